This design comes from an exercise in tuning for small area on the open sky130 flow, not from production work. RTL that was checked went through simulation tests only; none was proved equivalent to the original. Runs are listed by start time; runs that overlapped did not see each other's results, and the first one shown may already differ from the original design. Some runs may be left out. An edit can pass the tests and still lose a function that they never use. For runs 2, 4, 10 and 15, only the layout was checked, not whether the RTL still works. Power and IR drop assume default switching activity.

$ cat flow/config.mk
export PLATFORM = sky130hd
export DESIGN_NAME = kirin_cpu
export DESIGN_NICKNAME = kirin_cpu
export VERILOG_FILES = /design/flow/design.v
export SDC_FILE = /design/flow/constraint.sdc
export NUM_CORES = 4
export LEC_CHECK = 0
export CAP_MARGIN = 20
export CORE_MARGIN = 2
export CORE_UTILIZATION = 40
export SLEW_MARGIN = 20
$ cat flow/constraint.sdc
create_clock -name core_clock -period 6.0 [get_ports {clk}]
set_input_delay 1.2000 -clock core_clock [delete_from_list [all_inputs] [get_ports {clk}]]
set_output_delay 1.2000 -clock core_clock [all_outputs]
set_load 0.01 [all_outputs]
$ cat flow/design.v
module EQ_MI(
    input [15:0] data,
    output MI,
    output EQ
);
assign EQ = ~data[15] & ~data[14] & ~data[13] & ~data[12] & ~data[11] & ~data[10] & ~data[9] & ~data[8] & ~data[7] & ~data[6] & ~data[5] & ~data[4] & ~data[3] & ~data[2] & ~data[1] & ~data[0];
assign MI = data[15];
endmodule
module LDA_LDI(
    input [15:0] datain,
    input LDA_sig,
    output [15:0] dataout
);
assign dataout[15] = datain[15] & LDA_sig;
assign dataout[14] = datain[14] & LDA_sig;
assign dataout[13] = datain[13] & LDA_sig;
assign dataout[12] = datain[12] & LDA_sig;
assign dataout[11:0] = datain[11:0];
endmodule
module decoder(
    input [3:0] op,
    input fetch,
    input exec1,
    input exec2,
    input EQ,
    input MI,
	 input FIB_Ready,
	 input LCG_Ready,
    input LKL_Ready,
	 input count_en,
    output Extra,
    output Reset,
	 output Loop,
    output [11:0] control_port,
	 output LCG_sig,
	 output LKL_sig
);
wire LDA, STA, ADD, SUB, JMP, JMI, JEQ, STP, LDI, LSR, LSL, FIB, LCG, LKL;
assign LDA = ~op[3] & ~op[2] & ~op[1] & ~op[0];
assign STA = ~op[3] & ~op[2] & ~op[1] &  op[0];
assign ADD = ~op[3] & ~op[2] &  op[1] & ~op[0];
assign SUB = ~op[3] & ~op[2] &  op[1] &  op[0];
assign JMP = ~op[3] &  op[2] & ~op[1] & ~op[0];
assign JMI = ~op[3] &  op[2] & ~op[1] &  op[0];
assign JEQ = ~op[3] &  op[2] &  op[1] & ~op[0];
assign STP = ~op[3] &  op[2] &  op[1] &  op[0];
assign LDI =  op[3] & ~op[2] & ~op[1] & ~op[0];
assign LSL =  op[3] & ~op[2] & ~op[1] &  op[0];
assign LSR =  op[3] & ~op[2] &  op[1] & ~op[0];
assign FIB =  op[3] & ~op[2] &  op[1] &  op[0];
assign LCG =  op[3] &  op[2] & ~op[1] & ~op[0];
assign LKL =  op[3] &  op[2] & ~op[1] &  op[0];
assign Extra = LDA & exec1 | ADD & exec1 | SUB & exec1 | FIB & exec1 | LKL & exec1;
assign Reset = ~(FIB & exec1);
assign Loop = FIB & exec1 & ~FIB_Ready | LCG & exec1 & ~LCG_Ready | LKL & exec1 & ~LKL_Ready;
assign LCG_sig = LCG & exec1;
assign LKL_sig = LKL & exec1;
assign control_port[0] = STA & exec1 | FIB & exec2 & Reset;
assign control_port[1] = exec1 & ~count_en;
assign control_port[2] = LDA & exec2 | STA & exec1 | ADD & exec2 | SUB & exec2 | JMI & ~MI & exec1 | JEQ & ~EQ & exec1 | LDI & exec1 | LSR & exec1 | LSL & exec1 | FIB & exec2 | LCG & exec1 & LCG_Ready | LKL & exec2;
assign control_port[3] = JMP & exec1 | JMI & MI & exec1 | JEQ & EQ & exec1;
assign control_port[4] = ADD & exec2 | LSL & exec1;
assign control_port[5] = LDA & exec2 | ADD & exec2 | SUB & exec2 | LDI & exec1 | LSR & exec1 | LKL & exec2 | LSL & exec1;
assign control_port[6] = 0;  
assign control_port[7] = LDA & exec2 | ADD & exec2 | SUB & exec2 | LDI & exec1 | LKL & exec2 | LSL & exec1;
assign control_port[8] = LDA & exec1 | STA & exec1 | ADD & exec1 | SUB & exec1 | JMP & exec1 | JEQ & EQ & exec1 | JMI & MI & exec1 | LKL & exec1;
assign control_port[9] = LSL & exec1;
assign control_port[10] = LDA & exec2 | LDI & exec1;
assign control_port[11] = LDA & exec2;
endmodule
module state_machine(
    input [2:0] cs,
    input Extra,
    input Loop,
    output [2:0] ns,
    output fetch,
    output exec1,
    output exec2
);
assign ns[2] = 0;
assign ns[1] = ~cs[2]&~cs[1]&cs[0]&Extra&~Loop;
assign ns[0] = ~cs[2]&~cs[1]&~cs[0] | ~cs[2]&~cs[1]&cs[0]&Loop;
assign fetch = ~cs[2]&~cs[1]&~cs[0];
assign exec1 = ~cs[2]&~cs[1]&cs[0];
assign exec2 = ~cs[2]&cs[1]&~cs[0];
endmodule 
module LKL(
	input CLK,
	input rst,
	input [15:0] data,
	input LKL_sig,
	output [15:0] address,
	output reg LKL_Ready,
	output reg count_en
);
reg [15:0] previous_data;
reg [3:0] target;
reg [11:0] address_hold;
wire [11:0] address_now = (target == data[15:12]) ? previous_data[11:0] : (count_en == 0) ? {4'b0, data[7:0]} : data[11:0];
always@(posedge CLK)
begin
	if(rst)
	begin
		count_en <= 0;
		LKL_Ready <= 0;
		target <= 0;
		previous_data <= 0;
		address_hold <= 0;
	end
	else if(!LKL_sig)
	begin
		count_en <= 0;
		LKL_Ready <= 0;
		target <= 0;
		previous_data <= 0;
	end
	else
	begin
		count_en <= LKL_sig ? 1 : 0;
		LKL_Ready <= (target == data[15:12]) ? 1 : 0;
		target <= count_en ? target : data[11:8];
		previous_data <= (target != data[15:12]) ? data[15:0] : previous_data[15:0];
		address_hold <= address_now;
	end
end
assign address = {4'b0, LKL_sig ? address_now : address_hold};
endmodule
module LCG(
    input CLK,
    input rst,
    input LCG_sig,
	 input [11:0] number,
    output reg [15:0] sum,
	 output reg Ready
);
localparam [15:0] x0 = 2633;
localparam [15:0] a = 3;
localparam [15:0] b = 3;
reg [15:0] tmpN;
reg [15:0] tmpS;
reg [15:0] tmp;
reg [1:0] counter;
reg [8:0] i;
always@(posedge CLK)
begin
	if(rst)
	begin
		tmpN <= x0;
		tmpS <= 16'b0;
		tmp = 16'b0;
		counter = 0;
		i <= 0;
		Ready <= 0;
		sum <= 0;
	end
	else
	begin
	tmp = (counter == a) ? tmpN : tmp + tmpN;
	counter = (counter == a) ? 1 : counter + 1;
	if(counter == a)
	begin
		tmpN <=  LCG_sig ? tmp + b : 0;
	   tmpS <= LCG_sig ? tmpS + tmpN : 0;
		i <= (LCG_sig) ? (i==number-1) ? i : i + 1 : 0;
	   Ready <= (i == number-1) ? 1 : 0;
		sum <= tmpS;
	end
	end
end
endmodule
module Fibo(
	input CLK,
	input rst,
	input reset, 
	input [11:0] operand,
	input [15:0] number,
	output reg wren,
	output reg ready,
	output reg [11:0] address,
	output reg [15:0] result,
	output reg [11:0] bsf
);
reg[15:0] num1, num2;
reg[11:0] counter;
reg[1:0] stage;
always@(posedge CLK)
begin 
	if(rst)
	begin
		num1 <= 16'b0;
		num2 <= 16'b1;
		counter <= 12'b0;
		ready <= 0;
		result <= 16'b1;
		wren <= 1;
		bsf <= 12'b0;
		stage <= 0;
		address <= 0;
	end
	else if(reset)
	begin
		num1 <= 16'b0;
		num2 <= 16'b1;
		counter <= 12'b0;
		ready <= 0;
		wren <= 0;
		address <= 0;
		stage <= 0;
	end
	else
	begin
		if(operand <= bsf)
		begin 
			if((bsf == 0) & (operand == 0))
			begin 
				wren <= 1;
				address <= 0;
				stage <= 3;
				result <= 1;
				counter <= 0;
				ready <= 1;
			end
			else
			begin 
				wren <= 0;
				address <= operand;
				stage <= 3;
				counter <= operand;
				result <= number;
				ready <= (operand == address) ? 1 : 0;
			end
		end
		else
		begin
			if (bsf < 1)
			begin
				if (counter == operand)
				begin
					wren <= ready ? 0 : 1 ;
					stage <= 3;
					ready <= (operand == address) ? 1 : 0;
					bsf <= counter;
					address <= counter;
					result <= num2;
				end
				else
				begin 
					wren <= 1;
					address <= counter;
					counter <= counter + 1;
					num2 <= num1 + num2;
					num1 <= num2;
					result <= num1 + num2; 
					ready <=  0;
				end	
			end
			else 
			begin
					if (stage == 0)
					begin
						wren <= 0;
						address <= bsf - 1;
						stage <= 1;
					end 
					else if(stage == 1)
					begin 
						wren <= 0;
						address <= bsf;
						stage <= 2;
						counter <= bsf;
					end
					else if(stage == 2)
					begin 
						wren <= 0;
						num1 <= number;
						stage <= 3;
					end
					else
					begin
						if(counter == operand)
						begin
							wren <= ready ? 0 : 1 ;
							address <= operand;
							result <= num2;
							ready <= (operand == address) ? 1 : 0;
							stage <= 3;
							bsf <= counter ;
						end 
						else
						begin
						   wren <= 1;
							result <= (counter == bsf) ? number + num1 : num1 + num2;
							num1 <= (counter == bsf) ? number : num2;
							num2 <= num1 + num2;
							address <= counter + 1;
							counter <= counter + 1;
							ready <= 0;
						end
					end
			end	
		end
	end
end
endmodule 
module kirin_cpu(
	input clk,
	input rst,
	input [15:0] mem_rdata,
	output [11:0] mem_addr,
	output [15:0] mem_wdata,
	output mem_we,
	input [15:0] fib_rdata,
	output [11:0] fib_addr,
	output [15:0] fib_wdata,
	output fib_we,
	output [15:0] acc_out,
	output [15:0] lcg_sum
);
wire [2:0] cs, ns;
wire fetch, exec1, exec2;
wire Extra, Reset, Loop, LCG_sig, LKL_sig;
wire [11:0] Control;
wire EQ, MI;
wire FIB_Ready, LCG_Ready, LKL_Ready, count_en;
wire [15:0] lkl_address;
reg [2:0] state;
reg [15:0] IR;
reg [11:0] PC;
reg [15:0] ACC;
wire [15:0] Instruct = Control[1] ? mem_rdata : IR;
state_machine inst4(
	.cs(cs), .Extra(Extra), .Loop(Loop),
	.ns(ns), .fetch(fetch), .exec1(exec1), .exec2(exec2)
);
decoder inst(
	.op(Instruct[15:12]), .fetch(fetch), .exec1(exec1), .exec2(exec2),
	.EQ(EQ), .MI(MI),
	.FIB_Ready(FIB_Ready), .LCG_Ready(LCG_Ready), .LKL_Ready(LKL_Ready),
	.count_en(count_en),
	.Extra(Extra), .Reset(Reset), .Loop(Loop), .control_port(Control),
	.LCG_sig(LCG_sig), .LKL_sig(LKL_sig)
);
EQ_MI inst13(.data(ACC), .MI(MI), .EQ(EQ));
wire [15:0] mux4 = Control[9] ? ACC : mem_rdata;
wire [15:0] alu = Control[4] ? ACC + mux4 : ACC - mux4;
wire [15:0] lda_ldi;
LDA_LDI inst14(.datain(mux4), .LDA_sig(Control[11]), .dataout(lda_ldi));
wire [15:0] mux3 = Control[10] ? lda_ldi : alu;
wire [15:0] acc_d = LKL_Ready ? lkl_address : mux3;
wire [11:0] mux1 = Control[8] ? Instruct[11:0] : PC;
assign mem_addr = LKL_sig ? lkl_address[11:0] : mux1;
assign mem_wdata = ACC;
assign mem_we = Control[0];
LKL inst5(
	.CLK(clk), .rst(rst), .data(mem_rdata), .LKL_sig(LKL_sig),
	.address(lkl_address), .LKL_Ready(LKL_Ready), .count_en(count_en)
);
LCG inst9(
	.CLK(clk), .rst(rst), .LCG_sig(LCG_sig), .number(Instruct[11:0]),
	.sum(lcg_sum), .Ready(LCG_Ready)
);
wire [11:0] fib_bsf;
Fibo fibo(
	.CLK(clk), .rst(rst), .reset(Reset), .operand(Instruct[11:0]),
	.number(fib_rdata), .wren(fib_we), .ready(FIB_Ready),
	.address(fib_addr), .result(fib_wdata), .bsf(fib_bsf)
);
assign cs = state;
always @(posedge clk)
begin
	if (rst)
	begin
		state <= 3'b0;
		IR <= 16'b0;
		PC <= 12'b0;
		ACC <= 16'b0;
	end
	else
	begin
		state <= ns;
		if (Control[1])
			IR <= mem_rdata;
		if (Control[3])
			PC <= Instruct[11:0];
		else if (Control[2])
			PC <= PC + 12'd1;
		if (Control[5])
		begin
			if (Control[7])
				ACC <= acc_d;
			else
				ACC <= {Control[6], ACC[15:1]};
		end
	end
end
assign acc_out = ACC;
endmodule
$ cat flow/run.sh
#!/bin/bash
# synth_recipe.tcl (not shown) runs the flow's synth.tcl, then flattens the netlist and writes it again
# the make line also repeats each setting of config.mk as NAME=value (left out here)
make -C /OpenROAD-flow-scripts/flow DESIGN_CONFIG=/design/flow/config.mk WORK_HOME=/design/flow/orfs CLKGATE_MAP_FILE= SYNTH_SCRIPT=/design/flow/synth_recipe.tcl finish
==> results of run 1 <==
[through the flow]
stage | area, um^2 | cells | total power [mW] | utilization (%) | setup slack, ps
2_1_floorplan | 17200 | 2140 | 2.68 | - | 845
3_3_place_gp | 18900 | 2715 | 3.11 | 44.8 | 245
3_5_place_dp | 18900 | 2715 | 3.13 | 44.8 | 82.1
4_1_cts | 19900 | 2768 | 5.00 | 47.2 | 690
5_1_grt | 19900 | 2768 | 5.20 | 47.2 | 94.1
6_report | 19900 | 2768 | 4.97 | 47.2 | 646
[final cells by class]
type | instances | area (um^2) | area share, %
inverters | 57 | 219 | 1.10
clock inverters | 13 | 154 | 0.775
clock buffers | 40 | 847 | 4.26
multi-input cells | 1700 | 11500 | 57.9
well taps | 539 | 674 | 3.39
repair buffers | 179 | 1660 | 8.36
flip-flops and latches | 240 | 4800 | 24.2
[power by group through the flow]
stage                     Sequential [mW]  Clock [mW]  Combinational (mW)
after floorplan                      1.72           0               0.957
after global placement               1.73           0                1.38
after detailed placement             1.73           0                1.40
after CTS                            1.70        1.90                1.40
after global routing                 1.70        1.95                1.54
final                                1.70        1.85                1.42
[path summary, 6_finish.rpt]
kind / start / to / slack [ps] / cells after the start
worst min-delay path: fibo.result[0] / fibo.result[0] / 480 / 1
worst min register to register: fibo.result[0] / fibo.result[0] / 480 / 1
worst max register to register: inst5.count_en / ACC[14] / 830 / 17
worst max-delay path: mem_rdata[13] / ACC[14] / 650 / 18
[cells in the final DEF, fill, tap and decap left out, drive strengths merged, types with 23 or more instances in the layout]
| master | synthesis | final |
|---|---|---|
| clkdlybuf4s50 | 0 | 122 |
| xnor2 | 103 | 103 |
| nand3 | 51 | 51 |
| ha | 99 | 99 |
| o211ai | 24 | 24 |
| nand4 | 25 | 25 |
| nor4 | 23 | 23 |
| nand2 | 172 | 172 |
| mux2i | 116 | 116 |
| inv | 54 | 54 |
| dfxtp | 240 | 240 |
| a31oi | 25 | 25 |
| buf | 42 | 57 |
| a21o | 27 | 27 |
| nor3 | 64 | 64 |
| a211oi | 58 | 58 |
| a21oi | 167 | 167 |
| xor2 | 52 | 52 |
| clkbuf | 101 | 40 |
| o21ai | 83 | 83 |
| nor2 | 290 | 290 |
[logic make-up (layout without fill, tap and decap cells)]
| family | count (synthesis) | in the layout | synth area share [%] |
|---|---|---|---|
| muxes | 128 | 128 | 8.33 |
| xor gates and xnor gates | 155 | 155 | 7.96 |
| DFF | 240 | 240 | 28.0 |
| AOI/OAI and AO/OA | 572 | 572 | 22.4 |
| adders and majority gates | 104 | 104 | 7.81 |
| and+or+nand+nor | 741 | 741 | 20.3 |
| buffers and inverters | 200 | 289 | 5.17 |
[state kept, by name, indices dropped and copies added (netlist names), 16 cells and up]
register	flops
fibo.result	16
IR	16
inst9.tmp	16
fibo.num2	16
inst9.tmpN	16
ACC	16
fibo.num1	16
inst9.sum	16
inst9.tmpS	16
[routing by layer]
metal / share of wire (%) / GRT usage [%] / vias up
met3: 5.7 / 3.35 / 83
li1: - / - / 7931
met5: 0.069 / 0.779 / -
met2: 46 / 39.0 / 490
met1: 46 / 31.7 / 7748
met4: 2.5 / 6.39 / 2
==> results.sh, run 1 <==
export IMPL_outcome="timing/DRC/antenna clean"
export IMPL_yosysTopAreaCellShare_pct=28.0
export IMPL_yosys_register_bits=240
export IMPL_cp_required_ps=6480
export IMPL_crit_path_max_fanout=12
export IMPL_clkLatencyLatePin_ps=570
export IMPL_overflow=0
export IMPL_antenna_found_initial=0
export IMPL_grt_start_max_net_pins=48
export IMPL_cts_sinks=240
export IMPL_worst_pin_slew_ps=995
export IMPL_grt_usage_pct=23.5
export IMPL_end_kind="register"
export IMPL_cts_root_buf="clkbuf_16"
export IMPL_portBuffers=123
export IMPL_cts_tree="done"
export IMPL_p_per_area_nw_per_um2=250
export IMPL_final_setup_tns_ps=0
export IMPL_drt_vias_per_instance=5.87
export IMPL_clock_skew_ps=11.9
export IMPL_cts_setup_buffers=0
export IMPL_slew_viol_final=0
export IMPL_htree_levels=1
export IMPL_dp_hpwl_um=38700
export IMPL_initial_utilization_pct=40.7
export IMPL_clk_pin_slew_ps=70
export IMPL_vdd_ir_drop_worst_mv=0.246
export IMPL_worstPathArrival_ps=5830
export IMPL_drt_iter0_markers=1309
export IMPL_pwr_share_clk_pct=37.3
export IMPL_swShare_pct=33.8
export IMPL_drc_errors=0
export IMPL_grt_pass1_wl_um=84500
export IMPL_seq_area_frac_synth_pct=28.0
export IMPL_maxCapViolations=0
export IMPL_die_height_um=211
export IMPL_syn_nets=2278
export IMPL_cts_buffers=29
export IMPL_first_pass_iters=6
export IMPL_final_hold_violation_count=0
export IMPL_cts_resized=0
export IMPL_synth_area_leader_cell="dfxtp_1"
export IMPL_setup_violations=0
export IMPL_max_freq_mhz=187
export IMPL_synth_most_common_cell="nor2_1"
export IMPL_postCtsHoldBufs=0
export IMPL_gp_congestion=0.950
export IMPL_drive_gt1_share_pct=7.67
export IMPL_synth_edff_count=0
export IMPL_coreArea_um2=42100
export IMPL_combPwrFrac_pct=28.5
export IMPL_period_minus_slack_ps=5350
export IMPL_wirelength_um=53300
export IMPL_cp_start_kind="input pin"
export IMPL_fin_nets=2345
export IMPL_cpMaxStageDelayCell="nor2_1"
export IMPL_syn_avg_cell_area_um2=8.01
export IMPL_fin_crit_sh_pct=89.2
export IMPL_seqPwrFrac_pct=34.2
export IMPL_synthFlopType="dfxtp_1"
export IMPL_crit_family="compound AO/OA/AOI/OAI gates"
export IMPL_die_area_um2=44500
export IMPL_path_buf_inv=1
export IMPL_synth_area_um2=17200
export IMPL_hold_ws_ps=480
export IMPL_ios=124
export IMPL_grt_pass1_vias=15495
export IMPL_rsz0062_at_grt="no"
export IMPL_slew_headroom_pct=32.8
export IMPL_diodes=0
export IMPL_worstPathCellList="clkdlybuf4s50_1 > mux2i_1 > nand2_1 > nor3_1 > a31oi_1 > nor2_1 > nor2_1 > xnor2_1 > fa_1 > a21o_1 > a21oi_1 > o21ai_0 > a41oi_1 > o21ai_0 > o41ai_1 > xnor2_1 > a21oi_1 > a311oi_1"
export IMPL_syn_inst=2140
export IMPL_synth_cell_type_count=89
export IMPL_die_width_um=211
export IMPL_postSynth_asyncResetShare_pct=0
export IMPL_yosysWarnings=4
export IMPL_syn2layout_area_growth_pct=15.9
export IMPL_critPathKind="in -> reg"
export IMPL_synth_commonest_cells="nor2_1 (290), dfxtp_1 (240), nand2_1 (171), a21oi_1 (166), mux2i_1 (105)"
export IMPL_leakage_nw=7.52
export IMPL_ant_nets=0
export IMPL_rows=75
export IMPL_power_switching_mw=1.68
export IMPL_cp_slowest_stage_delay_ps=680
export IMPL_clockBufferDepth=3
export IMPL_internal_power_mw=3.29
export IMPL_fillers=4085
export IMPL_hp_class="reg -> reg"
export IMPL_synthTopCellsByArea="dfxtp_1 (28%), ha_1 (7.2%), nor2_1 (6.3%), mux2i_1 (6.1%), xnor2_1 (5.2%)"
export IMPL_routedWlPerCell_um=19.3
export IMPL_vias=16254
==> inputs of run 2 (changes only) <==
==> flow/design.v (replaced) <==
module add_seg #(parameter W = 16, parameter B = 4) (
	input [W-1:0] a,
	input [W-1:0] b,
	input ci,
	output [W-1:0] s
);
localparam NB = (W + B - 1) / B;
wire [W:0] c;
wire [NB:0] bc;               
assign bc[0] = ci;
genvar k, j;
generate
	for (k = 0; k < NB - 1; k = k + 1) begin : blk
		wire [B:0] gg;            
		wire [B:0] pp;            
		assign gg[0] = 1'b0;
		assign pp[0] = 1'b1;
		for (j = 0; j < B; j = j + 1) begin : bt
			assign gg[j+1] = a[k*B+j] & b[k*B+j] | (a[k*B+j] | b[k*B+j]) & gg[j];
			assign pp[j+1] = (a[k*B+j] | b[k*B+j]) & pp[j];
		end
		assign bc[k+1] = gg[B] | pp[B] & bc[k];
	end
	for (k = 0; k < W; k = k + 1) begin : bits
		wire cin = (k % B == 0) ? bc[k / B] : c[k];
		assign s[k] = a[k] ^ b[k] ^ cin;
		assign c[k+1] = a[k] & b[k] | a[k] & cin | b[k] & cin;
	end
endgenerate
endmodule
module inc #(parameter W = 12) (
	input [W-1:0] a,
	output [W-1:0] s,
	output co
);
wire [W:0] c;
assign c[0] = 1'b1;
genvar k;
generate
	for (k = 0; k < W; k = k + 1) begin : bits
		assign s[k] = a[k] ^ c[k];
		assign c[k+1] = a[k] & c[k];
	end
endgenerate
assign co = c[W];
endmodule
module dec #(parameter W = 12) (
	input [W-1:0] a,
	output [W-1:0] s
);
wire [W:0] b;
assign b[0] = 1'b1;
genvar k;
generate
	for (k = 0; k < W; k = k + 1) begin : bits
		assign s[k] = a[k] ^ b[k];
		assign b[k+1] = ~a[k] & b[k];
	end
endgenerate
endmodule
module LCG(
    input CLK,
    input rst,
    input LCG_sig,
    input [11:0] number,
    output reg [15:0] sum,
    output reg Ready
);
reg [15:0] N;
reg fN, fS;
reg [1:0] c;       
reg [8:0] i;
wire step = c[1];
wire [15:0] q = ({16{c[0]}} & {N[14:0], 1'b0}) | ({16{step}} & sum);
wire [15:0] s;
add_seg #(.W(16), .B(8)) add(.a(N), .b(q), .ci(~c[1] & ~c[0]), .s(s));
wire [8:0] i1;
wire i1c;
inc #(.W(9)) inci(.a(i), .s(i1), .co(i1c));
wire hit = {2'b0, i1c, i1} == number;      
always @(posedge CLK)
begin
	if (rst)
	begin
		c <= 2'd0;
		N <= 16'd7573;     
		fN <= 1'b1;
		fS <= 1'b0;
		sum <= 16'd0;
		i <= 9'd0;
		Ready <= 1'b0;
	end
	else
	begin
		c <= {c[0], ~c[1] & ~c[0]};
		N <= step ? (N | {16{~fN}}) : s;
		if (step)
		begin
			sum <= fS ? s : 16'd0;
			fN <= LCG_sig;
			fS <= LCG_sig;
			i <= LCG_sig ? (hit ? i : i1) : 9'd0;
			Ready <= hit;
		end
	end
end
endmodule
module kirin_cpu(
	input clk,
	input rst,
	input [15:0] mem_rdata,
	output [11:0] mem_addr,
	output [15:0] mem_wdata,
	output mem_we,
	input [15:0] fib_rdata,
	output [11:0] fib_addr,
	output [15:0] fib_wdata,
	output fib_we,
	output [15:0] acc_out,
	output [15:0] lcg_sum
);
reg e1, e2;                  
wire fetch = ~e1 & ~e2;
reg [11:0] IR;               
reg [1:0] irc;               
reg [11:0] PC;
reg [15:0] ACC;
reg count_en;                
reg lkl_rdy;
reg [15:0] num1;             
reg [15:0] num2;
reg [11:0] fa;               
reg [2:0] st;
reg D;                       
reg fready;
reg wren;
reg [11:0] bsf;
wire LCG_Ready;
wire [3:0] op = count_en ? 4'hD : mem_rdata[15:12];
wire oLDA = op == 4'h0, oSTA = op == 4'h1, oADD = op == 4'h2, oSUB = op == 4'h3;
wire oJMP = op == 4'h4, oJMI = op == 4'h5, oJEQ = op == 4'h6;
wire oLDI = op == 4'h8, oLSL = op == 4'h9, oLSR = op == 4'hA, oFIB = op == 4'hB;
wire oLCG = op == 4'hC, oLKL = op == 4'hD;
wire EQ = ACC == 16'd0;
wire MI = ACC[15];
wire LCG_sig = e1 & oLCG;
wire LKL_sig = e1 & oLKL;
wire fib_act = e1 & oFIB;
wire Loop = e1 & (oFIB & ~fready | oLCG & ~LCG_Ready | oLKL & ~lkl_rdy);
wire Extra = oLDA | oADD | oSUB | oFIB | oLKL;
wire sload = e1 & (oJMP | oJMI & MI | oJEQ & EQ);
wire cnt_en = e2 | e1 & (oSTA | oJMI & ~MI | oJEQ & ~EQ | oLDI | oLSR | oLSL | oLCG & LCG_Ready);
wire [11:0] operand = mem_rdata[11:0];
wire [11:0] prev = num1[11:0];
wire match = count_en & (IR[11:8] == mem_rdata[15:12]);
wire [11:0] lkl_addr = match ? prev : count_en ? mem_rdata[11:0] : {4'b0, mem_rdata[7:0]};
wire sel_op = e1 & (oLDA | oSTA | oADD | oSUB | oJMP | oJEQ & EQ | oJMI & MI);
assign mem_addr = LKL_sig ? lkl_addr : sel_op ? operand : PC;
assign mem_we = e1 & oSTA | e2 & (irc == 2'd3);
assign mem_wdata = ACC;
assign acc_out = ACC;
wire dsub = ~(e2 & (irc == 2'd1));
wire [15:0] addsub;
add_seg #(.W(16), .B(4)) acc_add(.a(ACC), .b(mem_rdata ^ {16{dsub}}), .ci(dsub), .s(addsub));
wire [11:0] pc1;
wire pc1c;
inc #(.W(12)) pc_inc(.a(PC), .s(pc1), .co(pc1c));
always @(posedge clk)
begin
	if (rst)
	begin
		e1 <= 1'b0;
		e2 <= 1'b0;
		IR <= 12'd0;
		irc <= 2'd0;
		PC <= 12'd0;
		ACC <= 16'd0;
		count_en <= 1'b0;
		lkl_rdy <= 1'b0;
	end
	else
	begin
		e1 <= fetch | Loop;
		e2 <= e1 & Extra & ~Loop;
		if (e1 & ~count_en)
		begin
			IR <= mem_rdata[11:0];
			irc <= {~(mem_rdata[15] ^ mem_rdata[13]), mem_rdata[13] & (mem_rdata[15] | ~mem_rdata[12])};
		end
		if (sload)
			PC <= operand;
		else if (cnt_en)
			PC <= pc1;
		if (e1)
		begin
			if (oLDI)
				ACC <= {4'b0, mem_rdata[11:0]};
			else if (oLSR)
				ACC <= {1'b0, ACC[15:1]};
			else if (oLSL)
				ACC <= {ACC[14:0], 1'b0};
		end
		else if (e2)
		begin
			case (irc)
			2'd2: ACC <= mem_rdata;
			2'd1: ACC <= addsub;
			2'd0: ACC <= lkl_rdy ? {4'b0, prev} : addsub;
			default: ;
			endcase
		end
		count_en <= LKL_sig;
		lkl_rdy <= LKL_sig & match;
	end
end
LCG lcg(
	.CLK(clk), .rst(rst), .LCG_sig(LCG_sig),
	.number((e1 & ~count_en) ? mem_rdata[11:0] : IR),
	.sum(lcg_sum), .Ready(LCG_Ready)
);
localparam [2:0] IDLE = 3'd0, S1 = 3'd1, S2 = 3'd2, S3 = 3'd3, SF = 3'd4, SG = 3'd5, DONE = 3'd6;
wire [15:0] number = fib_rdata;
wire bsf0 = bsf == 12'd0;
wire n0 = operand == 12'd0;
wire [11:0] fa1;
wire fa1c;
inc #(.W(12)) fa_inc(.a(fa), .s(fa1), .co(fa1c));
wire [11:0] bsfm1;
dec #(.W(12)) bsf_dec(.a(bsf), .s(bsfm1));
wire caseA = operand <= bsf;
wire hit1 = fa1 == operand;
wire loop0 = st == S1;                
wire st_num = st == S2 | st == S3 | st == SF;
wire [15:0] sum;
add_seg #(.W(16), .B(4)) fib_add(.a({num1[15:1], num1[0] | st == S2}), .b(st_num ? number : num2), .ci(1'b0), .s(sum));
assign fib_addr = fa;
assign fib_wdata = num2;
assign fib_we = wren;
always @(posedge clk)
begin
	if (rst)
	begin
		num1 <= 16'd0;
		num2 <= 16'd1;
		fa <= 12'd0;
		st <= IDLE;
		D <= 1'b0;
		fready <= 1'b0;
		wren <= 1'b1;
		bsf <= 12'd0;
	end
	else if (LKL_sig)
	begin
		if (~match)
			num1 <= {4'b0, mem_rdata[11:0]};
		num2 <= 16'd1;
		fa <= 12'd0;
		st <= IDLE;
		fready <= 1'b0;
		wren <= 1'b0;
	end
	else if (~fib_act)
	begin
		num1 <= 16'd0;
		num2 <= 16'd1;
		fa <= 12'd0;
		st <= IDLE;
		fready <= 1'b0;
		wren <= 1'b0;
	end
	else if (caseA)
	begin
		st <= DONE;
		if (bsf0)
		begin
			wren <= 1'b1;
			fa <= 12'd0;
			fready <= 1'b1;
		end
		else
		begin
			wren <= 1'b0;
			fa <= operand;
			fready <= (st != IDLE) | n0;
		end
	end
	else if (bsf0)
	begin
		wren <= 1'b1;
		fready <= 1'b0;
		if (loop0 & hit1)
		begin
			st <= DONE;
			bsf <= operand;
			fa <= operand;
		end
		else
		begin
			fa <= loop0 ? fa1 : fa;
			st <= S1;
			num2 <= sum;
			num1 <= num2;
		end
	end
	else
	begin
		case (st)
		IDLE: begin
			wren <= 1'b0;
			fa <= bsfm1;
			st <= S1;
		end
		S1: begin
			wren <= 1'b0;
			fa <= fa1;
			D <= hit1;
			st <= S2;
		end
		S2: begin
			wren <= 1'b0;
			num1 <= number;
			num2 <= sum;
			st <= S3;
		end
		S3: begin
			wren <= 1'b1;
			num1 <= num2;
			num2 <= sum;
			fa <= fa1;
			D <= hit1;
			st <= SF;
		end
		default: begin
			wren <= 1'b1;
			if (D)
			begin
				fa <= operand;
				fready <= 1'b1;
				bsf <= operand;
				st <= DONE;
				if (st == SF)
					num2 <= num1;
			end
			else
			begin
				if (st != SF)
					num1 <= num2;
				num2 <= sum;
				fa <= fa1;
				D <= hit1;
				st <= SG;
			end
		end
		endcase
	end
end
endmodule
==> results.sh, run 2 <==
export IMPL_outcome="timing/DRC/antenna clean"
export IMPL_first_pass_iters=6
export IMPL_grt_start_max_net_pins=71
export IMPL_top_layer="met5"
export IMPL_ant_nets=0
export IMPL_mostFrequentLayoutCell="dfxtp_1"
export IMPL_cts_buffers=17
export IMPL_max_freq_mhz=187
export IMPL_period_minus_slack_ps=5340
export IMPL_cp_required_ps=4800
export IMPL_seq_area_frac_synth_pct=25.6
export IMPL_dp_cells=1906
export IMPL_yosys_register_bits=154
export IMPL_r2r_end="lcg.sum[15]"
export IMPL_drc_errors=0
export IMPL_portBuffers=123
export IMPL_route_met3_wl_um=2220
export IMPL_antenna_found_initial=1
export IMPL_synth_area_leader_cell="dfxtp_1"
export IMPL_final_setup_tns_ps=0
export IMPL_rsz0062_at_grt="no"
export IMPL_synth_most_common_cell="dfxtp_1"
export IMPL_internal_power_mw=2.01
export IMPL_synthTopCellsByArea="dfxtp_1 (26%), ha_1 (11%), fa_1 (6.0%), a21oi_1 (4.5%), mux2i_1 (4.2%)"
export IMPL_synth_cell_type_count=76
export IMPL_slew_viol_final=0
export IMPL_fin_nets=1714
export IMPL_clk_pin_slew_ps=70
export IMPL_synth_area_um2=12100
export IMPL_seqPwrFrac_pct=38.8
export IMPL_vias=11071
export IMPL_initial_utilization_pct=40.7
export IMPL_wl_met1_um=17800
export IMPL_die_height_um=178
export IMPL_final_hold_violation_count=0
export IMPL_end_kind="output port"
export IMPL_hp_class="reg -> reg"
export IMPL_wirelength_um=38800
export IMPL_hold_ws_ps=460
export IMPL_power_switching_uw=997
export IMPL_slew_headroom_pct=25.3
export IMPL_maxCapViolations=0
export IMPL_clockBufferDepth=2
export IMPL_cts_resized=0
export IMPL_ff2ff_path_depth=19
export IMPL_cts_setup_buffers=0
export IMPL_swShare_pct=33.2
export IMPL_grt_pass1_vias=10746
export IMPL_overflow=0
export IMPL_met2_length_um=17600
export IMPL_clkLatencyLatePin_ps=440
export IMPL_drt_iter0_markers=970
export IMPL_die_width_um=178
export IMPL_htree_levels=4
export IMPL_drive_gt1_share_pct=7.69
export IMPL_holdPathStages=2
export IMPL_rows=63
export IMPL_syn_nets=1656
export IMPL_r2r_slack_ps=890
export IMPL_worstPathArrival_ps=4140
export IMPL_grt_pass1_wl_um=61300
export IMPL_postSynth_asyncResetShare_pct=0
export IMPL_r2r_start="lcg.c[0]"
export IMPL_hold_start="lcg.i[6]"
export IMPL_vdd_ir_drop_worst_mv=0.192
export IMPL_routedWlPerCell_um=20.0
export IMPL_leakage_nw=5.40
export IMPL_synth_edff_count=0
export IMPL_clock_skew_ps=9.82
export IMPL_worst_pin_slew_ps=1120
export IMPL_gp_congestion=0.923
export IMPL_cp_start_kind="input pin"
export IMPL_stdcell_count=1938
export IMPL_syn_inst=1477
export IMPL_synth_commonest_cells="dfxtp_1 (154), inv_1 (120), a21oi_1 (109), ha_1 (109), nor2_1 (109)"
export IMPL_grt_usage_pct=25.0
export IMPL_syn_avg_cell_area_um2=8.16
export IMPL_final_cell_mix="dfxtp_1 (154), clkdlybuf4s50_1 (122), inv_1 (120)"
export IMPL_critPathKind="in -> out"
export IMPL_fin_crit_sh_pct=89.1
export IMPL_combPwrFrac_pct=24.8
export IMPL_p_per_area_nw_per_um2=213
export IMPL_cts_sinks=154
export IMPL_ios=124
export IMPL_syn2layout_area_growth_pct=17.1
export IMPL_synthFlopType="dfxtp_1"
export IMPL_diodes=0
export IMPL_dp_hpwl_um=27900
export IMPL_cts_root_buf="clkbuf_16"
export IMPL_die_area_um2=31600
export IMPL_coreArea_um2=29600
export IMPL_whs_endpoint="lcg.i[6]"
export IMPL_setup_violations=0
export IMPL_crit_path_max_fanout=12
export IMPL_drt_vias_per_instance=5.71
export IMPL_cts_tree="done"
export IMPL_yosysTopAreaCellShare_pct=25.6
export IMPL_pwr_share_clk_pct=36.3
export IMPL_yosysWarnings=2
export IMPL_postCtsHoldBufs=0
-- run 2: changes by cell type after synthesis, sizes merged, moves of 66 or more --
cell	delta
xnor2	-82
nor2	-181
nand2	-67
inv	+66
dfxtp	-86
mux2i	-66
-- run 2: area by class of cell --
type	count	area (um^2)
timing repair buffer	164	1540
inverter	121	454
fill	2966	15500
clock inverter	12	129
multi-input combinational	1077	7980
sequential	154	3080
tap	390	488
clock buffer	20	447
-- run 2: kinds of logic (layout without fill, tap and decap cells) --
kind of cell | after synthesis | after routing | share of synthesized area (%)
AO/OA/AOI/OAI | 398 | 398 | 21.2
XOR/XNOR | 57 | 57 | 4.26
adder cells (fa/ha/maj) | 145 | 145 | 17.3
buffers and inverters | 246 | 317 | 8.65
flip-flops | 154 | 154 | 25.6
multiplexers | 78 | 78 | 7.08
AND/OR/NAND/NOR | 399 | 399 | 16.0
-- run 2: routing by layer --
layer	vias up	track usage, %
met5	-	0
met4	2	8.27
met3	74	3.79
met2	358	39.7
met1	5365	34.7
li1	5272	-
-- run 2: worst max path at each step --
stage / start / end / slack [ps]
6_report: mem_rdata[13] / mem_addr[11] / 660
5_1_grt: lcg.c[1] / lcg.sum[15] / 440
4_1_cts: mem_rdata[13] / mem_addr[11] / 720
3_5_place_dp: fib_rdata[0] / num2[15] / 390
3_3_place_gp: fib_rdata[0] / num2[15] / 410
2_1_floorplan: st[1] / num2[15] / 790
-- run 2: power by group through the flow --
stage / Combinational, mW / Sequential [mW] / Clock (mW)
after floorplan: 0.526 / 1.17 / 0
after global placement: 0.726 / 1.19 / 0
after detailed placement: 0.733 / 1.19 / 0
after CTS: 0.745 / 1.17 / 1.11
after global routing: 0.843 / 1.18 / 1.15
final: 0.747 / 1.17 / 1.09
-- run 2: worst max-delay path, cell delays in order --
cell and delay [ps]:
clkdlybuf4s50_1 460, buf_4 200, inv_1 120, a41o_1 250
a21bo_2 230, a31oi_1 590, mux2i_1 150, o21ai_0 330
clkdlybuf4s50_1 610
-- run 2: through the flow --
stage	util (%)	power (mW)	worst slack, ps	area [um^2]
after detailed placement	45.7	1.92	389	13500
after global placement	45.7	1.91	408	13500
final	47.6	3.01	657	14100
after CTS	47.6	3.02	723	14100
after floorplan	-	1.69	793	12100
after global routing	47.6	3.17	443	14100
==> inputs of run 3 (changes only) <==
--- a/flow/design.v
+++ b/flow/design.v
@@ -161,6 +161,7 @@
 assign acc_out = ACC;
 wire dsub = ~(e2 & (irc == 2'd1));
+wire [15:0] fib_a, fib_b;
 wire [15:0] addsub;
-add_seg #(.W(16), .B(4)) acc_add(.a(ACC), .b(mem_rdata ^ {16{dsub}}), .ci(dsub), .s(addsub));
+add_seg #(.W(16), .B(4)) add(.a(e1 ? fib_a : ACC), .b(e1 ? fib_b : mem_rdata ^ {16{dsub}}), .ci(~e1 & dsub), .s(addsub));
 wire [11:0] pc1;
 wire pc1c;
@@ -172,10 +173,6 @@
 		e1 <= 1'b0;
 		e2 <= 1'b0;
-		IR <= 12'd0;
-		irc <= 2'd0;
 		PC <= 12'd0;
 		ACC <= 16'd0;
-		count_en <= 1'b0;
-		lkl_rdy <= 1'b0;
 	end
 	else
@@ -183,9 +180,4 @@
 		e1 <= fetch | Loop;
 		e2 <= e1 & Extra & ~Loop;
-		if (e1 & ~count_en)
-		begin
-			IR <= mem_rdata[11:0];
-			irc <= {~(mem_rdata[15] ^ mem_rdata[13]), mem_rdata[13] & (mem_rdata[15] | ~mem_rdata[12])};
-		end
 		if (sload)
 			PC <= operand;
@@ -210,8 +202,16 @@
 			endcase
 		end
-		count_en <= LKL_sig;
-		lkl_rdy <= LKL_sig & match;
 	end
 end
+always @(posedge clk)
+begin
+	if (e1 & ~count_en)
+	begin
+		IR <= mem_rdata[11:0];
+		irc <= {~(mem_rdata[15] ^ mem_rdata[13]), mem_rdata[13] & (mem_rdata[15] | ~mem_rdata[12])};
+	end
+	count_en <= LKL_sig;
+	lkl_rdy <= LKL_sig & match;
+end
 LCG lcg(
 	.CLK(clk), .rst(rst), .LCG_sig(LCG_sig),
@@ -232,6 +232,7 @@
 wire loop0 = st == S1;                
 wire st_num = st == S2 | st == S3 | st == SF;
-wire [15:0] sum;
-add_seg #(.W(16), .B(4)) fib_add(.a({num1[15:1], num1[0] | st == S2}), .b(st_num ? number : num2), .ci(1'b0), .s(sum));
+assign fib_a = {num1[15:1], num1[0] | st == S2};
+assign fib_b = st_num ? number : num2;
+wire [15:0] sum = addsub;
 assign fib_addr = fa;
 assign fib_wdata = num2;
@@ -239,16 +240,5 @@
 always @(posedge clk)
 begin
-	if (rst)
-	begin
-		num1 <= 16'd0;
-		num2 <= 16'd1;
-		fa <= 12'd0;
-		st <= IDLE;
-		D <= 1'b0;
-		fready <= 1'b0;
-		wren <= 1'b1;
-		bsf <= 12'd0;
-	end
-	else if (LKL_sig)
+	if (LKL_sig)
 	begin
 		if (~match)
@@ -354,4 +344,11 @@
 		endcase
 	end
+	if (rst)
+	begin
+		num2 <= 16'd1;
+		fa <= 12'd0;
+		wren <= 1'b1;
+		bsf <= 12'd0;
+	end
 end
 endmodule
==> results.sh, run 3 <==
export IMPL_outcome="timing/DRC/antenna clean"
export IMPL_swShare_pct=34.0
export IMPL_clockBufferDepth=2
export IMPL_period_minus_slack_ps=5480
export IMPL_rows=61
export IMPL_cts_buffers=17
export IMPL_overflow=0
export IMPL_p_per_area_nw_per_um2=237
export IMPL_clk_pin_slew_ps=70
export IMPL_dp_hpwl_um=26100
export IMPL_syn2layout_area_growth_pct=17.5
export IMPL_synthTopCellsByArea="dfxtp_1 (24%), ha_1 (9.9%), mux2i_1 (8.5%), nor2_1 (5.9%), edfxtp_1 (5.0%)"
export IMPL_cts_tree="done"
export IMPL_grt_pass1_vias=9798
export IMPL_cts_root_buf="clkbuf_16"
export IMPL_rsz0062_at_grt="no"
export IMPL_cts_sinks=154
export IMPL_grt_pass1_wl_um=57800
export IMPL_grt_util_met3_pct=3.76
export IMPL_seqPwrFrac_pct=38.5
export IMPL_wirelength_um=37000
export IMPL_fin_area_um2=13400
export IMPL_final_setup_tns_ps=0
export IMPL_antenna_found_initial=0
export IMPL_diodes=0
export IMPL_internal_power_mw=2.09
export IMPL_drt_vias_per_instance=5.71
export IMPL_grt_use_met2_pct=38.4
export IMPL_clock_skew_ps=17.4
export IMPL_coreArea_um2=27900
export IMPL_routedWlPerCell_um=20.5
export IMPL_ios=124
export IMPL_synth_edff_count=19
export IMPL_ant_nets=0
export IMPL_htree_levels=4
export IMPL_crit_path_max_fanout=13
export IMPL_seq_area_frac_synth_pct=28.7
export IMPL_syn_avg_cell_area_um2=8.43
export IMPL_yosysTopAreaCellShare_pct=23.7
export IMPL_postCtsHoldBufs=0
export IMPL_fin_nets=1565
export IMPL_place_area_um2=12800
export IMPL_slew_headroom_pct=30.3
export IMPL_clkLatencyLatePin_ps=440
export IMPL_gp_congestion=0.948
export IMPL_portBuffers=123
export IMPL_die_width_um=173
export IMPL_end_kind="output port"
export IMPL_postSynth_asyncResetShare_pct=0
export IMPL_pwr_share_clk_pct=34.6
export IMPL_synth_area_um2=11400
export IMPL_vias=10305
export IMPL_grt_busiest_layer="met2"
export IMPL_max_freq_mhz=182
export IMPL_die_height_um=173
export IMPL_use_met1_pct=34.5
export IMPL_first_pass_iters=8
export IMPL_die_area_um2=29900
export IMPL_synthFlopType="dfxtp_1"
export IMPL_syn_inst=1352
export IMPL_drive_gt1_share_pct=8.40
export IMPL_fin_crit_sh_pct=91.3
export IMPL_synth_cell_type_count=72
export IMPL_worstPathArrival_ps=4280
export IMPL_critPathKind="in -> out"
export IMPL_synth_area_leader_cell="dfxtp_1"
export IMPL_synth_commonest_cells="nor2_1 (178), dfxtp_1 (135), mux2i_1 (97), ha_1 (90), nand2_1 (89)"
export IMPL_mostFrequentLayoutCell="nor2_1"
export IMPL_final_cell_mix="nor2_1 (177), dfxtp_1 (134), clkdlybuf4s50_1 (122)"
export IMPL_power_switching_mw=1.08
export IMPL_drt_iter0_markers=1140
export IMPL_cp_start_kind="input pin"
export IMPL_grt_usage_pct=24.5
export IMPL_syn_nets=1502
export IMPL_cts_resized=0
export IMPL_vdd_ir_drop_worst_mv=0.252
export IMPL_combPwrFrac_pct=26.9
export IMPL_slew_viol_final=0
export IMPL_hp_class="reg -> reg"
export IMPL_setup_violations=0
export IMPL_yosysWarnings=2
export IMPL_final_hold_violation_count=0
export IMPL_fillers=2808
export IMPL_worst_pin_slew_ps=1050
export IMPL_initial_utilization_pct=40.8
export IMPL_leakage_nw=5.74
export IMPL_yosys_register_bits=154
export IMPL_cts_setup_buffers=0
export IMPL_grt_start_max_net_pins=68
export IMPL_drc_errors=0
export IMPL_synth_most_common_cell="nor2_1"
export IMPL_maxCapViolations=0
export IMPL_cp_required_ps=4800
[run 3: changes by cell type in the layout (fill, tap and decap cells not counted), moves of 16 or more]
cell,change
nor2_1,+68
nand2b_1,-27
o211ai_1,-19
edfxtp_1,+19
o22ai_1,-21
nand2_1,-16
inv_1,-33
a21oi_1,-24
o21ai_0,-16
mux2i_1,+47
ha_1,-19
nand3_1,-29
dfxtp_1,-20
[run 3: power by group through the flow]
| stage | clock, mW | combinational [mW] | sequential [mW] |
|---|---|---|---|
| final | 1.10 | 0.853 | 1.22 |
| after floorplan | 0 | 0.611 | 1.21 |
| after global placement | 0 | 0.831 | 1.24 |
| after global routing | 1.15 | 0.951 | 1.23 |
| after CTS | 1.11 | 0.847 | 1.22 |
| after detailed placement | 0 | 0.841 | 1.24 |
[run 3: layer usage]
layer	vias to the layer above	part of all wire, %
met5	-	0
met4	0	2.7
met3	60	6.8
met2	429	45
met1	4945	46
li1	4871	-
[run 3: path summary, 6_finish.rpt]
path / start / endpoint / slack (ps) / depth (start not counted)
worst max register to register: st[2] / ACC[11] / 540 / 17
worst max-delay path: mem_rdata[13] / mem_addr[5] / 520 / 7
worst min-delay path: IR[4] / IR[4] / 460 / 2
worst min register to register: IR[4] / IR[4] / 460 / 2
[run 3: cell families (layout without fill, tap and decap cells)]
kind of cell,Yosys count,in the layout,synth area share [%]
AO/OA/AOI/OAI,310,310,17.9
flip-flops,154,154,28.7
adder cells (fa/ha/maj),116,116,14.4
buffers and inverters,205,281,8.10
XOR/XNOR,51,51,4.05
AND/OR/NAND/NOR,393,393,15.7
multiplexers,123,123,11.1
[run 3: cell type report]
| type | instances | area, um^2 | area share (%) |
|---|---|---|---|
| Tap cell | 378 | 473 | 3.53 |
| Sequential cell | 154 | 3270 | 24.4 |
| Clock inverter | 14 | 138 | 1.03 |
| Inverter | 88 | 330 | 2.47 |
| Multi-Input combinational cell | 993 | 7230 | 54.0 |
| Clock buffer | 18 | 439 | 3.28 |
| Timing Repair Buffer | 161 | 1510 | 11.3 |
[run 3: worst max-delay path, stage by stage]
cell and delay [ps]:
clkdlybuf4s50_1 530, buf_4 260, o221a_2 270, o21bai_1 790, o22ai_1 250, a31oi_1 370, clkdlybuf4s50_1 610
[run 3: stage by stage]
step | utilization [%] | power [mW] | cells | worst slack (ps) | hold slack [ps]
floorplan | - | 1.82 | 1352 | 893 | 424
global placement | 45.8 | 2.07 | 1774 | 348 | 443
detailed placement | 45.8 | 2.08 | 1774 | 287 | 452
CTS | 47.9 | 3.17 | 1806 | 612 | 462
global route | 47.9 | 3.34 | 1806 | 183 | 480
finish | 47.9 | 3.17 | 1806 | 519 | 461
==> inputs of run 4 (changes only) <==
--- a/flow/design.v
+++ b/flow/design.v
@@ -173,6 +173,10 @@
 		e1 <= 1'b0;
 		e2 <= 1'b0;
+		IR <= 12'd0;
+		irc <= 2'd0;
 		PC <= 12'd0;
 		ACC <= 16'd0;
+		count_en <= 1'b0;
+		lkl_rdy <= 1'b0;
 	end
 	else
@@ -180,4 +184,9 @@
 		e1 <= fetch | Loop;
 		e2 <= e1 & Extra & ~Loop;
+		if (e1 & ~count_en)
+		begin
+			IR <= mem_rdata[11:0];
+			irc <= {~(mem_rdata[15] ^ mem_rdata[13]), mem_rdata[13] & (mem_rdata[15] | ~mem_rdata[12])};
+		end
 		if (sload)
 			PC <= operand;
@@ -202,16 +211,8 @@
 			endcase
 		end
+		count_en <= LKL_sig;
+		lkl_rdy <= LKL_sig & match;
 	end
 end
-always @(posedge clk)
-begin
-	if (e1 & ~count_en)
-	begin
-		IR <= mem_rdata[11:0];
-		irc <= {~(mem_rdata[15] ^ mem_rdata[13]), mem_rdata[13] & (mem_rdata[15] | ~mem_rdata[12])};
-	end
-	count_en <= LKL_sig;
-	lkl_rdy <= LKL_sig & match;
-end
 LCG lcg(
 	.CLK(clk), .rst(rst), .LCG_sig(LCG_sig),
@@ -240,5 +241,16 @@
 always @(posedge clk)
 begin
-	if (LKL_sig)
+	if (rst)
+	begin
+		num1 <= 16'd0;
+		num2 <= 16'd1;
+		fa <= 12'd0;
+		st <= IDLE;
+		D <= 1'b0;
+		fready <= 1'b0;
+		wren <= 1'b1;
+		bsf <= 12'd0;
+	end
+	else if (LKL_sig)
 	begin
 		if (~match)
@@ -344,11 +356,4 @@
 		endcase
 	end
-	if (rst)
-	begin
-		num2 <= 16'd1;
-		fa <= 12'd0;
-		wren <= 1'b1;
-		bsf <= 12'd0;
-	end
 end
 endmodule
==> results.sh, run 4 <==
export IMPL_overflow=0
export IMPL_drt_iter0_markers=920
export IMPL_final_util_pct=48.3
export IMPL_holdPathStages=2
export IMPL_cp_slowest_stage_delay_ps=510
export IMPL_fin_area_um2=13400
export IMPL_synth_fa_ha_area_share_pct=14.6
export IMPL_fin_nets=1628
export IMPL_worst_pin_slew_ps=888
export IMPL_mostFrequentLayoutCell="nor2_1"
export IMPL_final_hold_violation_count=0
export IMPL_antenna_found_initial=1
export IMPL_synth_xor_area_share_pct=4.40
export IMPL_drc_errors=0
export IMPL_synth_edff_count=0
export IMPL_synth_compound_area_share_pct=20.5
export IMPL_first_pass_iters=5
export IMPL_path_common_cell="nor2_1"
export IMPL_rsz0062_at_grt="no"
export IMPL_clk_pin_slew_ps=80
export IMPL_wirelength_um=36900
export IMPL_synth_area_um2=11300
export IMPL_cts_sinks=154
export IMPL_yosysWarnings=2
export IMPL_slew_viol_final=0
export IMPL_p_per_area_nw_per_um2=230
export IMPL_diodes=0
export IMPL_routedWlPerCell_um=19.7
export IMPL_dp_cells=1837
export IMPL_die_height_um=172
export IMPL_leakage_nw=5.57
export IMPL_crit_family="compound AO/OA/AOI/OAI gates"
export IMPL_portBuffers=123
export IMPL_slew_headroom_pct=40.8
export IMPL_postCtsHoldBufs=0
export IMPL_cp_start_kind="input pin"
export IMPL_rows=61
export IMPL_grt_pass1_vias=10157
export IMPL_outcome="timing/DRC/antenna clean"
export IMPL_crit_path_max_fanout=2
export IMPL_grt_start_max_net_pins=79
export IMPL_syn_nets=1559
export IMPL_max_freq_mhz=189
export IMPL_hp_class="reg -> reg"
export IMPL_place_area_um2=12800
export IMPL_synthTopCellsByArea="dfxtp_1 (27%), ha_1 (10%), mux2i_1 (8.1%), nor2_1 (6.1%), fa_1 (4.6%)"
export IMPL_yosys_register_bits=154
export IMPL_cts_resized=0
export IMPL_critPathKind="in -> reg"
export IMPL_p_total_mw=3.09
export IMPL_grt_pass1_wl_um=57700
export IMPL_ff2ff_path_depth=19
export IMPL_cts_setup_buffers=0
export IMPL_grt_usage_pct=25.4
export IMPL_cp_depth=24
export IMPL_syn_avg_cell_area_um2=8.02
export IMPL_hold_ws_ps=461
export IMPL_setup_violations=0
export IMPL_ios=124
export IMPL_drive_gt1_share_pct=6.71
export IMPL_fin_crit_sh_pct=88.1
export IMPL_synth_cell_type_count=69
export IMPL_synthMuxAreaShare_pct=9.16
export IMPL_seq_area_frac_synth_pct=27.3
export IMPL_cpMaxStageDelayCell="clkdlybuf4s50_1"
export IMPL_initial_utilization_pct=40.7
export IMPL_fin_ws_ps=715
export IMPL_coreArea_um2=27800
export IMPL_htree_levels=4
export IMPL_cts_buffers=17
export IMPL_synth_commonest_cells="nor2_1 (183), dfxtp_1 (154), nand2_1 (110), a21oi_1 (95), mux2i_1 (91)"
export IMPL_cts_tree="done"
export IMPL_worstPathCellList="clkdlybuf4s50_1 > inv_1 > xnor2_1 > nor2_1 > a21oi_1 > inv_1 > ha_1 > nor2_1 > a21oi_1 > o31ai_1 > a21o_1 > a211oi_1 > o21bai_1 > a31oi_1 > fa_1 > fa_1 > inv_1 > fa_1 > nand2_1 > nor2_1 > a211oi_1 > a311oi_1 > a21oi_1 > nor2_1"
export IMPL_gp_congestion=0.898
export IMPL_maxCapViolations=0
export IMPL_clock_skew_ps=12.3
export IMPL_ant_nets=0
export IMPL_syn2layout_area_growth_pct=18.8
export IMPL_synth_area_leader_cell="dfxtp_1"
export IMPL_cp_required_ps=6320
export IMPL_clockBufferDepth=2
export IMPL_synth_most_common_cell="nor2_1"
export IMPL_vias=10508
export IMPL_synth_simple_gate_area_share_pct=16.2
export IMPL_syn_inst=1409
export IMPL_final_cell_mix="nor2_1 (183), dfxtp_1 (153), clkdlybuf4s50_1 (122)"
export IMPL_yosysTopAreaCellShare_pct=27.3
export IMPL_stdcell_count=1869
export IMPL_die_area_um2=29600
export IMPL_drt_vias_per_instance=5.62
export IMPL_synth_top_family_by_area="compound AO/OA/AOI/OAI gates"
export IMPL_end_kind="register"
export IMPL_die_width_um=172
export IMPL_final_setup_tns_ps=0
export IMPL_cts_root_buf="clkbuf_16"
export IMPL_synthFlopType="dfxtp_1"
export IMPL_dp_hpwl_um=26500
export IMPL_vdd_ir_drop_worst_mv=0.141
export IMPL_path_buf_inv=4
export IMPL_pre_cts_slack_ps=291
export IMPL_period_minus_slack_ps=5280
export IMPL_worstPathArrival_ps=5610
export IMPL_postSynth_asyncResetShare_pct=0
export IMPL_clkLatencyLatePin_ps=440
[run 4: kinds of logic (layout without fill, tap and decap cells)]
kind of cell             Yosys count  in the layout
AND/OR/NAND/NOR                  413            413
adder cells (fa/ha/maj)          116            116
XOR/XNOR                          55             55
multiplexers                     101            101
AO/OA/AOI/OAI                    357            357
flip-flops                       154            154
buffers and inverters            213            295
[run 4: cell type report]
type	instances	area [um^2]
Clock buffer	18	439
Clock inverter	14	139
Fill cell	2745	14400
Inverter	90	338
Multi-Input combinational cell	1042	7340
Sequential cell	154	3080
Tap cell	378	473
Timing Repair Buffer	173	1600
[run 4: where the power goes]
group	internal, mW	switching [mW]	total (mW)
registers	1.09	0.0849	1.17
logic	0.368	0.467	0.835
clock network	0.591	0.491	1.08
total	2.05	1.04	3.09
[run 4: metal layers]
metal | global-route usage [%] | part of all wire (%) | vias up
li1 | - | - | 5042
met1 | 34.6 | 45 | 5045
met2 | 41.1 | 46 | 369
met3 | 4.28 | 6.7 | 52
met4 | 8.22 | 2.7 | 0
met5 | 0 | 0 | -
[run 4: worst paths after layout]
| check | endpoint | slack (ps) | from |
|---|---|---|---|
| setup / recovery | ACC[14] | 720 | mem_rdata[0] |
| hold / removal | lcg.i[3] | 460 | lcg.i[3] |
| hold reg to reg | lcg.i[3] | 460 | lcg.i[3] |
| setup reg to reg | lcg.sum[14] | 760 | lcg.c[0] |
[run 4: worst reg2reg max path: cells and delay by family, from the launching register on]
| kind | cells | cell delay [ps] |
|---|---|---|
| adders and majority gates | 8 | 3220 |
| AOI/OAI and AO/OA | 6 | 1030 |
| and+or+nand+nor | 4 | 430 |
| DFF | 1 | 410 |
| buffers and inverters | 1 | 80 |
==> inputs of run 5 (changes only) <==
--- a/flow/design.v
+++ b/flow/design.v
@@ -173,10 +173,6 @@
 		e1 <= 1'b0;
 		e2 <= 1'b0;
-		IR <= 12'd0;
-		irc <= 2'd0;
 		PC <= 12'd0;
 		ACC <= 16'd0;
-		count_en <= 1'b0;
-		lkl_rdy <= 1'b0;
 	end
 	else
@@ -184,9 +180,4 @@
 		e1 <= fetch | Loop;
 		e2 <= e1 & Extra & ~Loop;
-		if (e1 & ~count_en)
-		begin
-			IR <= mem_rdata[11:0];
-			irc <= {~(mem_rdata[15] ^ mem_rdata[13]), mem_rdata[13] & (mem_rdata[15] | ~mem_rdata[12])};
-		end
 		if (sload)
 			PC <= operand;
@@ -211,8 +202,16 @@
 			endcase
 		end
-		count_en <= LKL_sig;
-		lkl_rdy <= LKL_sig & match;
 	end
 end
+always @(posedge clk)
+begin
+	if (e1 & ~count_en)
+	begin
+		IR <= mem_rdata[11:0];
+		irc <= {~(mem_rdata[15] ^ mem_rdata[13]), mem_rdata[13] & (mem_rdata[15] | ~mem_rdata[12])};
+	end
+	count_en <= LKL_sig;
+	lkl_rdy <= LKL_sig & match;
+end
 LCG lcg(
 	.CLK(clk), .rst(rst), .LCG_sig(LCG_sig),
@@ -241,16 +240,5 @@
 always @(posedge clk)
 begin
-	if (rst)
-	begin
-		num1 <= 16'd0;
-		num2 <= 16'd1;
-		fa <= 12'd0;
-		st <= IDLE;
-		D <= 1'b0;
-		fready <= 1'b0;
-		wren <= 1'b1;
-		bsf <= 12'd0;
-	end
-	else if (LKL_sig)
+	if (LKL_sig)
 	begin
 		if (~match)
@@ -356,4 +344,11 @@
 		endcase
 	end
+	if (rst)
+	begin
+		num2 <= 16'd1;
+		fa <= 12'd0;
+		wren <= 1'b1;
+		bsf <= 12'd0;
+	end
 end
 endmodule
==> flow/flow/run.sh (new file) <==
#!/bin/bash
# The standard layout (standard.sh, unchanged synthesis), except that
# the input and output ports are buffered with the smallest buffer, buf_1,
# instead of the resizer's default choice.
set -euo pipefail
export BUFFER_PORTS_ARGS="-buffer_cell sky130_fd_sc_hd__buf_1"
bash standard.sh > standard.log 2>&1
==> flow/standard.sh (new file) <==
#!/bin/bash
# synth_recipe.tcl (not shown) runs the flow's synth.tcl, then flattens the netlist and writes it again
# the make line also repeats each setting of config.mk as NAME=value (left out here)
make -C /OpenROAD-flow-scripts/flow DESIGN_CONFIG=/design/flow/config.mk WORK_HOME=/design/flow/orfs CLKGATE_MAP_FILE= SYNTH_SCRIPT=/design/flow/synth_recipe.tcl "${@:-finish}"
removed: flow/run.sh
==> results.sh, run 5 <==
export IMPL_outcome="timing/DRC/antenna clean"
export IMPL_cpMaxStageDelayCell="dfxtp_1"
export IMPL_pwr_share_clk_pct=34.5
export IMPL_htree_levels=4
export IMPL_gp_congestion=0.927
export IMPL_cts_tree="done"
export IMPL_cp_required_ps=6370
export IMPL_vdd_ir_drop_worst_mv=0.170
export IMPL_synth_area_um2=11400
export IMPL_worstPathArrival_ps=5620
export IMPL_mostFrequentLayoutCell="nor2_1"
export IMPL_die_area_um2=29900
export IMPL_synth_compound_area_share_pct=17.9
export IMPL_p_per_area_nw_per_um2=245
export IMPL_synth_area_leader_cell="dfxtp_1"
export IMPL_coreArea_um2=27900
export IMPL_crit_path_max_fanout=12
export IMPL_holdPathStages=2
export IMPL_synth_top_family_by_area="compound AO/OA/AOI/OAI gates"
export IMPL_fin_crit_sh_pct=87.6
export IMPL_fillers=2819
export IMPL_synth_fa_ha_area_share_pct=14.4
export IMPL_clkLatencyLatePin_ps=440
export IMPL_drc_errors=0
export IMPL_cts_setup_buffers=0
export IMPL_postCtsHoldBufs=0
export IMPL_cts_root_buf="clkbuf_16"
export IMPL_place_area_um2=12000
export IMPL_seq_area_frac_synth_pct=28.7
export IMPL_syn_avg_cell_area_um2=8.43
export IMPL_power_switching_mw=1.03
export IMPL_routedWlPerCell_um=19.9
export IMPL_worstPathCellList="nand2b_1 > a21boi_2 > mux2i_1 > a21oi_1 > inv_1 > ha_1 > nor2_1 > a21oi_1 > o21bai_1 > a221o_1 > a211o_1 > fa_1 > fa_1 > fa_1 > xnor2_1 > a211oi_1 > a21oi_1 > o211ai_1 > o21ai_0 > nor2_1"
export IMPL_slew_headroom_pct=27.2
export IMPL_period_minus_slack_ps=5260
export IMPL_cp_startpoint="st[2]"
export IMPL_wirelength_um=36000
export IMPL_maxCapViolations=0
export IMPL_internal_power_mw=2.05
export IMPL_syn_inst=1352
export IMPL_synth_most_common_cell="nor2_1"
export IMPL_drt_vias_per_instance=5.62
export IMPL_drive_gt1_share_pct=7.78
export IMPL_final_setup_tns_ps=0
export IMPL_ff2ff_path_depth=20
export IMPL_synth_simple_gate_area_share_pct=15.7
export IMPL_cp_start_kind="register"
export IMPL_synthMuxAreaShare_pct=11.1
export IMPL_clock_skew_ps=16.1
export IMPL_synthTopCellsByArea="dfxtp_1 (24%), ha_1 (9.9%), mux2i_1 (8.5%), nor2_1 (5.9%), edfxtp_1 (5.0%)"
export IMPL_die_width_um=173
export IMPL_die_height_um=173
export IMPL_critPathKind="reg -> reg"
export IMPL_setup_violations=0
export IMPL_hp_class="reg -> reg"
export IMPL_ios=124
export IMPL_hold_start="IR[6]"
export IMPL_synth_xor_area_share_pct=4.05
export IMPL_max_freq_mhz=190
export IMPL_rsz0062_at_grt="no"
export IMPL_leakage_nw=5.43
export IMPL_portBuffers=123
export IMPL_postSynth_asyncResetShare_pct=0
export IMPL_antenna_found_initial=0
export IMPL_cts_sinks=154
export IMPL_clockBufferDepth=2
export IMPL_fin_area_um2=12600
export IMPL_first_pass_iters=5
export IMPL_yosysTopAreaCellShare_pct=23.7
export IMPL_grt_pass1_wl_um=55700
export IMPL_initial_utilization_pct=40.8
export IMPL_seq_area_um2=3270
export IMPL_clk_pin_slew_ps=70
export IMPL_fin_nets=1563
export IMPL_r2r_start="st[2]"
export IMPL_yosysWarnings=2
export IMPL_swShare_pct=33.5
export IMPL_syn2layout_area_growth_pct=10.4
export IMPL_slew_viol_final=0
export IMPL_diodes=0
export IMPL_grt_start_max_net_pins=53
export IMPL_cts_buffers=17
export IMPL_end_kind="register"
export IMPL_cts_resized=0
export IMPL_syn_nets=1502
export IMPL_final_util_pct=45.1
export IMPL_ant_nets=0
export IMPL_combPwrFrac_pct=26.0
export IMPL_vias=10146
export IMPL_yosys_register_bits=154
export IMPL_final_cell_mix="nor2_1 (177), dfxtp_1 (134), buf_1 (122)"
export IMPL_multi_input_area_um2=7210
export IMPL_synth_edff_count=19
export IMPL_grt_usage_pct=23.7
export IMPL_rows=61
export IMPL_drt_iter0_markers=1050
export IMPL_grt_pass1_vias=9462
export IMPL_cp_slowest_stage_delay_ps=550
export IMPL_synth_commonest_cells="nor2_1 (178), dfxtp_1 (135), mux2i_1 (97), ha_1 (90), nand2_1 (89)"
export IMPL_synth_cell_type_count=72
export IMPL_overflow=0
export IMPL_worst_pin_slew_ps=1090
export IMPL_final_hold_violation_count=0
export IMPL_synthFlopType="dfxtp_1"
export IMPL_seqPwrFrac_pct=39.5
export IMPL_dp_hpwl_um=25500
run 5: cell count changes in the layout (fill, tap and decap cells not counted), moves of 11 or more:
| cell | delta |
|---|---|
| edfxtp_1 | +19 |
| o21ai_0 | +17 |
| mux2_2 | +23 |
| a211oi_1 | -14 |
| buf_1 | +122 |
| clkdlybuf4s50_1 | -122 |
| dfxtp_1 | -19 |
| o21ai_1 | -35 |
| nand2_1 | -21 |
| a21oi_1 | -11 |
| buf_4 | -16 |
run 5: final timing paths:
kind / endpoint / slack, ps
setup reg to reg: ACC[11] / 740
hold / removal: IR[6] / 460
setup / recovery: ACC[11] / 740
hold reg to reg: IR[6] / 460
run 5: area by class of cell:
cell class / count / share of cell area, %
repair buffers: 159 / 5.85
inverters: 88 / 2.62
well taps: 378 / 3.76
clock inverters: 10 / 0.755
clock buffers: 22 / 3.70
multi-input cells: 993 / 57.3
flip-flops and latches: 154 / 26.0
run 5: power groups by stage:
stage	clock, mW	combinational, mW	sequential, mW
finish	1.07	0.802	1.22
global route	1.12	0.898	1.23
CTS	1.08	0.797	1.22
detailed placement	0	0.791	1.24
global placement	0	0.786	1.24
floorplan	0	0.611	1.21
run 5: logic make-up (layout without fill, tap and decap cells):
group	count (synthesis)	in the layout
flops	154	154
buf+inv	205	279
fa+ha+maj	116	116
mux	123	123
xor+xnor	51	51
simple gates	393	393
compound gates	310	310
run 5: layer usage:
layer	routed length, um	track usage (%)	vias to the layer above
met5	0	0	-
met4	883	7.38	0
met3	2190	3.89	47
met2	15800	36.8	384
met1	17100	33.7	4871
li1	-	-	4844
run 5: critical path: cells and delay by family, from the launching register on:
family          cells  cell delay [ps]
compound gates     10             2170
xor+xnor            1              150
fa+ha+maj           4             1520
buf+inv             1              120
flops               1              550
mux                 1              290
simple gates        3              380
run 5: per-stage QoR:
step / cells / setup slack (ps) / hold WS (ps) / power, mW
2_1_floorplan: 1352 / 893 / 424 / 1.82
3_3_place_gp: 1771 / 651 / 436 / 2.02
3_5_place_dp: 1771 / 623 / 446 / 2.03
4_1_cts: 1803 / 762 / 458 / 3.10
5_1_grt: 1804 / 344 / 477 / 3.25
6_report: 1804 / 741 / 459 / 3.09
==> inputs of run 6 (changes only) <==
--- a/flow/design.v
+++ b/flow/design.v
@@ -133,8 +133,8 @@
 reg [2:0] st;
 reg D;                       
-reg fready;
 reg wren;
 reg [11:0] bsf;
 wire LCG_Ready;
+wire fready;
 wire [3:0] op = count_en ? 4'hD : mem_rdata[15:12];
 wire oLDA = op == 4'h0, oSTA = op == 4'h1, oADD = op == 4'h2, oSUB = op == 4'h3;
@@ -160,8 +160,9 @@
 assign mem_wdata = ACC;
 assign acc_out = ACC;
-wire dsub = ~(e2 & (irc == 2'd1));
+wire dsub = e2 & (irc == 2'd0);
 wire [15:0] fib_a, fib_b;
 wire [15:0] addsub;
-add_seg #(.W(16), .B(4)) add(.a(e1 ? fib_a : ACC), .b(e1 ? fib_b : mem_rdata ^ {16{dsub}}), .ci(~e1 & dsub), .s(addsub));
+wire lda2 = e2 & (irc == 2'd2);
+add_seg #(.W(16), .B(4)) add(.a(e1 ? fib_a : lda2 ? 16'd0 : ACC), .b(e1 ? fib_b : mem_rdata ^ {16{dsub}}), .ci(~e1 & dsub), .s(addsub));
 wire [11:0] pc1;
 wire pc1c;
@@ -196,6 +197,5 @@
 		begin
 			case (irc)
-			2'd2: ACC <= mem_rdata;
-			2'd1: ACC <= addsub;
+			2'd2, 2'd1: ACC <= addsub;
 			2'd0: ACC <= lkl_rdy ? {4'b0, prev} : addsub;
 			default: ;
@@ -235,4 +235,5 @@
 assign fib_b = st_num ? number : num2;
 wire [15:0] sum = addsub;
+assign fready = st == DONE;
 assign fib_addr = fa;
 assign fib_wdata = num2;
@@ -247,5 +248,4 @@
 		fa <= 12'd0;
 		st <= IDLE;
-		fready <= 1'b0;
 		wren <= 1'b0;
 	end
@@ -256,5 +256,4 @@
 		fa <= 12'd0;
 		st <= IDLE;
-		fready <= 1'b0;
 		wren <= 1'b0;
 	end
@@ -266,5 +265,4 @@
 			wren <= 1'b1;
 			fa <= 12'd0;
-			fready <= 1'b1;
 		end
 		else
@@ -272,5 +270,6 @@
 			wren <= 1'b0;
 			fa <= operand;
-			fready <= (st != IDLE) | n0;
+			if (st == IDLE & ~n0)
+				st <= SG;                 
 		end
 	end
@@ -278,8 +277,7 @@
 	begin
 		wren <= 1'b1;
-		fready <= 1'b0;
 		if (loop0 & hit1)
 		begin
-			st <= DONE;
+			st <= SG;                     
 			bsf <= operand;
 			fa <= operand;
@@ -326,5 +324,4 @@
 			begin
 				fa <= operand;
-				fready <= 1'b1;
 				bsf <= operand;
 				st <= DONE;
==> results.sh, run 6 <==
export IMPL_diodes=0
export IMPL_synthTopCellsByArea="dfxtp_1 (25%), ha_1 (11%), mux2i_1 (6.8%), edfxtp_1 (5.3%), nor2_1 (5.0%)"
export IMPL_clockBufferDepth=2
export IMPL_critPathKind="reg -> reg"
export IMPL_period_minus_slack_ps=5570
export IMPL_cts_resized=0
export IMPL_synth_cell_type_count=76
export IMPL_r2r_slack_ps=430
export IMPL_postCtsHoldBufs=0
export IMPL_ios=124
export IMPL_dp_cells=1680
export IMPL_antenna_found_initial=0
export IMPL_coreArea_um2=26800
export IMPL_dp_hpwl_um=25100
export IMPL_drt_vias_per_instance=5.76
export IMPL_first_pass_iters=5
export IMPL_drive_gt1_share_pct=7.08
export IMPL_routedWlPerCell_um=20.2
export IMPL_worst_pin_slew_ps=1040
export IMPL_grt_start_max_net_pins=79
export IMPL_vdd_ir_drop_worst_mv=0.135
export IMPL_die_area_um2=28500
export IMPL_leakage_nw=5.37
export IMPL_clock_skew_ps=15.0
export IMPL_mostFrequentLayoutCell="nor2_1"
export IMPL_hold_ws_ps=484
export IMPL_final_util_pct=45.3
export IMPL_cp_start_kind="register"
export IMPL_drt_iter0_markers=898
export IMPL_gp_congestion=0.970
export IMPL_cts_tree="done"
export IMPL_synth_edff_count=19
export IMPL_final_setup_tns_ps=0
export IMPL_grt_usage_pct=24.1
export IMPL_synth_area_um2=10900
export IMPL_worstPathArrival_ps=5850
export IMPL_pre_cts_slack_ps=562
export IMPL_final_hold_violation_count=0
export IMPL_final_cell_mix="nor2_1 (145), dfxtp_1 (133), buf_1 (122)"
export IMPL_outcome="timing/DRC/antenna clean"
export IMPL_yosys_register_bits=153
export IMPL_yosysTopAreaCellShare_pct=24.7
export IMPL_cts_setup_buffers=0
export IMPL_r2r_start="st[2]"
export IMPL_portBuffers=123
export IMPL_grt_pass1_wl_um=53100
export IMPL_initial_utilization_pct=40.5
export IMPL_r2r_end="ACC[11]"
export IMPL_whs_endpoint="IR[1]"
export IMPL_syn_inst=1288
export IMPL_vias=9864
export IMPL_drc_errors=0
export IMPL_p_per_area_nw_per_um2=252
export IMPL_fin_ws_ps=429
export IMPL_synth_area_leader_cell="dfxtp_1"
export IMPL_p_total_mw=3.06
export IMPL_holdPathStages=1
export IMPL_wirelength_um=34500
export IMPL_cp_required_ps=6280
export IMPL_hold_start="IR[1]"
export IMPL_fin_nets=1509
export IMPL_hp_class="reg -> reg"
export IMPL_die_height_um=169
export IMPL_rsz0062_at_grt="no"
export IMPL_grt_pass1_vias=9079
export IMPL_clkLatencyLatePin_ps=440
export IMPL_slew_viol_final=0
export IMPL_stdcell_count=1712
export IMPL_end_kind="register"
export IMPL_slew_headroom_pct=30.9
export IMPL_setup_violations=0
export IMPL_place_area_um2=11500
export IMPL_syn_avg_cell_area_um2=8.44
export IMPL_synth_commonest_cells="nor2_1 (145), dfxtp_1 (134), inv_1 (93), ha_1 (92), nand2_1 (89)"
export IMPL_ff2ff_path_depth=20
export IMPL_postSynth_asyncResetShare_pct=0
export IMPL_fin_area_um2=12100
export IMPL_yosysWarnings=2
export IMPL_die_width_um=169
export IMPL_clk_pin_slew_ps=80
export IMPL_ant_nets=0
export IMPL_maxCapViolations=0
export IMPL_cts_root_buf="clkbuf_16"
export IMPL_fin_crit_sh_pct=92.8
export IMPL_synth_most_common_cell="nor2_1"
export IMPL_syn_nets=1439
export IMPL_cts_buffers=17
export IMPL_overflow=0
export IMPL_seq_area_frac_synth_pct=29.9
export IMPL_cts_sinks=153
export IMPL_rows=60
export IMPL_synthFlopType="dfxtp_1"
export IMPL_htree_levels=4
export IMPL_crit_path_max_fanout=14
export IMPL_fillers=2668
export IMPL_max_freq_mhz=180
export IMPL_syn2layout_area_growth_pct=11.8
[run 6: cell count changes in the layout (fill, tap and decap cells not counted), sizes merged, moves of 9 or more]
cell | previous run | this run
nor2 | 179 | 145
mux2i | 97 | 74
o21ai | 63 | 78
a221oi | 16 | 2
a22oi | 22 | 36
mux2 | 26 | 15
inv | 89 | 99
nand3 | 24 | 14
a22o | 12 | 21
[run 6: worst max-delay path by stage]
stage | from | to | depth (start not counted)
after floorplan | mem_rdata[2] | ACC[15] | 19
after global placement | mem_rdata[0] | ACC[11] | 20
after detailed placement | st[2] | ACC[11] | 20
after CTS | st[2] | ACC[11] | 20
after global routing | st[2] | ACC[15] | 19
final | st[2] | ACC[11] | 20
[run 6: cells by family (layout without fill, tap and decap cells)]
| logic type | count (synthesis) | in the layout | synth area share, % |
|---|---|---|---|
| and+or+nand+nor | 339 | 339 | 14.3 |
| AOI/OAI and AO/OA | 337 | 337 | 20.1 |
| buffers and inverters | 200 | 283 | 7.71 |
| DFF | 153 | 153 | 29.9 |
| adders and majority gates | 117 | 117 | 15.2 |
| muxes | 90 | 90 | 8.58 |
| xor gates and xnor gates | 52 | 52 | 4.19 |
[run 6: layout make-up]
cell class / count / area (um^2) / area share (%)
Multi-Input combinational cell: 935 / 6790 / 55.9
Sequential cell: 153 / 3250 / 26.8
Timing Repair Buffer: 158 / 726 / 5.97
Tap cell: 341 / 427 / 3.51
Clock buffer: 17 / 425 / 3.50
Inverter: 93 / 349 / 2.87
Clock inverter: 15 / 180 / 1.48
[run 6: report_power, final]
group | switching, mW | internal, mW | total [mW]
clock network | 0.538 | 0.564 | 1.10
registers | 0.0887 | 1.12 | 1.20
logic | 0.442 | 0.314 | 0.756
[run 6: worst max-delay path: stages, from the launching register on]
cell and delay (ps):
dfxtp_1 610, or3b_2 530, and2_1 330, mux2i_1 180, mux2i_1 340, inv_1 90
ha_1 200, nor3_1 170, nor4_1 90, o41ai_1 460, a2111o_1 250, nand2_1 80
fa_1 460, fa_1 460, fa_1 440, xor2_1 200, o21ai_0 110, o21ai_0 160
a21oi_1 60, a21oi_1 140, nor2_1 50
[run 6: layer usage]
layer  routed length, um  vias to the layer above  GRT usage, %
li1                    -                     4664             -
met1               15600                     4720          34.8
met2               15200                      415          37.2
met3                2780                       65          3.90
met4                 869                        0          7.01
met5                   0                        -             0
==> inputs of run 7 (changes only) <==
==> flow/run.sh (new file) <==
#!/bin/bash
# synth_recipe.tcl (not shown) runs the flow's synth.tcl, then flattens the netlist and writes it again
# the make line also repeats each setting of config.mk as NAME=value (left out here)
make -C /OpenROAD-flow-scripts/flow DESIGN_CONFIG=/design/flow/config.mk WORK_HOME=/design/flow/orfs CLKGATE_MAP_FILE= SYNTH_SCRIPT=/design/flow/synth_recipe.tcl finish
--- a/flow/config.mk
+++ b/flow/config.mk
@@ -9,3 +9,4 @@
 export CORE_MARGIN = 2
 export CORE_UTILIZATION = 40
+export CTS_BUF_LIST = sky130_fd_sc_hd__clkbuf_8
 export SLEW_MARGIN = 20
removed: flow/flow/run.sh
removed: flow/standard.sh
==> results.sh, run 7 <==
export IMPL_final_hold_violation_count=0
export IMPL_cp_startpoint="mem_rdata[13]"
export IMPL_yosys_register_bits=153
export IMPL_die_area_um2=28500
export IMPL_clock_skew_ps=20.2
export IMPL_crit_family="buffers and inverters"
export IMPL_clkLatencyLatePin_ps=490
export IMPL_htree_levels=4
export IMPL_wirelength_um=35500
export IMPL_fin_ws_ps=348
export IMPL_slew_headroom_pct=27.2
export IMPL_grt_pass1_vias=9475
export IMPL_synth_area_leader_cell="dfxtp_1"
export IMPL_seqPwrFrac_pct=42.3
export IMPL_worst_pin_slew_ps=1090
export IMPL_synthFlopType="dfxtp_1"
export IMPL_fillers=2560
export IMPL_outcome="timing/DRC/antenna clean"
export IMPL_power_switching_mw=1.05
export IMPL_cts_tree="done"
export IMPL_clk_pin_slew_ps=100
export IMPL_syn2layout_area_growth_pct=17.6
export IMPL_clockBufferDepth=2
export IMPL_fin_area_um2=12800
export IMPL_path_buf_inv=4
export IMPL_critPathKind="in -> out"
export IMPL_coreArea_um2=26800
export IMPL_swShare_pct=36.8
export IMPL_cp_slowest_stage_delay_ps=600
export IMPL_seq_area_um2=3250
export IMPL_postSynth_asyncResetShare_pct=0
export IMPL_grt_usage_pct=25.0
export IMPL_rsz0062_at_grt="no"
export IMPL_die_height_um=169
export IMPL_drt_iter0_markers=880
export IMPL_hp_class="reg -> reg"
export IMPL_grt_pass1_wl_um=54800
export IMPL_syn_inst=1288
export IMPL_diodes=0
export IMPL_setup_violations=0
export IMPL_place_area_um2=12400
export IMPL_antenna_found_initial=0
export IMPL_vias=9794
export IMPL_slew_viol_final=0
export IMPL_pre_cts_slack_ps=223
export IMPL_period_minus_slack_ps=5650
export IMPL_cts_sinks=153
export IMPL_fin_crit_sh_pct=94.2
export IMPL_gp_congestion=0.970
export IMPL_first_pass_iters=6
export IMPL_maxCapViolations=0
export IMPL_cp_required_ps=4800
export IMPL_crit_path_max_fanout=14
export IMPL_portBuffers=123
export IMPL_initial_utilization_pct=40.5
export IMPL_worstPathCellList="clkdlybuf4s50_1 > nor4b_1 > nand4_1 > o41ai_1 > buf_4 > a21oi_1 > o21bai_2 > buf_4 > o22ai_1 > a31oi_1 > clkdlybuf4s50_1"
export IMPL_final_cell_mix="nor2_1 (145), dfxtp_1 (133), clkdlybuf4s50_1 (122)"
export IMPL_syn_avg_cell_area_um2=8.44
export IMPL_cts_root_buf="clkbuf_8"
export IMPL_synth_commonest_cells="nor2_1 (145), dfxtp_1 (134), inv_1 (93), ha_1 (92), nand2_1 (89)"
export IMPL_p_per_area_nw_per_um2=223
export IMPL_die_width_um=169
export IMPL_cpMaxStageDelayCell="clkdlybuf4s50_1"
export IMPL_synth_area_um2=10900
export IMPL_overflow=0
export IMPL_vdd_ir_drop_worst_mv=0.120
export IMPL_r2r_start="st[0]"
export IMPL_max_freq_mhz=177
export IMPL_cts_buffers=17
export IMPL_dp_hpwl_um=26200
export IMPL_end_kind="output port"
export IMPL_postCtsHoldBufs=0
export IMPL_synth_most_common_cell="nor2_1"
export IMPL_pwr_share_clk_pct=29.0
export IMPL_cts_resized=0
export IMPL_drive_gt1_share_pct=7.75
export IMPL_syn_nets=1439
export IMPL_multi_input_area_um2=6790
export IMPL_yosysWarnings=2
export IMPL_rows=60
export IMPL_cp_start_kind="input pin"
export IMPL_yosysTopAreaCellShare_pct=24.7
export IMPL_leakage_nw=5.63
export IMPL_synth_cell_type_count=76
export IMPL_hold_start="lcg.fS"
export IMPL_fin_nets=1518
export IMPL_internal_power_mw=1.80
export IMPL_worstPathArrival_ps=4450
export IMPL_synth_edff_count=19
export IMPL_cts_setup_buffers=0
export IMPL_final_setup_tns_ps=0
export IMPL_ios=124
export IMPL_ant_nets=0
export IMPL_mostFrequentLayoutCell="nor2_1"
export IMPL_combPwrFrac_pct=28.6
export IMPL_routedWlPerCell_um=20.7
export IMPL_seq_area_frac_synth_pct=29.9
export IMPL_synthTopCellsByArea="dfxtp_1 (25%), ha_1 (11%), mux2i_1 (6.8%), edfxtp_1 (5.3%), nor2_1 (5.0%)"
export IMPL_drc_errors=0
export IMPL_grt_start_max_net_pins=47
export IMPL_drt_vias_per_instance=5.69
==> run 7: final timing paths <==
kind | end | slack (ps) | cells after the start
worst max register to register | ACC[15] | 640 | 22
worst max-delay path | mem_addr[2] | 350 | 11
worst min-delay path | lcg.fS | 490 | 2
worst min register to register | lcg.fS | 490 | 2
==> run 7: per-stage QoR <==
step,std cells,power (mW),util (%),hold WS [ps]
floorplan,1288,1.77,-,442
global placement,1689,2.02,46.2,451
detailed placement,1689,2.03,46.2,463
CTS,1721,2.86,47.7,488
global route,1721,3.02,47.7,508
finish,1721,2.85,47.7,486
==> run 7: cell type report <==
type / count / share of cell area [%]
inverter: 93 / 2.73
clock inverter: 15 / 1.33
tap: 341 / 3.34
timing repair buffer: 167 / 12.2
sequential: 153 / 25.5
clock buffer: 17 / 1.83
multi-input combinational: 935 / 53.1
==> run 7: routing by layer <==
layer	share of wire, %	GRT usage, %	routed length [um]
met3	8.4	4.84	2980
met4	2.0	6.67	726
met5	0	0	0
met1	44	35.1	15700
met2	45	39.4	16100
==> run 7: kinds of logic (layout without fill, tap and decap cells) <==
| group | after synthesis | after routing | synth area share (%) |
|---|---|---|---|
| adder cells (fa/ha/maj) | 117 | 117 | 15.2 |
| AO/OA/AOI/OAI | 337 | 337 | 20.1 |
| multiplexers | 90 | 90 | 8.58 |
| buffers and inverters | 200 | 292 | 7.71 |
| AND/OR/NAND/NOR | 339 | 339 | 14.3 |
| flip-flops | 153 | 153 | 29.9 |
| XOR/XNOR | 52 | 52 | 4.19 |
==> run 7: tightest hold or removal path, cell delays in order, from the launching register on <==
cell     delay (ps)
dfxtp_1         330
nand2_1          60
a21oi_1          60
==> run 7: power by group through the flow <==
stage	Combinational, mW	Sequential (mW)	Clock [mW]
2_1_floorplan	0.565	1.20	0
3_5_place_dp	0.801	1.23	0
5_1_grt	0.916	1.22	0.884
4_1_cts	0.809	1.21	0.843
3_3_place_gp	0.791	1.23	0
6_report	0.815	1.21	0.827
==> inputs of run 8 (changes only) <==
==> flow/flow/run.sh (new file) <==
#!/bin/bash
# The standard layout (standard.sh, unchanged synthesis), except that
# the input and output ports are buffered with the smallest buffer, buf_1,
# instead of the resizer's default choice.
set -euo pipefail
export BUFFER_PORTS_ARGS="-buffer_cell sky130_fd_sc_hd__buf_1"
bash standard.sh > standard.log 2>&1
==> flow/standard.sh (new file) <==
#!/bin/bash
# synth_recipe.tcl (not shown) runs the flow's synth.tcl, then flattens the netlist and writes it again
# the make line also repeats each setting of config.mk as NAME=value (left out here)
make -C /OpenROAD-flow-scripts/flow DESIGN_CONFIG=/design/flow/config.mk WORK_HOME=/design/flow/orfs CLKGATE_MAP_FILE= SYNTH_SCRIPT=/design/flow/synth_recipe.tcl "${@:-finish}"
--- a/flow/config.mk
+++ b/flow/config.mk
@@ -10,3 +10,5 @@
 export CORE_UTILIZATION = 40
 export CTS_BUF_LIST = sky130_fd_sc_hd__clkbuf_8
+export CTS_CLUSTER_DIAMETER = 25
+export CTS_CLUSTER_SIZE = 10
 export SLEW_MARGIN = 20
removed: flow/run.sh
==> results.sh, run 8 <==
export IMPL_p_per_area_nw_per_um2=233
export IMPL_syn_avg_cell_area_um2=8.44
export IMPL_clock_skew_ps=18.5
export IMPL_outcome="timing/DRC/antenna clean"
export IMPL_critPathKind="reg -> reg"
export IMPL_setup_violations=0
export IMPL_drive_gt1_share_pct=7.08
export IMPL_yosysTopAreaCellShare_pct=24.7
export IMPL_met2_length_um=15200
export IMPL_mostFrequentLayoutCell="nor2_1"
export IMPL_seq_area_um2=3250
export IMPL_cp_startpoint="st[2]"
export IMPL_stdcell_count=1712
export IMPL_routedWlPerCell_um=20.1
export IMPL_cts_root_buf="clkbuf_8"
export IMPL_maxCapViolations=0
export IMPL_synth_cell_type_count=76
export IMPL_antenna_found_initial=0
export IMPL_cts_sinks=153
export IMPL_postCtsHoldBufs=0
export IMPL_clk_pin_slew_ps=110
export IMPL_overflow=0
export IMPL_fin_crit_sh_pct=94.1
export IMPL_hold_start="lcg.fN"
export IMPL_wirelength_um=34500
export IMPL_grt_usage_pct=24.1
export IMPL_drt_vias_per_instance=5.79
export IMPL_grt_pass1_wl_um=53000
export IMPL_seq_area_frac_synth_pct=29.9
export IMPL_top_layer="met4"
export IMPL_end_kind="register"
export IMPL_syn_nets=1439
export IMPL_grt_start_max_net_pins=79
export IMPL_vias=9908
export IMPL_drc_errors=0
export IMPL_cp_required_ps=6330
export IMPL_syn_inst=1288
export IMPL_first_pass_iters=6
export IMPL_synthFlopType="dfxtp_1"
export IMPL_grt_pass1_vias=9058
export IMPL_hold_ws_ps=477
export IMPL_slew_viol_final=0
export IMPL_dp_hpwl_um=25100
export IMPL_syn2layout_area_growth_pct=10.0
export IMPL_die_width_um=169
export IMPL_synth_edff_count=19
export IMPL_cts_tree="done"
export IMPL_cts_setup_buffers=0
export IMPL_die_height_um=169
export IMPL_hp_class="reg -> reg"
export IMPL_portBuffers=123
export IMPL_fillers=2702
export IMPL_crit_path_max_fanout=14
export IMPL_final_setup_tns_ps=0
export IMPL_wl_met1_um=15500
export IMPL_slew_headroom_pct=31.5
export IMPL_htree_levels=4
export IMPL_drt_iter0_markers=871
export IMPL_diodes=0
export IMPL_clockBufferDepth=2
export IMPL_worstPathArrival_ps=5980
export IMPL_rows=60
export IMPL_cts_resized=0
export IMPL_leakage_nw=5.29
export IMPL_ant_nets=0
export IMPL_ios=124
export IMPL_swShare_pct=37.1
export IMPL_yosys_register_bits=153
export IMPL_initial_utilization_pct=40.5
export IMPL_max_freq_mhz=177
export IMPL_power_switching_mw=1.03
export IMPL_dp_cells=1680
export IMPL_cp_start_kind="register"
export IMPL_synth_area_um2=10900
export IMPL_synth_area_leader_cell="dfxtp_1"
export IMPL_seqPwrFrac_pct=43.3
export IMPL_cts_buffers=17
export IMPL_final_hold_violation_count=0
export IMPL_synth_commonest_cells="nor2_1 (145), dfxtp_1 (134), inv_1 (93), ha_1 (92), nand2_1 (89)"
export IMPL_postSynth_asyncResetShare_pct=0
export IMPL_rsz0062_at_grt="no"
export IMPL_pwr_share_clk_pct=29.5
export IMPL_route_met3_wl_um=2850
export IMPL_vdd_ir_drop_worst_mv=0.146
export IMPL_synth_most_common_cell="nor2_1"
export IMPL_multi_input_area_um2=6790
export IMPL_fin_nets=1509
export IMPL_yosysWarnings=2
export IMPL_combPwrFrac_pct=27.2
export IMPL_r2r_start="st[2]"
export IMPL_final_cell_mix="nor2_1 (145), dfxtp_1 (133), buf_1 (122)"
export IMPL_clkLatencyLatePin_ps=480
export IMPL_gp_congestion=0.970
export IMPL_coreArea_um2=26800
export IMPL_internal_power_mw=1.75
export IMPL_period_minus_slack_ps=5650
export IMPL_die_area_um2=28500
export IMPL_synthTopCellsByArea="dfxtp_1 (25%), ha_1 (11%), mux2i_1 (6.8%), edfxtp_1 (5.3%), nor2_1 (5.0%)"
export IMPL_worst_pin_slew_ps=1030
==> run 8: worst paths after layout <==
check,endpoint,slack (ps),depth (start not counted)
worst min register to register,lcg.fN,480,2
worst max-delay path,ACC[11],350,20
worst min-delay path,lcg.fN,480,2
worst max register to register,ACC[11],350,20
==> run 8: worst max-delay path: stages, from the launching register on <==
cell	delay, ps
dfxtp_1	610
or3b_2	520
and2_1	330
mux2i_1	180
mux2i_1	350
inv_1	90
ha_1	200
nor3_1	170
nor4_1	90
o41ai_1	530
a2111o_1	270
nand2_1	80
fa_1	460
fa_1	460
fa_1	450
xor2_1	200
o21ai_0	110
o21ai_0	160
a21oi_1	60
a21oi_1	140
nor2_1	50
==> run 8: kinds of logic (layout without fill, tap and decap cells) <==
family,Yosys count,after routing,share of synthesized area (%)
compound gates,337,337,20.1
xor+xnor,52,52,4.19
fa+ha+maj,117,117,15.2
buf+inv,200,283,7.71
flops,153,153,29.9
mux,90,90,8.58
simple gates,339,339,14.3
==> run 8: metrics by stage <==
step	setup slack [ps]	total power, mW	cell area (um^2)	utilization [%]
detailed placement	562	1.97	11500	43.1
global route	205	2.95	12000	44.6
floorplan	969	1.77	10900	-
global placement	580	1.97	11500	43.1
finish	354	2.78	12000	44.6
CTS	473	2.80	12000	44.6
==> run 8: power by group through the flow <==
stage | combinational [mW] | sequential [mW] | clock (mW)
after floorplan | 0.565 | 1.20 | 0
after global placement | 0.739 | 1.23 | 0
after detailed placement | 0.745 | 1.23 | 0
after CTS | 0.751 | 1.20 | 0.841
after global routing | 0.846 | 1.22 | 0.883
final | 0.756 | 1.20 | 0.821
==> run 8: cell type report <==
cell class	count	area share [%]
clock buffer	17	1.96
inverter	93	2.92
clock inverter	15	1.51
multi-input combinational	935	56.8
timing repair buffer	158	6.07
tap	341	3.57
sequential	153	27.2
==> run 8: metal layers <==
layer  vias up  global-route usage (%)
met1      4725                    34.7
met3        70                    3.93
met2       452                    37.0
met4         0                    7.72
li1       4661                       -
met5         -                       0
==> inputs of run 9 (changes only) <==
--- a/flow/config.mk
+++ b/flow/config.mk
@@ -8,7 +8,6 @@
 export CAP_MARGIN = 20
 export CORE_MARGIN = 2
-export CORE_UTILIZATION = 40
+export CORE_UTILIZATION = 60
 export CTS_BUF_LIST = sky130_fd_sc_hd__clkbuf_8
-export CTS_CLUSTER_DIAMETER = 25
 export CTS_CLUSTER_SIZE = 10
 export SLEW_MARGIN = 20
==> results.sh, run 9 <==
export IMPL_internal_power_mw=1.75
export IMPL_grt_usage_pct=34.2
export IMPL_portBuffers=123
export IMPL_postCtsHoldBufs=0
export IMPL_yosysWarnings=2
export IMPL_slew_headroom_pct=29.1
export IMPL_cts_setup_buffers=0
export IMPL_swShare_pct=37.1
export IMPL_die_height_um=139
export IMPL_synth_cell_type_count=76
export IMPL_grt_pass1_wl_um=51300
export IMPL_drt_iter0_markers=868
export IMPL_setup_violations=0
export IMPL_drt_vias_per_instance=6.18
export IMPL_clkLatencyLatePin_ps=490
export IMPL_place_area_um2=11400
export IMPL_fillers=1555
export IMPL_seq_area_frac_synth_pct=29.9
export IMPL_path_buf_inv=2
export IMPL_cts_resized=0
export IMPL_hold_start="IR[10]"
export IMPL_p_per_area_nw_per_um2=235
export IMPL_cp_start_kind="register"
export IMPL_die_width_um=139
export IMPL_dp_hpwl_um=23800
export IMPL_clock_skew_ps=23.7
export IMPL_first_pass_iters=6
export IMPL_end_kind="register"
export IMPL_path_common_cell="fa_1"
export IMPL_max_freq_mhz=183
export IMPL_mostFrequentLayoutCell="nor2_1"
export IMPL_fin_nets=1507
export IMPL_r2r_slack_ps=540
export IMPL_yosysTopAreaCellShare_pct=24.7
export IMPL_period_minus_slack_ps=5460
export IMPL_critPathKind="reg -> reg"
export IMPL_grt_pass1_vias=9254
export IMPL_syn2layout_area_growth_pct=8.60
export IMPL_ios=124
export IMPL_gp_congestion=0.964
export IMPL_rows=49
export IMPL_synth_area_leader_cell="dfxtp_1"
export IMPL_fin_area_um2=11800
export IMPL_leakage_nw=5.27
export IMPL_cts_root_buf="clkbuf_8"
export IMPL_cp_startpoint="st[2]"
export IMPL_combPwrFrac_pct=27.0
export IMPL_cp_slowest_stage_delay_ps=600
export IMPL_fin_crit_sh_pct=91.1
export IMPL_slew_viol_final=0
export IMPL_antenna_found_initial=2
export IMPL_seqPwrFrac_pct=43.5
export IMPL_synth_commonest_cells="nor2_1 (145), dfxtp_1 (134), inv_1 (93), ha_1 (92), nand2_1 (89)"
export IMPL_cts_tree="done"
export IMPL_routedWlPerCell_um=20.7
export IMPL_grt_start_max_net_pins=65
export IMPL_outcome="timing/DRC/antenna clean"
export IMPL_synth_area_um2=10900
export IMPL_final_setup_tns_ps=0
export IMPL_yosys_register_bits=153
export IMPL_crit_family="compound AO/OA/AOI/OAI gates"
export IMPL_die_area_um2=19200
export IMPL_rsz0062_at_grt="no"
export IMPL_r2r_start="st[2]"
export IMPL_syn_nets=1439
export IMPL_syn_avg_cell_area_um2=8.44
export IMPL_clockBufferDepth=2
export IMPL_power_switching_mw=1.03
export IMPL_worst_pin_slew_ps=1060
export IMPL_cts_buffers=17
export IMPL_final_hold_violation_count=0
export IMPL_coreArea_um2=17800
export IMPL_worstPathArrival_ps=5820
export IMPL_pwr_share_clk_pct=29.5
export IMPL_ant_nets=0
export IMPL_drc_errors=0
export IMPL_cpMaxStageDelayCell="dfxtp_1"
export IMPL_synth_edff_count=19
export IMPL_clk_pin_slew_ps=100
export IMPL_final_cell_mix="nor2_1 (145), dfxtp_1 (133), buf_1 (122)"
export IMPL_cp_required_ps=6350
export IMPL_synth_most_common_cell="nor2_1"
export IMPL_hp_class="reg -> reg"
export IMPL_syn_inst=1288
export IMPL_wirelength_um=33100
export IMPL_crit_path_max_fanout=14
export IMPL_initial_utilization_pct=60.9
export IMPL_maxCapViolations=0
export IMPL_vdd_ir_drop_worst_mv=0.238
export IMPL_synthFlopType="dfxtp_1"
export IMPL_drive_gt1_share_pct=6.87
export IMPL_worstPathCellList="or3b_2 > and2_1 > mux2i_1 > mux2i_1 > inv_1 > ha_1 > nor3_1 > nor4_1 > o41ai_1 > a2111o_1 > a31o_2 > a211oi_1 > fa_1 > fa_1 > inv_1 > fa_1 > xnor2_1 > xnor2_1 > o221ai_1 > o21ai_0 > nor2_1"
export IMPL_htree_levels=4
export IMPL_cts_sinks=153
export IMPL_overflow=0
export IMPL_vias=9889
export IMPL_postSynth_asyncResetShare_pct=0
export IMPL_synthTopCellsByArea="dfxtp_1 (25%), ha_1 (11%), mux2i_1 (6.8%), edfxtp_1 (5.3%), nor2_1 (5.0%)"
[run 9: worst reg2reg max path: cells and delay by family, from the launching register on]
family	cells	cell delay (ps)
adders and majority gates	4	1010
muxes	2	500
buffers and inverters	2	150
and+or+nand+nor	5	1230
AOI/OAI and AO/OA	6	1420
DFF	1	600
xor gates and xnor gates	2	410
[run 9: logic make-up (layout without fill, tap and decap cells)]
| logic type | Yosys count | in the layout | synth area share (%) |
|---|---|---|---|
| and+or+nand+nor | 339 | 339 | 14.3 |
| AOI/OAI and AO/OA | 337 | 337 | 20.1 |
| muxes | 90 | 90 | 8.58 |
| other | 0 | 2 | 0 |
| adders and majority gates | 117 | 117 | 15.2 |
| xor gates and xnor gates | 52 | 52 | 4.19 |
| DFF | 153 | 153 | 29.9 |
| buffers and inverters | 200 | 281 | 7.71 |
[run 9: worst paths after layout]
path | endpoint | depth (start not counted)
worst max-delay path | ACC[15] | 21
worst min-delay path | IR[10] | 2
worst max register to register | ACC[15] | 21
worst min register to register | IR[10] | 2
[run 9: cell type report]
type,count,area [um^2],area share [%]
Timing Repair Buffer,156,711,6.02
Sequential cell,153,3250,27.6
Inverter,93,349,2.96
Tap cell,229,287,2.43
Clock inverter,15,180,1.53
Multi-Input combinational cell,935,6780,57.5
Antenna cell,2,5.00,0.0424
Clock buffer,17,234,1.98
[run 9: per-layer routing]
layer | up-vias | global-route usage (%) | routed length (um)
met5 | - | 0 | 0
met1 | 4692 | 45.6 | 13400
met4 | 0 | 15.5 | 1280
met3 | 76 | 5.97 | 2980
met2 | 461 | 54.6 | 15400
li1 | 4660 | - | -
[run 9: power by group through the flow]
| stage | combinational [mW] | clock (mW) | sequential (mW) |
|---|---|---|---|
| 2_1_floorplan | 0.565 | 0 | 1.20 |
| 3_3_place_gp | 0.730 | 0 | 1.23 |
| 3_5_place_dp | 0.741 | 0 | 1.23 |
| 4_1_cts | 0.745 | 0.827 | 1.21 |
| 5_1_grt | 0.838 | 0.868 | 1.22 |
| 6_report | 0.749 | 0.819 | 1.21 |
[run 9: per-stage QoR]
| step | hold slack, ps | worst slack, ps | total power [mW] | std cells | util (%) |
|---|---|---|---|---|---|
| floorplan | 442 | 969 | 1.77 | 1288 | - |
| global placement | 451 | 686 | 1.96 | 1566 | 63.8 |
| detailed placement | 456 | 583 | 1.97 | 1566 | 63.8 |
| CTS | 486 | 577 | 2.78 | 1598 | 66.1 |
| global route | 503 | 86.1 | 2.93 | 1598 | 66.1 |
| finish | 482 | 537 | 2.78 | 1600 | 66.1 |
==> inputs of run 10 (changes only) <==
--- a/flow/design.v
+++ b/flow/design.v
@@ -164,5 +164,5 @@
 wire [15:0] addsub;
 wire lda2 = e2 & (irc == 2'd2);
-add_seg #(.W(16), .B(4)) add(.a(e1 ? fib_a : lda2 ? 16'd0 : ACC), .b(e1 ? fib_b : mem_rdata ^ {16{dsub}}), .ci(~e1 & dsub), .s(addsub));
+add_seg #(.W(16), .B(4)) add(.a(e1 ? fib_a : lda2 ? 16'd0 : ACC), .b(e1 ? fib_b : mem_rdata ^ {16{dsub}}), .ci(e1 ? idle : dsub), .s(addsub));
 wire [11:0] pc1;
 wire pc1c;
@@ -219,5 +219,5 @@
 	.sum(lcg_sum), .Ready(LCG_Ready)
 );
-localparam [2:0] IDLE = 3'd0, S1 = 3'd1, S2 = 3'd2, S3 = 3'd3, SF = 3'd4, SG = 3'd5, DONE = 3'd6;
+localparam [2:0] IDLE = 3'd0, S1 = 3'd1, S2 = 3'd2, S3 = 3'd3, SF = 3'd4, SG = 3'd5, DONE = 3'd6, WAIT = 3'd7;
 wire [15:0] number = fib_rdata;
 wire bsf0 = bsf == 12'd0;
@@ -228,10 +228,11 @@
 wire [11:0] bsfm1;
 dec #(.W(12)) bsf_dec(.a(bsf), .s(bsfm1));
-wire caseA = operand <= bsf;
+wire idle = st == IDLE;
+wire caseA = idle ? addsub[12] : (st == DONE | st == WAIT);
 wire hit1 = fa1 == operand;
 wire loop0 = st == S1;                
 wire st_num = st == S2 | st == S3 | st == SF;
-assign fib_a = {num1[15:1], num1[0] | st == S2};
-assign fib_b = st_num ? number : num2;
+assign fib_a = {num1[15:1], num1[0] | st == S2} | {4'b0, bsf & {12{idle}}};
+assign fib_b = idle ? {4'b0, ~operand} : st_num ? number : num2;
 wire [15:0] sum = addsub;
 assign fready = st == DONE;
@@ -271,5 +272,5 @@
 			fa <= operand;
 			if (st == IDLE & ~n0)
-				st <= SG;                 
+				st <= WAIT;               
 		end
 	end
@@ -279,5 +280,5 @@
 		if (loop0 & hit1)
 		begin
-			st <= SG;                     
+			st <= WAIT;                   
 			bsf <= operand;
 			fa <= operand;
@@ -287,5 +288,6 @@
 			fa <= loop0 ? fa1 : fa;
 			st <= S1;
-			num2 <= sum;
+			if (loop0)
+				num2 <= sum;              
 			num1 <= num2;
 		end
--- a/flow/config.mk
+++ b/flow/config.mk
@@ -8,5 +8,5 @@
 export CAP_MARGIN = 20
 export CORE_MARGIN = 2
-export CORE_UTILIZATION = 60
+export CORE_UTILIZATION = 40
 export CTS_BUF_LIST = sky130_fd_sc_hd__clkbuf_8
 export CTS_CLUSTER_SIZE = 10
==> results.sh, run 10 <==
export IMPL_syn_avg_cell_area_um2=8.40
export IMPL_crit_path_end="ACC[11]"
export IMPL_synth_area_leader_cell="dfxtp_1"
export IMPL_synth_edff_count=19
export IMPL_fillers=2724
export IMPL_slew_viol_final=0
export IMPL_worst_pin_slew_ps=1030
export IMPL_r2r_end="ACC[11]"
export IMPL_pwr_share_clk_pct=30.2
export IMPL_vias=10249
export IMPL_grt_pass1_vias=9867
export IMPL_antenna_found_initial=0
export IMPL_ios=124
export IMPL_die_area_um2=29000
export IMPL_p_per_area_nw_per_um2=235
export IMPL_yosysTopAreaCellShare_pct=24.3
export IMPL_maxCapViolations=0
export IMPL_drt_vias_per_instance=5.88
export IMPL_rsz0062_at_grt="no"
export IMPL_final_setup_tns_ps=0
export IMPL_power_switching_mw=1.04
export IMPL_stdcell_count=1744
export IMPL_seqPwrFrac_pct=41.8
export IMPL_synthTopCellsByArea="dfxtp_1 (24%), ha_1 (9.2%), mux2i_1 (7.2%), edfxtp_1 (5.2%), nor2_1 (4.9%)"
export IMPL_cts_root_buf="clkbuf_8"
export IMPL_drive_gt1_share_pct=7.56
export IMPL_cts_setup_buffers=0
export IMPL_critPathKind="reg -> reg"
export IMPL_wirelength_um=36900
export IMPL_postCtsHoldBufs=0
export IMPL_setup_violations=0
export IMPL_cts_tree="done"
export IMPL_final_hold_violation_count=0
export IMPL_slew_headroom_pct=30.9
export IMPL_diodes=0
export IMPL_die_height_um=170
export IMPL_cp_start_kind="register"
export IMPL_drt_iter0_markers=989
export IMPL_ff2ff_path_depth=20
export IMPL_first_pass_iters=5
export IMPL_outcome="timing/DRC/antenna clean"
export IMPL_internal_power_mw=1.82
export IMPL_portBuffers=123
export IMPL_r2r_start="st[0]"
export IMPL_htree_levels=4
export IMPL_dp_cells=1712
export IMPL_die_width_um=170
export IMPL_synth_commonest_cells="nor2_1 (144), dfxtp_1 (134), nand2_1 (115), inv_1 (94), ha_1 (81)"
export IMPL_clock_skew_ps=24.2
export IMPL_synth_area_um2=11100
export IMPL_overflow=0
export IMPL_yosysWarnings=2
export IMPL_syn2layout_area_growth_pct=9.90
export IMPL_seq_area_frac_synth_pct=29.4
export IMPL_postSynth_asyncResetShare_pct=0
export IMPL_combPwrFrac_pct=28.0
export IMPL_final_cell_mix="nor2_1 (144), dfxtp_1 (133), buf_1 (122)"
export IMPL_cp_required_ps=6390
export IMPL_grt_pass1_wl_um=57400
export IMPL_coreArea_um2=27000
export IMPL_swShare_pct=36.4
export IMPL_initial_utilization_pct=40.9
export IMPL_leakage_nw=5.15
export IMPL_fin_nets=1531
export IMPL_clkLatencyLatePin_ps=470
export IMPL_rows=60
export IMPL_syn_inst=1316
export IMPL_end_kind="register"
export IMPL_yosys_register_bits=153
export IMPL_hold_ws_ps=457
export IMPL_dp_hpwl_um=27200
export IMPL_ant_nets=0
export IMPL_crit_path_max_fanout=17
export IMPL_clk_pin_slew_ps=110
export IMPL_mostFrequentLayoutCell="nor2_1"
export IMPL_grt_usage_pct=25.6
export IMPL_grt_start_max_net_pins=57
export IMPL_cp_startpoint="st[0]"
export IMPL_gp_congestion=0.995
export IMPL_clockBufferDepth=2
export IMPL_vdd_ir_drop_worst_mv=0.131
export IMPL_synth_most_common_cell="nor2_1"
export IMPL_period_minus_slack_ps=5270
export IMPL_worstPathArrival_ps=5660
export IMPL_cts_resized=0
export IMPL_cts_sinks=153
export IMPL_synth_cell_type_count=81
export IMPL_r2r_slack_ps=730
export IMPL_hp_class="reg -> reg"
export IMPL_syn_nets=1457
export IMPL_max_freq_mhz=190
export IMPL_cts_buffers=17
export IMPL_routedWlPerCell_um=21.1
export IMPL_drc_errors=0
export IMPL_fin_crit_sh_pct=87.9
export IMPL_synthFlopType="dfxtp_1"
run 10: how the worst min path moves through the flow:
stage / end / start / cells after the start / slack [ps]
after floorplan: IR[3] / IR[3] / 2 / 440
after CTS: IR[7] / IR[7] / 2 / 460
after global placement: IR[7] / IR[7] / 2 / 450
after global routing: IR[3] / IR[3] / 2 / 490
after detailed placement: IR[7] / IR[7] / 2 / 450
final: IR[7] / IR[7] / 2 / 460
run 10: through the flow:
step                      area, um^2  total power, mW  utilization (%)  worst slack [ps]
after global placement         11700             2.00             43.4               906
after global routing           12200             3.03             45.0               257
after detailed placement       11700             2.01             43.4               803
after floorplan                11100             1.78                -               664
after CTS                      12200             2.87             45.0               800
final                          12200             2.86             45.0               729
run 10: final cells by class:
type,count,area [um^2],share of cell area [%]
tap,341,427,3.51
timing repair buffer,162,756,6.22
sequential,153,3250,26.8
clock inverter,15,178,1.46
multi-input combinational,961,6950,57.2
inverter,95,357,2.93
clock buffer,17,234,1.93
run 10: per-layer routing:
metal / vias to the layer above / wire length [um] / track usage, %
li1: 4819 / - / -
met1: 4940 / 17100 / 36.0
met2: 440 / 16200 / 39.7
met3: 50 / 2750 / 4.74
met4: 0 / 848 / 8.21
met5: - / 0 / 0
run 10: worst max-delay path, stage by stage (launching register included):
cell      delay, ps
dfxtp_1         700
nor2_1          310
a21oi_2         210
buf_4           320
mux2i_1         230
o221ai_1        220
inv_1           120
ha_1            180
inv_1            50
a21oi_1         140
nor2_1           50
nor3_1          170
o21bai_1        170
a21bo_2         250
fa_1            460
fa_1            480
fa_1            470
xnor2_1         170
a21oi_1         140
o21ai_0          90
a211oi_1        250
run 10: kinds of logic after synthesis:
logic type / synth area share [%]
AO/OA/AOI/OAI: 22.5
AND/OR/NAND/NOR: 14.5
buffers and inverters: 7.83
flip-flops: 29.4
adder cells (fa/ha/maj): 13.9
multiplexers: 8.44
XOR/XNOR: 3.53
run 10: power groups by stage:
stage	registers (mW)	clock network (mW)	logic, mW
detailed placement	1.22	0	0.790
global route	1.21	0.920	0.900
finish	1.20	0.863	0.801
global placement	1.22	0	0.778
CTS	1.20	0.881	0.797
floorplan	1.19	0	0.593
==> inputs of run 11 (changes only) <==
--- a/flow/design.v
+++ b/flow/design.v
@@ -164,5 +164,5 @@
 wire [15:0] addsub;
 wire lda2 = e2 & (irc == 2'd2);
-add_seg #(.W(16), .B(4)) add(.a(e1 ? fib_a : lda2 ? 16'd0 : ACC), .b(e1 ? fib_b : mem_rdata ^ {16{dsub}}), .ci(e1 ? idle : dsub), .s(addsub));
+add_seg #(.W(16), .B(4)) add(.a(e1 ? fib_a : lda2 ? 16'd0 : ACC), .b(e1 ? fib_b : mem_rdata ^ {16{dsub}}), .ci(~e1 & dsub), .s(addsub));
 wire [11:0] pc1;
 wire pc1c;
@@ -219,5 +219,5 @@
 	.sum(lcg_sum), .Ready(LCG_Ready)
 );
-localparam [2:0] IDLE = 3'd0, S1 = 3'd1, S2 = 3'd2, S3 = 3'd3, SF = 3'd4, SG = 3'd5, DONE = 3'd6, WAIT = 3'd7;
+localparam [2:0] IDLE = 3'd0, S1 = 3'd1, S2 = 3'd2, S3 = 3'd3, SF = 3'd4, SG = 3'd5, DONE = 3'd6;
 wire [15:0] number = fib_rdata;
 wire bsf0 = bsf == 12'd0;
@@ -228,11 +228,10 @@
 wire [11:0] bsfm1;
 dec #(.W(12)) bsf_dec(.a(bsf), .s(bsfm1));
-wire idle = st == IDLE;
-wire caseA = idle ? addsub[12] : (st == DONE | st == WAIT);
+wire caseA = operand <= bsf;
 wire hit1 = fa1 == operand;
 wire loop0 = st == S1;                
 wire st_num = st == S2 | st == S3 | st == SF;
-assign fib_a = {num1[15:1], num1[0] | st == S2} | {4'b0, bsf & {12{idle}}};
-assign fib_b = idle ? {4'b0, ~operand} : st_num ? number : num2;
+assign fib_a = {num1[15:1], num1[0] | st == S2};
+assign fib_b = st_num ? number : num2;
 wire [15:0] sum = addsub;
 assign fready = st == DONE;
@@ -272,5 +271,5 @@
 			fa <= operand;
 			if (st == IDLE & ~n0)
-				st <= WAIT;               
+				st <= SG;                 
 		end
 	end
@@ -280,5 +279,5 @@
 		if (loop0 & hit1)
 		begin
-			st <= WAIT;                   
+			st <= SG;                     
 			bsf <= operand;
 			fa <= operand;
@@ -288,6 +287,5 @@
 			fa <= loop0 ? fa1 : fa;
 			st <= S1;
-			if (loop0)
-				num2 <= sum;              
+			num2 <= sum;
 			num1 <= num2;
 		end
--- a/flow/config.mk
+++ b/flow/config.mk
@@ -8,6 +8,5 @@
 export CAP_MARGIN = 20
 export CORE_MARGIN = 2
-export CORE_UTILIZATION = 40
+export CORE_UTILIZATION = 75
 export CTS_BUF_LIST = sky130_fd_sc_hd__clkbuf_8
-export CTS_CLUSTER_SIZE = 10
 export SLEW_MARGIN = 20
==> results.sh, run 11 <==
export IMPL_rsz0062_at_grt="no"
export IMPL_place_area_um2=11300
export IMPL_drt_iter0_markers=1421
export IMPL_ios=124
export IMPL_die_width_um=124
export IMPL_die_area_um2=15500
export IMPL_drt_vias_per_instance=6.69
export IMPL_slew_headroom_pct=26.8
export IMPL_gp_congestion=1.02
export IMPL_yosysWarnings=2
export IMPL_routedWlPerCell_um=21.1
export IMPL_diodes=0
export IMPL_postCtsHoldBufs=0
export IMPL_clockBufferDepth=2
export IMPL_worstPathArrival_ps=5760
export IMPL_synth_area_um2=10900
export IMPL_final_util_pct=83.3
export IMPL_cts_sinks=153
export IMPL_syn2layout_area_growth_pct=7.62
export IMPL_first_pass_iters=6
export IMPL_whs_endpoint="IR[10]"
export IMPL_dp_cells=1513
export IMPL_hold_start="IR[10]"
export IMPL_grt_pass1_vias=9809
export IMPL_grt_usage_pct=41.0
export IMPL_htree_levels=4
export IMPL_slew_viol_final=0
export IMPL_cts_setup_buffers=0
export IMPL_cp_start_kind="register"
export IMPL_hold_ws_ps=488
export IMPL_syn_nets=1439
export IMPL_fin_ws_ps=568
export IMPL_fin_area_um2=11700
export IMPL_setup_violations=0
export IMPL_cts_resized=0
export IMPL_outcome="timing/DRC/antenna clean"
export IMPL_drive_gt1_share_pct=6.59
export IMPL_hp_class="reg -> reg"
export IMPL_wirelength_um=32600
export IMPL_clock_skew_ps=14.7
export IMPL_initial_utilization_pct=77.4
export IMPL_end_kind="register"
export IMPL_maxCapViolations=0
export IMPL_ant_nets=0
export IMPL_final_cell_mix="nor2_1 (145), dfxtp_1 (133), buf_1 (122)"
export IMPL_drc_errors=0
export IMPL_synth_commonest_cells="nor2_1 (145), dfxtp_1 (134), inv_1 (93), ha_1 (92), nand2_1 (89)"
export IMPL_syn_avg_cell_area_um2=8.44
export IMPL_period_minus_slack_ps=5430
export IMPL_rows=43
export IMPL_yosysTopAreaCellShare_pct=24.7
export IMPL_critPathKind="reg -> reg"
export IMPL_portBuffers=123
export IMPL_r2r_slack_ps=570
export IMPL_max_freq_mhz=184
export IMPL_holdPathStages=2
export IMPL_syn_inst=1288
export IMPL_leakage_nw=5.25
export IMPL_clkLatencyLatePin_ps=480
export IMPL_vias=10331
export IMPL_r2r_end="lcg.N[15]"
export IMPL_synth_edff_count=19
export IMPL_p_total_mw=2.78
export IMPL_worstPathCellList="and2_1 > inv_1 > ha_1 > nor3_1 > o22ai_1 > a21oi_1 > nor2_1 > nor2_1 > o31ai_1 > a21oi_1 > fa_1 > fa_1 > fa_1 > fa_1 > fa_1 > fa_1 > inv_1 > fa_1 > xnor2_1 > xnor2_1 > o22ai_1 > nor2_1"
export IMPL_coreArea_um2=14000
export IMPL_cts_buffers=17
export IMPL_grt_start_max_net_pins=81
export IMPL_cp_required_ps=6330
export IMPL_cts_root_buf="clkbuf_8"
export IMPL_mostFrequentLayoutCell="nor2_1"
export IMPL_dp_hpwl_um=23400
export IMPL_crit_family="adder cells"
export IMPL_synthFlopType="dfxtp_1"
export IMPL_cts_tree="done"
export IMPL_worst_pin_slew_ps=1090
export IMPL_final_hold_violation_count=0
export IMPL_synth_area_leader_cell="dfxtp_1"
export IMPL_postSynth_asyncResetShare_pct=0
export IMPL_antenna_found_initial=1
export IMPL_final_setup_tns_ps=0
export IMPL_synth_cell_type_count=76
export IMPL_cp_slowest_stage_delay_ps=500
export IMPL_yosys_register_bits=153
export IMPL_vdd_ir_drop_worst_mv=0.389
export IMPL_overflow=0
export IMPL_clk_pin_slew_ps=100
export IMPL_p_per_area_nw_per_um2=238
export IMPL_seq_area_frac_synth_pct=29.9
export IMPL_synthTopCellsByArea="dfxtp_1 (25%), ha_1 (11%), mux2i_1 (6.8%), edfxtp_1 (5.3%), nor2_1 (5.0%)"
export IMPL_grt_pass1_wl_um=50800
export IMPL_stdcell_count=1545
export IMPL_pre_cts_slack_ps=646
export IMPL_cpMaxStageDelayCell="dfxtp_1"
export IMPL_path_common_cell="fa_1"
export IMPL_synth_most_common_cell="nor2_1"
export IMPL_die_height_um=124
export IMPL_fin_crit_sh_pct=90.5
export IMPL_ff2ff_path_depth=22
export IMPL_path_buf_inv=2
export IMPL_r2r_start="lcg.c[1]"
export IMPL_fin_nets=1503
export IMPL_crit_path_max_fanout=15
==> run 11: changes by cell type after synthesis, moves of 8 or more <==
| cell | previous run | this run |
|---|---|---|
| ha_1 | 81 | 92 |
| a21oi_1 | 66 | 88 |
| nand2b_1 | 7 | 15 |
| nand2_1 | 115 | 89 |
| a22oi_1 | 44 | 36 |
| a221o_1 | 0 | 9 |
| o32ai_1 | 0 | 9 |
| o221ai_1 | 17 | 4 |
| o21ai_1 | 0 | 13 |
| o211ai_1 | 35 | 4 |
==> run 11: worst max path at each step <==
stage / from / end / slack, ps / cells after the start
finish: lcg.c[1] / lcg.N[15] / 570 / 22
floorplan: mem_rdata[2] / ACC[15] / 970 / 19
detailed placement: lcg.c[1] / lcg.N[14] / 650 / 19
global placement: mem_rdata[0] / ACC[11] / 720 / 20
global route: st[2] / ACC[15] / 230 / 19
CTS: lcg.c[1] / lcg.N[15] / 580 / 22
==> run 11: logic make-up after synthesis <==
logic type,Yosys count,synth area share [%]
xor gates and xnor gates,52,4.19
adders and majority gates,117,15.2
buffers and inverters,200,7.71
DFF,153,29.9
AOI/OAI and AO/OA,337,20.1
and+or+nand+nor,339,14.3
muxes,90,8.58
==> run 11: power by group <==
part	total [mW]	internal, mW	leakage [nW]	switching (mW)
clock	0.811	0.320	0.206	0.492
combinational	0.759	0.314	3.73	0.445
sequential	1.21	1.12	1.32	0.0990
==> run 11: cell type report <==
type / count / area, um^2
multi-input combinational: 935 / 6780
timing repair buffer: 152 / 681
clock buffer: 17 / 234
tap: 180 / 225
inverter: 93 / 349
sequential: 153 / 3250
fill: 923 / 2350
clock inverter: 15 / 176
==> run 11: worst reg2reg max path, delay by kind of cell, from the launching register on <==
| kind | cells | cell delay [ps] |
|---|---|---|
| flip-flops | 1 | 500 |
| buffers and inverters | 2 | 190 |
| adder cells (fa/ha/maj) | 8 | 2920 |
| AND/OR/NAND/NOR | 5 | 560 |
| XOR/XNOR | 2 | 270 |
| AO/OA/AOI/OAI | 5 | 880 |
==> run 11: routing by layer <==
layer | vias to the layer above | routed length [um] | GRT usage, %
li1 | 4657 | - | -
met1 | 4806 | 12000 | 51.4
met2 | 697 | 15200 | 66.9
met3 | 169 | 3470 | 7.69
met4 | 2 | 1950 | 22.3
met5 | - | 12 | 0
==> inputs of run 12 (changes only) <==
--- a/flow/config.mk
+++ b/flow/config.mk
@@ -6,7 +6,7 @@
 export NUM_CORES = 4
 export LEC_CHECK = 0
-export CAP_MARGIN = 20
+export CAP_MARGIN = 5
 export CORE_MARGIN = 2
 export CORE_UTILIZATION = 75
 export CTS_BUF_LIST = sky130_fd_sc_hd__clkbuf_8
-export SLEW_MARGIN = 20
+export SLEW_MARGIN = 5
==> results.sh, run 12 <==
export IMPL_leakage_nw=5.25
export IMPL_final_setup_tns_ps=0
export IMPL_drc_errors=0
export IMPL_cp_start_kind="register"
export IMPL_cts_setup_buffers=0
export IMPL_drt_iter0_markers=1421
export IMPL_synth_most_common_cell="nor2_1"
export IMPL_overflow=0
export IMPL_setup_violations=0
export IMPL_combPwrFrac_pct=27.3
export IMPL_whs_endpoint="IR[10]"
export IMPL_seq_area_frac_synth_pct=29.9
export IMPL_worstPathCellList="and2_1 > inv_1 > ha_1 > nor3_1 > o22ai_1 > a21oi_1 > nor2_1 > nor2_1 > o31ai_1 > a21oi_1 > fa_1 > fa_1 > fa_1 > fa_1 > fa_1 > fa_1 > inv_1 > fa_1 > xnor2_1 > xnor2_1 > o22ai_1 > nor2_1"
export IMPL_cts_root_buf="clkbuf_8"
export IMPL_worst_pin_slew_ps=1090
export IMPL_synth_area_leader_cell="dfxtp_1"
export IMPL_cp_required_ps=6330
export IMPL_drt_vias_per_instance=6.69
export IMPL_internal_power_mw=1.75
export IMPL_power_switching_mw=1.04
export IMPL_slew_headroom_pct=26.8
export IMPL_fillers=923
export IMPL_wirelength_um=32600
export IMPL_vdd_ir_drop_worst_mv=0.389
export IMPL_r2r_end="lcg.N[15]"
export IMPL_dp_hpwl_um=23400
export IMPL_cp_slowest_stage_delay_ps=500
export IMPL_ios=124
export IMPL_grt_usage_pct=41.0
export IMPL_r2r_slack_ps=570
export IMPL_swShare_pct=37.2
export IMPL_hold_ws_ps=488
export IMPL_synth_area_um2=10900
export IMPL_maxCapViolations=0
export IMPL_seqPwrFrac_pct=43.6
export IMPL_synthTopCellsByArea="dfxtp_1 (25%), ha_1 (11%), mux2i_1 (6.8%), edfxtp_1 (5.3%), nor2_1 (5.0%)"
export IMPL_syn_inst=1288
export IMPL_coreArea_um2=14000
export IMPL_die_width_um=124
export IMPL_ff2ff_path_depth=22
export IMPL_diodes=0
export IMPL_cts_sinks=153
export IMPL_cts_tree="done"
export IMPL_p_per_area_nw_per_um2=238
export IMPL_htree_levels=4
export IMPL_period_minus_slack_ps=5430
export IMPL_fin_area_um2=11700
export IMPL_clkLatencyLatePin_ps=480
export IMPL_end_kind="register"
export IMPL_rsz0062_at_grt="no"
export IMPL_wl_met1_um=12000
export IMPL_portBuffers=123
export IMPL_worstPathArrival_ps=5760
export IMPL_yosysWarnings=2
export IMPL_outcome="timing/DRC/antenna clean"
export IMPL_yosysTopAreaCellShare_pct=24.7
export IMPL_seq_area_um2=3250
export IMPL_clock_skew_ps=14.7
export IMPL_routedWlPerCell_um=21.1
export IMPL_synth_commonest_cells="nor2_1 (145), dfxtp_1 (134), inv_1 (93), ha_1 (92), nand2_1 (89)"
export IMPL_fin_nets=1503
export IMPL_final_cell_mix="nor2_1 (145), dfxtp_1 (133), buf_1 (122)"
export IMPL_syn2layout_area_growth_pct=7.62
export IMPL_die_height_um=124
export IMPL_synthFlopType="dfxtp_1"
export IMPL_postCtsHoldBufs=0
export IMPL_gp_congestion=1.02
export IMPL_grt_pass1_wl_um=50800
export IMPL_cpMaxStageDelayCell="dfxtp_1"
export IMPL_synth_edff_count=19
export IMPL_syn_nets=1439
export IMPL_max_freq_mhz=184
export IMPL_fin_crit_sh_pct=90.5
export IMPL_rows=43
export IMPL_place_area_um2=11300
export IMPL_drive_gt1_share_pct=6.59
export IMPL_grt_start_max_net_pins=81
export IMPL_slew_viol_final=0
export IMPL_clk_pin_slew_ps=100
export IMPL_met2_length_um=15200
export IMPL_hp_class="reg -> reg"
export IMPL_postSynth_asyncResetShare_pct=0
export IMPL_ant_nets=0
export IMPL_p_total_mw=2.78
export IMPL_yosys_register_bits=153
export IMPL_antenna_found_initial=1
export IMPL_grt_pass1_vias=9809
export IMPL_holdPathStages=2
export IMPL_top_layer="met5"
export IMPL_crit_path_max_fanout=15
export IMPL_initial_utilization_pct=77.4
export IMPL_cts_buffers=17
export IMPL_pwr_share_clk_pct=29.1
export IMPL_r2r_start="lcg.c[1]"
export IMPL_route_met3_wl_um=3470
export IMPL_cts_resized=0
export IMPL_hold_start="IR[10]"
export IMPL_first_pass_iters=6
export IMPL_vias=10331
export IMPL_mostFrequentLayoutCell="nor2_1"
export IMPL_synth_cell_type_count=76
export IMPL_path_buf_inv=2
export IMPL_final_hold_violation_count=0
export IMPL_die_area_um2=15500
export IMPL_clockBufferDepth=2
export IMPL_critPathKind="reg -> reg"
export IMPL_multi_input_area_um2=6780
export IMPL_crit_family="adder cells"
export IMPL_path_common_cell="fa_1"
export IMPL_syn_avg_cell_area_um2=8.44
-- run 12: cell counts in the layout (fill, tap and decap cells not counted) --
Identical to the previous run, type by type.
-- run 12: metrics by stage --
| step | utilization [%] | cells | setup WS [ps] |
|---|---|---|---|
| 2_1_floorplan | - | 1288 | 969 |
| 3_3_place_gp | 80.4 | 1513 | 719 |
| 3_5_place_dp | 80.4 | 1513 | 646 |
| 4_1_cts | 83.3 | 1545 | 585 |
| 5_1_grt | 83.3 | 1545 | 226 |
| 6_report | 83.3 | 1545 | 568 |
-- run 12: metal layers --
layer,vias up,GRT usage (%)
met2,697,66.9
li1,4657,-
met1,4806,51.4
met4,2,22.3
met5,-,0
met3,169,7.69
-- run 12: kinds of logic (layout without fill, tap and decap cells) --
| group | count (synthesis) | in the layout | share of synthesized area [%] |
|---|---|---|---|
| xor gates and xnor gates | 52 | 52 | 4.19 |
| buffers and inverters | 200 | 277 | 7.71 |
| muxes | 90 | 90 | 8.58 |
| AOI/OAI and AO/OA | 337 | 337 | 20.1 |
| adders and majority gates | 117 | 117 | 15.2 |
| and+or+nand+nor | 339 | 339 | 14.3 |
| DFF | 153 | 153 | 29.9 |
-- run 12: how the worst max path moves through the flow --
stage | startpoint | endpoint | slack [ps] | depth (start not counted)
after global routing | st[2] | ACC[15] | 230 | 19
after detailed placement | lcg.c[1] | lcg.N[14] | 650 | 19
final | lcg.c[1] | lcg.N[15] | 570 | 22
after CTS | lcg.c[1] | lcg.N[15] | 580 | 22
after global placement | mem_rdata[0] | ACC[11] | 720 | 20
after floorplan | mem_rdata[2] | ACC[15] | 970 | 19
-- run 12: area by class of cell --
cell class,instances,share of cell area [%]
Sequential cell,153,27.8
Clock inverter,15,1.51
Clock buffer,17,2.00
Timing Repair Buffer,152,5.82
Multi-Input combinational cell,935,57.9
Tap cell,180,1.93
Inverter,93,2.98
-- run 12: worst register-to-register path: stages, from the launching register on --
cell and delay [ps]:
dfxtp_1 500, and2_1 280, inv_1 100, ha_1 170, nor3_1 50, o22ai_1 170
a21oi_1 90, nor2_1 110, nor2_1 60, o31ai_1 300, a21oi_1 150, fa_1 460
fa_1 440, fa_1 430, fa_1 420, fa_1 420, fa_1 390, inv_1 90
fa_1 190, xnor2_1 140, xnor2_1 130, o22ai_1 170, nor2_1 60
-- run 12: power by group through the flow --
| stage | clock, mW | sequential, mW | combinational, mW |
|---|---|---|---|
| 3_3_place_gp | 0 | 1.23 | 0.708 |
| 6_report | 0.811 | 1.21 | 0.759 |
| 4_1_cts | 0.808 | 1.21 | 0.747 |
| 5_1_grt | 0.849 | 1.23 | 0.833 |
| 2_1_floorplan | 0 | 1.20 | 0.565 |
| 3_5_place_dp | 0 | 1.23 | 0.739 |
==> inputs of run 13 (changes only) <==
==> flow/flow/run.sh (replaced) <==
#!/bin/bash
# The standard layout (standard.sh, unchanged synthesis), except:
# - the input and output ports are buffered with the smallest buffer, buf_1,
#   instead of the resizer's default choice;
# - clock tree synthesis inserts no dummy loads (extra inverters hung on the
#   clock nets only to balance them).
set -euo pipefail
export BUFFER_PORTS_ARGS="-buffer_cell sky130_fd_sc_hd__buf_1"
export CTS_ARGS="-sink_clustering_enable -repair_clock_nets -buf_list {sky130_fd_sc_hd__clkbuf_4 sky130_fd_sc_hd__clkbuf_8} -dont_use_dummy_load"
bash standard.sh > standard.log 2>&1
--- a/flow/config.mk
+++ b/flow/config.mk
@@ -6,7 +6,7 @@
 export NUM_CORES = 4
 export LEC_CHECK = 0
-export CAP_MARGIN = 5
+export CAP_MARGIN = 20
 export CORE_MARGIN = 2
 export CORE_UTILIZATION = 75
 export CTS_BUF_LIST = sky130_fd_sc_hd__clkbuf_8
-export SLEW_MARGIN = 5
+export SLEW_MARGIN = 20
==> results.sh, run 13 <==
export IMPL_outcome="timing/DRC/antenna clean"
export IMPL_synthFlopType="dfxtp_1"
export IMPL_p_total_mw=2.57
export IMPL_cp_required_ps=6290
export IMPL_synth_fa_ha_area_share_pct=15.2
export IMPL_grt_usage_pct=40.8
export IMPL_overflow=0
export IMPL_cts_setup_buffers=0
export IMPL_cts_buffers=17
export IMPL_clkLatencyLatePin_ps=470
export IMPL_clock_skew_ps=46.9
export IMPL_rsz0062_at_grt="no"
export IMPL_first_pass_iters=8
export IMPL_synth_most_common_cell="nor2_1"
export IMPL_postSynth_asyncResetShare_pct=0
export IMPL_final_setup_tns_ps=0
export IMPL_diodes=0
export IMPL_r2r_slack_ps=530
export IMPL_stdcell_count=1530
export IMPL_postCtsHoldBufs=0
export IMPL_leakage_nw=5.17
export IMPL_drc_errors=0
export IMPL_grt_pass1_vias=9756
export IMPL_worstPathArrival_ps=5760
export IMPL_final_hold_violation_count=0
export IMPL_die_width_um=124
export IMPL_vias=10219
export IMPL_grt_pass1_wl_um=50600
export IMPL_slew_viol_final=0
export IMPL_rows=43
export IMPL_period_minus_slack_ps=5470
export IMPL_synth_compound_area_share_pct=20.1
export IMPL_synth_edff_count=19
export IMPL_setup_violations=0
export IMPL_gp_congestion=1.02
export IMPL_maxCapViolations=0
export IMPL_cts_root_buf="clkbuf_8"
export IMPL_drt_iter0_markers=1311
export IMPL_synth_area_leader_cell="dfxtp_1"
export IMPL_synth_xor_area_share_pct=4.19
export IMPL_place_area_um2=11300
export IMPL_clk_pin_slew_ps=100
export IMPL_r2r_start="st[2]"
export IMPL_max_freq_mhz=183
export IMPL_yosysWarnings=2
export IMPL_drt_vias_per_instance=6.68
export IMPL_worst_pin_slew_ps=1110
export IMPL_syn_inst=1288
export IMPL_ff2ff_path_depth=20
export IMPL_die_area_um2=15500
export IMPL_synth_simple_gate_area_share_pct=14.3
export IMPL_syn2layout_area_growth_pct=6.00
export IMPL_die_height_um=124
export IMPL_cts_sinks=153
export IMPL_synth_cell_type_count=76
export IMPL_hold_start="lcg.fS"
export IMPL_yosysTopAreaCellShare_pct=24.7
export IMPL_dp_cells=1513
export IMPL_htree_levels=4
export IMPL_cts_tree="done"
export IMPL_fin_area_um2=11500
export IMPL_cts_resized=0
export IMPL_coreArea_um2=14000
export IMPL_initial_utilization_pct=77.4
export IMPL_synth_commonest_cells="nor2_1 (145), dfxtp_1 (134), inv_1 (93), ha_1 (92), nand2_1 (89)"
export IMPL_dp_hpwl_um=23400
export IMPL_ant_nets=0
export IMPL_hp_class="reg -> reg"
export IMPL_critPathKind="reg -> reg"
export IMPL_synthMuxAreaShare_pct=8.58
export IMPL_holdPathStages=2
export IMPL_synth_top_family_by_area="compound AO/OA/AOI/OAI gates"
export IMPL_ios=124
export IMPL_routedWlPerCell_um=21.2
export IMPL_cp_start_kind="register"
export IMPL_wirelength_um=32400
export IMPL_clockBufferDepth=2
export IMPL_seq_area_frac_synth_pct=29.9
export IMPL_final_cell_mix="nor2_1 (145), dfxtp_1 (133), buf_1 (122)"
export IMPL_mostFrequentLayoutCell="nor2_1"
export IMPL_crit_path_max_fanout=14
export IMPL_cp_startpoint="st[2]"
export IMPL_whs_endpoint="lcg.fS"
export IMPL_end_kind="register"
export IMPL_antenna_found_initial=0
export IMPL_syn_nets=1439
export IMPL_synthTopCellsByArea="dfxtp_1 (25%), ha_1 (11%), mux2i_1 (6.8%), edfxtp_1 (5.3%), nor2_1 (5.0%)"
export IMPL_slew_headroom_pct=25.6
export IMPL_fin_crit_sh_pct=91.1
export IMPL_p_per_area_nw_per_um2=223
export IMPL_drive_gt1_share_pct=5.56
export IMPL_vdd_ir_drop_worst_mv=0.359
export IMPL_syn_avg_cell_area_um2=8.44
export IMPL_r2r_end="ACC[11]"
export IMPL_portBuffers=123
export IMPL_yosys_register_bits=153
export IMPL_fin_nets=1503
export IMPL_grt_start_max_net_pins=81
export IMPL_synth_area_um2=10900
==> run 13: cell counts after synthesis <==
Identical to the previous run, type by type.
==> run 13: cells by family (layout without fill, tap and decap cells) <==
family                     after synthesis  count (layout)
AOI/OAI and AO/OA                      337             337
xor gates and xnor gates                52              52
adders and majority gates              117             117
buffers and inverters                  200             262
DFF                                    153             153
muxes                                   90              90
and+or+nand+nor                        339             339
==> run 13: power breakdown <==
group	internal [mW]	total, mW	switching, mW
clock network	0.250	0.598	0.348
logic	0.314	0.756	0.441
registers	1.12	1.22	0.0998
==> run 13: cell type report <==
class                   count  area (um^2)
multi-input cells         935         6780
flip-flops and latches    153         3250
repair buffers            152          681
inverters                  93          349
clock buffers              17          234
fillers                   974         2520
well taps                 180          225
==> run 13: routing by layer <==
layer  global-route usage [%]  vias up  wire (um)
li1                         -     4641          -
met1                     51.8     4742      12200
met2                     66.3      664      15000
met3                     7.26      172       3170
met4                     22.0        0       1960
met5                        0        -          0
==> run 13: per-stage QoR <==
stage	util (%)	setup WS (ps)	hold WS, ps
after floorplan	-	969	442
after global placement	80.4	719	452
after detailed placement	80.4	646	466
after CTS	82.0	616	490
after global routing	82.0	218	511
final	82.0	532	487
==> run 13: worst max-delay path by stage <==
stage / to / slack, ps / cells past startpoint
final: ACC[11] / 530 / 20
after global routing: ACC[15] / 220 / 19
after CTS: lcg.N[14] / 620 / 19
after detailed placement: lcg.N[14] / 650 / 19
after global placement: ACC[11] / 720 / 20
after floorplan: ACC[15] / 970 / 19
==> run 13: critical path, cell delays in order, from the launching register on <==
cell,delay (ps)
dfxtp_1,600
or3b_2,520
and2_1,280
mux2i_1,190
mux2i_1,320
inv_1,80
ha_1,200
nor3_1,190
nor4_1,100
o41ai_1,440
a2111o_1,240
nand2_1,90
fa_1,460
fa_1,460
fa_1,440
xor2_1,190
o21ai_0,100
o21ai_0,150
a21oi_1,60
a21oi_1,150
nor2_1,50
==> inputs of run 14 (changes only) <==
--- a/flow/flow/run.sh
+++ b/flow/flow/run.sh
@@ -7,4 +7,4 @@
 set -euo pipefail
 export BUFFER_PORTS_ARGS="-buffer_cell sky130_fd_sc_hd__buf_1"
-export CTS_ARGS="-sink_clustering_enable -repair_clock_nets -buf_list {sky130_fd_sc_hd__clkbuf_4 sky130_fd_sc_hd__clkbuf_8} -dont_use_dummy_load"
+export CTS_ARGS="-sink_clustering_enable -repair_clock_nets -buf_list sky130_fd_sc_hd__clkbuf_8 -dont_use_dummy_load"
 bash standard.sh > standard.log 2>&1
==> results.sh, run 14 <==
export IMPL_outcome="timing/DRC/antenna clean"
export IMPL_grt_pass1_vias=9756
export IMPL_p_total_mw=2.57
export IMPL_internal_power_mw=1.68
export IMPL_power_switching_uw=889
export IMPL_drive_gt1_share_pct=5.56
export IMPL_grt_start_max_net_pins=81
export IMPL_yosysTopAreaCellShare_pct=24.7
export IMPL_seqPwrFrac_pct=47.3
export IMPL_yosysWarnings=2
export IMPL_synth_edff_count=19
export IMPL_first_pass_iters=8
export IMPL_coreArea_um2=14000
export IMPL_syn_inst=1288
export IMPL_fin_crit_sh_pct=91.1
export IMPL_clk_pin_slew_ps=100
export IMPL_place_area_um2=11300
export IMPL_drt_iter0_markers=1311
export IMPL_postSynth_asyncResetShare_pct=0
export IMPL_p_per_area_nw_per_um2=223
export IMPL_clock_skew_ps=46.9
export IMPL_dp_hpwl_um=23400
export IMPL_cts_tree="done"
export IMPL_synth_commonest_cells="nor2_1 (145), dfxtp_1 (134), inv_1 (93), ha_1 (92), nand2_1 (89)"
export IMPL_fin_ws_ps=532
export IMPL_end_kind="register"
export IMPL_pwr_share_clk_pct=23.3
export IMPL_gp_congestion=1.02
export IMPL_drc_errors=0
export IMPL_ff2ff_path_depth=20
export IMPL_fin_nets=1503
export IMPL_synthTopCellsByArea="dfxtp_1 (25%), ha_1 (11%), mux2i_1 (6.8%), edfxtp_1 (5.3%), nor2_1 (5.0%)"
export IMPL_vdd_ir_drop_worst_mv=0.359
export IMPL_antenna_found_initial=0
export IMPL_rsz0062_at_grt="no"
export IMPL_grt_usage_pct=40.8
export IMPL_ant_nets=0
export IMPL_synth_most_common_cell="nor2_1"
export IMPL_cts_resized=0
export IMPL_overflow=0
export IMPL_synth_area_leader_cell="dfxtp_1"
export IMPL_worst_pin_slew_ps=1110
export IMPL_cts_root_buf="clkbuf_8"
export IMPL_initial_utilization_pct=77.4
export IMPL_cts_buffers=17
export IMPL_vias=10219
export IMPL_syn2layout_area_growth_pct=6.00
export IMPL_fillers=974
export IMPL_slew_viol_final=0
export IMPL_final_setup_tns_ps=0
export IMPL_synth_cell_type_count=76
export IMPL_postCtsHoldBufs=0
export IMPL_cp_required_ps=6290
export IMPL_hold_ws_ps=487
export IMPL_syn_avg_cell_area_um2=8.44
export IMPL_synth_area_um2=10900
export IMPL_yosys_register_bits=153
export IMPL_combPwrFrac_pct=29.4
export IMPL_cts_sinks=153
export IMPL_period_minus_slack_ps=5470
export IMPL_leakage_nw=5.17
export IMPL_synthFlopType="dfxtp_1"
export IMPL_grt_pass1_wl_um=50600
export IMPL_crit_path_max_fanout=14
export IMPL_clkLatencyLatePin_ps=470
export IMPL_syn_nets=1439
export IMPL_portBuffers=123
export IMPL_cts_setup_buffers=0
export IMPL_slew_headroom_pct=25.6
export IMPL_drt_vias_per_instance=6.68
export IMPL_cp_start_kind="register"
export IMPL_clockBufferDepth=2
export IMPL_worstPathArrival_ps=5760
export IMPL_htree_levels=4
export IMPL_max_freq_mhz=183
export IMPL_routedWlPerCell_um=21.2
export IMPL_swShare_pct=34.6
export IMPL_fin_area_um2=11500
export IMPL_rows=43
export IMPL_die_height_um=124
export IMPL_seq_area_frac_synth_pct=29.9
export IMPL_ios=124
export IMPL_setup_violations=0
export IMPL_maxCapViolations=0
export IMPL_mostFrequentLayoutCell="nor2_1"
export IMPL_hp_class="reg -> reg"
export IMPL_die_area_um2=15500
export IMPL_wirelength_um=32400
export IMPL_final_hold_violation_count=0
export IMPL_critPathKind="reg -> reg"
export IMPL_diodes=0
export IMPL_final_cell_mix="nor2_1 (145), dfxtp_1 (133), buf_1 (122)"
export IMPL_holdPathStages=2
export IMPL_die_width_um=124
export IMPL_pre_cts_slack_ps=646
## run 14: power by group through the flow
stage | combinational, mW | clock, mW | sequential [mW]
6_report | 0.756 | 0.598 | 1.22
5_1_grt | 0.832 | 0.633 | 1.23
4_1_cts | 0.746 | 0.591 | 1.21
3_5_place_dp | 0.739 | 0 | 1.23
3_3_place_gp | 0.708 | 0 | 1.23
2_1_floorplan | 0.565 | 0 | 1.20
## run 14: cells by family (layout without fill, tap and decap cells)
logic type | count (synthesis) | in the layout | share of synthesized area, %
xor+xnor | 52 | 52 | 4.19
simple gates | 339 | 339 | 14.3
flops | 153 | 153 | 29.9
compound gates | 337 | 337 | 20.1
buf+inv | 200 | 262 | 7.71
mux | 90 | 90 | 8.58
fa+ha+maj | 117 | 117 | 15.2
## run 14: area by class of cell
type	instances	area, um^2	share of cell area (%)
clock buffer	17	234	2.03
inverter	93	349	3.03
multi-input combinational	935	6780	58.8
sequential	153	3250	28.3
tap	180	225	1.96
timing repair buffer	152	681	5.91
## run 14: through the flow
step	utilization [%]	cells
after global routing	82.0	1530
after detailed placement	80.4	1513
after floorplan	-	1288
after CTS	82.0	1530
after global placement	80.4	1513
final	82.0	1530
## run 14: routing by layer
layer / vias up / routed length [um] / track usage (%)
li1: 4641 / - / -
met3: 172 / 3170 / 7.26
met4: 0 / 1960 / 22.0
met5: - / 0 / 0
met1: 4742 / 12200 / 51.8
met2: 664 / 15000 / 66.3
## run 14: final timing paths
kind | to | slack, ps | from
setup / recovery | ACC[11] | 530 | st[2]
hold / removal | lcg.fS | 490 | lcg.fS
setup reg to reg | ACC[11] | 530 | st[2]
hold reg to reg | lcg.fS | 490 | lcg.fS
## run 14: critical path, cell delays in order, from the launching register on
cell,delay (ps)
dfxtp_1,600
or3b_2,520
and2_1,280
mux2i_1,190
mux2i_1,320
inv_1,80
ha_1,200
nor3_1,190
nor4_1,100
o41ai_1,440
a2111o_1,240
nand2_1,90
fa_1,460
fa_1,460
fa_1,440
xor2_1,190
o21ai_0,100
o21ai_0,150
a21oi_1,60
a21oi_1,150
nor2_1,50
==> inputs of run 15 (changes only) <==
--- a/flow/design.v
+++ b/flow/design.v
@@ -165,7 +165,9 @@
 wire lda2 = e2 & (irc == 2'd2);
 add_seg #(.W(16), .B(4)) add(.a(e1 ? fib_a : lda2 ? 16'd0 : ACC), .b(e1 ? fib_b : mem_rdata ^ {16{dsub}}), .ci(~e1 & dsub), .s(addsub));
-wire [11:0] pc1;
-wire pc1c;
-inc #(.W(12)) pc_inc(.a(PC), .s(pc1), .co(pc1c));
+wire fa_run = e1 & (st != 3'd0);
+wire [11:0] inc_o;
+wire inc_c;
+inc #(.W(12)) inc12(.a(fa_run ? fa : fib_act ? ~bsf : PC), .s(inc_o), .co(inc_c));
+wire [11:0] pc1 = inc_o;
 always @(posedge clk)
 begin
@@ -224,8 +226,6 @@
 wire n0 = operand == 12'd0;
 wire [11:0] fa1;
-wire fa1c;
-inc #(.W(12)) fa_inc(.a(fa), .s(fa1), .co(fa1c));
-wire [11:0] bsfm1;
-dec #(.W(12)) bsf_dec(.a(bsf), .s(bsfm1));
+assign fa1 = inc_o;
+wire [11:0] bsfm1 = ~inc_o;
 wire caseA = operand <= bsf;
 wire hit1 = fa1 == operand;
==> results.sh, run 15 <==
export IMPL_pre_cts_slack_ps=-89.1
export IMPL_fin_area_um2=11900
export IMPL_drc_errors=0
export IMPL_stdcell_count=1591
export IMPL_cp_required_ps=6050
export IMPL_postSynth_asyncResetShare_pct=0
export IMPL_rows=44
export IMPL_place_area_um2=11600
export IMPL_wirelength_um=34700
export IMPL_synth_commonest_cells="nand2_1 (141), dfxtp_1 (134), nor2_1 (127), inv_1 (85), a21oi_1 (83)"
export IMPL_slew_headroom_pct=24.8
export IMPL_portBuffers=123
export IMPL_cts_tree="done"
export IMPL_antenna_found_initial=1
export IMPL_power_switching_uw=971
export IMPL_cts_root_buf="clkbuf_8"
export IMPL_synth_area_leader_cell="dfxtp_1"
export IMPL_r2r_slack_ps=560
export IMPL_critPathKind="in -> reg"
export IMPL_fin_nets=1541
export IMPL_yosys_register_bits=153
export IMPL_drive_gt1_share_pct=7.82
export IMPL_mostFrequentLayoutCell="nand2_1"
export IMPL_synth_edff_count=19
export IMPL_cp_start_kind="input pin"
export IMPL_setup_violations=0
export IMPL_syn_nets=1477
export IMPL_die_area_um2=15800
export IMPL_fin_crit_sh_pct=95.7
export IMPL_slew_viol_final=0
export IMPL_worstPathCellList="buf_1 > nor3b_4 > nand2_1 > a21oi_1 > o21ai_0 > ha_1 > ha_1 > ha_1 > ha_1 > ha_1 > ha_1 > ha_1 > ha_1 > ha_1 > ha_1 > xor2_1 > nor4_2 > nand4_1 > mux2i_2 > and3_1 > o32ai_4"
export IMPL_clock_skew_ps=38.8
export IMPL_clockBufferDepth=2
export IMPL_leakage_nw=4.98
export IMPL_rsz0062_at_grt="no"
export IMPL_clk_pin_slew_ps=70
export IMPL_synthTopCellsByArea="dfxtp_1 (24%), ha_1 (8.2%), mux2i_1 (6.5%), edfxtp_1 (5.1%), nand2_1 (4.8%)"
export IMPL_fin_ws_ps=256
export IMPL_maxCapViolations=0
export IMPL_vdd_ir_drop_worst_mv=0.205
export IMPL_swShare_pct=35.8
export IMPL_vias=11015
export IMPL_pwr_share_clk_pct=21.9
export IMPL_p_per_area_nw_per_um2=228
export IMPL_seq_area_frac_synth_pct=29.2
export IMPL_synth_area_um2=11100
export IMPL_first_pass_iters=6
export IMPL_htree_levels=4
export IMPL_dp_cells=1573
export IMPL_cts_sinks=153
export IMPL_syn_inst=1344
export IMPL_grt_pass1_wl_um=53700
export IMPL_ios=124
export IMPL_routedWlPerCell_um=21.8
export IMPL_p_total_mw=2.71
export IMPL_combPwrFrac_pct=33.2
export IMPL_hold_ws_ps=483
export IMPL_drt_iter0_markers=1565
export IMPL_crit_path_end="num1[12]"
export IMPL_max_freq_mhz=174
export IMPL_yosysWarnings=2
export IMPL_dp_hpwl_um=25000
export IMPL_die_width_um=126
export IMPL_syn2layout_area_growth_pct=6.83
export IMPL_syn_avg_cell_area_um2=8.29
export IMPL_r2r_start="st[1]"
export IMPL_hp_class="reg -> reg"
export IMPL_grt_start_max_net_pins=44
export IMPL_drt_vias_per_instance=6.92
export IMPL_final_hold_violation_count=0
export IMPL_crit_path_max_fanout=16
export IMPL_synth_cell_type_count=76
export IMPL_cp_slowest_stage_delay_ps=720
export IMPL_initial_utilization_pct=76.7
export IMPL_cts_buffers=17
export IMPL_seqPwrFrac_pct=44.9
export IMPL_grt_usage_pct=43.0
export IMPL_ant_nets=0
export IMPL_coreArea_um2=14500
export IMPL_outcome="timing/DRC/antenna clean"
export IMPL_path_common_cell="ha_1"
export IMPL_r2r_end="num1[12]"
export IMPL_period_minus_slack_ps=5740
export IMPL_cts_setup_buffers=0
export IMPL_overflow=0
export IMPL_gp_congestion=1.01
export IMPL_synthFlopType="dfxtp_1"
export IMPL_final_cell_mix="nand2_1 (141), dfxtp_1 (133), nor2_1 (127)"
export IMPL_crit_family="adder cells"
export IMPL_cp_startpoint="mem_rdata[14]"
export IMPL_yosysTopAreaCellShare_pct=24.1
export IMPL_cp_depth=21
export IMPL_worst_pin_slew_ps=1120
export IMPL_ff2ff_path_depth=20
export IMPL_end_kind="register"
export IMPL_worstPathArrival_ps=5800
export IMPL_clkLatencyLatePin_ps=460
export IMPL_die_height_um=126
export IMPL_path_buf_inv=1
export IMPL_internal_power_mw=1.74
export IMPL_synth_most_common_cell="nand2_1"
export IMPL_cpMaxStageDelayCell="o32ai_4"
export IMPL_grt_pass1_vias=10320
## run 15: cell types whose count changed in the layout (fill, tap and decap cells not counted), moves of 11 or more
cell      before  now
o21ai_1       13    0
a211oi_1      18   34
nor2_1       145  127
buf_4         29   41
a222oi_1       0   11
nand2_1       89  141
ha_1          92   73
## run 15: power groups by stage
stage / Sequential (mW) / Clock (mW) / Combinational [mW]
2_1_floorplan: 1.21 / 0 / 0.660
3_3_place_gp: 1.24 / 0 / 0.836
3_5_place_dp: 1.24 / 0 / 0.864
4_1_cts: 1.22 / 0.591 / 0.878
5_1_grt: 1.23 / 0.622 / 0.990
6_report: 1.22 / 0.593 / 0.900
## run 15: routing by layer
layer	GRT usage (%)	vias up	routed length (um)
met2	68.3	814	15600
met4	22.4	0	2060
met1	53.2	5099	12300
met5	0	-	0
li1	-	4898	-
met3	12.8	204	4760
## run 15: logic make-up (layout without fill, tap and decap cells)
family / Yosys count / count (layout) / share of synthesized area (%)
DFF: 153 / 153 / 29.2
xor gates and xnor gates: 51 / 51 / 4.13
buffers and inverters: 207 / 269 / 7.86
and+or+nand+nor: 375 / 375 / 14.8
muxes: 97 / 97 / 9.03
adders and majority gates: 99 / 99 / 12.9
AOI/OAI and AO/OA: 362 / 362 / 22.1
other: 0 / 1 / 0
## run 15: stage by stage
stage	util (%)	TNS, ps
2_1_floorplan	-	0
3_3_place_gp	80.1	0
3_5_place_dp	80.1	-1540
4_1_cts	81.7	0
5_1_grt	81.9	0
6_report	81.9	0
## run 15: worst min-delay path by stage
| stage | from | end | cells after the start |
|---|---|---|---|
| after floorplan | lcg.fN | lcg.fN | 2 |
| after global placement | lcg.fN | lcg.fN | 2 |
| after detailed placement | lcg.fN | lcg.fN | 2 |
| after CTS | IR[10] | IR[10] | 2 |
| after global routing | IR[10] | IR[10] | 2 |
| final | IR[10] | IR[10] | 2 |
## run 15: final cells by class
type / count / area [um^2]
Antenna cell: 1 / 2.50
Fill cell: 951 / 2630
Tap cell: 184 / 230
Timing Repair Buffer: 165 / 791
Multi-Input combinational cell: 984 / 7060
Sequential cell: 153 / 3250
Clock buffer: 17 / 234
Inverter: 87 / 327
## run 15: tightest hold or removal path, stage by stage (launching register included)
cell and delay [ps]:
dfxtp_1 340, nand2_1 60, nand2_1 40
## run 15: repair_timing
item	4_1_cts	5_1_grt
gates resized for setup	0	2
hold buffers	0	0
endpoints found under the setup margin	0	20
==> inputs of run 16 (changes only) <==
--- a/flow/design.v
+++ b/flow/design.v
@@ -165,9 +165,7 @@
 wire lda2 = e2 & (irc == 2'd2);
 add_seg #(.W(16), .B(4)) add(.a(e1 ? fib_a : lda2 ? 16'd0 : ACC), .b(e1 ? fib_b : mem_rdata ^ {16{dsub}}), .ci(~e1 & dsub), .s(addsub));
-wire fa_run = e1 & (st != 3'd0);
-wire [11:0] inc_o;
-wire inc_c;
-inc #(.W(12)) inc12(.a(fa_run ? fa : fib_act ? ~bsf : PC), .s(inc_o), .co(inc_c));
-wire [11:0] pc1 = inc_o;
+wire [11:0] pc1;
+wire pc1c;
+inc #(.W(12)) pc_inc(.a(PC), .s(pc1), .co(pc1c));
 always @(posedge clk)
 begin
@@ -226,6 +224,8 @@
 wire n0 = operand == 12'd0;
 wire [11:0] fa1;
-assign fa1 = inc_o;
-wire [11:0] bsfm1 = ~inc_o;
+wire fa1c;
+inc #(.W(12)) fa_inc(.a(fa), .s(fa1), .co(fa1c));
+wire [11:0] bsfm1;
+dec #(.W(12)) bsf_dec(.a(bsf), .s(bsfm1));
 wire caseA = operand <= bsf;
 wire hit1 = fa1 == operand;
--- a/flow/config.mk
+++ b/flow/config.mk
@@ -8,5 +8,5 @@
 export CAP_MARGIN = 20
 export CORE_MARGIN = 2
-export CORE_UTILIZATION = 75
+export CORE_UTILIZATION = 85
 export CTS_BUF_LIST = sky130_fd_sc_hd__clkbuf_8
 export SLEW_MARGIN = 20
==> results.sh, run 16 <==
export IMPL_outcome="timing/DRC/antenna clean"
export IMPL_seqPwrFrac_pct=46.2
export IMPL_synth_top_family_by_area="compound AO/OA/AOI/OAI gates"
export IMPL_cp_start_kind="register"
export IMPL_swShare_pct=36.1
export IMPL_initial_utilization_pct=86.5
export IMPL_clkLatencyLatePin_ps=500
export IMPL_stdcell_count=1524
export IMPL_cp_required_ps=6320
export IMPL_mostFrequentLayoutCell="nor2_1"
export IMPL_synth_area_leader_cell="dfxtp_1"
export IMPL_end_kind="register"
export IMPL_slew_viol_final=0
export IMPL_synth_area_um2=10900
export IMPL_rsz0062_at_grt="no"
export IMPL_critPathKind="reg -> reg"
export IMPL_grt_start_max_net_pins=80
export IMPL_fin_crit_sh_pct=93.2
export IMPL_dp_cells=1507
export IMPL_synth_most_common_cell="nor2_1"
export IMPL_synth_commonest_cells="nor2_1 (145), dfxtp_1 (134), inv_1 (93), ha_1 (92), nand2_1 (89)"
export IMPL_synth_edff_count=19
export IMPL_grt_usage_pct=56.2
export IMPL_drt_iter0_markers=2636
export IMPL_syn_nets=1439
export IMPL_final_cell_mix="nor2_1 (145), dfxtp_1 (132), buf_1 (122)"
export IMPL_clk_pin_slew_ps=90
export IMPL_pwr_share_clk_pct=23.1
export IMPL_synth_simple_gate_area_share_pct=14.3
export IMPL_seq_area_frac_synth_pct=29.9
export IMPL_slew_headroom_pct=19.1
export IMPL_portBuffers=123
export IMPL_cts_root_buf="clkbuf_8"
export IMPL_cts_resized=0
export IMPL_cts_tree="done"
export IMPL_drt_vias_per_instance=7.42
export IMPL_diodes=0
export IMPL_worst_pin_slew_ps=1210
export IMPL_die_area_um2=13700
export IMPL_synthTopCellsByArea="dfxtp_1 (25%), ha_1 (11%), mux2i_1 (6.8%), edfxtp_1 (5.3%), nor2_1 (5.0%)"
export IMPL_synth_cell_type_count=76
export IMPL_postCtsHoldBufs=0
export IMPL_postSynth_asyncResetShare_pct=0
export IMPL_antenna_found_initial=1
export IMPL_combPwrFrac_pct=30.7
export IMPL_yosys_register_bits=153
export IMPL_routedWlPerCell_um=24.8
export IMPL_syn_avg_cell_area_um2=8.44
export IMPL_synth_xor_area_share_pct=4.19
export IMPL_htree_levels=4
export IMPL_overflow=0
export IMPL_maxCapViolations=0
export IMPL_syn_inst=1288
export IMPL_ios=124
export IMPL_synthMuxAreaShare_pct=8.58
export IMPL_yosysTopAreaCellShare_pct=24.7
export IMPL_dp_hpwl_um=24800
export IMPL_vdd_ir_drop_worst_mv=0.229
export IMPL_p_per_area_nw_per_um2=229
export IMPL_grt_pass1_wl_um=57700
export IMPL_first_pass_iters=14
export IMPL_final_setup_tns_ps=0
export IMPL_setup_violations=0
export IMPL_gp_congestion=1.07
export IMPL_yosysWarnings=2
export IMPL_worstPathArrival_ps=5920
export IMPL_ant_nets=0
export IMPL_final_hold_violation_count=0
export IMPL_max_freq_mhz=179
export IMPL_leakage_nw=5.17
export IMPL_coreArea_um2=12600
export IMPL_power_switching_uw=952
export IMPL_vias=11311
export IMPL_cts_buffers=17
export IMPL_grt_pass1_vias=11062
export IMPL_cts_sinks=153
export IMPL_wirelength_um=37800
export IMPL_cts_setup_buffers=0
export IMPL_fin_nets=1505
export IMPL_internal_power_mw=1.69
export IMPL_period_minus_slack_ps=5590
export IMPL_rows=41
export IMPL_crit_path_max_fanout=12
export IMPL_drive_gt1_share_pct=5.84
export IMPL_synthFlopType="dfxtp_1"
export IMPL_synth_compound_area_share_pct=20.1
export IMPL_synth_fa_ha_area_share_pct=15.2
export IMPL_drc_errors=0
export IMPL_clockBufferDepth=2
export IMPL_syn2layout_area_growth_pct=6.09
export IMPL_die_height_um=117
export IMPL_die_width_um=117
export IMPL_hp_class="reg -> reg"
export IMPL_clock_skew_ps=37.1
## run 16: cell type report
type | instances | area, um^2
clock buffers | 17 | 234
fillers | 538 | 1040
inverters | 93 | 349
multi-input cells | 935 | 6780
flip-flops and latches | 153 | 3260
well taps | 172 | 215
repair buffers | 154 | 696
## run 16: worst max-delay path, cell delays in order (launching register included)
cell and delay, ps:
dfxtp_1 450, or3b_2 560, and2_1 300, mux2i_2 240, mux2i_1 340, inv_1 90
ha_1 200, nor3_1 170, nor4_1 90, o41ai_1 400, a2111o_1 270, nand2_1 100
fa_1 480, fa_1 470, fa_1 440, xor2_1 200, o21ai_0 90, o21ai_0 190
a21oi_1 90, a21oi_1 180, nor2_1 60
## run 16: kinds of logic after synthesis
| family | count (synthesis) |
|---|---|
| multiplexers | 90 |
| buffers and inverters | 200 |
| flip-flops | 153 |
| AO/OA/AOI/OAI | 337 |
| adder cells (fa/ha/maj) | 117 |
| AND/OR/NAND/NOR | 339 |
| XOR/XNOR | 52 |
## run 16: power groups by stage
stage / clock [mW] / sequential, mW / combinational (mW)
2_1_floorplan: 0 / 1.20 / 0.565
3_3_place_gp: 0 / 1.23 / 0.703
3_5_place_dp: 0 / 1.23 / 0.751
4_1_cts: 0.587 / 1.21 / 0.772
5_1_grt: 0.629 / 1.23 / 0.872
6_report: 0.609 / 1.22 / 0.810
## run 16: path summary, 6_finish.rpt
| path | startpoint | to | slack (ps) | depth (start not counted) |
|---|---|---|---|---|
| worst min-delay path | lcg.i[6] | lcg.i[6] | 510 | 1 |
| worst max register to register | st[1] | ACC[11] | 410 | 20 |
| worst min register to register | lcg.i[6] | lcg.i[6] | 510 | 1 |
| worst max-delay path | st[1] | ACC[11] | 410 | 20 |
## run 16: through the flow
| step | setup slack, ps | instance area [um^2] | power (mW) | hold slack [ps] | util (%) |
|---|---|---|---|---|---|
| 5_1_grt | 95.2 | 11500 | 2.73 | 517 | 91.7 |
| 2_1_floorplan | 969 | 10900 | 1.77 | 442 | - |
| 4_1_cts | 441 | 11500 | 2.57 | 500 | 91.7 |
| 3_5_place_dp | 495 | 11300 | 1.98 | 469 | 89.8 |
| 3_3_place_gp | 764 | 11300 | 1.93 | 451 | 89.8 |
| 6_report | 406 | 11500 | 2.64 | 508 | 91.7 |
## run 16: per-layer routing
metal	up-vias	share of wire (%)	global-route usage, %	wire (um)
li1	4634	-	-	-
met1	5034	31	61.0	11700
met2	1180	43	83.7	16400
met3	463	15	25.9	5780
met4	0	10	46.1	3900
met5	-	0	3.33	0

## re-timing with driven ports
No port has a modelled driver above. Below, the same layouts with a new extraction and two added sets of constraints. Step 1 assumes that a clkbuf_16 drives the clock port and a buf_2 every other input. Step 2, shift: input delay + t, output delay - t, t = (earliest + latest rising clock arrival at the registers) / 2. This alone moves slack from input paths to output paths. Three values: ideal, step 1, step 2; two values: the first two.
run | t, ns | setup slack, ns | worst setup path after step 2 | pins driven straight from the clock port
run 1 | 0.613 | 0.646 / 0.648 / 0.058 | input to register | 1
run 2 | 0.489 | 0.657 / 0.632 / 0.376 | input to register | 1
run 3 | 0.483 | 0.519 / 0.497 / 0.249 | input to register | 1
run 4 | 0.481 | 0.715 / 0.680 / 0.251 | input to register | 1
run 5 | 0.481 | 0.741 / 0.741 / 0.571 | input to register | 1
run 6 | 0.480 | 0.429 / 0.429 / 0.429 | register to register | 1
run 7 | 0.514 | 0.348 / 0.317 / 0.126 | input to register | 1
run 8 | 0.517 | 0.354 / 0.354 / 0.354 | register to register | 1
run 9 | 0.518 | 0.537 / 0.537 / 0.531 | input to register | 1
run 10 | 0.508 | 0.729 / 0.729 / 0.729 | register to register | 1
run 11 | 0.508 | 0.568 / 0.568 / 0.568 | register to register | 1
run 12 | 0.508 | 0.568 / 0.568 / 0.568 | register to register | 1
run 13 | 0.486 | 0.532 / 0.532 / 0.488 | input to register | 1
run 14 | 0.486 | 0.532 / 0.532 / 0.488 | input to register | 1
run 15 | 0.488 | 0.256 / 0.273 / -0.214 | input to register | 1
run 16 | 0.524 | 0.406 / 0.406 / 0.288 | input to register | 1
With both steps, setup timing fails in run 15, where it was met with ideal ports. The setup slack of run 1, which loses most, moves by +0.002 ns with the drivers and by -0.588 ns with both steps.
